This design comes from an exercise in tuning for small area, a short achievable clock period and few clock cycles on the open sky130 flow, not from production work.
Function was checked by simulation only, so behaviour that the tests miss may differ from the original.
The runs stand in the order in which they began. Some may have run side by side, so a run need not build on the results above it, and the first need not be the original design.
The series may have gaps, and a smaller design here may also do less where the tests do not look.

## config.mk

```make
export PLATFORM = sky130hd
export DESIGN_NAME = axifull_dev
export DESIGN_NICKNAME = axifull_dev
export VERILOG_FILES = /design/flow/design.v
export SDC_FILE = /design/flow/constraint.sdc
export NUM_CORES = 4
export LEC_CHECK = 0
export CAP_MARGIN = 20
export CORE_MARGIN = 2
export CORE_UTILIZATION = 45
export PLACE_DENSITY = 0.6
export SLEW_MARGIN = 20
```

## constraint.sdc

```tcl
create_clock -name core_clock -period 5.0 [get_ports {s00_axi_aclk}]
set_input_delay 1.0000 -clock core_clock [delete_from_list [all_inputs] [get_ports {s00_axi_aclk}]]
set_output_delay 1.0000 -clock core_clock [all_outputs]
set_load 0.01 [all_outputs]
```

## design.v

```verilog
`timescale 1 ns / 1 ps
	module axifull_dev_S00_AXI #
	(
		parameter integer C_S_AXI_ID_WIDTH	= 1,
		parameter integer C_S_AXI_DATA_WIDTH	= 128,
		parameter integer C_S_AXI_ADDR_WIDTH	= 10,
		parameter integer C_S_AXI_AWUSER_WIDTH	= 0,
		parameter integer C_S_AXI_ARUSER_WIDTH	= 0,
		parameter integer C_S_AXI_WUSER_WIDTH	= 0,
		parameter integer C_S_AXI_RUSER_WIDTH	= 0,
		parameter integer C_S_AXI_BUSER_WIDTH	= 0
	)
	(
		input wire  S_AXI_ACLK,
		input wire  S_AXI_ARESETN,
		input wire [C_S_AXI_ID_WIDTH-1 : 0] S_AXI_AWID,
		input wire [C_S_AXI_ADDR_WIDTH-1 : 0] S_AXI_AWADDR,
		input wire [7 : 0] S_AXI_AWLEN,
		input wire [2 : 0] S_AXI_AWSIZE,
		input wire [1 : 0] S_AXI_AWBURST,
		input wire  S_AXI_AWLOCK,
		input wire [3 : 0] S_AXI_AWCACHE,
		input wire [2 : 0] S_AXI_AWPROT,
		input wire [3 : 0] S_AXI_AWQOS,
		input wire [3 : 0] S_AXI_AWREGION,
		input wire  S_AXI_AWVALID,
		output wire  S_AXI_AWREADY,
		input wire [C_S_AXI_DATA_WIDTH-1 : 0] S_AXI_WDATA,
		input wire [(C_S_AXI_DATA_WIDTH/8)-1 : 0] S_AXI_WSTRB,
		input wire  S_AXI_WLAST,
		input wire  S_AXI_WVALID,
		output wire  S_AXI_WREADY,
		output wire [C_S_AXI_ID_WIDTH-1 : 0] S_AXI_BID,
		output wire [1 : 0] S_AXI_BRESP,
		output wire  S_AXI_BVALID,
		input wire  S_AXI_BREADY,
		input wire [C_S_AXI_ID_WIDTH-1 : 0] S_AXI_ARID,
		input wire [C_S_AXI_ADDR_WIDTH-1 : 0] S_AXI_ARADDR,
		input wire [7 : 0] S_AXI_ARLEN,
		input wire [2 : 0] S_AXI_ARSIZE,
		input wire [1 : 0] S_AXI_ARBURST,
		input wire  S_AXI_ARLOCK,
		input wire [3 : 0] S_AXI_ARCACHE,
		input wire [2 : 0] S_AXI_ARPROT,
		input wire [3 : 0] S_AXI_ARQOS,
		input wire [3 : 0] S_AXI_ARREGION,
		input wire  S_AXI_ARVALID,
		output wire  S_AXI_ARREADY,
		output wire [C_S_AXI_ID_WIDTH-1 : 0] S_AXI_RID,
		output wire [C_S_AXI_DATA_WIDTH-1 : 0] S_AXI_RDATA,
		output wire [1 : 0] S_AXI_RRESP,
		output wire  S_AXI_RLAST,
		output wire  S_AXI_RVALID,
		input wire  S_AXI_RREADY
	);
	reg [C_S_AXI_ADDR_WIDTH-1 : 0]	axi_awaddr;
	reg	axi_awready;
	reg	axi_wready;
	reg [1 : 0]	axi_bresp;
	reg	axi_bvalid;
	reg [C_S_AXI_ADDR_WIDTH-1 : 0]	axi_araddr;
	reg	axi_arready;
	reg [C_S_AXI_DATA_WIDTH-1 : 0]	axi_rdata;
	reg [1 : 0]	axi_rresp;
	reg	axi_rlast;
	reg	axi_rvalid;
	wire aw_wrap_en;
	wire ar_wrap_en;
	wire [31:0]  aw_wrap_size ;
	wire [31:0]  ar_wrap_size ;
	reg axi_awv_awr_flag;
	reg axi_arv_arr_flag;
	reg [7:0] axi_awlen_cntr;
	reg [7:0] axi_arlen_cntr;
	reg [1:0] axi_arburst;
	reg [1:0] axi_awburst;
	reg [7:0] axi_arlen;
	reg [7:0] axi_awlen;
	localparam integer ADDR_LSB = (C_S_AXI_DATA_WIDTH/32);
	localparam integer OPT_MEM_ADDR_BITS = C_S_AXI_ADDR_WIDTH - ADDR_LSB - 1;
	localparam integer USER_NUM_MEM = 1;
	wire [OPT_MEM_ADDR_BITS:0] mem_address;
	wire [USER_NUM_MEM-1:0] mem_select;
	reg [C_S_AXI_DATA_WIDTH-1:0] mem_data_out;
	reg [C_S_AXI_ID_WIDTH-1 : 0]	axi_bid;
	reg [C_S_AXI_ID_WIDTH-1 : 0]	axi_rid;
	genvar i;
	genvar j;
	genvar mem_byte_index;
	assign S_AXI_AWREADY	= axi_awready;
	assign S_AXI_WREADY	= axi_wready;
	assign S_AXI_BRESP	= axi_bresp;
	assign S_AXI_BVALID	= axi_bvalid;
	assign S_AXI_ARREADY	= axi_arready;
	assign S_AXI_RDATA	= axi_rdata;
	assign S_AXI_RRESP	= axi_rresp;
	assign S_AXI_RLAST	= axi_rlast;
	assign S_AXI_RVALID	= axi_rvalid;
	assign S_AXI_BID = axi_bid;
	assign S_AXI_RID = axi_rid;
	always @( posedge S_AXI_ACLK )
	begin
	  if ( S_AXI_ARESETN == 1'b0 )
	    begin
	      axi_bid <= 0;
	      axi_rid <= 0;
	    end
	  else
	    begin
	      if (axi_awready && S_AXI_AWVALID)
	        axi_bid <= S_AXI_AWID;
	      if (axi_arready && S_AXI_ARVALID)
	        axi_rid <= S_AXI_ARID;
	    end
	end
	assign  aw_wrap_size = (C_S_AXI_DATA_WIDTH/8 * (axi_awlen));
	assign  ar_wrap_size = (C_S_AXI_DATA_WIDTH/8 * (axi_arlen));
	assign  aw_wrap_en = ((axi_awaddr & aw_wrap_size) == aw_wrap_size)? 1'b1: 1'b0;
	assign  ar_wrap_en = ((axi_araddr & ar_wrap_size) == ar_wrap_size)? 1'b1: 1'b0;
	always @( posedge S_AXI_ACLK )
	begin
	  if ( S_AXI_ARESETN == 1'b0 )
	    begin
	      axi_awready <= 1'b0;
	      axi_awv_awr_flag <= 1'b0;
	    end
	  else
	    begin
	      if (~axi_awready && S_AXI_AWVALID && ~axi_awv_awr_flag && ~axi_arv_arr_flag)
	        begin
	          axi_awready <= 1'b1;
	          axi_awv_awr_flag  <= 1'b1;
	        end
	      else if (S_AXI_WLAST && axi_wready)
	        begin
	          axi_awv_awr_flag  <= 1'b0;
	        end
	      else
	        begin
	          axi_awready <= 1'b0;
	        end
	    end
	end
	always @( posedge S_AXI_ACLK )
	begin
	  if ( S_AXI_ARESETN == 1'b0 )
	    begin
	      axi_awaddr <= 0;
	      axi_awlen_cntr <= 0;
	      axi_awburst <= 0;
	      axi_awlen <= 0;
	    end
	  else
	    begin
	      if (~axi_awready && S_AXI_AWVALID && ~axi_awv_awr_flag)
	        begin
	          axi_awaddr <= S_AXI_AWADDR[C_S_AXI_ADDR_WIDTH - 1:0];
	           axi_awburst <= S_AXI_AWBURST;
	           axi_awlen <= S_AXI_AWLEN;
	          axi_awlen_cntr <= 0;
	        end
	      else if((axi_awlen_cntr <= axi_awlen) && axi_wready && S_AXI_WVALID)
	        begin
	          axi_awlen_cntr <= axi_awlen_cntr + 1;
	          case (axi_awburst)
	            2'b00:  
	              begin
	                axi_awaddr <= axi_awaddr;
	              end
	            2'b01:  
	              begin
	                axi_awaddr[C_S_AXI_ADDR_WIDTH - 1:ADDR_LSB] <= axi_awaddr[C_S_AXI_ADDR_WIDTH - 1:ADDR_LSB] + 1;
	                axi_awaddr[ADDR_LSB-1:0]  <= {ADDR_LSB{1'b0}};
	              end
	            2'b10:  
	              if (aw_wrap_en)
	                begin
	                  axi_awaddr <= (axi_awaddr - aw_wrap_size);
	                end
	              else
	                begin
	                  axi_awaddr[C_S_AXI_ADDR_WIDTH - 1:ADDR_LSB] <= axi_awaddr[C_S_AXI_ADDR_WIDTH - 1:ADDR_LSB] + 1;
	                  axi_awaddr[ADDR_LSB-1:0]  <= {ADDR_LSB{1'b0}};
	                end
	            default:  
	              begin
	                axi_awaddr <= axi_awaddr[C_S_AXI_ADDR_WIDTH - 1:ADDR_LSB] + 1;
	              end
	          endcase
	        end
	    end
	end
	always @( posedge S_AXI_ACLK )
	begin
	  if ( S_AXI_ARESETN == 1'b0 )
	    begin
	      axi_wready <= 1'b0;
	    end
	  else
	    begin
	      if ( ~axi_wready && S_AXI_WVALID && axi_awv_awr_flag)
	        begin
	          axi_wready <= 1'b1;
	        end
	      else if (S_AXI_WLAST && axi_wready)
	        begin
	          axi_wready <= 1'b0;
	        end
	    end
	end
	always @( posedge S_AXI_ACLK )
	begin
	  if ( S_AXI_ARESETN == 1'b0 )
	    begin
	      axi_bvalid <= 0;
	      axi_bresp <= 2'b0;
	    end
	  else
	    begin
	      if (axi_awv_awr_flag && axi_wready && S_AXI_WVALID && ~axi_bvalid && S_AXI_WLAST )
	        begin
	          axi_bvalid <= 1'b1;
	          axi_bresp  <= 2'b0;
	        end
	      else
	        begin
	          if (S_AXI_BREADY && axi_bvalid)
	            begin
	              axi_bvalid <= 1'b0; 
	            end
	        end
	    end
	 end
	always @( posedge S_AXI_ACLK )
	begin
	  if ( S_AXI_ARESETN == 1'b0 )
	    begin
	      axi_arready <= 1'b0;
	      axi_arv_arr_flag <= 1'b0;
	    end
	  else
	    begin
	      if (~axi_arready && S_AXI_ARVALID && ~axi_awv_awr_flag && ~axi_arv_arr_flag)
	        begin
	          axi_arready <= 1'b1;
	          axi_arv_arr_flag <= 1'b1;
	        end
	      else if (axi_rvalid && S_AXI_RREADY && axi_arlen_cntr == axi_arlen)
	        begin
	          axi_arv_arr_flag  <= 1'b0;
	        end
	      else
	        begin
	          axi_arready <= 1'b0;
	        end
	    end
	end
	always @( posedge S_AXI_ACLK )
	begin
	  if ( S_AXI_ARESETN == 1'b0 )
	    begin
	      axi_araddr <= 0;
	      axi_arlen_cntr <= 0;
	      axi_arburst <= 0;
	      axi_arlen <= 0;
	      axi_rlast <= 1'b0;
	    end
	  else
	    begin
	      if (~axi_arready && S_AXI_ARVALID && ~axi_arv_arr_flag)
	        begin
	          axi_araddr <= S_AXI_ARADDR[C_S_AXI_ADDR_WIDTH - 1:0];
	          axi_arburst <= S_AXI_ARBURST;
	          axi_arlen <= S_AXI_ARLEN;
	          axi_arlen_cntr <= 0;
	          axi_rlast <= 1'b0;
	        end
	      else if((axi_arlen_cntr <= axi_arlen) && axi_rvalid && S_AXI_RREADY)
	        begin
	          axi_arlen_cntr <= axi_arlen_cntr + 1;
	          axi_rlast <= 1'b0;
	          case (axi_arburst)
	            2'b00:  
	              begin
	                axi_araddr       <= axi_araddr;
	              end
	            2'b01:  
	              begin
	                axi_araddr[C_S_AXI_ADDR_WIDTH - 1:ADDR_LSB] <= axi_araddr[C_S_AXI_ADDR_WIDTH - 1:ADDR_LSB] + 1;
	                axi_araddr[ADDR_LSB-1:0]  <= {ADDR_LSB{1'b0}};
	              end
	            2'b10:  
	              if (ar_wrap_en)
	                begin
	                  axi_araddr <= (axi_araddr - ar_wrap_size); 
	                end
	              else
	                begin
	                axi_araddr[C_S_AXI_ADDR_WIDTH - 1:ADDR_LSB] <= axi_araddr[C_S_AXI_ADDR_WIDTH - 1:ADDR_LSB] + 1;
	                axi_araddr[ADDR_LSB-1:0]  <= {ADDR_LSB{1'b0}};   
	                end
	            default:  
	              begin
	                axi_araddr <= axi_araddr[C_S_AXI_ADDR_WIDTH - 1:ADDR_LSB]+1;
	              end
	          endcase
	        end
	      else if((axi_arlen_cntr == axi_arlen) && ~axi_rlast && axi_arv_arr_flag )
	        begin
	          axi_rlast <= 1'b1;
	        end
	      else if (S_AXI_RREADY)
	        begin
	          axi_rlast <= 1'b0;
	        end
	    end
	end
	always @( posedge S_AXI_ACLK )
	begin
	  if ( S_AXI_ARESETN == 1'b0 )
	    begin
	      axi_rvalid <= 0;
	      axi_rresp  <= 0;
	    end
	  else
	    begin
	      if (axi_arv_arr_flag && ~axi_rvalid)
	        begin
	          axi_rvalid <= 1'b1;
	          axi_rresp  <= 2'b0;
	        end
	      else if (axi_rvalid && S_AXI_RREADY)
	        begin
	          axi_rvalid <= 1'b0;
	        end
	    end
	end
	generate
	  if (USER_NUM_MEM >= 1)
	    begin
	      assign mem_select  = 1;
	      assign mem_address = (axi_arv_arr_flag? axi_araddr[ADDR_LSB+OPT_MEM_ADDR_BITS:ADDR_LSB]:(axi_awv_awr_flag? axi_awaddr[ADDR_LSB+OPT_MEM_ADDR_BITS:ADDR_LSB]:0));
	    end
	endgenerate
	generate 
	  for(i=0; i<= USER_NUM_MEM-1; i=i+1)
	    begin:BRAM_GEN
	      wire mem_rden;
	      wire mem_wren;
	      assign mem_wren = axi_wready && S_AXI_WVALID ;
	      assign mem_rden = axi_arv_arr_flag ;  
	      for(mem_byte_index=0; mem_byte_index<= (C_S_AXI_DATA_WIDTH/8-1); mem_byte_index=mem_byte_index+1)
	      begin:BYTE_BRAM_GEN
	        wire [8-1:0] data_in ;
	        wire [8-1:0] data_out;
	        reg  [8-1:0] byte_ram [0 : (1<<(OPT_MEM_ADDR_BITS+1))-1];
	        integer  j;
	        assign data_in  = S_AXI_WDATA[(mem_byte_index*8+7) -: 8];
	        assign data_out = byte_ram[mem_address];
	        always @( posedge S_AXI_ACLK )
	        begin
	          if (mem_wren && S_AXI_WSTRB[mem_byte_index])
	            begin
	              byte_ram[mem_address] <= data_in;
	            end
	        end
	        always @( posedge S_AXI_ACLK )
	        begin
	          if (mem_rden)
	            begin
	              mem_data_out[(mem_byte_index*8+7) -: 8] <= data_out;
	            end
	        end
	    end
	  end
	endgenerate
	always @( mem_data_out, axi_rvalid)
	begin
	  if (axi_rvalid)
	    begin
	      axi_rdata <= mem_data_out;
	    end
	  else
	    begin
	      axi_rdata <= 32'h00000000;
	    end
	end
	endmodule
`timescale 1 ns / 1 ps
	module axifull_dev #
	(
		parameter integer C_S00_AXI_ID_WIDTH	= 8,
		parameter integer C_S00_AXI_DATA_WIDTH	= 128,
		parameter integer C_S00_AXI_ADDR_WIDTH	= 8,
		parameter integer C_S00_AXI_AWUSER_WIDTH	= 0,
		parameter integer C_S00_AXI_ARUSER_WIDTH	= 0,
		parameter integer C_S00_AXI_WUSER_WIDTH	= 0,
		parameter integer C_S00_AXI_RUSER_WIDTH	= 0,
		parameter integer C_S00_AXI_BUSER_WIDTH	= 0
	)
	(
		input wire  s00_axi_aclk,
		input wire  s00_axi_aresetn,
		input wire [C_S00_AXI_ID_WIDTH-1 : 0] s00_axi_awid,
		input wire [C_S00_AXI_ADDR_WIDTH-1 : 0] s00_axi_awaddr,
		input wire [7 : 0] s00_axi_awlen,
		input wire [2 : 0] s00_axi_awsize,
		input wire [1 : 0] s00_axi_awburst,
		input wire  s00_axi_awlock,
		input wire [3 : 0] s00_axi_awcache,
		input wire [2 : 0] s00_axi_awprot,
		input wire [3 : 0] s00_axi_awqos,
		input wire [3 : 0] s00_axi_awregion,
		input wire  s00_axi_awvalid,
		output wire  s00_axi_awready,
		input wire [C_S00_AXI_DATA_WIDTH-1 : 0] s00_axi_wdata,
		input wire [(C_S00_AXI_DATA_WIDTH/8)-1 : 0] s00_axi_wstrb,
		input wire  s00_axi_wlast,
		input wire  s00_axi_wvalid,
		output wire  s00_axi_wready,
		output wire [C_S00_AXI_ID_WIDTH-1 : 0] s00_axi_bid,
		output wire [1 : 0] s00_axi_bresp,
		output wire  s00_axi_bvalid,
		input wire  s00_axi_bready,
		input wire [C_S00_AXI_ID_WIDTH-1 : 0] s00_axi_arid,
		input wire [C_S00_AXI_ADDR_WIDTH-1 : 0] s00_axi_araddr,
		input wire [7 : 0] s00_axi_arlen,
		input wire [2 : 0] s00_axi_arsize,
		input wire [1 : 0] s00_axi_arburst,
		input wire  s00_axi_arlock,
		input wire [3 : 0] s00_axi_arcache,
		input wire [2 : 0] s00_axi_arprot,
		input wire [3 : 0] s00_axi_arqos,
		input wire [3 : 0] s00_axi_arregion,
		input wire  s00_axi_arvalid,
		output wire  s00_axi_arready,
		output wire [C_S00_AXI_ID_WIDTH-1 : 0] s00_axi_rid,
		output wire [C_S00_AXI_DATA_WIDTH-1 : 0] s00_axi_rdata,
		output wire [1 : 0] s00_axi_rresp,
		output wire  s00_axi_rlast,
		output wire  s00_axi_rvalid,
		input wire  s00_axi_rready
	);
	axifull_dev_S00_AXI # (
		.C_S_AXI_ID_WIDTH(C_S00_AXI_ID_WIDTH),
		.C_S_AXI_DATA_WIDTH(C_S00_AXI_DATA_WIDTH),
		.C_S_AXI_ADDR_WIDTH(C_S00_AXI_ADDR_WIDTH),
		.C_S_AXI_AWUSER_WIDTH(C_S00_AXI_AWUSER_WIDTH),
		.C_S_AXI_ARUSER_WIDTH(C_S00_AXI_ARUSER_WIDTH),
		.C_S_AXI_WUSER_WIDTH(C_S00_AXI_WUSER_WIDTH),
		.C_S_AXI_RUSER_WIDTH(C_S00_AXI_RUSER_WIDTH),
		.C_S_AXI_BUSER_WIDTH(C_S00_AXI_BUSER_WIDTH)
	) axifull_dev_S00_AXI_inst (
		.S_AXI_ACLK(s00_axi_aclk),
		.S_AXI_ARESETN(s00_axi_aresetn),
		.S_AXI_AWID(s00_axi_awid),
		.S_AXI_AWADDR(s00_axi_awaddr),
		.S_AXI_AWLEN(s00_axi_awlen),
		.S_AXI_AWSIZE(s00_axi_awsize),
		.S_AXI_AWBURST(s00_axi_awburst),
		.S_AXI_AWLOCK(s00_axi_awlock),
		.S_AXI_AWCACHE(s00_axi_awcache),
		.S_AXI_AWPROT(s00_axi_awprot),
		.S_AXI_AWQOS(s00_axi_awqos),
		.S_AXI_AWREGION(s00_axi_awregion),
		.S_AXI_AWVALID(s00_axi_awvalid),
		.S_AXI_AWREADY(s00_axi_awready),
		.S_AXI_WDATA(s00_axi_wdata),
		.S_AXI_WSTRB(s00_axi_wstrb),
		.S_AXI_WLAST(s00_axi_wlast),
		.S_AXI_WVALID(s00_axi_wvalid),
		.S_AXI_WREADY(s00_axi_wready),
		.S_AXI_BID(s00_axi_bid),
		.S_AXI_BRESP(s00_axi_bresp),
		.S_AXI_BVALID(s00_axi_bvalid),
		.S_AXI_BREADY(s00_axi_bready),
		.S_AXI_ARID(s00_axi_arid),
		.S_AXI_ARADDR(s00_axi_araddr),
		.S_AXI_ARLEN(s00_axi_arlen),
		.S_AXI_ARSIZE(s00_axi_arsize),
		.S_AXI_ARBURST(s00_axi_arburst),
		.S_AXI_ARLOCK(s00_axi_arlock),
		.S_AXI_ARCACHE(s00_axi_arcache),
		.S_AXI_ARPROT(s00_axi_arprot),
		.S_AXI_ARQOS(s00_axi_arqos),
		.S_AXI_ARREGION(s00_axi_arregion),
		.S_AXI_ARVALID(s00_axi_arvalid),
		.S_AXI_ARREADY(s00_axi_arready),
		.S_AXI_RID(s00_axi_rid),
		.S_AXI_RDATA(s00_axi_rdata),
		.S_AXI_RRESP(s00_axi_rresp),
		.S_AXI_RLAST(s00_axi_rlast),
		.S_AXI_RVALID(s00_axi_rvalid),
		.S_AXI_RREADY(s00_axi_rready)
	);
	endmodule
```

## run.sh

```bash
#!/bin/bash
# synth_recipe.tcl (not shown) runs the flow's synth.tcl, then flattens the netlist and writes it again
# the make line also repeats each setting of config.mk as NAME=value (left out here)
make -C /OpenROAD-flow-scripts/flow DESIGN_CONFIG=/design/flow/config.mk WORK_HOME=/design/flow/orfs CLKGATE_MAP_FILE= SYNTH_SCRIPT=/design/flow/synth_recipe.tcl finish
```

==> impl_metrics.json, run 1 <==
{
  "fillCellCount": 16700,
  "final_cell_mix": "edfxtp_1 (2176), nand2_1 (1896), nand3_1 (1185)",
  "gr-total-overflow": 0,
  "ff_latch_area_um2": 66700,
  "clk_pin_slew_worst_paths_ns": 0.06,
  "cp-start-kind": "flop",
  "grt_usage": 0.219,
  "slew_headroom": 0.248,
  "place_hpwl_mm": 135,
  "cts_post_setup_buffers_inserted": 0,
  "post_cts_resized": 0,
  "setup_viol": 0,
  "nets": 7495,
  "design.core.area_um2": 198000,
  "initial_core_util": 0.454,
  "synth_edf_count": 2176,
  "port_buffers": 345,
  "clock-sinks": 2244,
  "max_freq_ghz": 0.238,
  "clkLatencyLatePin_ns": 0.87,
  "synth_area_leader_cell": "edfxtp_1",
  "slew_violations": 0,
  "status": "no timing/DRC/antenna violations",
  "drt_iter0_drc": 5643,
  "cts.root.buffer_cell": "clkbuf_16",
  "wl_per_cell_um": 22.6,
  "min_path_cells": 2,
  "syn_area_per_cell_um2": 12.8,
  "worst_slew_pin_slew_ns": 1.13,
  "final_common_cell": "edfxtp_1",
  "cts_max_path_buffers": 3,
  "rsz0062_at_grt": "false",
  "routed_wl_mm": 227,
  "die_width_um": 451,
  "hold_path.class": "reg -> reg",
  "setup.worst_path.class": "reg -> reg",
  "timing.final.crit_period_ns": 4.20,
  "cp_max_fo": 59,
  "required_ns": 5.47,
  "finalSetupTns_ns": 0,
  "grt_pass1_wl_mm": 339,
  "synth.distinct_cells": 62,
  "fin_skew_ns": 0.0290,
  "die_area_um2": 203000,
  "netlist_instances": 7016,
  "critPathArrivalTime_ns": 4.68,
  "grt_pass1_vias": 54000,
  "cts_tree": "done",
  "vias_per_cell": 5.54,
  "ys_ff_latch": 2244,
  "grt_max_degree": 186,
  "holdBufCountCts": 0,
  "ys_async_sr_fraction": 0,
  "pin_count": 396,
  "hold_viol_final": 0,
  "rr_worst_depth": 4,
  "multi_input_area_um2": 20800,
  "routed-via-count": 55700,
  "postRouteAntennaNets": 0,
  "dr.pass1.iters": 6,
  "end_kind": "flop",
  "synth_top_area_frac": 0.728,
  "drv_cap": 0,
  "holdWs_ns": 0.466,
  "fin_crit_sh": 0.840,
  "synth_ff_type": "edfxtp_1",
  "cts_inserted_buffers": 227,
  "finalWeightedCongestion": 0.780,
  "antenna_found_initial": 18,
  "yosysWarnings": 1,
  "htree_levels": 4,
  "fp-row-count": 163,
  "drive_gt1_frac": 0.0613,
  "synth.top_cells.by_area": "edfxtp_1 (73%), nand2_1 (7.9%), nand3_1 (6.7%)",
  "synth-seq-area-share": 0.743,
  "dieHeight_um": 451,
  "area_delta_synth_final_pct": 14.0,
  "synthesis.area_um2": 89800,
  "drc": 0
}
[cells by family after synthesis]
logic type / after synthesis / share of synthesized area
simple gates: 3682 / 0.180
buf+inv: 521 / 0.0271
xor+xnor: 15 / 0.00146
compound gates: 508 / 0.0424
flops: 2244 / 0.743
mux: 3 / 0.000348
other cells: 1 / 0.0000418
fa+ha+maj: 42 / 0.00602
[per-layer routing]
| layer | share of wire | global-route usage | vias to the layer above |
|---|---|---|---|
| met5 | 0.00012 | 0 | - |
| met4 | 0.031 | 0.0747 | 4 |
| met3 | 0.062 | 0.0323 | 363 |
| met2 | 0.48 | 0.353 | 1781 |
| met1 | 0.43 | 0.305 | 27600 |
| li1 | - | - | 25900 |
[synthesized netlist by cell type, types with 4 or more instances]
| library cell | n |
|---|---|
| a211oi_1 | 111 |
| a211oi_2 | 20 |
| a21boi_0 | 36 |
| a21oi_1 | 24 |
| a31oi_1 | 137 |
| a32oi_1 | 128 |
| and2_1 | 136 |
| and3_1 | 129 |
| buf_1 | 35 |
| buf_2 | 247 |
| buf_4 | 10 |
| buf_6 | 18 |
| clkbuf_1 | 176 |
| dfxtp_1 | 68 |
| edfxtp_1 | 2176 |
| ha_1 | 40 |
| inv_1 | 35 |
| nand2_1 | 1897 |
| nand2b_1 | 5 |
| nand3_1 | 1197 |
| nand3_2 | 4 |
| nand4_1 | 7 |
| nor2_1 | 274 |
| nor2b_1 | 5 |
| nor4_1 | 4 |
| o211ai_1 | 7 |
| o21a_1 | 4 |
| o21ai_0 | 19 |
| or3_1 | 5 |
| xnor2_1 | 11 |
| xor2_1 | 4 |
[flip-flops by register name, indices dropped and copies added, names as in the netlist, 2 cells and up]
name                                                      cells
axifull_dev_S00_AXI_inst.axi_awlen                            8
axifull_dev_S00_AXI_inst.axi_awaddr                           4
axifull_dev_S00_AXI_inst.mem_data_out                       128
axifull_dev_S00_AXI_inst.axi_awlen_cntr                       8
axifull_dev_S00_AXI_inst.axi_rid                              8
axifull_dev_S00_AXI_inst.axi_arburst                          2
axifull_dev_S00_AXI_inst.BRAM_GEN.BYTE_BRAM_GEN.byte_ram   2048
axifull_dev_S00_AXI_inst.axi_araddr                           4
axifull_dev_S00_AXI_inst.axi_arlen                            8
axifull_dev_S00_AXI_inst.axi_bid                              8
axifull_dev_S00_AXI_inst.axi_arlen_cntr                       8
axifull_dev_S00_AXI_inst.axi_awburst                          2
[through the flow]
stage               utilization  cell area, um^2  setup slack (ns)  instances
floorplan                     -            89800              1.07       7019
global placement          0.482            95400             0.839       9622
detailed placement        0.482            95400             0.779       9622
CTS                       0.517           102000             0.733      10000
global route              0.518           102000             0.654      10000
finish                    0.518           102000             0.799      10000
[final cells by class]
type                    instances  share of cell area
flip-flops and latches       2244               0.652
multi-input cells            4254               0.203
clock buffers                 285              0.0576
repair buffers                449              0.0432
well taps                    2640              0.0323
clock inverters               128              0.0108
inverters                      35             0.00128
diodes                          7            0.000171
[worst max-delay path, stage by stage (launching register included)]
cell,delay [ns]
dfxtp_4,0.63
nand2_4,0.50
nand2_8,0.64
nand3_2,0.94
nor2_1,1.02
[path summary, 6_finish.rpt]
check	slack, ns	start	endpoint
worst min register to register	0.47	axifull_dev_S00_AXI_inst.axi_bid[6]$_SDFFE_PN0P_	axifull_dev_S00_AXI_inst.axi_bid[6]$_SDFFE_PN0P_
worst max-delay path	0.80	axifull_dev_S00_AXI_inst.axi_arv_arr_flag$_SDFFE_PN0P_	flop
worst min-delay path	0.47	axifull_dev_S00_AXI_inst.axi_bid[6]$_SDFFE_PN0P_	axifull_dev_S00_AXI_inst.axi_bid[6]$_SDFFE_PN0P_
worst max register to register	0.80	axifull_dev_S00_AXI_inst.axi_arv_arr_flag$_SDFFE_PN0P_	flop
Testbench counts, summed over its fixed seeds: cycles 35,333.
Power of run 1 is not shown: the default activity estimate is doubtful for this run.
==> run 2, diff against run 1 <==
==> design.v (replaced) <==
`timescale 1 ns / 1 ps
	module axifull_dev_S00_AXI #
	(
		parameter integer C_S_AXI_ID_WIDTH	= 1,
		parameter integer C_S_AXI_DATA_WIDTH	= 128,
		parameter integer C_S_AXI_ADDR_WIDTH	= 10,
		parameter integer C_S_AXI_AWUSER_WIDTH	= 0,
		parameter integer C_S_AXI_ARUSER_WIDTH	= 0,
		parameter integer C_S_AXI_WUSER_WIDTH	= 0,
		parameter integer C_S_AXI_RUSER_WIDTH	= 0,
		parameter integer C_S_AXI_BUSER_WIDTH	= 0
	)
	(
		input wire  S_AXI_ACLK,
		input wire  S_AXI_ARESETN,
		input wire [C_S_AXI_ID_WIDTH-1 : 0] S_AXI_AWID,
		input wire [C_S_AXI_ADDR_WIDTH-1 : 0] S_AXI_AWADDR,
		input wire [7 : 0] S_AXI_AWLEN,
		input wire [2 : 0] S_AXI_AWSIZE,
		input wire [1 : 0] S_AXI_AWBURST,
		input wire  S_AXI_AWLOCK,
		input wire [3 : 0] S_AXI_AWCACHE,
		input wire [2 : 0] S_AXI_AWPROT,
		input wire [3 : 0] S_AXI_AWQOS,
		input wire [3 : 0] S_AXI_AWREGION,
		input wire  S_AXI_AWVALID,
		output wire  S_AXI_AWREADY,
		input wire [C_S_AXI_DATA_WIDTH-1 : 0] S_AXI_WDATA,
		input wire [(C_S_AXI_DATA_WIDTH/8)-1 : 0] S_AXI_WSTRB,
		input wire  S_AXI_WLAST,
		input wire  S_AXI_WVALID,
		output wire  S_AXI_WREADY,
		output wire [C_S_AXI_ID_WIDTH-1 : 0] S_AXI_BID,
		output wire [1 : 0] S_AXI_BRESP,
		output wire  S_AXI_BVALID,
		input wire  S_AXI_BREADY,
		input wire [C_S_AXI_ID_WIDTH-1 : 0] S_AXI_ARID,
		input wire [C_S_AXI_ADDR_WIDTH-1 : 0] S_AXI_ARADDR,
		input wire [7 : 0] S_AXI_ARLEN,
		input wire [2 : 0] S_AXI_ARSIZE,
		input wire [1 : 0] S_AXI_ARBURST,
		input wire  S_AXI_ARLOCK,
		input wire [3 : 0] S_AXI_ARCACHE,
		input wire [2 : 0] S_AXI_ARPROT,
		input wire [3 : 0] S_AXI_ARQOS,
		input wire [3 : 0] S_AXI_ARREGION,
		input wire  S_AXI_ARVALID,
		output wire  S_AXI_ARREADY,
		output wire [C_S_AXI_ID_WIDTH-1 : 0] S_AXI_RID,
		output wire [C_S_AXI_DATA_WIDTH-1 : 0] S_AXI_RDATA,
		output wire [1 : 0] S_AXI_RRESP,
		output wire  S_AXI_RLAST,
		output wire  S_AXI_RVALID,
		input wire  S_AXI_RREADY
	);
	localparam integer DW = C_S_AXI_DATA_WIDTH;
	localparam integer NB = DW/8;
	localparam integer AW = C_S_AXI_ADDR_WIDTH;
	localparam integer NW = 16;           
	localparam integer KW = 4;            
	localparam integer KR = 8;            
	localparam integer SW = NW/KW;
	localparam integer SR = NW/KR;
	reg  [3:0]      m;
	reg  [3:0]      e;
	reg  [NW*DW-1:0] ring;
	reg             st_idle, st_wr, st_rd;
	reg             acc;                  
	reg             wrdy;                 
	reg             pend;                 
	reg             lastb;                
	reg             fixed;
	reg             wdone;                
	reg  [NB-1:0]   mask;
	reg  [DW-1:0]   dbuf;
	reg  [C_S_AXI_ID_WIDTH-1:0] id;
	reg             bvalid, rvalid, rlast;
	reg  [7:0]      rleft;                
	assign S_AXI_AWREADY = acc;
	assign S_AXI_ARREADY = acc;
	assign S_AXI_WREADY  = wrdy;
	assign S_AXI_BID     = id;
	assign S_AXI_BRESP   = 2'b00;
	assign S_AXI_BVALID  = bvalid;
	assign S_AXI_RID     = id;
	assign S_AXI_RDATA   = dbuf;
	assign S_AXI_RRESP   = 2'b00;
	assign S_AXI_RLAST   = rlast;
	assign S_AXI_RVALID  = rvalid;
	wire al_w = (e % SW) == 0;
	wire al_r = (e % SR) == 0;
	wire commit = pend & al_w & (~fixed | lastb);
	reg [NW*DW-1:0] ring_n;
	integer k, b;
	always @* begin
	  for (k = 0; k < NW; k = k + 1)
	    ring_n[k*DW +: DW] = ring[((k+1)%NW)*DW +: DW];
	  for (k = 0; k < KW; k = k + 1)
	    for (b = 0; b < NB; b = b + 1)
	      if (commit && e == k*SW && mask[b])
	        ring_n[k*SW*DW + b*8 +: 8] = dbuf[b*8 +: 8];
	end
	always @(posedge S_AXI_ACLK)
	  ring <= ring_n;
	reg [DW-1:0] tap;
	always @* begin
	  tap = ring[1*DW +: DW];
	  for (k = 0; k < KR; k = k + 1)
	    if (e == k*SR)
	      tap = ring[((k*SR+1)%NW)*DW +: DW];
	end
	reg n_idle, n_wr, n_rd, n_pend, n_lastb, n_fixed, n_wdone;
	reg [NB-1:0] n_mask;
	reg [DW-1:0] n_dbuf;
	reg [C_S_AXI_ID_WIDTH-1:0] n_id;
	reg n_bvalid, n_rvalid, n_rlast;
	reg [7:0] n_rleft;
	reg [3:0] n_e;
	reg will_commit;
	wire aw_hs = acc & S_AXI_AWVALID;
	wire ar_hs = acc & S_AXI_ARVALID & ~S_AXI_AWVALID;
	wire w_hs  = wrdy & S_AXI_WVALID;
	wire rfree = ~rvalid | (S_AXI_RREADY & ~rlast & ~fixed);
	wire rload = st_rd & al_r & rfree;
	always @* begin
	  n_idle = st_idle; n_wr = st_wr; n_rd = st_rd;
	  n_pend = pend; n_lastb = lastb; n_fixed = fixed; n_wdone = wdone;
	  n_mask = mask; n_dbuf = dbuf; n_id = id;
	  n_bvalid = bvalid; n_rvalid = rvalid; n_rlast = rlast; n_rleft = rleft;
	  n_e = e - 4'd1;
	  if (commit) begin
	    n_pend = 1'b0;
	    if (!fixed) n_e = e;
	  end
	  if (aw_hs) begin
	    n_idle = 1'b0; n_wr = 1'b1; n_wdone = 1'b0;
	    n_id = S_AXI_AWID;
	    n_fixed = (S_AXI_AWBURST == 2'b00);
	    n_e = S_AXI_AWADDR[AW-1:AW-4] + m;
	  end
	  if (ar_hs) begin
	    n_idle = 1'b0; n_rd = 1'b1;
	    n_id = S_AXI_ARID;
	    n_fixed = (S_AXI_ARBURST == 2'b00);
	    n_e = S_AXI_ARADDR[AW-1:AW-4] + m;
	    n_rleft = S_AXI_ARLEN;
	    n_rvalid = 1'b0;
	  end
	  if (st_wr) begin
	    if (!fixed) begin
	      if (wrdy) begin
	        n_dbuf = S_AXI_WDATA;
	        n_mask = S_AXI_WSTRB;
	        n_lastb = S_AXI_WLAST;
	      end
	      if (w_hs) begin
	        n_pend = 1'b1;
	        n_wdone = S_AXI_WLAST;
	      end
	    end else if (w_hs) begin
	      for (b = 0; b < NB; b = b + 1)
	        if (S_AXI_WSTRB[b]) n_dbuf[b*8 +: 8] = S_AXI_WDATA[b*8 +: 8];
	      n_mask = (pend ? mask : {NB{1'b0}}) | S_AXI_WSTRB;
	      n_pend = 1'b1;
	      n_lastb = S_AXI_WLAST;
	      n_wdone = S_AXI_WLAST;
	    end
	  end
	  if (st_rd) begin
	    if (rvalid && S_AXI_RREADY) begin
	      if (rlast) begin
	        n_rvalid = 1'b0; n_rd = 1'b0; n_idle = 1'b1;
	      end else begin
	        n_rleft = rleft - 8'd1;
	        n_rlast = (rleft == 8'd1);
	        if (!fixed && !al_r) n_rvalid = 1'b0;
	      end
	    end
	    if (rload) begin
	      n_dbuf = tap;
	      n_rvalid = 1'b1;
	      if (!rvalid) n_rlast = (rleft == 8'd0);
	      if (!fixed) n_e = e;
	    end
	  end
	  will_commit = n_pend & ((n_e % SW) == 0) & (~n_fixed | n_lastb);
	  if (st_wr && !(bvalid && S_AXI_BREADY) && n_wdone && (!n_pend || will_commit))
	    n_bvalid = 1'b1;
	  if (bvalid && S_AXI_BREADY) begin
	    n_bvalid = 1'b0; n_wr = 1'b0; n_idle = 1'b1;
	  end
	end
	always @(posedge S_AXI_ACLK) begin
	  m     <= m - 4'd1;
	  e     <= n_e;
	  pend  <= n_pend;
	  mask  <= n_mask;
	  dbuf  <= n_dbuf;
	  id    <= n_id;
	  fixed <= n_fixed;
	  rleft <= n_rleft;
	  rlast <= n_rlast;
	  if (S_AXI_ARESETN == 1'b0) begin
	    st_idle <= 1'b1; st_wr <= 1'b0; st_rd <= 1'b0;
	    acc     <= ~n_pend;
	    wrdy    <= 1'b0;
	    bvalid  <= 1'b0;
	    rvalid  <= 1'b0;
	    wdone   <= 1'b0;
	    lastb   <= 1'b1;
	  end else begin
	    st_idle <= n_idle; st_wr <= n_wr; st_rd <= n_rd;
	    acc     <= n_idle & ~n_pend;
	    wrdy    <= n_wr & ~n_wdone & (n_fixed | ~n_pend | will_commit);
	    bvalid  <= n_bvalid;
	    rvalid  <= n_rvalid;
	    wdone   <= n_wdone;
	    lastb   <= n_lastb;
	  end
	end
	endmodule
`timescale 1 ns / 1 ps
	module axifull_dev #
	(
		parameter integer C_S00_AXI_ID_WIDTH	= 8,
		parameter integer C_S00_AXI_DATA_WIDTH	= 128,
		parameter integer C_S00_AXI_ADDR_WIDTH	= 8,
		parameter integer C_S00_AXI_AWUSER_WIDTH	= 0,
		parameter integer C_S00_AXI_ARUSER_WIDTH	= 0,
		parameter integer C_S00_AXI_WUSER_WIDTH	= 0,
		parameter integer C_S00_AXI_RUSER_WIDTH	= 0,
		parameter integer C_S00_AXI_BUSER_WIDTH	= 0
	)
	(
		input wire  s00_axi_aclk,
		input wire  s00_axi_aresetn,
		input wire [C_S00_AXI_ID_WIDTH-1 : 0] s00_axi_awid,
		input wire [C_S00_AXI_ADDR_WIDTH-1 : 0] s00_axi_awaddr,
		input wire [7 : 0] s00_axi_awlen,
		input wire [2 : 0] s00_axi_awsize,
		input wire [1 : 0] s00_axi_awburst,
		input wire  s00_axi_awlock,
		input wire [3 : 0] s00_axi_awcache,
		input wire [2 : 0] s00_axi_awprot,
		input wire [3 : 0] s00_axi_awqos,
		input wire [3 : 0] s00_axi_awregion,
		input wire  s00_axi_awvalid,
		output wire  s00_axi_awready,
		input wire [C_S00_AXI_DATA_WIDTH-1 : 0] s00_axi_wdata,
		input wire [(C_S00_AXI_DATA_WIDTH/8)-1 : 0] s00_axi_wstrb,
		input wire  s00_axi_wlast,
		input wire  s00_axi_wvalid,
		output wire  s00_axi_wready,
		output wire [C_S00_AXI_ID_WIDTH-1 : 0] s00_axi_bid,
		output wire [1 : 0] s00_axi_bresp,
		output wire  s00_axi_bvalid,
		input wire  s00_axi_bready,
		input wire [C_S00_AXI_ID_WIDTH-1 : 0] s00_axi_arid,
		input wire [C_S00_AXI_ADDR_WIDTH-1 : 0] s00_axi_araddr,
		input wire [7 : 0] s00_axi_arlen,
		input wire [2 : 0] s00_axi_arsize,
		input wire [1 : 0] s00_axi_arburst,
		input wire  s00_axi_arlock,
		input wire [3 : 0] s00_axi_arcache,
		input wire [2 : 0] s00_axi_arprot,
		input wire [3 : 0] s00_axi_arqos,
		input wire [3 : 0] s00_axi_arregion,
		input wire  s00_axi_arvalid,
		output wire  s00_axi_arready,
		output wire [C_S00_AXI_ID_WIDTH-1 : 0] s00_axi_rid,
		output wire [C_S00_AXI_DATA_WIDTH-1 : 0] s00_axi_rdata,
		output wire [1 : 0] s00_axi_rresp,
		output wire  s00_axi_rlast,
		output wire  s00_axi_rvalid,
		input wire  s00_axi_rready
	);
	axifull_dev_S00_AXI # (
		.C_S_AXI_ID_WIDTH(C_S00_AXI_ID_WIDTH),
		.C_S_AXI_DATA_WIDTH(C_S00_AXI_DATA_WIDTH),
		.C_S_AXI_ADDR_WIDTH(C_S00_AXI_ADDR_WIDTH),
		.C_S_AXI_AWUSER_WIDTH(C_S00_AXI_AWUSER_WIDTH),
		.C_S_AXI_ARUSER_WIDTH(C_S00_AXI_ARUSER_WIDTH),
		.C_S_AXI_WUSER_WIDTH(C_S00_AXI_WUSER_WIDTH),
		.C_S_AXI_RUSER_WIDTH(C_S00_AXI_RUSER_WIDTH),
		.C_S_AXI_BUSER_WIDTH(C_S00_AXI_BUSER_WIDTH)
	) axifull_dev_S00_AXI_inst (
		.S_AXI_ACLK(s00_axi_aclk),
		.S_AXI_ARESETN(s00_axi_aresetn),
		.S_AXI_AWID(s00_axi_awid),
		.S_AXI_AWADDR(s00_axi_awaddr),
		.S_AXI_AWLEN(s00_axi_awlen),
		.S_AXI_AWSIZE(s00_axi_awsize),
		.S_AXI_AWBURST(s00_axi_awburst),
		.S_AXI_AWLOCK(s00_axi_awlock),
		.S_AXI_AWCACHE(s00_axi_awcache),
		.S_AXI_AWPROT(s00_axi_awprot),
		.S_AXI_AWQOS(s00_axi_awqos),
		.S_AXI_AWREGION(s00_axi_awregion),
		.S_AXI_AWVALID(s00_axi_awvalid),
		.S_AXI_AWREADY(s00_axi_awready),
		.S_AXI_WDATA(s00_axi_wdata),
		.S_AXI_WSTRB(s00_axi_wstrb),
		.S_AXI_WLAST(s00_axi_wlast),
		.S_AXI_WVALID(s00_axi_wvalid),
		.S_AXI_WREADY(s00_axi_wready),
		.S_AXI_BID(s00_axi_bid),
		.S_AXI_BRESP(s00_axi_bresp),
		.S_AXI_BVALID(s00_axi_bvalid),
		.S_AXI_BREADY(s00_axi_bready),
		.S_AXI_ARID(s00_axi_arid),
		.S_AXI_ARADDR(s00_axi_araddr),
		.S_AXI_ARLEN(s00_axi_arlen),
		.S_AXI_ARSIZE(s00_axi_arsize),
		.S_AXI_ARBURST(s00_axi_arburst),
		.S_AXI_ARLOCK(s00_axi_arlock),
		.S_AXI_ARCACHE(s00_axi_arcache),
		.S_AXI_ARPROT(s00_axi_arprot),
		.S_AXI_ARQOS(s00_axi_arqos),
		.S_AXI_ARREGION(s00_axi_arregion),
		.S_AXI_ARVALID(s00_axi_arvalid),
		.S_AXI_ARREADY(s00_axi_arready),
		.S_AXI_RID(s00_axi_rid),
		.S_AXI_RDATA(s00_axi_rdata),
		.S_AXI_RRESP(s00_axi_rresp),
		.S_AXI_RLAST(s00_axi_rlast),
		.S_AXI_RVALID(s00_axi_rvalid),
		.S_AXI_RREADY(s00_axi_rready)
	);
	endmodule
==> run 2 against run 1 <==
Net effect:
- worst hold slack worse by 0.18 ns
- synthesized cell count fell by 25%
- critical path depth is 2 higher
==> impl_metrics.json, run 2 <==
{
  "status": "no timing/DRC/antenna violations",
  "postRouteAntennaNets": 0,
  "cts_post_setup_buffers_inserted": 0,
  "cts.root.buffer_cell": "clkbuf_16",
  "grt_pass1_wl_mm": 273,
  "synth_area_leader_cell": "dfxtp_1",
  "initial_core_util": 0.453,
  "critPathArrivalTime_ns": 4.53,
  "grt_max_degree": 125,
  "end_kind": "flop",
  "dieHeight_um": 387,
  "worstHoldStart": "axifull_dev_S00_AXI_inst.ring[1330]$_DFF_P_",
  "grt_usage": 0.244,
  "timing.final.crit_period_ns": 3.80,
  "path_cells": "inv_1 -> ha_4 -> nand3_1 -> nor2_4 -> nand2_1 -> mux2_2",
  "cts_inserted_buffers": 210,
  "fin_crit_sh": 0.759,
  "finalSetupTns_ns": 0,
  "min_path_cells": 0,
  "slowest_delay_ns": 0.90,
  "synth.top_cells.by_area": "dfxtp_1 (67%), mux2_2 (9.8%), o22ai_1 (2.4%)",
  "final_common_cell": "dfxtp_1",
  "worst-path-buf-inv": 1,
  "gr-total-overflow": 0,
  "regMostFlops": "axifull_dev_S00_AXI_inst.ring",
  "synth_common_cells": "dfxtp_1 (2201), mux2_2 (572), nand2_1 (359), a21oi_1 (273), o21ai_0 (262)",
  "setup.worst_path.class": "reg -> reg",
  "dp.cells": 7307,
  "hold_path.class": "reg -> reg",
  "final_cell_mix": "dfxtp_1 (2200), mux2_2 (572), nand2_1 (357)",
  "die_area_um2": 149000,
  "area_delta_synth_final_pct": 18.9,
  "synth_top_area_frac": 0.669,
  "clock-sinks": 2228,
  "cp.depth": 6,
  "grt_busiest_layer": "met2",
  "cts_tree": "done",
  "setup_viol": 0,
  "synthesis.area_um2": 65800,
  "drive_gt1_frac": 0.194,
  "antenna_found_initial": 14,
  "synth_ff_type": "dfxtp_1",
  "drv_cap": 0,
  "place_hpwl_mm": 107,
  "instances_no_fill": 7696,
  "cp_max_fo": 43,
  "reg2reg_from": "axifull_dev_S00_AXI_inst.e[0]$_DFF_P_",
  "clkLatencyLatePin_ns": 0.86,
  "netlist_instances": 5289,
  "r2r-end": "axifull_dev_S00_AXI_inst.ring[1539]$_DFF_P_",
  "grt_pass1_vias": 41200,
  "yosysWarnings": 1,
  "synth.distinct_cells": 67,
  "design.core.area_um2": 145000,
  "port_buffers": 337,
  "post_cts_resized": 0,
  "required_ns": 5.73,
  "fp-row-count": 140,
  "drc": 0,
  "htree_levels": 4,
  "hold_viol_final": 0,
  "use_met3": 0.0523,
  "reg2reg_slack_ns": 1.20,
  "vias_per_cell": 5.47,
  "syn_area_per_cell_um2": 12.4,
  "grtUsageMet1": 0.339,
  "ys_async_sr_fraction": 0,
  "die_width_um": 387,
  "worst_slew_pin_slew_ns": 1.12,
  "pin_count": 396,
  "routed_wl_mm": 187,
  "clk_pin_slew_worst_paths_ns": 0.06,
  "reg_top3": "axifull_dev_S00_AXI_inst.ring (2048), axifull_dev_S00_AXI_inst.dbuf (128), axifull_dev_S00_AXI_inst.mask (16)",
  "holdBufCountCts": 0,
  "slew_violations": 0,
  "synth_most_common_cell": "dfxtp_1",
  "routed-via-count": 42100,
  "drt_iter0_drc": 3195,
  "cp-start-kind": "flop",
  "nets": 5859,
  "wl_per_cell_um": 24.3,
  "synth_edf_count": 27,
  "rr_worst_depth": 6,
  "cp_top_family": "simple AND/OR/NAND/NOR gates",
  "largest_reg_flops": 2048,
  "min_to": "axifull_dev_S00_AXI_inst.ring[1202]$_DFF_P_",
  "synth-seq-area-share": 0.682,
  "cts_max_path_buffers": 3,
  "dr.pass1.iters": 7,
  "slew_headroom": 0.250,
  "rsz0062_at_grt": "false",
  "fin_skew_ns": 0.0457,
  "max_freq_ghz": 0.263,
  "finalWeightedCongestion": 0.791,
  "slowest_stage": "nor2_4",
  "ys_ff_latch": 2228,
  "grt_use_met2": 0.380
}
==> run 2: kinds of logic (layout without fill, tap and decap cells) <==
| family | after synthesis | after routing | share of synthesized area |
|---|---|---|---|
| adder cells (fa/ha/maj) | 15 | 15 | 0.00308 |
| other | 1 | 8 | 0.0000570 |
| AO/OA/AOI/OAI | 1239 | 1239 | 0.123 |
| buffers and inverters | 327 | 810 | 0.0205 |
| multiplexers | 726 | 726 | 0.122 |
| AND/OR/NAND/NOR | 743 | 743 | 0.0487 |
| flip-flops | 2228 | 2228 | 0.682 |
| XOR/XNOR | 10 | 10 | 0.00133 |
==> run 2: worst max-delay path by stage <==
stage	startpoint	end	slack [ns]
5_1_grt	axifull_dev_S00_AXI_inst.e[0]$_DFF_P_	axifull_dev_S00_AXI_inst.ring[1559]$_DFF_P_	1.06
3_5_place_dp	axifull_dev_S00_AXI_inst.e[0]$_DFF_P_	axifull_dev_S00_AXI_inst.ring[1626]$_DFF_P_	1.21
3_3_place_gp	axifull_dev_S00_AXI_inst.e[0]$_DFF_P_	axifull_dev_S00_AXI_inst.ring[5]$_DFF_P_	1.16
4_1_cts	axifull_dev_S00_AXI_inst.e[0]$_DFF_P_	axifull_dev_S00_AXI_inst.ring[1626]$_DFF_P_	1.18
6_report	axifull_dev_S00_AXI_inst.e[0]$_DFF_P_	axifull_dev_S00_AXI_inst.ring[1539]$_DFF_P_	1.20
2_1_floorplan	s00_axi_wvalid	axifull_dev_S00_AXI_inst.bvalid$_SDFFE_PP0P_	2.32
==> run 2: routing by layer <==
layer / up-vias / share of wire / wire [um]
li1: 19400 / - / -
met1: 20900 / 0.45 / 84700
met2: 1542 / 0.44 / 82800
met3: 323 / 0.078 / 14500
met4: 6 / 0.025 / 4590
met5: - / 0.00021 / 39
==> run 2: cell type report <==
| cell class | count | area, um^2 |
|---|---|---|
| Timing Repair Buffer | 407 | 4030 |
| Clock buffer | 305 | 6130 |
| Fill cell | 12400 | 67100 |
| Antenna cell | 4 | 10.0 |
| Multi-Input combinational cell | 2737 | 19800 |
| Clock inverter | 80 | 966 |
| Sequential cell | 2228 | 44900 |
| Tap cell | 1917 | 2400 |
| Inverter | 18 | 72.6 |
==> run 2: stage by stage <==
| step | area, um^2 | util | hold slack, ns | worst slack, ns |
|---|---|---|---|---|
| final | 78300 | 0.538 | 0.283 | 1.20 |
| after global routing | 78300 | 0.538 | 0.293 | 1.06 |
| after CTS | 78300 | 0.538 | 0.272 | 1.18 |
| after detailed placement | 71200 | 0.490 | 0.312 | 1.21 |
| after global placement | 71200 | 0.490 | 0.310 | 1.16 |
| after floorplan | 65900 | - | 0.310 | 2.32 |
Testbench counts for the RTL of run 2, summed over its fixed seeds: cycles 27,433.
Power of run 2 is not shown: the default activity estimate is doubtful for this run.
==> run 3, diff against run 2 <==
--- a/design.v
+++ b/design.v
@@ -58,7 +58,7 @@
 	localparam integer AW = C_S_AXI_ADDR_WIDTH;
 	localparam integer NW = 16;           
 	localparam integer KW = 4;            
-	localparam integer KR = 8;            
+	localparam integer KR = 4;            
 	localparam integer SW = NW/KW;
 	localparam integer SR = NW/KR;
 	reg  [3:0]      m;
@@ -87,9 +87,12 @@
 	assign S_AXI_RRESP   = 2'b00;
 	assign S_AXI_RLAST   = rlast;
 	assign S_AXI_RVALID  = rvalid;
-	wire al_w = (e % SW) == 0;
-	wire al_r = (e % SR) == 0;
-	wire commit = pend & al_w & (~fixed | lastb);
+	reg  [KW-1:0]   wc;
+	reg  [KR-1:0]   ta, tb;
+	reg             ra, rb;               
+	reg             ldi, ldf;             
+	wire commit = |wc;
+	wire rload  = ra | (rb & S_AXI_RREADY);
 	reg [NW*DW-1:0] ring_n;
 	integer k, b;
 	always @* begin
@@ -97,35 +100,43 @@
 	    ring_n[k*DW +: DW] = ring[((k+1)%NW)*DW +: DW];
 	  for (k = 0; k < KW; k = k + 1)
 	    for (b = 0; b < NB; b = b + 1)
-	      if (commit && e == k*SW && mask[b])
+	      if (wc[k] && mask[b])
 	        ring_n[k*SW*DW + b*8 +: 8] = dbuf[b*8 +: 8];
 	end
 	always @(posedge S_AXI_ACLK)
 	  ring <= ring_n;
-	reg [DW-1:0] tap;
+	wire [NB-1:0] selw = {NB{ldi}} | ({NB{ldf & S_AXI_WVALID}} & S_AXI_WSTRB);
+	wire [NB-1:0] selh = ~selw & {NB{~rload}};
+	reg  [KR-1:0] selt;
+	reg  [DW-1:0] dbuf_n;
 	always @* begin
-	  tap = ring[1*DW +: DW];
 	  for (k = 0; k < KR; k = k + 1)
-	    if (e == k*SR)
-	      tap = ring[((k*SR+1)%NW)*DW +: DW];
+	    selt[k] = ta[k] | (tb[k] & S_AXI_RREADY);
+	  for (b = 0; b < NB; b = b + 1)
+	    dbuf_n[b*8 +: 8] = ({8{selw[b]}} & S_AXI_WDATA[b*8 +: 8]) |
+	                       ({8{selh[b]}} & dbuf[b*8 +: 8]);
+	  for (k = 0; k < KR; k = k + 1)
+	    dbuf_n = dbuf_n | ({DW{selt[k]}} & ring[((k*SR+1)%NW)*DW +: DW]);
 	end
+	always @(posedge S_AXI_ACLK)
+	  dbuf <= dbuf_n;
 	reg n_idle, n_wr, n_rd, n_pend, n_lastb, n_fixed, n_wdone;
 	reg [NB-1:0] n_mask;
-	reg [DW-1:0] n_dbuf;
 	reg [C_S_AXI_ID_WIDTH-1:0] n_id;
 	reg n_bvalid, n_rvalid, n_rlast;
 	reg [7:0] n_rleft;
 	reg [3:0] n_e;
-	reg will_commit;
+	reg n_acc, n_wrdy, n_ra, n_rb, n_ldi, n_ldf;
+	reg [KW-1:0] n_wc;
+	reg [KR-1:0] n_ta, n_tb;
+	reg will_commit, al_r_n;
 	wire aw_hs = acc & S_AXI_AWVALID;
 	wire ar_hs = acc & S_AXI_ARVALID & ~S_AXI_AWVALID;
 	wire w_hs  = wrdy & S_AXI_WVALID;
-	wire rfree = ~rvalid | (S_AXI_RREADY & ~rlast & ~fixed);
-	wire rload = st_rd & al_r & rfree;
 	always @* begin
 	  n_idle = st_idle; n_wr = st_wr; n_rd = st_rd;
 	  n_pend = pend; n_lastb = lastb; n_fixed = fixed; n_wdone = wdone;
-	  n_mask = mask; n_dbuf = dbuf; n_id = id;
+	  n_mask = mask; n_id = id;
 	  n_bvalid = bvalid; n_rvalid = rvalid; n_rlast = rlast; n_rleft = rleft;
 	  n_e = e - 4'd1;
 	  if (commit) begin
@@ -149,7 +160,6 @@
 	  if (st_wr) begin
 	    if (!fixed) begin
 	      if (wrdy) begin
-	        n_dbuf = S_AXI_WDATA;
 	        n_mask = S_AXI_WSTRB;
 	        n_lastb = S_AXI_WLAST;
 	      end
@@ -158,8 +168,6 @@
 	        n_wdone = S_AXI_WLAST;
 	      end
 	    end else if (w_hs) begin
-	      for (b = 0; b < NB; b = b + 1)
-	        if (S_AXI_WSTRB[b]) n_dbuf[b*8 +: 8] = S_AXI_WDATA[b*8 +: 8];
 	      n_mask = (pend ? mask : {NB{1'b0}}) | S_AXI_WSTRB;
 	      n_pend = 1'b1;
 	      n_lastb = S_AXI_WLAST;
@@ -173,11 +181,10 @@
 	      end else begin
 	        n_rleft = rleft - 8'd1;
 	        n_rlast = (rleft == 8'd1);
-	        if (!fixed && !al_r) n_rvalid = 1'b0;
+	        if (!rload && !fixed) n_rvalid = 1'b0;
 	      end
 	    end
 	    if (rload) begin
-	      n_dbuf = tap;
 	      n_rvalid = 1'b1;
 	      if (!rvalid) n_rlast = (rleft == 8'd0);
 	      if (!fixed) n_e = e;
@@ -189,35 +196,52 @@
 	  if (bvalid && S_AXI_BREADY) begin
 	    n_bvalid = 1'b0; n_wr = 1'b0; n_idle = 1'b1;
 	  end
-	end
-	always @(posedge S_AXI_ACLK) begin
-	  m     <= m - 4'd1;
-	  e     <= n_e;
-	  pend  <= n_pend;
-	  mask  <= n_mask;
-	  dbuf  <= n_dbuf;
-	  id    <= n_id;
-	  fixed <= n_fixed;
-	  rleft <= n_rleft;
-	  rlast <= n_rlast;
 	  if (S_AXI_ARESETN == 1'b0) begin
-	    st_idle <= 1'b1; st_wr <= 1'b0; st_rd <= 1'b0;
-	    acc     <= ~n_pend;
-	    wrdy    <= 1'b0;
-	    bvalid  <= 1'b0;
-	    rvalid  <= 1'b0;
-	    wdone   <= 1'b0;
-	    lastb   <= 1'b1;
-	  end else begin
-	    st_idle <= n_idle; st_wr <= n_wr; st_rd <= n_rd;
-	    acc     <= n_idle & ~n_pend;
-	    wrdy    <= n_wr & ~n_wdone & (n_fixed | ~n_pend | will_commit);
-	    bvalid  <= n_bvalid;
-	    rvalid  <= n_rvalid;
-	    wdone   <= n_wdone;
-	    lastb   <= n_lastb;
+	    n_idle = 1'b1; n_wr = 1'b0; n_rd = 1'b0;
+	    n_bvalid = 1'b0; n_rvalid = 1'b0; n_wdone = 1'b0;
+	    n_lastb = 1'b1;
+	    will_commit = n_pend & ((n_e % SW) == 0);
+	  end
+	  n_acc  = n_idle & ~n_pend;
+	  n_wrdy = n_wr & ~n_wdone & (n_fixed | ~n_pend | will_commit);
+	  n_ldi  = n_wr & ~n_fixed & n_wrdy;
+	  n_ldf  = n_wr & n_fixed & n_wrdy;
+	  for (k = 0; k < KW; k = k + 1)
+	    n_wc[k] = will_commit & (n_e == k*SW);
+	  al_r_n = (n_e % SR) == 0;
+	  n_ra = n_rd & al_r_n & ~n_rvalid;
+	  n_rb = n_rd & al_r_n & n_rvalid & ~n_rlast & ~n_fixed;
+	  for (k = 0; k < KR; k = k + 1) begin
+	    n_ta[k] = n_ra & (n_e == k*SR);
+	    n_tb[k] = n_rb & (n_e == k*SR);
 	  end
 	end
+	always @(posedge S_AXI_ACLK) begin
+	  m       <= m - 4'd1;
+	  e       <= n_e;
+	  pend    <= n_pend;
+	  mask    <= n_mask;
+	  id      <= n_id;
+	  fixed   <= n_fixed;
+	  rleft   <= n_rleft;
+	  rlast   <= n_rlast;
+	  st_idle <= n_idle;
+	  st_wr   <= n_wr;
+	  st_rd   <= n_rd;
+	  acc     <= n_acc;
+	  wrdy    <= n_wrdy;
+	  bvalid  <= n_bvalid;
+	  rvalid  <= n_rvalid;
+	  wdone   <= n_wdone;
+	  lastb   <= n_lastb;
+	  wc      <= n_wc;
+	  ta      <= n_ta;
+	  tb      <= n_tb;
+	  ra      <= n_ra;
+	  rb      <= n_rb;
+	  ldi     <= n_ldi;
+	  ldf     <= n_ldf;
+	end
 	endmodule
 `timescale 1 ns / 1 ps
 	module axifull_dev #
--- a/config.mk
+++ b/config.mk
@@ -9,4 +9,5 @@
 export CORE_MARGIN = 2
 export CORE_UTILIZATION = 45
 export PLACE_DENSITY = 0.6
+export SETUP_SLACK_MARGIN = 2.5
 export SLEW_MARGIN = 20
==> run 3 against run 2 <==
Net effect:
- still clean on timing, DRC and antenna
- register-to-register slack improved by 1.5 ns
- synthesized cell count decreased by 25%
- via count decreased by 29%
- worst setup slack improved by 1.3 ns
- worst hold slack got worse by 0.0081 ns
- sequential cell count increased by 16
- clock-buffer cell count decreased by 2
- critical path depth increased by 5
==> impl_metrics.json, run 3 <==
{
  "ff_latch_area_um2": 45500,
  "synth-compound-area-share": 0.0557,
  "synth_top_family_by_area": "multiplexers",
  "synth-simple-area-share": 0.0426,
  "clkLatencyLatePin_ns": 0.82,
  "regMostFlops": "axifull_dev_S00_AXI_inst.ring",
  "synth-adder-area-share": 0.00287,
  "synth_ff_type": "dfxtp_1",
  "synth-seq-area-share": 0.785,
  "grt_usage": 0.181,
  "postRouteAntennaNets": 0,
  "nets": 4711,
  "slew_violations": 0,
  "worstHoldStart": "axifull_dev_S00_AXI_inst.ring[257]$_DFF_P_",
  "wl_per_cell_um": 18.9,
  "reg_top3": "axifull_dev_S00_AXI_inst.ring (2048), axifull_dev_S00_AXI_inst.dbuf (128), axifull_dev_S00_AXI_inst.mask (16)",
  "area_delta_synth_final_pct": 22.6,
  "fin_crit_sh": 0.497,
  "grt_pass1_vias": 30300,
  "timing.final.crit_period_ns": 2.49,
  "routed-via-count": 30000,
  "fp-row-count": 131,
  "final_common_cell": "dfxtp_1",
  "clk_pin_slew_worst_paths_ns": 0.06,
  "setup_viol": 0,
  "htree_levels": 4,
  "rsz0062_at_grt": "true",
  "cts_max_path_buffers": 3,
  "slew_headroom": 0.415,
  "vias_per_cell": 4.76,
  "drv_cap": 0,
  "reg2reg_from": "axifull_dev_S00_AXI_inst.wc[1]$_DFF_P_",
  "ys_async_sr_fraction": 0,
  "synth_edf_count": 24,
  "die_area_um2": 131000,
  "drive_gt1_frac": 0.265,
  "drt_iter0_drc": 1666,
  "synth.distinct_cells": 62,
  "finalWeightedCongestion": 0.767,
  "design.core.area_um2": 127000,
  "final_cell_mix": "dfxtp_1 (2087), mux2_2 (512), nand2_1 (369)",
  "routed_wl_mm": 119,
  "yosysWarnings": 1,
  "multi_input_area_um2": 11900,
  "finalSetupTns_ns": 0,
  "netlist_instances": 3987,
  "cp-start-kind": "primary input",
  "antenna_found_initial": 12,
  "setup.worst_path.class": "in -> reg",
  "fillCellCount": 10400,
  "clock-sinks": 2244,
  "muxShareOfSynthArea": 0.101,
  "critPathArrivalTime_ns": 3.22,
  "synth_area_leader_cell": "dfxtp_1",
  "fin_skew_ns": 0.0609,
  "worst_slew_pin_slew_ns": 0.877,
  "initial_core_util": 0.452,
  "synth_common_cells": "dfxtp_1 (2220), mux2_2 (512), nand2_1 (370), a22oi_1 (256), o21ai_0 (140)",
  "largest_reg_flops": 2048,
  "grt_max_degree": 110,
  "max_freq_ghz": 0.402,
  "die_width_um": 362,
  "cts_inserted_buffers": 206,
  "drc": 0,
  "hold_viol_final": 0,
  "synth_most_common_cell": "dfxtp_1",
  "ys_ff_latch": 2244,
  "grt_pass1_wl_mm": 180,
  "dieHeight_um": 362,
  "synth.top_cells.by_area": "dfxtp_1 (77%), mux2_2 (10%), a22oi_1 (3.3%)",
  "hold_path.class": "reg -> reg",
  "holdBufCountCts": 0,
  "crit_start": "s00_axi_araddr[4]",
  "place_hpwl_mm": 69.0,
  "port_buffers": 337,
  "required_ns": 5.73,
  "gr-total-overflow": 0,
  "instances_no_fill": 6303,
  "cts.root.buffer_cell": "clkbuf_16",
  "dp.cells": 5880,
  "syn_area_per_cell_um2": 14.4,
  "synth-xor-area-share": 0.00122,
  "status": "no timing/DRC/antenna violations",
  "synthesis.area_um2": 57500,
  "pin_count": 396,
  "dr.pass1.iters": 7,
  "cts_tree": "done",
  "synth_top_area_frac": 0.773,
  "end_kind": "flop",
  "cp_max_fo": 6
}
## run 3: changes by cell type after synthesis, sizes merged, moves of 124 or more
cell and delta:
a21oi -256, a22oi +211, mux2i -128, nand3 +124, nor2 -174, o22ai -256
## run 3: critical path: stages
cell             delay, ns
clkdlybuf4s50_1       0.51
ha_4                  0.15
inv_2                 0.04
fa_2                  0.37
xor2_1                0.14
nand2_1               0.09
a31o_1                0.23
a32oi_2               0.23
nand4_1               0.13
buf_4                 0.18
nor3_2                0.15
## run 3: worst paths after layout
| kind | slack (ns) | end | cells past startpoint |
|---|---|---|---|
| setup / recovery | 2.51 | axifull_dev_S00_AXI_inst.wc[0]$_DFF_P_ | 11 |
| setup reg to reg | 2.67 | axifull_dev_S00_AXI_inst.ta[1]$_DFF_P_ | 7 |
| hold reg to reg | 0.28 | axifull_dev_S00_AXI_inst.ring[129]$_DFF_P_ | 0 |
| hold / removal | 0.28 | axifull_dev_S00_AXI_inst.ring[129]$_DFF_P_ | 0 |
## run 3: logic make-up after synthesis
family	Yosys count
AO/OA/AOI/OAI	479
multiplexers	515
buffers and inverters	161
XOR/XNOR	8
flip-flops	2244
AND/OR/NAND/NOR	567
other	1
adder cells (fa/ha/maj)	12
## run 3: layer usage
layer / GRT usage / part of all wire / vias to the layer above
met4: 0.0743 / 0.032 / 10
met1: 0.239 / 0.46 / 14500
met3: 0.0412 / 0.048 / 243
met2: 0.288 / 0.46 / 646
met5: 0 / 0.00055 / -
li1: - / - / 14600
## run 3: area by class of cell
cell class                 instances  area share
timing repair buffer             397      0.0527
inverter                          23     0.00122
clock inverter                    83      0.0159
antenna                            6    0.000213
sequential                      2244       0.646
tap                             1662      0.0295
multi-input combinational       1585       0.168
clock buffer                     303      0.0865
## run 3: through the flow
| step | setup slack (ns) | instance area (um^2) | utilization | hold slack, ns |
|---|---|---|---|---|
| after floorplan | 2.39 | 57600 | - | 0.310 |
| after global placement | 1.32 | 62800 | 0.494 | 0.310 |
| after detailed placement | 1.41 | 62800 | 0.494 | 0.312 |
| after CTS | 2.24 | 70400 | 0.554 | 0.273 |
| after global routing | 2.41 | 70500 | 0.554 | 0.292 |
| final | 2.51 | 70500 | 0.555 | 0.275 |
## run 3: repair_timing
action,in CTS,in global routing
pin swaps,1,4
gates resized for setup,713,39
buffers inserted,26,5
setup endpoints to repair,173,45
Testbench counts for the RTL of run 3, summed over its fixed seeds: cycles 28,633.
Power of run 3 is not shown: the default activity estimate is doubtful for this run.
==> run 4, diff against run 3 <==
--- a/design.v
+++ b/design.v
@@ -64,6 +64,7 @@
 	reg  [3:0]      m;
 	reg  [3:0]      e;
 	reg  [NW*DW-1:0] ring;
+	integer k, b;
 	reg             st_idle, st_wr, st_rd;
 	reg             acc;                  
 	reg             wrdy;                 
@@ -91,10 +92,22 @@
 	reg  [KR-1:0]   ta, tb;
 	reg             ra, rb;               
 	reg             ldi, ldf;             
+	wire aw_hs = acc & S_AXI_AWVALID;
+	wire ar_hs = acc & S_AXI_ARVALID & ~S_AXI_AWVALID;
+	wire w_hs  = wrdy & S_AXI_WVALID;
+	reg  [KR-1:0]   tm;
+	reg  [3:0]      tw;
+	always @* begin
+	  for (k = 0; k < KR; k = k + 1) begin
+	    tw = k*SR;
+	    tw = tw - m - 4'd1;
+	    tm[k] = ar_hs & (S_AXI_ARADDR[AW-1:AW-4] == tw);
+	  end
+	end
+	wire tm_any = |tm;
 	wire commit = |wc;
 	wire rload  = ra | (rb & S_AXI_RREADY);
 	reg [NW*DW-1:0] ring_n;
-	integer k, b;
 	always @* begin
 	  for (k = 0; k < NW; k = k + 1)
 	    ring_n[k*DW +: DW] = ring[((k+1)%NW)*DW +: DW];
@@ -106,12 +119,12 @@
 	always @(posedge S_AXI_ACLK)
 	  ring <= ring_n;
 	wire [NB-1:0] selw = {NB{ldi}} | ({NB{ldf & S_AXI_WVALID}} & S_AXI_WSTRB);
-	wire [NB-1:0] selh = ~selw & {NB{~rload}};
+	wire [NB-1:0] selh = ~selw & {NB{~rload & ~tm_any}};
 	reg  [KR-1:0] selt;
 	reg  [DW-1:0] dbuf_n;
 	always @* begin
 	  for (k = 0; k < KR; k = k + 1)
-	    selt[k] = ta[k] | (tb[k] & S_AXI_RREADY);
+	    selt[k] = ta[k] | (tb[k] & S_AXI_RREADY) | tm[k];
 	  for (b = 0; b < NB; b = b + 1)
 	    dbuf_n[b*8 +: 8] = ({8{selw[b]}} & S_AXI_WDATA[b*8 +: 8]) |
 	                       ({8{selh[b]}} & dbuf[b*8 +: 8]);
@@ -125,37 +138,37 @@
 	reg [C_S_AXI_ID_WIDTH-1:0] n_id;
 	reg n_bvalid, n_rvalid, n_rlast;
 	reg [7:0] n_rleft;
-	reg [3:0] n_e;
+	reg [3:0] n_e, n_ei;
 	reg n_acc, n_wrdy, n_ra, n_rb, n_ldi, n_ldf;
 	reg [KW-1:0] n_wc;
 	reg [KR-1:0] n_ta, n_tb;
 	reg will_commit, al_r_n;
-	wire aw_hs = acc & S_AXI_AWVALID;
-	wire ar_hs = acc & S_AXI_ARVALID & ~S_AXI_AWVALID;
-	wire w_hs  = wrdy & S_AXI_WVALID;
+	reg [3:0] tw2;
 	always @* begin
 	  n_idle = st_idle; n_wr = st_wr; n_rd = st_rd;
 	  n_pend = pend; n_lastb = lastb; n_fixed = fixed; n_wdone = wdone;
 	  n_mask = mask; n_id = id;
 	  n_bvalid = bvalid; n_rvalid = rvalid; n_rlast = rlast; n_rleft = rleft;
-	  n_e = e - 4'd1;
+	  n_ei = e - 4'd1;
 	  if (commit) begin
 	    n_pend = 1'b0;
-	    if (!fixed) n_e = e;
+	    if (!fixed) n_ei = e;
 	  end
 	  if (aw_hs) begin
 	    n_idle = 1'b0; n_wr = 1'b1; n_wdone = 1'b0;
 	    n_id = S_AXI_AWID;
 	    n_fixed = (S_AXI_AWBURST == 2'b00);
-	    n_e = S_AXI_AWADDR[AW-1:AW-4] + m;
 	  end
 	  if (ar_hs) begin
 	    n_idle = 1'b0; n_rd = 1'b1;
 	    n_id = S_AXI_ARID;
 	    n_fixed = (S_AXI_ARBURST == 2'b00);
-	    n_e = S_AXI_ARADDR[AW-1:AW-4] + m;
 	    n_rleft = S_AXI_ARLEN;
 	    n_rvalid = 1'b0;
+	    if (tm_any) begin
+	      n_rvalid = 1'b1;
+	      n_rlast = (S_AXI_ARLEN == 8'd0);
+	    end
 	  end
 	  if (st_wr) begin
 	    if (!fixed) begin
@@ -187,10 +200,10 @@
 	    if (rload) begin
 	      n_rvalid = 1'b1;
 	      if (!rvalid) n_rlast = (rleft == 8'd0);
-	      if (!fixed) n_e = e;
+	      if (!fixed) n_ei = e;
 	    end
 	  end
-	  will_commit = n_pend & ((n_e % SW) == 0) & (~n_fixed | n_lastb);
+	  will_commit = n_pend & ((n_ei % SW) == 0) & (~n_fixed | n_lastb);
 	  if (st_wr && !(bvalid && S_AXI_BREADY) && n_wdone && (!n_pend || will_commit))
 	    n_bvalid = 1'b1;
 	  if (bvalid && S_AXI_BREADY) begin
@@ -200,20 +213,35 @@
 	    n_idle = 1'b1; n_wr = 1'b0; n_rd = 1'b0;
 	    n_bvalid = 1'b0; n_rvalid = 1'b0; n_wdone = 1'b0;
 	    n_lastb = 1'b1;
-	    will_commit = n_pend & ((n_e % SW) == 0);
+	    will_commit = n_pend & ((n_ei % SW) == 0);
 	  end
 	  n_acc  = n_idle & ~n_pend;
 	  n_wrdy = n_wr & ~n_wdone & (n_fixed | ~n_pend | will_commit);
 	  n_ldi  = n_wr & ~n_fixed & n_wrdy;
 	  n_ldf  = n_wr & n_fixed & n_wrdy;
 	  for (k = 0; k < KW; k = k + 1)
-	    n_wc[k] = will_commit & (n_e == k*SW);
-	  al_r_n = (n_e % SR) == 0;
+	    n_wc[k] = will_commit & (n_ei == k*SW);
+	  al_r_n = (n_ei % SR) == 0;
 	  n_ra = n_rd & al_r_n & ~n_rvalid;
 	  n_rb = n_rd & al_r_n & n_rvalid & ~n_rlast & ~n_fixed;
 	  for (k = 0; k < KR; k = k + 1) begin
-	    n_ta[k] = n_ra & (n_e == k*SR);
-	    n_tb[k] = n_rb & (n_e == k*SR);
+	    n_ta[k] = n_ra & (n_ei == k*SR);
+	    n_tb[k] = n_rb & (n_ei == k*SR);
+	  end
+	  n_e = n_ei;
+	  if (aw_hs && S_AXI_ARESETN)
+	    n_e = S_AXI_AWADDR[AW-1:AW-4] + m;
+	  if (ar_hs && S_AXI_ARESETN) begin
+	    n_e = S_AXI_ARADDR[AW-1:AW-4] + m;
+	    if (tm_any) n_e = n_e + 4'd1;
+	    for (k = 0; k < KR; k = k + 1) begin
+	      tw2 = k*SR;
+	      tw2 = tw2 - m;
+	      n_ta[k] = ~tm_any & (S_AXI_ARADDR[AW-1:AW-4] == tw2);
+	      n_tb[k] = tm[k] & (S_AXI_ARBURST != 2'b00) & (S_AXI_ARLEN != 8'd0);
+	    end
+	    n_ra = |n_ta;
+	    n_rb = |n_tb;
 	  end
 	end
 	always @(posedge S_AXI_ACLK) begin
--- a/config.mk
+++ b/config.mk
@@ -8,6 +8,8 @@
 export CAP_MARGIN = 20
 export CORE_MARGIN = 2
 export CORE_UTILIZATION = 45
+export CTS_CLUSTER_DIAMETER = 100
+export CTS_CLUSTER_SIZE = 25
 export PLACE_DENSITY = 0.6
 export SETUP_SLACK_MARGIN = 2.5
 export SLEW_MARGIN = 20
==> run 4 against run 3 <==
Net effect:
- critical path type unchanged
- wire length increased by 7.6%
- highest routed layer unchanged
- register-to-register slack got worse by 0.19 ns
- clock-buffer cell count decreased by 185
- fmax decreased by 2.1%
- sequential share of layout area increased by 0.82 points
- synthesized cell count increased by 0.85%
- sequential cell count unchanged
- first-iteration DRC count increased by 8.9%
- core utilization decreased by 1.7 points
==> impl_metrics.json, run 4 <==
{
  "clock-sinks": 2244,
  "dieHeight_um": 365,
  "required_ns": 5.61,
  "fin_skew_ns": 0.0410,
  "use_met3": 0.0351,
  "initial_core_util": 0.453,
  "slew_violations": 0,
  "ys_ff_latch": 2244,
  "cp-start-kind": "primary input",
  "wl_per_cell_um": 20.6,
  "status": "no timing/DRC/antenna violations",
  "clkLatencyLatePin_ns": 0.76,
  "critPathArrivalTime_ns": 3.15,
  "hold_path.class": "reg -> reg",
  "end_kind": "flop",
  "fp-row-count": 132,
  "synth_most_common_cell": "dfxtp_1",
  "slew_headroom": 0.357,
  "postRouteAntennaNets": 0,
  "hold_viol_final": 0,
  "area_delta_synth_final_pct": 18.6,
  "vias_per_cell": 4.80,
  "grt_use_met2": 0.291,
  "design.core.area_um2": 129000,
  "final_cell_mix": "dfxtp_1 (2085), mux2_2 (513), nand2_1 (368)",
  "synth.top_cells.by_area": "dfxtp_1 (76%), mux2_2 (9.9%), a221oi_2 (2.7%)",
  "grt_usage": 0.181,
  "reg2reg_from": "axifull_dev_S00_AXI_inst.m[0]$_DFF_P_",
  "htree_levels": 3,
  "synth_top_family_by_area": "multiplexers",
  "die_area_um2": 133000,
  "rr_worst_depth": 10,
  "rsz0062_at_grt": "true",
  "synth-simple-area-share": 0.0402,
  "clk_pin_slew_worst_paths_ns": 0.11,
  "synth_edf_count": 24,
  "reg_top3": "axifull_dev_S00_AXI_inst.ring (2048), axifull_dev_S00_AXI_inst.dbuf (128), axifull_dev_S00_AXI_inst.mask (16)",
  "yosysWarnings": 1,
  "pin_count": 396,
  "drt_iter0_drc": 1815,
  "worst_slew_pin_slew_ns": 0.965,
  "grtUsageMet1": 0.250,
  "cp_max_fo": 8,
  "cts.root.buffer_cell": "clkbuf_16",
  "max_freq_ghz": 0.393,
  "routed-via-count": 29900,
  "setup.worst_path.class": "in -> reg",
  "synth.distinct_cells": 58,
  "final_common_cell": "dfxtp_1",
  "grt_max_degree": 52,
  "cts_inserted_buffers": 100,
  "grt_busiest_layer": "met2",
  "place_hpwl_mm": 72.2,
  "routed_wl_mm": 128,
  "fin_crit_sh": 0.508,
  "min_path_cells": 0,
  "synth-seq-area-share": 0.771,
  "finalWeightedCongestion": 0.775,
  "grt_pass1_vias": 29400,
  "synth-xor-area-share": 0.00382,
  "muxShareOfSynthArea": 0.0996,
  "drv_cap": 0,
  "gr-total-overflow": 0,
  "synthesis.area_um2": 58600,
  "ys_async_sr_fraction": 0,
  "dr.pass1.iters": 5,
  "die_width_um": 365,
  "synth_ff_type": "dfxtp_1",
  "cts_tree": "done",
  "largest_reg_flops": 2048,
  "netlist_instances": 4021,
  "port_buffers": 337,
  "synth_common_cells": "dfxtp_1 (2220), mux2_2 (513), nand2_1 (368), a21oi_1 (160), nor2_1 (144)",
  "min_to": "axifull_dev_S00_AXI_inst.ring[1279]$_DFF_P_",
  "cts_max_path_buffers": 3,
  "synth_area_leader_cell": "dfxtp_1",
  "reg2reg_slack_ns": 2.48,
  "regMostFlops": "axifull_dev_S00_AXI_inst.ring",
  "worstHoldStart": "axifull_dev_S00_AXI_inst.ring[1407]$_DFF_P_",
  "r2r-end": "axifull_dev_S00_AXI_inst.dbuf[45]$_DFF_P_",
  "syn_area_per_cell_um2": 14.6,
  "synth-compound-area-share": 0.0689,
  "timing.final.crit_period_ns": 2.54,
  "finalSetupTns_ns": 0,
  "antenna_found_initial": 13,
  "drc": 0,
  "synth-adder-area-share": 0.00303,
  "grt_pass1_wl_mm": 182,
  "nets": 4723,
  "synth_top_area_frac": 0.758,
  "setup_viol": 0,
  "drive_gt1_frac": 0.259
}
[run 4: kinds of logic after synthesis]
group / count (synthesis)
other: 1
and+or+nand+nor: 582
xor gates and xnor gates: 23
DFF: 2244
buffers and inverters: 153
muxes: 519
adders and majority gates: 13
AOI/OAI and AO/OA: 486
[run 4: how the worst max path moves through the flow]
stage                                             start                                          to  slack [ns]  cells past startpoint
2_1_floorplan                            s00_axi_wvalid  axifull_dev_S00_AXI_inst.dbuf[127]$_DFF_P_        2.39                      8
3_3_place_gp                          s00_axi_araddr[5]  axifull_dev_S00_AXI_inst.dbuf[107]$_DFF_P_        0.92                      8
3_5_place_dp                          s00_axi_araddr[5]  axifull_dev_S00_AXI_inst.dbuf[117]$_DFF_P_        0.85                      8
4_1_cts        axifull_dev_S00_AXI_inst.id[1]$_DFFE_PP_                              s00_axi_bid[1]        2.46                      1
5_1_grt           axifull_dev_S00_AXI_inst.m[0]$_DFF_P_   axifull_dev_S00_AXI_inst.dbuf[43]$_DFF_P_        2.42                     10
6_report                              s00_axi_araddr[7]   axifull_dev_S00_AXI_inst.dbuf[45]$_DFF_P_        2.46                     10
[run 4: repair_timing]
action,in CTS,in global routing
gates cloned,7,27
buffers inserted,31,27
resized for setup,502,150
hold buffers,0,0
pin swaps,14,43
setup endpoints to repair,293,149
[run 4: through the flow]
step	hold WS, ns	worst slack, ns	cell area, um^2	std cells	util
after floorplan	0.310	2.39	58700	4024	-
after global placement	0.310	0.923	64100	6016	0.496
after detailed placement	0.312	0.847	64100	6016	0.496
after CTS	0.317	2.46	67800	6180	0.524
after global routing	0.318	2.42	69500	6235	0.537
final	0.315	2.46	69500	6236	0.537
[run 4: layout make-up]
cell class	instances	area, um^2
clock buffer	118	2630
antenna	2	5.00
clock inverter	8	113
fill	10800	59900
tap	1742	2180
inverter	17	71.3
multi-input combinational	1631	13800
sequential	2244	45400
timing repair buffer	474	5280
[run 4: worst max-delay path: stages]
cell and delay, ns:
clkdlybuf4s15_1 0.26, xor2_4 0.20, buf_12 0.16, xor2_4 0.20
xnor2_4 0.15, a221o_4 0.45, buf_12 0.17, clkbuf_16 0.21
a221oi_2 0.22, nand2_1 0.08
[run 4: layer usage]
layer	part of all wire	wire length, um	up-vias
met5	0.00052	66	-
met4	0.023	2990	10
met3	0.053	6860	182
met2	0.46	59000	520
met1	0.46	59200	14600
li1	-	-	14600
Testbench counts for the RTL of run 4, summed over its fixed seeds: cycles 27,385.
Power of run 4 is not shown: the default activity estimate is doubtful for this run.
==> run 5, diff against run 4 <==
--- a/config.mk
+++ b/config.mk
@@ -9,7 +9,7 @@
 export CORE_MARGIN = 2
 export CORE_UTILIZATION = 45
 export CTS_CLUSTER_DIAMETER = 100
-export CTS_CLUSTER_SIZE = 25
+export CTS_CLUSTER_SIZE = 30
 export PLACE_DENSITY = 0.6
 export SETUP_SLACK_MARGIN = 2.5
 export SLEW_MARGIN = 20
==> run 5 against run 4 <==
Net effect:
- first-iteration DRC count shrank 8.8%
- sequential share of layout area down 0.41 points
- non-clock buffer count increased by 27
- clock skew decreased by 0.015 ns
- wire length rose by 0.20%
- worst setup slack lost 0.21 ns
- critical path depth is 1 higher
==> impl_metrics.json, run 5 <==
{
  "status": "no timing/DRC/antenna violations",
  "largest_reg_flops": 2048,
  "die_width_um": 365,
  "clock-sinks": 2244,
  "yosysWarnings": 1,
  "dp_slack_ns": 0.847,
  "synth-seq-area-share": 0.771,
  "routed-via-count": 30000,
  "routed_wl_mm": 128,
  "fin_crit_sh": 0.550,
  "cts_max_path_buffers": 3,
  "pin_count": 396,
  "synth.distinct_cells": 58,
  "timing.final.crit_period_ns": 2.75,
  "critPathArrivalTime_ns": 3.34,
  "ys_ff_latch": 2244,
  "synth_top_area_frac": 0.758,
  "die_area_um2": 133000,
  "cts_tree": "done",
  "wl_per_cell_um": 20.6,
  "finalWeightedCongestion": 0.775,
  "cp-start-kind": "flop",
  "fillCellCount": 10700,
  "slew_headroom": 0.357,
  "cts.root.buffer_cell": "clkbuf_16",
  "synth_ff_type": "dfxtp_1",
  "nets": 4735,
  "synth.top_cells.by_area": "dfxtp_1 (76%), mux2_2 (9.9%), a221oi_2 (2.7%)",
  "regMostFlops": "axifull_dev_S00_AXI_inst.ring",
  "cts_inserted_buffers": 85,
  "port_buffers": 337,
  "synth_common_cells": "dfxtp_1 (2220), mux2_2 (513), nand2_1 (368), a21oi_1 (160), nor2_1 (144)",
  "clkLatencyLatePin_ns": 0.70,
  "gr-total-overflow": 0,
  "slew_violations": 0,
  "clk_pin_slew_worst_paths_ns": 0.11,
  "initial_core_util": 0.453,
  "rsz0062_at_grt": "true",
  "antenna_found_initial": 11,
  "worst_slew_pin_slew_ns": 0.965,
  "fp-row-count": 132,
  "synth_area_leader_cell": "dfxtp_1",
  "setup.worst_path.class": "reg -> reg",
  "synthesis.area_um2": 58600,
  "place_hpwl_mm": 72.2,
  "end_kind": "flop",
  "synth_edf_count": 24,
  "reg_top3": "axifull_dev_S00_AXI_inst.ring (2048), axifull_dev_S00_AXI_inst.dbuf (128), axifull_dev_S00_AXI_inst.mask (16)",
  "postRouteAntennaNets": 0,
  "cp_max_fo": 12,
  "holdBufCountCts": 0,
  "synth_most_common_cell": "dfxtp_1",
  "finalSetupTns_ns": 0,
  "netlist_instances": 4021,
  "design.core.area_um2": 129000,
  "grt_pass1_wl_mm": 189,
  "dr.pass1.iters": 5,
  "grt_usage": 0.189,
  "final_cell_mix": "dfxtp_1 (2082), mux2_2 (513), nand2_1 (367)",
  "required_ns": 5.59,
  "fin_skew_ns": 0.0260,
  "grt_max_degree": 52,
  "htree_levels": 3,
  "drc": 0,
  "final_common_cell": "dfxtp_1",
  "hold_viol_final": 0,
  "vias_per_cell": 4.80,
  "area_delta_synth_final_pct": 19.4,
  "setup_viol": 0,
  "setup_ws_ns": 2.25,
  "drive_gt1_frac": 0.266,
  "grt_pass1_vias": 29700,
  "drv_cap": 0,
  "max_freq_ghz": 0.364,
  "ys_async_sr_fraction": 0,
  "drt_iter0_drc": 1656,
  "hold_path.class": "reg -> reg",
  "dieHeight_um": 365,
  "syn_area_per_cell_um2": 14.6
}
run 5: cell counts after synthesis:
No cell type changed its count.
run 5: worst max-delay path: stages, from the launching register on:
cell        delay, ns
dfxtp_4          0.38
clkinvlp_4       0.10
ha_4             0.31
xor3_2           0.37
nand3_4          0.12
nor2b_4          0.06
a221o_4          0.44
buf_6            0.13
buf_12           0.15
clkbuf_16        0.22
a221oi_2         0.25
nand2_1          0.08
run 5: path summary, 6_finish.rpt:
path                                                            startpoint                                          to  slack, ns  cells after the start
worst max-delay path                 axifull_dev_S00_AXI_inst.m[0]$_DFF_P_   axifull_dev_S00_AXI_inst.dbuf[38]$_DFF_P_       2.25                     11
worst min-delay path            axifull_dev_S00_AXI_inst.ring[889]$_DFF_P_  axifull_dev_S00_AXI_inst.ring[761]$_DFF_P_       0.31                      0
worst max register to register       axifull_dev_S00_AXI_inst.m[0]$_DFF_P_   axifull_dev_S00_AXI_inst.dbuf[38]$_DFF_P_       2.25                     11
worst min register to register  axifull_dev_S00_AXI_inst.ring[889]$_DFF_P_  axifull_dev_S00_AXI_inst.ring[761]$_DFF_P_       0.31                      0
run 5: cells by family after synthesis:
group / synth area share
fa+ha+maj: 0.00303
mux: 0.0996
simple gates: 0.0402
xor+xnor: 0.00382
buf+inv: 0.0136
other cells: 0.0000640
flops: 0.771
compound gates: 0.0689
run 5: cell type report:
type	instances	area (um^2)	area share
Antenna cell	2	5.00	0.0000716
Clock buffer	103	2280	0.0326
Clock inverter	7	81.3	0.00116
Inverter	17	67.6	0.000966
Multi-Input combinational cell	1631	13900	0.198
Sequential cell	2244	45500	0.650
Tap cell	1742	2180	0.0312
Timing Repair Buffer	501	6000	0.0859
run 5: timing repair:
action,4_1_cts,5_1_grt
pin swaps,142,50
setup endpoints to repair,293,162
gates resized for setup,614,102
cloned,37,6
buffers inserted,65,11
run 5: per-stage QoR:
stage	instance area (um^2)	hold slack (ns)	std cells	utilization
global route	69900	0.316	6246	0.541
floorplan	58700	0.310	4024	-
finish	69900	0.312	6247	0.541
CTS	69200	0.321	6228	0.535
global placement	64100	0.310	6016	0.496
detailed placement	64100	0.312	6016	0.496
run 5: per-layer routing:
metal / track usage / part of all wire
met1: 0.262 / 0.47
met2: 0.309 / 0.46
met3: 0.0338 / 0.042
met4: 0.0441 / 0.019
met5: 0 / 0.00053
Power of run 5 is not shown: the default activity estimate is doubtful for this run.
==> run 6, diff against run 5 <==
--- a/design.v
+++ b/design.v
@@ -95,13 +95,19 @@
 	wire aw_hs = acc & S_AXI_AWVALID;
 	wire ar_hs = acc & S_AXI_ARVALID & ~S_AXI_AWVALID;
 	wire w_hs  = wrdy & S_AXI_WVALID;
-	reg  [KR-1:0]   tm;
-	reg  [3:0]      tw;
+	localparam integer LS = (SR >= 16) ? 4 : (SR >= 8) ? 3 : (SR >= 4) ? 2 : (SR >= 2) ? 1 : 0;
+	wire [3:0]      ara = S_AXI_ARADDR[AW-1:AW-4];
+	wire [3:0]      w0  = ~m;
+	wire [3:0]      w1  = ~m + 4'd1;
+	wire            lo0 = (ara[LS-1:0] == w0[LS-1:0]);
+	wire            lo1 = (ara[LS-1:0] == w1[LS-1:0]);
+	reg  [KR-1:0]   tm, tn;
+	reg  [3-LS:0]   kk;
 	always @* begin
 	  for (k = 0; k < KR; k = k + 1) begin
-	    tw = k*SR;
-	    tw = tw - m - 4'd1;
-	    tm[k] = ar_hs & (S_AXI_ARADDR[AW-1:AW-4] == tw);
+	    kk = k;
+	    tm[k] = ar_hs & lo0 & (ara[3:LS] == w0[3:LS] + kk);
+	    tn[k] = lo1 & (ara[3:LS] == w1[3:LS] + kk);
 	  end
 	end
 	wire tm_any = |tm;
@@ -143,7 +149,6 @@
 	reg [KW-1:0] n_wc;
 	reg [KR-1:0] n_ta, n_tb;
 	reg will_commit, al_r_n;
-	reg [3:0] tw2;
 	always @* begin
 	  n_idle = st_idle; n_wr = st_wr; n_rd = st_rd;
 	  n_pend = pend; n_lastb = lastb; n_fixed = fixed; n_wdone = wdone;
@@ -235,9 +240,7 @@
 	    n_e = S_AXI_ARADDR[AW-1:AW-4] + m;
 	    if (tm_any) n_e = n_e + 4'd1;
 	    for (k = 0; k < KR; k = k + 1) begin
-	      tw2 = k*SR;
-	      tw2 = tw2 - m;
-	      n_ta[k] = ~tm_any & (S_AXI_ARADDR[AW-1:AW-4] == tw2);
+	      n_ta[k] = ~tm_any & tn[k];
 	      n_tb[k] = tm[k] & (S_AXI_ARBURST != 2'b00) & (S_AXI_ARLEN != 8'd0);
 	    end
 	    n_ra = |n_ta;
--- a/config.mk
+++ b/config.mk
@@ -9,7 +9,7 @@
 export CORE_MARGIN = 2
 export CORE_UTILIZATION = 45
 export CTS_CLUSTER_DIAMETER = 100
-export CTS_CLUSTER_SIZE = 30
+export CTS_CLUSTER_SIZE = 25
 export PLACE_DENSITY = 0.6
 export SETUP_SLACK_MARGIN = 2.5
 export SLEW_MARGIN = 20
==> run 6 against run 5 <==
Net effect:
- still clean on timing, DRC and antenna
- clock-buffer cell count increased by 15
- first-iteration DRC count increased by 47%
- sequential cell count is the same
- sequential share of layout area grew 4.2 points
- wire length is 5.1% lower
- non-clock buffer count down 113
- worst hold slack better by 0.0082 ns
- critical endpoint is now axifull_dev_S00_AXI_inst.dbuf[26]$_DFF_P_
- highest routed layer unchanged
==> impl_metrics.json, run 6 <==
{
  "status": "no timing/DRC/antenna violations",
  "slew_headroom": 0.388,
  "synth_top_area_frac": 0.784,
  "rsz0062_at_grt": "false",
  "cp-start-kind": "primary input",
  "synth_most_common_cell": "dfxtp_1",
  "drive_gt1_frac": 0.227,
  "clock-sinks": 2244,
  "cts.root.buffer_cell": "clkbuf_16",
  "antenna_found_initial": 13,
  "die_width_um": 359,
  "design.core.area_um2": 125000,
  "die_area_um2": 129000,
  "fp-row-count": 130,
  "timing.final.crit_period_ns": 2.46,
  "synth_common_cells": "dfxtp_1 (2220), mux2_2 (512), nand2_1 (242), a222oi_1 (240), clkbuf_1 (58)",
  "synth.top_cells.by_area": "dfxtp_1 (78%), mux2_2 (10%), a222oi_1 (4.2%)",
  "max_freq_ghz": 0.407,
  "synth-simple-area-share": 0.0252,
  "yosysWarnings": 1,
  "synth.distinct_cells": 51,
  "synth-seq-area-share": 0.797,
  "port_buffers": 337,
  "synth_area_leader_cell": "dfxtp_1",
  "postRouteAntennaNets": 0,
  "drv_cap": 0,
  "final_cell_mix": "dfxtp_1 (2096), mux2_2 (512), a222oi_1 (240)",
  "clkLatencyLatePin_ns": 0.70,
  "critPathArrivalTime_ns": 3.03,
  "htree_levels": 3,
  "final_common_cell": "dfxtp_1",
  "drt_iter0_drc": 2442,
  "wl_per_cell_um": 21.4,
  "syn_area_per_cell_um2": 15.5,
  "topRoutingLayerUsed": "met5",
  "largest_reg_flops": 2048,
  "synth-xor-area-share": 0.00269,
  "required_ns": 5.57,
  "synth_top_family_by_area": "multiplexers",
  "routed-via-count": 28400,
  "regMostFlops": "axifull_dev_S00_AXI_inst.ring",
  "fin_skew_ns": 0.0254,
  "initial_core_util": 0.452,
  "synth-adder-area-share": 0.00314,
  "synth_ff_type": "dfxtp_1",
  "wl_met2_mm": 56.0,
  "instances_no_fill": 5695,
  "wl_met1_mm": 56.3,
  "gr-total-overflow": 0,
  "synth_edf_count": 24,
  "area_delta_synth_final_pct": 15.6,
  "hold_viol_final": 0,
  "holdBufCountCts": 0,
  "cp_max_fo": 9,
  "netlist_instances": 3646,
  "setup_viol": 0,
  "finalWeightedCongestion": 0.759,
  "wl_met3_mm": 6.41,
  "drc": 0,
  "hold_path.class": "reg -> reg",
  "worst_slew_pin_slew_ns": 0.918,
  "place_hpwl_mm": 69.1,
  "ys_ff_latch": 2244,
  "slew_violations": 0,
  "ys_async_sr_fraction": 0,
  "grt_usage": 0.186,
  "synthesis.area_um2": 56700,
  "cts_max_path_buffers": 3,
  "dp.cells": 5532,
  "routed_wl_mm": 122,
  "cts_inserted_buffers": 100,
  "fin_crit_sh": 0.492,
  "grt_pass1_wl_mm": 180,
  "clk_pin_slew_worst_paths_ns": 0.09,
  "setup.worst_path.class": "in -> reg",
  "finalSetupTns_ns": 0,
  "synth-compound-area-share": 0.0579,
  "grt_max_degree": 94,
  "nets": 4274,
  "vias_per_cell": 4.99,
  "dieHeight_um": 359,
  "pin_count": 396,
  "muxShareOfSynthArea": 0.103,
  "cts_tree": "done",
  "grt_pass1_vias": 28200,
  "end_kind": "flop",
  "reg_top3": "axifull_dev_S00_AXI_inst.ring (2048), axifull_dev_S00_AXI_inst.dbuf (128), axifull_dev_S00_AXI_inst.mask (16)",
  "dr.pass1.iters": 8
}
==> run 6: worst paths after layout <==
path / slack (ns) / cells past startpoint / end / startpoint
hold reg to reg: 0.32 / 0 / axifull_dev_S00_AXI_inst.ring[413]$_DFF_P_ / axifull_dev_S00_AXI_inst.ring[541]$_DFF_P_
hold / removal: 0.32 / 0 / axifull_dev_S00_AXI_inst.ring[413]$_DFF_P_ / axifull_dev_S00_AXI_inst.ring[541]$_DFF_P_
setup / recovery: 2.54 / 6 / axifull_dev_S00_AXI_inst.dbuf[26]$_DFF_P_ / s00_axi_wvalid
setup reg to reg: 2.63 / 9 / axifull_dev_S00_AXI_inst.dbuf[19]$_DFF_P_ / axifull_dev_S00_AXI_inst.m[3]$_DFF_P_
==> run 6: kinds of logic after synthesis <==
kind of cell,count (synthesis)
muxes,519
other,1
buffers and inverters,142
xor gates and xnor gates,15
adders and majority gates,13
DFF,2244
and+or+nand+nor,343
AOI/OAI and AO/OA,369
==> run 6: through the flow <==
stage               utilization  setup WS, ns  cell area (um^2)  hold WS (ns)
floorplan                     -          2.42             56900         0.310
global placement          0.494          1.03             61900         0.310
detailed placement        0.494          1.02             61900         0.312
CTS                       0.523          2.50             65500         0.317
global route              0.523          2.50             65500         0.318
finish                    0.523          2.54             65500         0.320
==> run 6: final cells by class <==
type                    count  area, um^2
inverters                  20        75.1
well taps                1650        2060
flip-flops and latches   2244       45300
diodes                      4        10.0
fillers                 10500       59700
clock inverters             6        82.6
clock buffers             118        2640
multi-input cells        1265       11200
repair buffers            388        4050
==> run 6: repair_timing <==
item	in CTS	in global routing
gates cloned	11	0
resized for setup	446	48
pin swaps	22	8
setup endpoints to repair	290	120
buffers inserted	23	1
==> run 6: critical path, cell delays in order <==
cell,delay [ns]
clkdlybuf4s50_1,0.55
and2_4,0.30
a21o_1,0.47
nor2_2,0.24
a222oi_1,0.36
nand2_1,0.09
==> run 6: layer usage <==
metal  track usage  up-vias
met3        0.0355      191
met1         0.254    14100
met4        0.0519       14
met5             0        -
met2         0.301      669
li1              -    13500
Testbench counts for the RTL of run 6, summed over its fixed seeds: cycles 27,385.
Power of run 6 is not shown: the default activity estimate is doubtful for this run.
==> run 7, diff against run 6 <==
--- a/config.mk
+++ b/config.mk
@@ -11,5 +11,5 @@
 export CTS_CLUSTER_DIAMETER = 100
 export CTS_CLUSTER_SIZE = 25
 export PLACE_DENSITY = 0.6
-export SETUP_SLACK_MARGIN = 2.5
+export SETUP_SLACK_MARGIN = 2.8
 export SLEW_MARGIN = 20
==> run 7 against run 6 <==
Net effect:
- core utilization grew 2.4 points
- critical path depth grew 5
- wire length grew 5.6%
- sequential share of layout area shrank 2.5 points
- worst hold slack lost 0.0082 ns
- highest routed layer unchanged
- still clean
- worst setup slack lost 0.018 ns
- fmax shrank 0.72%
- via count grew 3.4%
- clock-buffer cell count grew 3
- first-iteration DRC count grew 8.4%
- clock skew grew 0.0056 ns
- cell count grew 3.7%
==> impl_metrics.json, run 7 <==
{
  "synth_edf_count": 24,
  "wl_per_cell_um": 21.8,
  "setup.worst_path.class": "in -> reg",
  "reg2reg_slack_ns": 2.59,
  "status": "no timing/DRC/antenna violations",
  "yosysWarnings": 1,
  "port_buffers": 337,
  "finalWeightedCongestion": 0.768,
  "dieHeight_um": 359,
  "synth_most_common_cell": "dfxtp_1",
  "pin_count": 396,
  "cts.root.buffer_cell": "clkbuf_16",
  "critPathArrivalTime_ns": 3.09,
  "drv_cap": 0,
  "cts_inserted_buffers": 100,
  "postRouteAntennaNets": 0,
  "slew_headroom": 0.331,
  "hold_path.class": "reg -> reg",
  "setup_viol": 0,
  "syn_area_per_cell_um2": 15.5,
  "cp-start-kind": "primary input",
  "vias_per_cell": 4.98,
  "synth_top_area_frac": 0.784,
  "max_freq_ghz": 0.404,
  "grtUsageMet1": 0.263,
  "reg2reg_from": "axifull_dev_S00_AXI_inst.m[1]$_DFF_P_",
  "die_width_um": 359,
  "fp-row-count": 130,
  "worst_slew_pin_slew_ns": 1.00,
  "grt_pass1_vias": 29100,
  "cts_tree": "done",
  "slew_violations": 0,
  "design.core.area_um2": 125000,
  "synth_area_leader_cell": "dfxtp_1",
  "grt_use_met2": 0.319,
  "cp_max_fo": 8,
  "cts_max_path_buffers": 3,
  "required_ns": 5.61,
  "grt_usage": 0.195,
  "worstHoldStart": "axifull_dev_S00_AXI_inst.ring[1957]$_DFF_P_",
  "holdBufCountCts": 0,
  "synth.distinct_cells": 51,
  "min_to": "axifull_dev_S00_AXI_inst.ring[1829]$_DFF_P_",
  "finalSetupTns_ns": 0,
  "place_hpwl_mm": 69.5,
  "ys_async_sr_fraction": 0,
  "ys_ff_latch": 2244,
  "final_common_cell": "dfxtp_1",
  "synth_ff_type": "dfxtp_1",
  "fin_skew_ns": 0.0310,
  "clock-sinks": 2244,
  "synthesis.area_um2": 56700,
  "die_area_um2": 129000,
  "clkLatencyLatePin_ns": 0.74,
  "gr-total-overflow": 0,
  "min_path_cells": 0,
  "reg_top3": "axifull_dev_S00_AXI_inst.ring (2048), axifull_dev_S00_AXI_inst.dbuf (128), axifull_dev_S00_AXI_inst.mask (16)",
  "use_met3": 0.0352,
  "rr_worst_depth": 10,
  "dr.pass1.iters": 9,
  "grt_busiest_layer": "met2",
  "drive_gt1_frac": 0.297,
  "area_delta_synth_final_pct": 20.9,
  "clk_pin_slew_worst_paths_ns": 0.09,
  "regMostFlops": "axifull_dev_S00_AXI_inst.ring",
  "initial_core_util": 0.452,
  "fin_crit_sh": 0.495,
  "end_kind": "flop",
  "grt_pass1_wl_mm": 188,
  "synth.top_cells.by_area": "dfxtp_1 (78%), mux2_2 (10%), a222oi_1 (4.2%)",
  "drc": 0,
  "netlist_instances": 3646,
  "timing.final.crit_period_ns": 2.48,
  "htree_levels": 3,
  "final_cell_mix": "dfxtp_1 (2079), mux2_2 (512), a222oi_1 (240)",
  "antenna_found_initial": 5,
  "synth-seq-area-share": 0.797,
  "drt_iter0_drc": 2647,
  "routed-via-count": 29400,
  "routed_wl_mm": 129,
  "hold_viol_final": 0,
  "r2r-end": "axifull_dev_S00_AXI_inst.dbuf[56]$_DFF_P_",
  "synth_common_cells": "dfxtp_1 (2220), mux2_2 (512), nand2_1 (242), a222oi_1 (240), clkbuf_1 (58)",
  "rsz0062_at_grt": "true",
  "grt_max_degree": 35,
  "nets": 4486,
  "largest_reg_flops": 2048
}
[run 7: worst max-delay path, cell delays in order]
cell and delay, ns:
buf_2 0.15, ha_4 0.25, and2_4 0.16, nand2_4 0.09
nor2_4 0.05, a221o_4 0.45, buf_16 0.20, buf_12 0.16
buf_16 0.14, a222oi_1 0.30, nand2_1 0.08
[run 7: repair_timing]
item                                    4_1_cts  5_1_grt
endpoints found under the hold margin         0        0
endpoints found under the setup margin      358      289
pin swaps                                    60       41
setup buffers                               188       23
cloned                                       30        4
gates resized for setup                    1214       31
[run 7: logic make-up after synthesis]
group,Yosys count,synth area share
muxes,519,0.103
and+or+nand+nor,343,0.0252
xor gates and xnor gates,15,0.00269
adders and majority gates,13,0.00314
other,1,0.0000662
AOI/OAI and AO/OA,369,0.0579
DFF,2244,0.797
buffers and inverters,142,0.0110
[run 7: metal layers]
layer,wire length (um),vias to the layer above
li1,-,14000
met4,3590,4
met5,26,-
met3,7310,171
met2,59600,787
met1,58100,14500
[run 7: final cells by class]
| type | count | area [um^2] |
|---|---|---|
| Antenna cell | 1 | 2.50 |
| Clock buffer | 121 | 2660 |
| Clock inverter | 7 | 85.1 |
| Fill cell | 10200 | 56800 |
| Inverter | 20 | 75.1 |
| Multi-Input combinational cell | 1268 | 11500 |
| Sequential cell | 2244 | 45700 |
| Tap cell | 1650 | 2060 |
| Timing Repair Buffer | 597 | 6480 |
[run 7: worst max-delay path by stage]
stage | from | to | cells after the start
4_1_cts | axifull_dev_S00_AXI_inst.m[0]$_DFF_P_ | axifull_dev_S00_AXI_inst.dbuf[105]$_DFF_P_ | 10
3_3_place_gp | s00_axi_araddr[4] | axifull_dev_S00_AXI_inst.dbuf[61]$_DFF_P_ | 9
3_5_place_dp | s00_axi_araddr[4] | axifull_dev_S00_AXI_inst.dbuf[10]$_DFF_P_ | 9
6_report | s00_axi_araddr[4] | axifull_dev_S00_AXI_inst.dbuf[56]$_DFF_P_ | 11
5_1_grt | axifull_dev_S00_AXI_inst.m[1]$_DFF_P_ | axifull_dev_S00_AXI_inst.dbuf[90]$_DFF_P_ | 10
2_1_floorplan | s00_axi_araddr[5] | axifull_dev_S00_AXI_inst.dbuf[118]$_DFF_P_ | 9
[run 7: through the flow]
step	cell area [um^2]	hold slack, ns	instances	setup slack (ns)	utilization
final	68500	0.311	5908	2.52	0.547
after global routing	68500	0.316	5907	2.49	0.547
after CTS	68100	0.314	5880	2.51	0.543
after detailed placement	62000	0.312	5534	0.947	0.495
after global placement	62000	0.309	5534	0.938	0.495
after floorplan	57000	0.310	3649	2.42	-
Power of run 7 is not shown: the default activity estimate is doubtful for this run.
==> run 8, diff against run 7 <==
--- a/design.v
+++ b/design.v
@@ -61,6 +61,8 @@
 	localparam integer KR = 4;            
 	localparam integer SW = NW/KW;
 	localparam integer SR = NW/KR;
+	localparam integer LW = (SW >= 16) ? 4 : (SW >= 8) ? 3 : (SW >= 4) ? 2 : (SW >= 2) ? 1 : 0;
+	localparam integer LR = (SR >= 16) ? 4 : (SR >= 8) ? 3 : (SR >= 4) ? 2 : (SR >= 2) ? 1 : 0;
 	reg  [3:0]      m;
 	reg  [3:0]      e;
 	reg  [NW*DW-1:0] ring;
@@ -77,9 +79,18 @@
 	reg  [C_S_AXI_ID_WIDTH-1:0] id;
 	reg             bvalid, rvalid, rlast;
 	reg  [7:0]      rleft;                
+	reg  [KW-1:0]   wc;
+	reg  [KR-1:0]   ta, tb;
+	reg             ra, rb;               
+	reg             ldi, ldf;             
+	wire aw_hs = acc & S_AXI_AWVALID;
+	wire ar_hs = acc & S_AXI_ARVALID & ~S_AXI_AWVALID;
+	wire wready = wrdy | aw_hs;
+	wire w_hs  = wready & S_AXI_WVALID;
+	wire w0_hs = aw_hs & S_AXI_WVALID;
 	assign S_AXI_AWREADY = acc;
 	assign S_AXI_ARREADY = acc;
-	assign S_AXI_WREADY  = wrdy;
+	assign S_AXI_WREADY  = wready;
 	assign S_AXI_BID     = id;
 	assign S_AXI_BRESP   = 2'b00;
 	assign S_AXI_BVALID  = bvalid;
@@ -88,26 +99,23 @@
 	assign S_AXI_RRESP   = 2'b00;
 	assign S_AXI_RLAST   = rlast;
 	assign S_AXI_RVALID  = rvalid;
-	reg  [KW-1:0]   wc;
-	reg  [KR-1:0]   ta, tb;
-	reg             ra, rb;               
-	reg             ldi, ldf;             
-	wire aw_hs = acc & S_AXI_AWVALID;
-	wire ar_hs = acc & S_AXI_ARVALID & ~S_AXI_AWVALID;
-	wire w_hs  = wrdy & S_AXI_WVALID;
-	localparam integer LS = (SR >= 16) ? 4 : (SR >= 8) ? 3 : (SR >= 4) ? 2 : (SR >= 2) ? 1 : 0;
 	wire [3:0]      ara = S_AXI_ARADDR[AW-1:AW-4];
+	wire [3:0]      awa = S_AXI_AWADDR[AW-1:AW-4];
 	wire [3:0]      w0  = ~m;
 	wire [3:0]      w1  = ~m + 4'd1;
-	wire            lo0 = (ara[LS-1:0] == w0[LS-1:0]);
-	wire            lo1 = (ara[LS-1:0] == w1[LS-1:0]);
 	reg  [KR-1:0]   tm, tn;
-	reg  [3-LS:0]   kk;
+	reg  [KW-1:0]   pn;
+	reg  [3-LR:0]   kr;
+	reg  [3-LW:0]   kw;
 	always @* begin
 	  for (k = 0; k < KR; k = k + 1) begin
-	    kk = k;
-	    tm[k] = ar_hs & lo0 & (ara[3:LS] == w0[3:LS] + kk);
-	    tn[k] = lo1 & (ara[3:LS] == w1[3:LS] + kk);
+	    kr = k;
+	    tm[k] = ar_hs & (ara[LR-1:0] == w0[LR-1:0]) & (ara[3:LR] == w0[3:LR] + kr);
+	    tn[k] = (ara[LR-1:0] == w1[LR-1:0]) & (ara[3:LR] == w1[3:LR] + kr);
+	  end
+	  for (k = 0; k < KW; k = k + 1) begin
+	    kw = k;
+	    pn[k] = (awa[LW-1:0] == w1[LW-1:0]) & (awa[3:LW] == w1[3:LW] + kw);
 	  end
 	end
 	wire tm_any = |tm;
@@ -124,7 +132,7 @@
 	end
 	always @(posedge S_AXI_ACLK)
 	  ring <= ring_n;
-	wire [NB-1:0] selw = {NB{ldi}} | ({NB{ldf & S_AXI_WVALID}} & S_AXI_WSTRB);
+	wire [NB-1:0] selw = {NB{ldi | aw_hs}} | ({NB{ldf & S_AXI_WVALID}} & S_AXI_WSTRB);
 	wire [NB-1:0] selh = ~selw & {NB{~rload & ~tm_any}};
 	reg  [KR-1:0] selt;
 	reg  [DW-1:0] dbuf_n;
@@ -144,7 +152,7 @@
 	reg [C_S_AXI_ID_WIDTH-1:0] n_id;
 	reg n_bvalid, n_rvalid, n_rlast;
 	reg [7:0] n_rleft;
-	reg [3:0] n_e, n_ei;
+	reg [3:0] n_e;
 	reg n_acc, n_wrdy, n_ra, n_rb, n_ldi, n_ldf;
 	reg [KW-1:0] n_wc;
 	reg [KR-1:0] n_ta, n_tb;
@@ -154,26 +162,10 @@
 	  n_pend = pend; n_lastb = lastb; n_fixed = fixed; n_wdone = wdone;
 	  n_mask = mask; n_id = id;
 	  n_bvalid = bvalid; n_rvalid = rvalid; n_rlast = rlast; n_rleft = rleft;
-	  n_ei = e - 4'd1;
+	  n_e = e - 4'd1;
 	  if (commit) begin
 	    n_pend = 1'b0;
-	    if (!fixed) n_ei = e;
-	  end
-	  if (aw_hs) begin
-	    n_idle = 1'b0; n_wr = 1'b1; n_wdone = 1'b0;
-	    n_id = S_AXI_AWID;
-	    n_fixed = (S_AXI_AWBURST == 2'b00);
-	  end
-	  if (ar_hs) begin
-	    n_idle = 1'b0; n_rd = 1'b1;
-	    n_id = S_AXI_ARID;
-	    n_fixed = (S_AXI_ARBURST == 2'b00);
-	    n_rleft = S_AXI_ARLEN;
-	    n_rvalid = 1'b0;
-	    if (tm_any) begin
-	      n_rvalid = 1'b1;
-	      n_rlast = (S_AXI_ARLEN == 8'd0);
-	    end
+	    if (!fixed) n_e = e;
 	  end
 	  if (st_wr) begin
 	    if (!fixed) begin
@@ -205,11 +197,49 @@
 	    if (rload) begin
 	      n_rvalid = 1'b1;
 	      if (!rvalid) n_rlast = (rleft == 8'd0);
-	      if (!fixed) n_ei = e;
+	      if (!fixed) n_e = e;
+	    end
+	  end
+	  will_commit = n_pend & ((n_e % SW) == 0) & (~n_fixed | n_lastb);
+	  for (k = 0; k < KW; k = k + 1)
+	    n_wc[k] = will_commit & (n_e == k*SW);
+	  al_r_n = (n_e % SR) == 0;
+	  n_ra = n_rd & al_r_n & ~n_rvalid;
+	  n_rb = n_rd & al_r_n & n_rvalid & ~n_rlast & ~n_fixed;
+	  for (k = 0; k < KR; k = k + 1) begin
+	    n_ta[k] = n_ra & (n_e == k*SR);
+	    n_tb[k] = n_rb & (n_e == k*SR);
+	  end
+	  if (aw_hs) begin
+	    n_idle = 1'b0; n_wr = 1'b1;
+	    n_id = S_AXI_AWID;
+	    n_fixed = (S_AXI_AWBURST == 2'b00);
+	    n_e = awa + m;
+	    n_mask = S_AXI_WSTRB;
+	    n_lastb = S_AXI_WLAST;
+	    n_pend = S_AXI_WVALID;
+	    n_wdone = S_AXI_WVALID & S_AXI_WLAST;
+	    will_commit = S_AXI_WVALID & (n_fixed ? S_AXI_WLAST : 1'b1) & (|pn);
+	    n_wc = {KW{S_AXI_WVALID & (n_fixed ? S_AXI_WLAST : 1'b1)}} & pn;
+	  end
+	  if (ar_hs) begin
+	    n_idle = 1'b0; n_rd = 1'b1;
+	    n_id = S_AXI_ARID;
+	    n_fixed = (S_AXI_ARBURST == 2'b00);
+	    n_e = ara + m;
+	    n_rleft = S_AXI_ARLEN;
+	    n_rvalid = 1'b0;
+	    if (tm_any) begin
+	      n_e = ara + m + 4'd1;
+	      n_rvalid = 1'b1;
+	      n_rlast = (S_AXI_ARLEN == 8'd0);
 	    end
+	    n_ta = {KR{~tm_any}} & tn;
+	    n_tb = tm & {KR{(S_AXI_ARBURST != 2'b00) & (S_AXI_ARLEN != 8'd0)}};
+	    n_ra = |n_ta;
+	    n_rb = |n_tb;
 	  end
-	  will_commit = n_pend & ((n_ei % SW) == 0) & (~n_fixed | n_lastb);
-	  if (st_wr && !(bvalid && S_AXI_BREADY) && n_wdone && (!n_pend || will_commit))
+	  if ((st_wr || aw_hs) && !(bvalid && S_AXI_BREADY) && n_wdone && (!n_pend || will_commit))
 	    n_bvalid = 1'b1;
 	  if (bvalid && S_AXI_BREADY) begin
 	    n_bvalid = 1'b0; n_wr = 1'b0; n_idle = 1'b1;
@@ -218,34 +248,16 @@
 	    n_idle = 1'b1; n_wr = 1'b0; n_rd = 1'b0;
 	    n_bvalid = 1'b0; n_rvalid = 1'b0; n_wdone = 1'b0;
 	    n_lastb = 1'b1;
-	    will_commit = n_pend & ((n_ei % SW) == 0);
+	    will_commit = n_pend & ((n_e % SW) == 0);
+	    for (k = 0; k < KW; k = k + 1)
+	      n_wc[k] = will_commit & (n_e == k*SW);
+	    n_ra = 1'b0; n_rb = 1'b0;
+	    n_ta = {KR{1'b0}}; n_tb = {KR{1'b0}};
 	  end
 	  n_acc  = n_idle & ~n_pend;
 	  n_wrdy = n_wr & ~n_wdone & (n_fixed | ~n_pend | will_commit);
 	  n_ldi  = n_wr & ~n_fixed & n_wrdy;
 	  n_ldf  = n_wr & n_fixed & n_wrdy;
-	  for (k = 0; k < KW; k = k + 1)
-	    n_wc[k] = will_commit & (n_ei == k*SW);
-	  al_r_n = (n_ei % SR) == 0;
-	  n_ra = n_rd & al_r_n & ~n_rvalid;
-	  n_rb = n_rd & al_r_n & n_rvalid & ~n_rlast & ~n_fixed;
-	  for (k = 0; k < KR; k = k + 1) begin
-	    n_ta[k] = n_ra & (n_ei == k*SR);
-	    n_tb[k] = n_rb & (n_ei == k*SR);
-	  end
-	  n_e = n_ei;
-	  if (aw_hs && S_AXI_ARESETN)
-	    n_e = S_AXI_AWADDR[AW-1:AW-4] + m;
-	  if (ar_hs && S_AXI_ARESETN) begin
-	    n_e = S_AXI_ARADDR[AW-1:AW-4] + m;
-	    if (tm_any) n_e = n_e + 4'd1;
-	    for (k = 0; k < KR; k = k + 1) begin
-	      n_ta[k] = ~tm_any & tn[k];
-	      n_tb[k] = tm[k] & (S_AXI_ARBURST != 2'b00) & (S_AXI_ARLEN != 8'd0);
-	    end
-	    n_ra = |n_ta;
-	    n_rb = |n_tb;
-	  end
 	end
 	always @(posedge S_AXI_ACLK) begin
 	  m       <= m - 4'd1;
--- a/config.mk
+++ b/config.mk
@@ -11,5 +11,5 @@
 export CTS_CLUSTER_DIAMETER = 100
 export CTS_CLUSTER_SIZE = 25
 export PLACE_DENSITY = 0.6
-export SETUP_SLACK_MARGIN = 2.8
+export SETUP_SLACK_MARGIN = 2.5
 export SLEW_MARGIN = 20
==> run 8 against run 7 <==
Net effect:
- still clean
- critical path depth down 1
- worst hold slack gained 0.0067 ns
- clock skew fell by 0.010 ns
- core utilization is 2.2 points lower
- die area is 1.2% higher
- register-to-register slack gained 0.05 ns
- synthesized cell count increased by 3.8%
- clock-buffer cell count increased by 1
- sequential share of layout area rose by 1.9 points
- non-clock buffer count fell by 199
- via count decreased by 2.0%
==> impl_metrics.json, run 8 <==
{
  "dp_slack_ns": 0.900,
  "cts_tree": "done",
  "antenna_found_initial": 14,
  "grt_pass1_vias": 28700,
  "hold_path.class": "reg -> reg",
  "ys_ff_latch": 2244,
  "synth_most_common_cell": "dfxtp_1",
  "synthesis.area_um2": 57400,
  "area_delta_synth_final_pct": 15.5,
  "clkLatencyLatePin_ns": 0.72,
  "instances_no_fill": 5836,
  "finalSetupTns_ns": 0,
  "yosysWarnings": 1,
  "timing.final.crit_period_ns": 2.50,
  "setup.worst_path.class": "in -> reg",
  "hold_viol_final": 0,
  "postRouteAntennaNets": 0,
  "required_ns": 5.64,
  "slew_violations": 0,
  "largest_reg_flops": 2048,
  "vias_per_cell": 4.93,
  "synth.top_cells.by_area": "dfxtp_1 (77%), mux2_2 (10%), a222oi_1 (2.2%)",
  "nets": 4417,
  "pin_count": 396,
  "finalWeightedCongestion": 0.768,
  "routed_wl_mm": 117,
  "synth_common_cells": "dfxtp_1 (2212), mux2_2 (513), nand2_1 (248), nand3_1 (135), a22oi_1 (130)",
  "dr.pass1.iters": 9,
  "cts_max_path_buffers": 3,
  "max_freq_ghz": 0.401,
  "netlist_instances": 3786,
  "holdWs_ns": 0.318,
  "die_area_um2": 130000,
  "fin_skew_ns": 0.0206,
  "drc": 0,
  "path_cells": "clkdlybuf4s50_1 -> buf_6 -> a21oi_4 -> buf_12 -> or3b_2 -> a22oi_1 -> nand4b_1 -> buf_4 -> nand2b_1 -> o21ai_0",
  "fillCellCount": 10500,
  "initial_core_util": 0.455,
  "grt_usage": 0.177,
  "wl_per_cell_um": 20.0,
  "cts.root.buffer_cell": "clkbuf_16",
  "end_kind": "flop",
  "setup_viol": 0,
  "die_width_um": 361,
  "htree_levels": 3,
  "setup_ws_ns": 2.50,
  "worst_slew_pin_slew_ns": 0.952,
  "grt_max_degree": 54,
  "fp-row-count": 130,
  "synth-seq-area-share": 0.789,
  "reg_top3": "axifull_dev_S00_AXI_inst.ring (2048), axifull_dev_S00_AXI_inst.dbuf (128), axifull_dev_S00_AXI_inst.mask (16)",
  "gr-total-overflow": 0,
  "syn_area_per_cell_um2": 15.1,
  "slew_headroom": 0.365,
  "place_hpwl_mm": 70.4,
  "design.core.area_um2": 126000,
  "clk_pin_slew_worst_paths_ns": 0.10,
  "rsz0062_at_grt": "true",
  "holdBufCountCts": 0,
  "status": "no timing/DRC/antenna violations",
  "routed-via-count": 28800,
  "cp-start-kind": "primary input",
  "dp.cells": 5668,
  "dieHeight_um": 361,
  "cp_max_fo": 4,
  "synth_area_leader_cell": "dfxtp_1",
  "clock-sinks": 2244,
  "synth_top_area_frac": 0.772,
  "slowest_stage": "clkdlybuf4s50_1",
  "port_buffers": 337,
  "synth_edf_count": 32,
  "ys_async_sr_fraction": 0,
  "final_common_cell": "dfxtp_1",
  "final_cell_mix": "dfxtp_1 (2081), mux2_2 (513), nand2_1 (244)",
  "grt_pass1_wl_mm": 176,
  "slowest_delay_ns": 0.47,
  "drive_gt1_frac": 0.228,
  "synth_ff_type": "dfxtp_1",
  "fin_crit_sh": 0.499,
  "regMostFlops": "axifull_dev_S00_AXI_inst.ring",
  "drv_cap": 0,
  "cts_inserted_buffers": 101,
  "drt_iter0_drc": 2091,
  "synth.distinct_cells": 66,
  "critPathArrivalTime_ns": 3.14
}
==> run 8: cell families (layout without fill, tap and decap cells) <==
group,after synthesis,after routing,share of synthesized area
AO/OA/AOI/OAI,366,366,0.0527
XOR/XNOR,32,32,0.00515
adder cells (fa/ha/maj),14,14,0.00332
buffers and inverters,144,539,0.0116
flip-flops,2244,2244,0.789
multiplexers,519,519,0.102
other,1,6,0.0000654
AND/OR/NAND/NOR,466,466,0.0364
==> run 8: through the flow <==
step	instance area, um^2	utilization
finish	66200	0.525
global route	66200	0.525
CTS	66000	0.524
detailed placement	62600	0.497
global placement	62600	0.497
floorplan	57500	-
==> run 8: final timing paths <==
| check | startpoint | end | slack, ns | cells past startpoint |
|---|---|---|---|---|
| setup / recovery | s00_axi_rready | axifull_dev_S00_AXI_inst.tb[0]$_SDFF_PN0_ | 2.50 | 10 |
| hold / removal | axifull_dev_S00_AXI_inst.ring[1381]$_DFF_P_ | axifull_dev_S00_AXI_inst.ring[1253]$_DFF_P_ | 0.32 | 0 |
| setup reg to reg | axifull_dev_S00_AXI_inst.wc[2]$_DFF_P_ | axifull_dev_S00_AXI_inst.wc[1]$_DFF_P_ | 2.64 | 7 |
| hold reg to reg | axifull_dev_S00_AXI_inst.ring[1381]$_DFF_P_ | axifull_dev_S00_AXI_inst.ring[1253]$_DFF_P_ | 0.32 | 0 |
==> run 8: area by class of cell <==
type                            instances  area (um^2)  area share
Timing Repair Buffer                  398         4060      0.0613
Sequential cell                      2244        45400       0.686
Clock buffer                          122         2700      0.0408
Multi-Input combinational cell       1401        11800       0.178
Clock inverter                          4         68.8     0.00104
Inverter                               15         57.6    0.000869
Tap cell                             1650         2060      0.0312
Antenna cell                            2         5.00   0.0000756
==> run 8: critical path, delay by kind of cell <==
kind	cells	cell delay [ns]
buf+inv	4	0.92
simple gates	3	0.71
compound gates	3	0.51
==> run 8: timing repair <==
action / 4_1_cts / 5_1_grt
gates resized for setup: 481 / 65
setup buffers: 24 / 14
cloned: 2 / 0
endpoints found under the hold margin: 0 / 0
pin swaps: 21 / 8
endpoints found under the setup margin: 302 / 58
==> run 8: metal layers <==
layer / part of all wire / global-route usage
met1: 0.46 / 0.239
met2: 0.45 / 0.281
met3: 0.063 / 0.0443
met4: 0.029 / 0.0564
met5: 0.0011 / 0
Testbench counts for the RTL of run 8, summed over its fixed seeds: cycles 26,205.
Power of run 8 is not shown: the default activity estimate is doubtful for this run.
==> run 9, diff against run 8 <==
==> design.v: back to that of run 6 <==
==> flow/run.sh (new file) <==
#!/bin/bash
# The standard layout, with plain buf_1 cells as the port buffers
# (buffer_ports otherwise picks clkdlybuf4s50_1, a larger delay cell).
set -euo pipefail
export BUFFER_PORTS_ARGS="-buffer_cell sky130_fd_sc_hd__buf_1"
bash standard.sh > standard.log 2>&1
==> standard.sh (new file) <==
#!/bin/bash
# synth_recipe.tcl (not shown) runs the flow's synth.tcl, then flattens the netlist and writes it again
# the make line also repeats each setting of config.mk as NAME=value (left out here)
make -C /OpenROAD-flow-scripts/flow DESIGN_CONFIG=/design/flow/config.mk WORK_HOME=/design/flow/orfs CLKGATE_MAP_FILE= SYNTH_SCRIPT=/design/flow/synth_recipe.tcl "${@:-finish}"
removed: run.sh
==> run 9 against run 8 <==
Net effect:
- still clean
- die area shrank 1.2%
- wire length increased by 1.7%
- via count shrank 2.2%
- global-route usage grew 0.061 points
- cell count down 2.8%
- critical path depth shrank 1
- largest cell class unchanged
==> impl_metrics.json, run 9 <==
{
  "status": "no timing/DRC/antenna violations",
  "rsz0062_at_grt": "true",
  "final_cell_mix": "dfxtp_1 (2199), mux2_2 (512), buf_1 (300)",
  "yosysWarnings": 1,
  "routed_wl_mm": 119,
  "reg2reg_slack_ns": 2.52,
  "area_delta_synth_final_pct": 11.0,
  "initial_core_util": 0.452,
  "drive_gt1_frac": 0.187,
  "slowest_delay_ns": 0.48,
  "synth_edf_count": 24,
  "postRouteAntennaNets": 0,
  "wl_per_cell_um": 21.0,
  "design.core.area_um2": 125000,
  "netlist_instances": 3646,
  "drc": 0,
  "syn_area_per_cell_um2": 15.5,
  "nets": 4250,
  "multi_input_area_um2": 11100,
  "regMostFlops": "axifull_dev_S00_AXI_inst.ring",
  "synth-seq-area-share": 0.797,
  "synthesis.area_um2": 56700,
  "synth.distinct_cells": 51,
  "slowest_stage": "a221o_4",
  "antenna_found_initial": 17,
  "cts_tree": "done",
  "ff_latch_area_um2": 45200,
  "slew_violations": 0,
  "gr-total-overflow": 0,
  "dr.pass1.iters": 9,
  "cts_inserted_buffers": 100,
  "setup.worst_path.class": "in -> reg",
  "place_hpwl_mm": 68.6,
  "hold_viol_final": 0,
  "fillCellCount": 10700,
  "htree_levels": 3,
  "vias_per_cell": 4.97,
  "die_area_um2": 129000,
  "reg_top3": "axifull_dev_S00_AXI_inst.ring (2048), axifull_dev_S00_AXI_inst.dbuf (128), axifull_dev_S00_AXI_inst.mask (16)",
  "fp-row-count": 130,
  "drv_cap": 0,
  "timing.final.crit_period_ns": 2.48,
  "fin_skew_ns": 0.0323,
  "ys_ff_latch": 2244,
  "required_ns": 5.61,
  "synth_most_common_cell": "dfxtp_1",
  "critPathArrivalTime_ns": 3.10,
  "synth_area_leader_cell": "dfxtp_1",
  "grt_pass1_wl_mm": 174,
  "slew_headroom": 0.367,
  "largest_reg_flops": 2048,
  "path_cells": "buf_2 -> ha_4 -> and2_4 -> nand2_4 -> nor2_2 -> a221o_4 -> buf_12 -> a222oi_1 -> nand2_1",
  "clk_pin_slew_worst_paths_ns": 0.10,
  "cts_max_path_buffers": 3,
  "cp_max_fo": 43,
  "pin_count": 396,
  "end_kind": "flop",
  "cp_top_family": "compound AO/OA/AOI/OAI gates",
  "finalWeightedCongestion": 0.780,
  "worst_slew_pin_slew_ns": 0.949,
  "port_buffers": 337,
  "clkLatencyLatePin_ns": 0.74,
  "cp-start-kind": "primary input",
  "setup_viol": 0,
  "synth_common_cells": "dfxtp_1 (2220), mux2_2 (512), nand2_1 (242), a222oi_1 (240), clkbuf_1 (58)",
  "grt_pass1_vias": 27700,
  "die_width_um": 359,
  "final_common_cell": "dfxtp_1",
  "drt_iter0_drc": 2395,
  "max_freq_ghz": 0.403,
  "synth.top_cells.by_area": "dfxtp_1 (78%), mux2_2 (10%), a222oi_1 (4.2%)",
  "ys_async_sr_fraction": 0,
  "hold_path.class": "reg -> reg",
  "cts.root.buffer_cell": "clkbuf_16",
  "worst-path-buf-inv": 2,
  "fin_crit_sh": 0.497,
  "synth_ff_type": "dfxtp_1",
  "routed-via-count": 28200,
  "finalSetupTns_ns": 0,
  "clock-sinks": 2244,
  "synth_top_area_frac": 0.784,
  "dieHeight_um": 359,
  "grt_usage": 0.178,
  "grt_max_degree": 87
}
==> run 9: logic make-up (layout without fill, tap and decap cells) <==
logic type               Yosys count  count (layout)  share of synthesized area
XOR/XNOR                          15              15                    0.00269
flip-flops                      2244            2244                      0.797
multiplexers                     519             519                      0.103
adder cells (fa/ha/maj)           13              13                    0.00314
other                              1              10                  0.0000662
buffers and inverters            142             510                     0.0110
AO/OA/AOI/OAI                    369             370                     0.0579
AND/OR/NAND/NOR                  343             343                     0.0252
==> run 9: worst paths after layout <==
check / start / to / cells after the start
worst max-delay path: s00_axi_araddr[5] / axifull_dev_S00_AXI_inst.dbuf[111]$_DFF_P_ / 9
worst min-delay path: axifull_dev_S00_AXI_inst.ring[811]$_DFF_P_ / axifull_dev_S00_AXI_inst.ring[683]$_DFF_P_ / 0
worst max register to register: axifull_dev_S00_AXI_inst.m[1]$_DFF_P_ / axifull_dev_S00_AXI_inst.dbuf[111]$_DFF_P_ / 8
worst min register to register: axifull_dev_S00_AXI_inst.ring[811]$_DFF_P_ / axifull_dev_S00_AXI_inst.ring[683]$_DFF_P_ / 0
==> run 9: layer usage <==
layer  share of wire  up-vias  track usage
li1                -    13400            -
met2            0.45      701        0.284
met3           0.058      205       0.0399
met5         0.00097        -            0
met4           0.031       18       0.0625
met1            0.46    13800        0.238
==> run 9: cell type report <==
| type | instances | share of cell area |
|---|---|---|
| inverter | 20 | 0.00119 |
| timing repair buffer | 365 | 0.0276 |
| antenna | 6 | 0.000239 |
| clock buffer | 120 | 0.0425 |
| clock inverter | 5 | 0.00121 |
| sequential | 2244 | 0.718 |
| tap | 1650 | 0.0328 |
| multi-input combinational | 1264 | 0.176 |
==> run 9: what timing repair did <==
action / in CTS / in global routing
gates resized for setup: 57 / 33
cloned: 2 / 4
hold buffers: 0 / 0
buffers inserted: 3 / 2
endpoints found under the setup margin: 171 / 135
pin swaps: 1 / 13
==> run 9: per-stage QoR <==
stage	util	setup WS [ns]	hold WS (ns)	std cells	instance area (um^2)
after floorplan	-	2.42	0.310	3649	56900
after global placement	0.477	1.12	0.310	5532	59800
after detailed placement	0.477	1.13	0.312	5532	59800
after CTS	0.501	2.48	0.307	5662	62700
after global routing	0.502	2.44	0.308	5673	62900
final	0.502	2.52	0.302	5674	62900
Testbench counts for the RTL of run 9, summed over its fixed seeds: cycles 27,385.
Power of run 9 is not shown: the default activity estimate is doubtful for this run.
==> run 10, diff against run 9 <==
==> design.v: back to that of run 8 <==
==> run 10 against run 9 <==
Net effect:
- still clean on timing, DRC and antenna
- cell count up 2.5%
- fmax up 0.40%
- sequential cell count did not move
- design area is 1.1% higher
- wire length decreased by 4.8%
- clock skew up 0.0018 ns
- worst setup slack better by 0.0098 ns
- global-route usage fell by 0.59 points
- worst hold slack gained 0.00084 ns
- critical path depth is 5 lower
- critical path type is now in -> out
- largest cell class unchanged
==> impl_metrics.json, run 10 <==
{
  "synth-seq-area-share": 0.789,
  "grt_use_met2": 0.266,
  "cts.root.buffer_cell": "clkbuf_16",
  "pin_count": 396,
  "cts_inserted_buffers": 100,
  "largest_reg_flops": 2048,
  "vias_per_cell": 4.90,
  "timing.final.crit_period_ns": 2.47,
  "synthesis.area_um2": 57400,
  "syn_area_per_cell_um2": 15.1,
  "synth.top_cells.by_area": "dfxtp_1 (77%), mux2_2 (10%), a222oi_1 (2.2%)",
  "end_kind": "primary output",
  "path_cells": "clkbuf_4 -> nand2_8 -> nand2b_4 -> buf_6",
  "clk_pin_slew_worst_paths_ns": 0.09,
  "finalSetupTns_ns": 0,
  "use_met3": 0.0422,
  "ff_latch_area_um2": 45300,
  "hold_path.class": "reg -> reg",
  "place_hpwl_mm": 68.9,
  "synth_top_area_frac": 0.772,
  "instances_no_fill": 5814,
  "slew_violations": 0,
  "drv_cap": 0,
  "final_cell_mix": "dfxtp_1 (2188), mux2_2 (513), buf_1 (283)",
  "multi_input_area_um2": 11700,
  "fp-row-count": 130,
  "slowest_stage": "clkbuf_4",
  "die_width_um": 361,
  "fillCellCount": 10800,
  "cp_max_fo": 9,
  "grt_max_degree": 76,
  "synth_area_leader_cell": "dfxtp_1",
  "cp_top_family": "buffers and inverters",
  "antenna_found_initial": 23,
  "drc": 0,
  "cts_max_path_buffers": 3,
  "setup_viol": 0,
  "wl_per_cell_um": 19.5,
  "synth_edf_count": 32,
  "max_freq_ghz": 0.404,
  "grt_pass1_wl_mm": 171,
  "grt_busiest_layer": "met2",
  "gr-total-overflow": 0,
  "netlist_instances": 3786,
  "clkLatencyLatePin_ns": 0.74,
  "final_common_cell": "dfxtp_1",
  "required_ns": 4.00,
  "drive_gt1_frac": 0.188,
  "reg2reg_slack_ns": 2.59,
  "rsz0062_at_grt": "true",
  "finalWeightedCongestion": 0.784,
  "status": "no timing/DRC/antenna violations",
  "synth_ff_type": "dfxtp_1",
  "initial_core_util": 0.455,
  "routed-via-count": 28500,
  "hold_viol_final": 0,
  "clock-sinks": 2244,
  "nets": 4383,
  "worst_slew_pin_slew_ns": 0.857,
  "slew_headroom": 0.429,
  "area_delta_synth_final_pct": 10.9,
  "die_area_um2": 130000,
  "worst-path-buf-inv": 2,
  "synth.distinct_cells": 66,
  "dr.pass1.iters": 9,
  "cp-start-kind": "primary input",
  "design.core.area_um2": 126000,
  "slowest_delay_ns": 0.17,
  "ys_ff_latch": 2244,
  "postRouteAntennaNets": 0,
  "synth_common_cells": "dfxtp_1 (2212), mux2_2 (513), nand2_1 (248), nand3_1 (135), a22oi_1 (130)",
  "cts_tree": "done",
  "fin_skew_ns": 0.0342,
  "grt_pass1_vias": 28100,
  "setup.worst_path.class": "in -> out",
  "regMostFlops": "axifull_dev_S00_AXI_inst.ring",
  "port_buffers": 337,
  "grt_usage": 0.172,
  "fin_crit_sh": 0.495,
  "routed_wl_mm": 113,
  "htree_levels": 3,
  "drt_iter0_drc": 2213,
  "ys_async_sr_fraction": 0,
  "dp.cells": 5663,
  "synth_most_common_cell": "dfxtp_1",
  "holdBufCountCts": 0,
  "utilization": 0.504,
  "yosysWarnings": 1,
  "critPathArrivalTime_ns": 1.47,
  "grtUsageMet1": 0.237,
  "reg_top3": "axifull_dev_S00_AXI_inst.ring (2048), axifull_dev_S00_AXI_inst.dbuf (128), axifull_dev_S00_AXI_inst.mask (16)",
  "dieHeight_um": 361
}
[run 10: cell count changes in the layout (fill, tap and decap cells not counted), moves of 6 or more]
cell      change
nor2_1        -6
a22oi_1     +105
dfxtp_1      -11
edfxtp_1      +8
buf_12       +10
a222oi_1    -112
buf_2        +14
nand3_1     +117
xnor2_1       +9
nand2_1       +6
xor2_1        +9
buf_1        -17
[run 10: cell type report]
| type | instances | share of cell area |
|---|---|---|
| Antenna cell | 11 | 0.000433 |
| Sequential cell | 2244 | 0.712 |
| Clock inverter | 8 | 0.00136 |
| Timing Repair Buffer | 365 | 0.0277 |
| Tap cell | 1650 | 0.0325 |
| Inverter | 15 | 0.000905 |
| Multi-Input combinational cell | 1401 | 0.184 |
| Clock buffer | 120 | 0.0412 |
[run 10: cell families after synthesis]
| kind of cell | synth area share |
|---|---|
| buffers and inverters | 0.0116 |
| other | 0.0000654 |
| adder cells (fa/ha/maj) | 0.00332 |
| flip-flops | 0.789 |
| XOR/XNOR | 0.00515 |
| AO/OA/AOI/OAI | 0.0527 |
| multiplexers | 0.102 |
| AND/OR/NAND/NOR | 0.0364 |
[run 10: worst register-to-register path, cell delays in order, from the launching register on]
cell and delay (ns):
dfxtp_1 0.39, ha_1 0.33, and2_1 0.25, nand2_4 0.21, o21ai_4 0.31, buf_16 0.43, a22oi_1 0.30, nand3_1 0.12
[run 10: per-stage QoR]
step / worst slack (ns) / hold slack [ns] / cell area, um^2
2_1_floorplan: 2.26 / 0.310 / 57500
3_3_place_gp: 1.39 / 0.310 / 60500
3_5_place_dp: 1.35 / 0.312 / 60500
4_1_cts: 2.40 / 0.306 / 63400
5_1_grt: 2.48 / 0.310 / 63600
6_report: 2.53 / 0.303 / 63600
[run 10: routing by layer]
| layer | vias up | share of wire |
|---|---|---|
| met5 | - | 0.0014 |
| met4 | 24 | 0.028 |
| met3 | 194 | 0.064 |
| met2 | 617 | 0.44 |
| met1 | 13900 | 0.47 |
| li1 | 13800 | - |
[run 10: path summary, 6_finish.rpt]
check / from / end / cells after the start
max: s00_axi_awvalid / s00_axi_wready / 4
min: axifull_dev_S00_AXI_inst.ring[350]$_DFF_P_ / axifull_dev_S00_AXI_inst.ring[222]$_DFF_P_ / 0
max reg2reg: axifull_dev_S00_AXI_inst.m[1]$_DFF_P_ / axifull_dev_S00_AXI_inst.dbuf[50]$_DFF_P_ / 7
min reg2reg: axifull_dev_S00_AXI_inst.ring[350]$_DFF_P_ / axifull_dev_S00_AXI_inst.ring[222]$_DFF_P_ / 0
[run 10: timing repair]
action / in CTS / in global routing
pin swaps: 2 / 4
setup buffers: 3 / 9
gates resized for setup: 68 / 40
endpoints found under the setup margin: 178 / 141
cloned: 0 / 0
Testbench counts for the RTL of run 10, summed over its fixed seeds: cycles 26,205.
Power of run 10 is not shown: the default activity estimate is doubtful for this run.
==> run 11, diff against run 10 <==
--- a/config.mk
+++ b/config.mk
@@ -11,5 +11,5 @@
 export CTS_CLUSTER_DIAMETER = 100
 export CTS_CLUSTER_SIZE = 25
 export PLACE_DENSITY = 0.6
-export SETUP_SLACK_MARGIN = 2.5
+export SETUP_SLACK_MARGIN = 2.8
 export SLEW_MARGIN = 20
==> run 11 against run 10 <==
Net effect:
- synthesized area unchanged
- highest routed layer unchanged
- still clean on timing, DRC and antenna
- global-route usage up 1.2 points
- clock-buffer cell count did not move
- largest cell class unchanged
- design area up 5.6%
- die area unchanged
- worst hold slack improved by 0.0020 ns
- sequential share of layout area fell by 3.1 points
- synthesized cell count unchanged
- non-clock buffer count rose by 179
- sequential cell count is the same
- fmax rose by 3.4%
==> impl_metrics.json, run 11 <==
{
  "slew_violations": 0,
  "worst_slew_pin_slew_ns": 0.887,
  "required_ns": 4.00,
  "ys_ff_latch": 2244,
  "largest_reg_flops": 2048,
  "yosysWarnings": 1,
  "dieHeight_um": 361,
  "path_cells": "buf_6 -> nand2_8 -> nand2b_4 -> buf_6",
  "finalSetupTns_ns": 0,
  "min_to": "axifull_dev_S00_AXI_inst.ring[1801]$_DFF_P_",
  "r2r-end": "axifull_dev_S00_AXI_inst.wc[3]$_DFF_P_",
  "slew_headroom": 0.409,
  "min_path_cells": 0,
  "routed-via-count": 29600,
  "routed_wl_mm": 125,
  "place_hpwl_mm": 68.5,
  "status": "no timing/DRC/antenna violations",
  "ys_async_sr_fraction": 0,
  "reg_top3": "axifull_dev_S00_AXI_inst.ring (2048), axifull_dev_S00_AXI_inst.dbuf (128), axifull_dev_S00_AXI_inst.mask (16)",
  "final_cell_mix": "dfxtp_1 (2071), mux2_2 (513), nand2_1 (244)",
  "cp_top_family": "buffers and inverters",
  "synth.top_cells.by_area": "dfxtp_1 (77%), mux2_2 (10%), a222oi_1 (2.2%)",
  "reg2reg_slack_ns": 2.79,
  "timing.final.crit_period_ns": 2.39,
  "clk_pin_slew_worst_paths_ns": 0.10,
  "setup_viol": 0,
  "cts_inserted_buffers": 100,
  "cts_tree": "done",
  "clkLatencyLatePin_ns": 0.75,
  "initial_core_util": 0.455,
  "end_kind": "primary output",
  "die_area_um2": 130000,
  "grt_pass1_vias": 29100,
  "rsz0062_at_grt": "true",
  "holdBufCountCts": 0,
  "setup.worst_path.class": "in -> out",
  "worst-path-buf-inv": 2,
  "max_freq_ghz": 0.418,
  "fp-row-count": 130,
  "synth-seq-area-share": 0.789,
  "synth_area_leader_cell": "dfxtp_1",
  "antenna_found_initial": 20,
  "drt_iter0_drc": 2139,
  "hold_path.class": "reg -> reg",
  "drive_gt1_frac": 0.279,
  "synth_ff_type": "dfxtp_1",
  "finalWeightedCongestion": 0.804,
  "cp_max_fo": 9,
  "area_delta_synth_final_pct": 17.1,
  "dr.pass1.iters": 8,
  "vias_per_cell": 4.94,
  "grt_pass1_wl_mm": 182,
  "syn_area_per_cell_um2": 15.1,
  "nets": 4562,
  "port_buffers": 337,
  "reg2reg_from": "axifull_dev_S00_AXI_inst.m[0]$_DFF_P_",
  "htree_levels": 3,
  "wl_per_cell_um": 20.8,
  "synth_most_common_cell": "dfxtp_1",
  "final_common_cell": "dfxtp_1",
  "die_width_um": 361,
  "holdWs_ns": 0.305,
  "cpMostUsedCell": "buf_6",
  "hold_viol_final": 0,
  "slowest_delay_ns": 0.13,
  "drc": 0,
  "fin_skew_ns": 0.0302,
  "postRouteAntennaNets": 0,
  "design.core.area_um2": 126000,
  "cts_max_path_buffers": 3,
  "regMostFlops": "axifull_dev_S00_AXI_inst.ring",
  "grt_usage": 0.184,
  "cts.root.buffer_cell": "clkbuf_16",
  "netlist_instances": 3786,
  "synth.distinct_cells": 66,
  "synth_top_area_frac": 0.772,
  "synthesis.area_um2": 57400,
  "rr_worst_depth": 9,
  "worstHoldStart": "axifull_dev_S00_AXI_inst.ring[1929]$_DFF_P_",
  "clock-sinks": 2244,
  "cp-start-kind": "primary input",
  "fin_crit_sh": 0.479,
  "synth_common_cells": "dfxtp_1 (2212), mux2_2 (513), nand2_1 (248), nand3_1 (135), a22oi_1 (130)",
  "critPathArrivalTime_ns": 1.39,
  "synth_edf_count": 32,
  "drv_cap": 0,
  "slowest_stage": "buf_6",
  "pin_count": 396,
  "gr-total-overflow": 0,
  "grt_max_degree": 63
}
[run 11: worst max-delay path by stage]
stage,start,slack [ns],endpoint,depth (start not counted)
final,s00_axi_awvalid,2.61,s00_axi_wready,4
after floorplan,s00_axi_araddr[4],2.26,axifull_dev_S00_AXI_inst.wc[1]$_DFF_P_,7
after global placement,s00_axi_wvalid,1.41,axifull_dev_S00_AXI_inst.dbuf[10]$_DFF_P_,6
after CTS,axifull_dev_S00_AXI_inst.acc$_DFF_P_,2.55,s00_axi_wready,3
after detailed placement,s00_axi_araddr[5],1.39,axifull_dev_S00_AXI_inst.dbuf[9]$_DFF_P_,8
after global routing,axifull_dev_S00_AXI_inst.acc$_DFF_P_,2.56,s00_axi_wready,3
[run 11: cells by family after synthesis]
logic type	count (synthesis)	synth area share
other cells	1	0.0000654
compound gates	366	0.0527
xor+xnor	32	0.00515
flops	2244	0.789
fa+ha+maj	14	0.00332
mux	519	0.102
buf+inv	144	0.0116
simple gates	466	0.0364
[run 11: metal layers]
| layer | share of wire | global-route usage | routed length, um | vias to the layer above |
|---|---|---|---|---|
| li1 | - | - | - | 14200 |
| met1 | 0.47 | 0.258 | 58200 | 14500 |
| met2 | 0.45 | 0.289 | 55900 | 772 |
| met3 | 0.062 | 0.0369 | 7730 | 173 |
| met4 | 0.021 | 0.0560 | 2680 | 14 |
| met5 | 0.00074 | 0 | 92 | - |
[run 11: repair_timing]
action,in CTS,in global routing
buffers inserted,162,18
gates resized for setup,663,49
setup endpoints to repair,301,284
gates cloned,8,8
pin swaps,8,46
[run 11: layout make-up]
class | instances | area [um^2]
inverter | 15 | 61.3
sequential | 2244 | 45700
clock inverter | 8 | 135
tap | 1650 | 2060
clock buffer | 120 | 2620
timing repair buffer | 544 | 4550
multi-input combinational | 1401 | 12000
fill | 10400 | 58900
antenna | 6 | 15.0
[run 11: through the flow]
stage | instances | worst slack (ns) | instance area, um^2 | utilization
2_1_floorplan | 3789 | 2.26 | 58000 | -
3_3_place_gp | 5658 | 1.41 | 60600 | 0.481
3_5_place_dp | 5658 | 1.39 | 60600 | 0.481
4_1_cts | 5956 | 2.55 | 66600 | 0.528
5_1_grt | 5983 | 2.56 | 67100 | 0.533
6_report | 5988 | 2.61 | 67100 | 0.533
[run 11: worst register-to-register path: cells and delay by family (launching register included)]
kind	cells	cell delay, ns
AO/OA/AOI/OAI	4	0.75
adder cells (fa/ha/maj)	2	0.59
buffers and inverters	1	0.03
flip-flops	1	0.40
AND/OR/NAND/NOR	2	0.35
Power of run 11 is not shown: the default activity estimate is doubtful for this run.
==> run 12, diff against run 11 <==
--- a/design.v
+++ b/design.v
@@ -101,22 +101,40 @@
 	assign S_AXI_RVALID  = rvalid;
 	wire [3:0]      ara = S_AXI_ARADDR[AW-1:AW-4];
 	wire [3:0]      awa = S_AXI_AWADDR[AW-1:AW-4];
-	wire [3:0]      w0  = ~m;
-	wire [3:0]      w1  = ~m + 4'd1;
-	reg  [KR-1:0]   tm, tn;
-	reg  [KW-1:0]   pn;
+	wire [3:0]      w1n = ~m + 4'd1;      
+	wire [3:0]      w2n = ~m + 4'd2;      
+	reg  [LR-1:0]   tl0, tl1;
+	reg  [LW-1:0]   pl1;
+	reg  [(4-LR)*KR-1:0] th0, th1;
+	reg  [(4-LW)*KW-1:0] ph1;
 	reg  [3-LR:0]   kr;
 	reg  [3-LW:0]   kw;
-	always @* begin
+	always @(posedge S_AXI_ACLK) begin
+	  tl0 <= w1n[LR-1:0];
+	  tl1 <= w2n[LR-1:0];
+	  pl1 <= w2n[LW-1:0];
 	  for (k = 0; k < KR; k = k + 1) begin
 	    kr = k;
-	    tm[k] = ar_hs & (ara[LR-1:0] == w0[LR-1:0]) & (ara[3:LR] == w0[3:LR] + kr);
-	    tn[k] = (ara[LR-1:0] == w1[LR-1:0]) & (ara[3:LR] == w1[3:LR] + kr);
+	    th0[k*(4-LR) +: 4-LR] <= w1n[3:LR] + kr;
+	    th1[k*(4-LR) +: 4-LR] <= w2n[3:LR] + kr;
 	  end
 	  for (k = 0; k < KW; k = k + 1) begin
 	    kw = k;
-	    pn[k] = (awa[LW-1:0] == w1[LW-1:0]) & (awa[3:LW] == w1[3:LW] + kw);
+	    ph1[k*(4-LW) +: 4-LW] <= w2n[3:LW] + kw;
+	  end
+	end
+	reg  [KR-1:0]   tm, tn;
+	reg  [KW-1:0]   pn;
+	wire            lo0 = (ara[LR-1:0] == tl0);
+	wire            lo1 = (ara[LR-1:0] == tl1);
+	wire            plo = (awa[LW-1:0] == pl1);
+	always @* begin
+	  for (k = 0; k < KR; k = k + 1) begin
+	    tm[k] = ar_hs & lo0 & (ara[3:LR] == th0[k*(4-LR) +: 4-LR]);
+	    tn[k] = lo1 & (ara[3:LR] == th1[k*(4-LR) +: 4-LR]);
 	  end
+	  for (k = 0; k < KW; k = k + 1)
+	    pn[k] = plo & (awa[3:LW] == ph1[k*(4-LW) +: 4-LW]);
 	end
 	wire tm_any = |tm;
 	wire commit = |wc;
--- a/config.mk
+++ b/config.mk
@@ -11,5 +11,5 @@
 export CTS_CLUSTER_DIAMETER = 100
 export CTS_CLUSTER_SIZE = 25
 export PLACE_DENSITY = 0.6
-export SETUP_SLACK_MARGIN = 2.8
+export SETUP_SLACK_MARGIN = 2.5
 export SLEW_MARGIN = 20
==> run 12 against run 11 <==
Net effect:
- critical path depth increased by 5
- synthesized area grew 1.0%
- core utilization decreased by 2.8 points
- sequential share of layout area up 2.7 points
- still clean on timing, DRC and antenna
- fmax fell by 12%
- critical endpoint is now axifull_dev_S00_AXI_inst.ldi$_DFF_P_
- sequential cell count grew 14
==> impl_metrics.json, run 12 <==
{
  "regMostFlops": "axifull_dev_S00_AXI_inst.ring",
  "wl_per_cell_um": 20.1,
  "grt_usage": 0.177,
  "pin_count": 396,
  "synth.distinct_cells": 58,
  "finalSetupTns_ns": 0,
  "drv_cap": 0,
  "vias_per_cell": 5.02,
  "setup_viol": 0,
  "worst_slew_pin_slew_ns": 1.04,
  "ys_ff_latch": 2258,
  "initial_core_util": 0.454,
  "cts_tree": "done",
  "clock-sinks": 2258,
  "place_hpwl_mm": 69.9,
  "drive_gt1_frac": 0.185,
  "cts_max_path_buffers": 3,
  "area_delta_synth_final_pct": 11.1,
  "finalWeightedCongestion": 0.773,
  "synth.top_cells.by_area": "dfxtp_1 (77%), mux2_2 (10%), a222oi_1 (2.2%)",
  "fin_crit_sh": 0.542,
  "postRouteAntennaNets": 0,
  "dp_slack_ns": 1.28,
  "grt_pass1_wl_mm": 177,
  "slew_headroom": 0.306,
  "fin_skew_ns": 0.0397,
  "design.core.area_um2": 128000,
  "rsz0062_at_grt": "true",
  "hold_viol_final": 0,
  "fp-row-count": 131,
  "final_common_cell": "dfxtp_1",
  "cts_inserted_buffers": 102,
  "dieHeight_um": 363,
  "clkLatencyLatePin_ns": 0.74,
  "synth_top_area_frac": 0.769,
  "max_freq_ghz": 0.369,
  "final_cell_mix": "dfxtp_1 (2209), mux2_2 (513), buf_1 (289)",
  "syn_area_per_cell_um2": 15.1,
  "synth_common_cells": "dfxtp_1 (2226), mux2_2 (513), nand3_1 (254), a22oi_1 (134), nand2_1 (130)",
  "drt_iter0_drc": 2213,
  "antenna_found_initial": 20,
  "synth_most_common_cell": "dfxtp_1",
  "status": "no timing/DRC/antenna violations",
  "cts.root.buffer_cell": "clkbuf_16",
  "yosysWarnings": 1,
  "synth_ff_type": "dfxtp_1",
  "largest_reg_flops": 2048,
  "synth-seq-area-share": 0.786,
  "synthesis.area_um2": 58000,
  "netlist_instances": 3836,
  "grt_pass1_vias": 29100,
  "end_kind": "flop",
  "critPathArrivalTime_ns": 3.36,
  "synth_edf_count": 32,
  "hold_path.class": "reg -> reg",
  "nets": 4447,
  "required_ns": 5.65,
  "cp_max_fo": 2,
  "clk_pin_slew_worst_paths_ns": 0.10,
  "setup.worst_path.class": "in -> reg",
  "die_width_um": 363,
  "cp-start-kind": "primary input",
  "setup_ws_ns": 2.29,
  "gr-total-overflow": 0,
  "ys_async_sr_fraction": 0,
  "reg_top3": "axifull_dev_S00_AXI_inst.ring (2048), axifull_dev_S00_AXI_inst.dbuf (128), axifull_dev_S00_AXI_inst.mask (16)",
  "timing.final.crit_period_ns": 2.71,
  "slew_violations": 0,
  "htree_levels": 3,
  "synth_area_leader_cell": "dfxtp_1",
  "routed_wl_mm": 118,
  "grt_max_degree": 78,
  "drc": 0,
  "port_buffers": 337,
  "die_area_um2": 132000,
  "routed-via-count": 29600,
  "dr.pass1.iters": 6
}
## run 12: cell types whose count changed after synthesis, moves of 11 or more
| cell | delta |
|---|---|
| buf_2 | -42 |
| clkbuf_1 | +48 |
| a21oi_1 | +12 |
| nand2_1 | -118 |
| dfxtp_1 | +14 |
| xnor2_1 | +11 |
| nand3_1 | +119 |
## run 12: final timing paths
check,from,end,slack [ns],cells after the start
worst max-delay path,s00_axi_araddr[4],axifull_dev_S00_AXI_inst.ldi$_DFF_P_,2.29,9
worst min register to register,axifull_dev_S00_AXI_inst.ring[2022]$_DFF_P_,axifull_dev_S00_AXI_inst.ring[1894]$_DFF_P_,0.30,0
worst min-delay path,axifull_dev_S00_AXI_inst.ring[2022]$_DFF_P_,axifull_dev_S00_AXI_inst.ring[1894]$_DFF_P_,0.30,0
worst max register to register,axifull_dev_S00_AXI_inst.m[0]$_DFF_P_,axifull_dev_S00_AXI_inst.ldi$_DFF_P_,2.35,8
## run 12: final cells by class
class	instances	area [um^2]
Sequential cell	2258	45600
Tap cell	1662	2080
Timing Repair Buffer	374	1740
Clock inverter	11	134
Fill cell	10900	63300
Inverter	22	82.6
Clock buffer	118	2660
Multi-Input combinational cell	1432	12100
Antenna cell	8	20.0
## run 12: what timing repair did
action,CTS,global route
hold buffers,0,0
pin swaps,8,13
endpoints found under the setup margin,175,153
endpoints found under the hold margin,0,0
gates resized for setup,62,38
setup buffers,9,12
gates cloned,2,0
## run 12: cell families (layout without fill, tap and decap cells)
logic type                 count (synthesis)  in the layout  share of synthesized area
other                                      1             12                  0.0000647
AOI/OAI and AO/OA                        386            388                     0.0547
and+or+nand+nor                          465            465                     0.0385
DFF                                     2258           2258                      0.786
adders and majority gates                 15             15                    0.00350
xor gates and xnor gates                  43             43                    0.00650
muxes                                    517            517                      0.100
buffers and inverters                    151            525                     0.0109
## run 12: layer usage
layer  up-vias  GRT usage  wire [um]
met5         -          0         72
met4        12     0.0657       4210
met3       220     0.0422       7390
met2       736      0.274      52400
met1     14500      0.240      54100
li1      14100          -          -
## run 12: metrics by stage
step           hold WS (ns)   util  instance area [um^2]  instances
2_1_floorplan         0.310      -                 58200       3839
3_3_place_gp          0.310  0.479                 61200       5725
3_5_place_dp          0.312  0.479                 61200       5725
4_1_cts               0.294  0.503                 64200       5865
5_1_grt               0.303  0.504                 64400       5883
6_report              0.301  0.504                 64400       5885
## run 12: critical path, stage by stage
cell and delay, ns:
buf_1 0.12, ha_4 0.19, fa_1 0.60, ha_1 0.26
nor2_1 0.11, a22oi_2 0.07, and3_4 0.19, or4b_4 0.53
a311oi_2 0.29
Testbench counts for the RTL of run 12, summed over its fixed seeds: cycles 26,205.
Power of run 12 is not shown: the default activity estimate is doubtful for this run.
==> run 13, diff against run 12 <==
--- a/config.mk
+++ b/config.mk
@@ -11,5 +11,5 @@
 export CTS_CLUSTER_DIAMETER = 100
 export CTS_CLUSTER_SIZE = 25
 export PLACE_DENSITY = 0.6
-export SETUP_SLACK_MARGIN = 2.5
+export SETUP_SLACK_MARGIN = 2.65
 export SLEW_MARGIN = 20
==> run 13 against run 12 <==
Net effect:
- wire length rose by 2.4%
- fmax is 5.8% higher
- non-clock buffer count grew 21
- core utilization increased by 0.78 points
- clock-buffer cell count down 1
- synthesized cell count unchanged
- die area unchanged
- synthesized area stayed put
- worst hold slack improved by 0.015 ns
- critical endpoint unchanged
==> impl_metrics.json, run 13 <==
{
  "cts_inserted_buffers": 102,
  "clkLatencyLatePin_ns": 0.74,
  "die_area_um2": 132000,
  "slowest_stage": "fa_1",
  "nets": 4466,
  "cp.depth": 8,
  "setup_viol": 0,
  "grt_max_degree": 81,
  "critPathArrivalTime_ns": 3.21,
  "htree_levels": 3,
  "port_buffers": 337,
  "fp-row-count": 131,
  "clk_pin_slew_worst_paths_ns": 0.10,
  "grt_usage": 0.179,
  "synth_common_cells": "dfxtp_1 (2226), mux2_2 (513), nand3_1 (254), a22oi_1 (134), nand2_1 (130)",
  "rr_worst_depth": 7,
  "ys_ff_latch": 2258,
  "reg2reg_slack_ns": 2.50,
  "min_path_cells": 0,
  "required_ns": 5.65,
  "drt_iter0_drc": 2222,
  "fin_crit_sh": 0.512,
  "drive_gt1_frac": 0.240,
  "largest_reg_flops": 2048,
  "cp-start-kind": "primary input",
  "end_kind": "flop",
  "dr.pass1.iters": 9,
  "min_to": "axifull_dev_S00_AXI_inst.ring[1775]$_DFF_P_",
  "cts_max_path_buffers": 3,
  "dieHeight_um": 363,
  "place_hpwl_mm": 71.2,
  "max_freq_ghz": 0.391,
  "drc": 0,
  "hold_path.class": "reg -> reg",
  "final_common_cell": "dfxtp_1",
  "worstHoldStart": "axifull_dev_S00_AXI_inst.ring[1903]$_DFF_P_",
  "path_cells": "buf_2 -> ha_4 -> fa_1 -> buf_4 -> or3_1 -> and3_4 -> or4b_4 -> a311oi_2",
  "syn_area_per_cell_um2": 15.1,
  "area_delta_synth_final_pct": 12.8,
  "synth_edf_count": 32,
  "fin_skew_ns": 0.0268,
  "grt_pass1_vias": 29200,
  "cp_max_fo": 2,
  "finalSetupTns_ns": 0,
  "clock-sinks": 2258,
  "finalWeightedCongestion": 0.774,
  "die_width_um": 363,
  "synth.distinct_cells": 58,
  "routed_wl_mm": 121,
  "synth.top_cells.by_area": "dfxtp_1 (77%), mux2_2 (10%), a222oi_1 (2.2%)",
  "cts_tree": "done",
  "grt_pass1_wl_mm": 179,
  "synth_most_common_cell": "dfxtp_1",
  "postRouteAntennaNets": 0,
  "synth_top_area_frac": 0.769,
  "cp_top_family": "simple AND/OR/NAND/NOR gates",
  "slowest_delay_ns": 0.49,
  "cts.root.buffer_cell": "clkbuf_16",
  "worst_slew_pin_slew_ns": 1.01,
  "worst-path-buf-inv": 2,
  "yosysWarnings": 1,
  "slew_headroom": 0.327,
  "routed-via-count": 29400,
  "synth-seq-area-share": 0.786,
  "fillCellCount": 10900,
  "holdBufCountCts": 0,
  "r2r-end": "axifull_dev_S00_AXI_inst.ldi$_DFF_P_",
  "setup.worst_path.class": "in -> reg",
  "hold_viol_final": 0,
  "slew_violations": 0,
  "synth_area_leader_cell": "dfxtp_1",
  "ys_async_sr_fraction": 0,
  "regMostFlops": "axifull_dev_S00_AXI_inst.ring",
  "synthesis.area_um2": 58000,
  "reg_top3": "axifull_dev_S00_AXI_inst.ring (2048), axifull_dev_S00_AXI_inst.dbuf (128), axifull_dev_S00_AXI_inst.mask (16)",
  "antenna_found_initial": 22,
  "wl_per_cell_um": 20.5,
  "netlist_instances": 3836,
  "pin_count": 396,
  "timing.final.crit_period_ns": 2.56,
  "design.core.area_um2": 128000,
  "rsz0062_at_grt": "true",
  "reg2reg_from": "axifull_dev_S00_AXI_inst.m[0]$_DFF_P_",
  "final_cell_mix": "dfxtp_1 (2087), mux2_2 (513), nand3_1 (244)",
  "gr-total-overflow": 0,
  "status": "no timing/DRC/antenna violations",
  "synth_ff_type": "dfxtp_1",
  "initial_core_util": 0.454,
  "drv_cap": 0,
  "vias_per_cell": 4.98
}
[run 13: worst max-delay path by stage]
stage                                                from                                     end  slack [ns]
global placement                        s00_axi_araddr[6]  axifull_dev_S00_AXI_inst.wc[3]$_DFF_P_        1.48
floorplan                               s00_axi_araddr[4]    axifull_dev_S00_AXI_inst.ldi$_DFF_P_        1.93
finish                                  s00_axi_araddr[4]    axifull_dev_S00_AXI_inst.ldi$_DFF_P_        2.44
CTS                  axifull_dev_S00_AXI_inst.acc$_DFF_P_                          s00_axi_wready        2.49
detailed placement                      s00_axi_araddr[6]  axifull_dev_S00_AXI_inst.wc[3]$_DFF_P_        1.41
global route        axifull_dev_S00_AXI_inst.m[0]$_DFF_P_    axifull_dev_S00_AXI_inst.ldi$_DFF_P_        2.43
[run 13: final cells by class]
type | count | area, um^2 | area share
inverter | 22 | 82.6 | 0.00126
antenna | 3 | 7.51 | 0.000115
clock buffer | 117 | 2650 | 0.0405
multi-input combinational | 1430 | 12100 | 0.185
timing repair buffer | 395 | 2340 | 0.0358
tap | 1662 | 2080 | 0.0318
clock inverter | 11 | 176 | 0.00270
sequential | 2258 | 45900 | 0.703
[run 13: cell families after synthesis]
kind of cell,Yosys count,synth area share
muxes,517,0.100
xor gates and xnor gates,43,0.00650
AOI/OAI and AO/OA,386,0.0547
and+or+nand+nor,465,0.0385
other,1,0.0000647
DFF,2258,0.786
buffers and inverters,151,0.0109
adders and majority gates,15,0.00350
[run 13: layer usage]
metal	share of wire	GRT usage	wire length, um	vias to the layer above
li1	-	-	-	14100
met1	0.47	0.247	56300	14300
met2	0.44	0.274	52800	684
met3	0.069	0.0493	8340	223
met4	0.028	0.0564	3390	28
met5	0.0014	0	170	-
[run 13: repair_timing]
action                                 in CTS  in global routing
resized for setup                         385                 96
gates cloned                                2                  4
buffers inserted                           20                 11
setup endpoints to repair                 281                211
endpoints found under the hold margin       0                  0
pin swaps                                  10                  7
[run 13: through the flow]
| stage | hold WS [ns] | utilization | setup WS (ns) | instance area [um^2] | cells |
|---|---|---|---|---|---|
| final | 0.316 | 0.512 | 2.44 | 65400 | 5898 |
| after global routing | 0.322 | 0.512 | 2.43 | 65400 | 5898 |
| after CTS | 0.308 | 0.509 | 2.49 | 64900 | 5880 |
| after detailed placement | 0.312 | 0.479 | 1.41 | 61200 | 5730 |
| after global placement | 0.309 | 0.479 | 1.48 | 61200 | 5730 |
| after floorplan | 0.310 | - | 1.93 | 58500 | 3839 |
Power of run 13 is not shown: the default activity estimate is doubtful for this run.
==> run 14, diff against run 13 <==
--- a/design.v
+++ b/design.v
@@ -170,7 +170,7 @@
 	reg [C_S_AXI_ID_WIDTH-1:0] n_id;
 	reg n_bvalid, n_rvalid, n_rlast;
 	reg [7:0] n_rleft;
-	reg [3:0] n_e;
+	reg [3:0] n_e, n_e0;
 	reg n_acc, n_wrdy, n_ra, n_rb, n_ldi, n_ldf;
 	reg [KW-1:0] n_wc;
 	reg [KR-1:0] n_ta, n_tb;
@@ -228,6 +228,7 @@
 	    n_ta[k] = n_ra & (n_e == k*SR);
 	    n_tb[k] = n_rb & (n_e == k*SR);
 	  end
+	  n_e0 = n_e;
 	  if (aw_hs) begin
 	    n_idle = 1'b0; n_wr = 1'b1;
 	    n_id = S_AXI_AWID;
@@ -266,6 +267,8 @@
 	    n_idle = 1'b1; n_wr = 1'b0; n_rd = 1'b0;
 	    n_bvalid = 1'b0; n_rvalid = 1'b0; n_wdone = 1'b0;
 	    n_lastb = 1'b1;
+	    n_e = n_e0;
+	    n_pend = pend & ~commit;
 	    will_commit = n_pend & ((n_e % SW) == 0);
 	    for (k = 0; k < KW; k = k + 1)
 	      n_wc[k] = will_commit & (n_e == k*SW);
--- a/config.mk
+++ b/config.mk
@@ -11,5 +11,5 @@
 export CTS_CLUSTER_DIAMETER = 100
 export CTS_CLUSTER_SIZE = 25
 export PLACE_DENSITY = 0.6
-export SETUP_SLACK_MARGIN = 2.65
+export SETUP_SLACK_MARGIN = 2.5
 export SLEW_MARGIN = 20
==> run 14 against run 13 <==
Net effect:
- critical path depth grew 1
- sequential cell count is the same
- cell count grew 3.5%
- critical path type unchanged
- critical endpoint is now axifull_dev_S00_AXI_inst.dbuf[107]$_DFF_P_
- non-clock buffer count decreased by 2
==> impl_metrics.json, run 14 <==
{
  "status": "no timing/DRC/antenna violations",
  "finalWeightedCongestion": 0.785,
  "wl_met2_mm": 53.3,
  "fin_crit_sh": 0.502,
  "routed_wl_mm": 121,
  "critPathArrivalTime_ns": 3.11,
  "ys_async_sr_fraction": 0,
  "setup.worst_path.class": "in -> reg",
  "clk_pin_slew_worst_paths_ns": 0.09,
  "cts_inserted_buffers": 101,
  "cts_tree": "done",
  "reg2reg_slack_ns": 2.57,
  "grt_max_degree": 44,
  "synth.top_cells.by_area": "dfxtp_1 (76%), mux2_2 (9.9%), a222oi_1 (2.2%)",
  "reg_top3": "axifull_dev_S00_AXI_inst.ring (2048), axifull_dev_S00_AXI_inst.dbuf (128), axifull_dev_S00_AXI_inst.mask (16)",
  "rsz0062_at_grt": "true",
  "worst_slew_pin_slew_ns": 1.03,
  "synth_top_area_frac": 0.762,
  "synth-seq-area-share": 0.779,
  "required_ns": 5.60,
  "routed-via-count": 29700,
  "worstHoldStart": "axifull_dev_S00_AXI_inst.ring[291]$_DFF_P_",
  "synth_edf_count": 32,
  "synth_ff_type": "dfxtp_1",
  "slew_violations": 0,
  "reg2reg_from": "axifull_dev_S00_AXI_inst.m[2]$_DFF_P_",
  "cp_max_fo": 31,
  "port_buffers": 337,
  "die_width_um": 364,
  "antenna_found_initial": 15,
  "clock-sinks": 2258,
  "wl_met3_mm": 8.08,
  "drive_gt1_frac": 0.180,
  "netlist_instances": 3976,
  "dieHeight_um": 364,
  "syn_area_per_cell_um2": 14.7,
  "pin_count": 396,
  "die_area_um2": 133000,
  "holdBufCountCts": 0,
  "rr_worst_depth": 8,
  "slew_headroom": 0.310,
  "drt_iter0_drc": 2052,
  "setup_viol": 0,
  "finalSetupTns_ns": 0,
  "grt_usage": 0.180,
  "fillCellCount": 11200,
  "dr.pass1.iters": 8,
  "place_hpwl_mm": 69.8,
  "wl_met1_mm": 55.2,
  "largest_reg_flops": 2048,
  "final_cell_mix": "dfxtp_1 (2209), mux2_2 (512), buf_1 (293)",
  "fin_skew_ns": 0.0215,
  "final_common_cell": "dfxtp_1",
  "htree_levels": 3,
  "wl_per_cell_um": 19.8,
  "synth.distinct_cells": 62,
  "design.core.area_um2": 129000,
  "utilization": 0.504,
  "hold_viol_final": 0,
  "ys_ff_latch": 2258,
  "hold_path.class": "reg -> reg",
  "grt_pass1_vias": 29000,
  "gr-total-overflow": 0,
  "min_to": "axifull_dev_S00_AXI_inst.ring[163]$_DFF_P_",
  "min_path_cells": 0,
  "cts_max_path_buffers": 3,
  "regMostFlops": "axifull_dev_S00_AXI_inst.ring",
  "synthesis.area_um2": 58400,
  "cts.root.buffer_cell": "clkbuf_16",
  "r2r-end": "axifull_dev_S00_AXI_inst.dbuf[107]$_DFF_P_",
  "grt_pass1_wl_mm": 180,
  "fp-row-count": 132,
  "nets": 4595,
  "postRouteAntennaNets": 0,
  "drv_cap": 0,
  "yosysWarnings": 1,
  "synth_common_cells": "dfxtp_1 (2226), mux2_2 (512), nand2_1 (256), nor2b_1 (137), nand3_1 (135)",
  "synth_area_leader_cell": "dfxtp_1",
  "end_kind": "flop",
  "max_freq_ghz": 0.398,
  "area_delta_synth_final_pct": 11.5,
  "initial_core_util": 0.453,
  "timing.final.crit_period_ns": 2.51,
  "clkLatencyLatePin_ns": 0.73,
  "topRoutingLayerUsed": "met5",
  "drc": 0,
  "cp-start-kind": "primary input",
  "vias_per_cell": 4.87,
  "synth_most_common_cell": "dfxtp_1"
}
run 14: cell count changes after synthesis, moves of 7 or more:
cell,previous run,this run
a22oi_1,134,0
a31oi_1,2,132
nand2_1,130,256
nor2b_1,13,137
nand3_1,254,135
a21o_1,36,21
buf_2,3,18
buf_1,10,3
nor2_1,24,31
xor2_1,17,24
run 14: metal layers:
metal  up-vias  track usage
met5         -            0
met4        20       0.0619
met3       215       0.0467
met2       660        0.281
met1     14500        0.242
li1      14400            -
run 14: what timing repair did:
action                                  in CTS  in global routing
setup buffers                               15                  3
endpoints found under the setup margin     177                149
pin swaps                                    7                  4
cloned                                       9                  0
resized for setup                           68                 29
run 14: how the worst max path moves through the flow:
stage | from | end | slack, ns | depth (start not counted)
2_1_floorplan | s00_axi_araddr[5] | axifull_dev_S00_AXI_inst.dbuf[100]$_DFF_P_ | 2.25 | 9
3_3_place_gp | s00_axi_awvalid | axifull_dev_S00_AXI_inst.dbuf[32]$_DFF_P_ | 1.12 | 8
3_5_place_dp | s00_axi_awvalid | axifull_dev_S00_AXI_inst.dbuf[91]$_DFF_P_ | 1.11 | 8
4_1_cts | axifull_dev_S00_AXI_inst.dbuf[40]$_DFF_P_ | s00_axi_rdata[40] | 2.50 | 1
5_1_grt | axifull_dev_S00_AXI_inst.m[2]$_DFF_P_ | axifull_dev_S00_AXI_inst.dbuf[107]$_DFF_P_ | 2.46 | 8
6_report | s00_axi_awvalid | axifull_dev_S00_AXI_inst.dbuf[107]$_DFF_P_ | 2.49 | 9
run 14: cell families (layout without fill, tap and decap cells):
| family | Yosys count | count (layout) | share of synthesized area |
|---|---|---|---|
| AO/OA/AOI/OAI | 368 | 368 | 0.0486 |
| XOR/XNOR | 44 | 44 | 0.00659 |
| adder cells (fa/ha/maj) | 15 | 15 | 0.00347 |
| buffers and inverters | 168 | 548 | 0.0125 |
| flip-flops | 2258 | 2258 | 0.779 |
| multiplexers | 515 | 515 | 0.0992 |
| other | 1 | 6 | 0.0000642 |
| AND/OR/NAND/NOR | 607 | 611 | 0.0507 |
run 14: final cells by class:
| class | count | area [um^2] | area share |
|---|---|---|---|
| clock inverters | 8 | 98.8 | 0.00152 |
| repair buffers | 393 | 2090 | 0.0321 |
| multi-input cells | 1557 | 12500 | 0.192 |
| well taps | 1742 | 2180 | 0.0335 |
| inverters | 27 | 101 | 0.00156 |
| clock buffers | 120 | 2640 | 0.0405 |
| flip-flops and latches | 2258 | 45600 | 0.699 |
| diodes | 2 | 5.00 | 0.0000768 |
run 14: critical path, stage by stage:
cell and delay, ns:
buf_2 0.14, nand3b_4 0.20, or3_4 0.45, o21bai_4 0.27, nor2b_4 0.19, buf_4 0.19, buf_12 0.17, a31oi_1 0.32
nand3_1 0.10
run 14: through the flow:
step                worst slack (ns)  instance area, um^2  hold slack, ns  cells
CTS                             2.50                65000           0.314   6102
detailed placement              1.11                61800           0.312   5950
floorplan                       2.25                58600           0.310   3979
finish                          2.49                65100           0.321   6107
global placement                1.12                61800           0.309   5950
global route                    2.46                65100           0.323   6106
Testbench counts for the RTL of run 14, summed over its fixed seeds: cycles 26,205.
Power of run 14 is not shown: the default activity estimate is doubtful for this run.
==> run 15, diff against run 14 <==
--- a/config.mk
+++ b/config.mk
@@ -11,5 +11,6 @@
 export CTS_CLUSTER_DIAMETER = 100
 export CTS_CLUSTER_SIZE = 25
 export PLACE_DENSITY = 0.6
-export SETUP_SLACK_MARGIN = 2.5
+export SETUP_SLACK_MARGIN = 2.7
 export SLEW_MARGIN = 20
+export TNS_END_PERCENT = 10
==> run 15 against run 14 <==
Net effect:
- non-clock buffer count up 6
- global-route usage fell by 0.16 points
- worst setup slack improved by 0.069 ns
- die area unchanged
- register-to-register slack improved by 0.04 ns
- first-iteration DRC count up 5.8%
- fmax grew 2.8%
- design area increased by 0.49%
- core utilization grew 0.25 points
- critical path depth decreased by 6
- critical path type is now in -> out
- critical endpoint is now s00_axi_wready
- largest cell class unchanged
- highest routed layer unchanged
==> impl_metrics.json, run 15 <==
{
  "drt_iter0_drc": 2170,
  "netlist_instances": 3976,
  "cp_max_fo": 6,
  "finalSetupTns_ns": 0,
  "hold_viol_final": 0,
  "rsz0062_at_grt": "true",
  "syn_area_per_cell_um2": 14.7,
  "critPathArrivalTime_ns": 1.44,
  "cts_inserted_buffers": 101,
  "grt_pass1_wl_mm": 179,
  "regMostFlops": "axifull_dev_S00_AXI_inst.ring",
  "synth-seq-area-share": 0.779,
  "ys_async_sr_fraction": 0,
  "ys_ff_latch": 2258,
  "vias_per_cell": 4.86,
  "clkLatencyLatePin_ns": 0.74,
  "nets": 4601,
  "reg_top3": "axifull_dev_S00_AXI_inst.ring (2048), axifull_dev_S00_AXI_inst.dbuf (128), axifull_dev_S00_AXI_inst.mask (16)",
  "synth_most_common_cell": "dfxtp_1",
  "htree_levels": 3,
  "grt_max_degree": 70,
  "holdWs_ns": 0.308,
  "die_width_um": 364,
  "synth.top_cells.by_area": "dfxtp_1 (76%), mux2_2 (9.9%), a222oi_1 (2.2%)",
  "synth_area_leader_cell": "dfxtp_1",
  "pin_count": 396,
  "cts_max_path_buffers": 3,
  "largest_reg_flops": 2048,
  "clock-sinks": 2258,
  "hold_path.class": "reg -> reg",
  "final_cell_mix": "dfxtp_1 (2174), mux2_2 (512), buf_1 (278)",
  "synthesis.area_um2": 58400,
  "initial_core_util": 0.453,
  "area_delta_synth_final_pct": 12.0,
  "instances_no_fill": 6112,
  "fin_skew_ns": 0.0307,
  "slew_headroom": 0.317,
  "port_buffers": 337,
  "finalWeightedCongestion": 0.793,
  "setup_viol": 0,
  "final_common_cell": "dfxtp_1",
  "cts.root.buffer_cell": "clkbuf_16",
  "setup.worst_path.class": "in -> out",
  "routed_wl_mm": 121,
  "max_freq_ghz": 0.410,
  "synth_top_area_frac": 0.762,
  "drc": 0,
  "end_kind": "primary output",
  "synth_edf_count": 32,
  "worst_slew_pin_slew_ns": 1.02,
  "synth.distinct_cells": 62,
  "slew_violations": 0,
  "clk_pin_slew_worst_paths_ns": 0.09,
  "synth_ff_type": "dfxtp_1",
  "fp-row-count": 132,
  "utilization": 0.507,
  "die_area_um2": 133000,
  "grt_usage": 0.178,
  "design.core.area_um2": 129000,
  "dr.pass1.iters": 7,
  "antenna_found_initial": 10,
  "routed-via-count": 29700,
  "timing.final.crit_period_ns": 2.44,
  "dp.cells": 5950,
  "place_hpwl_mm": 70.0,
  "cts_tree": "done",
  "status": "no timing/DRC/antenna violations",
  "wl_per_cell_um": 19.9,
  "required_ns": 4.00,
  "fin_crit_sh": 0.488,
  "postRouteAntennaNets": 0,
  "cp-start-kind": "primary input",
  "dieHeight_um": 364,
  "drv_cap": 0,
  "drive_gt1_frac": 0.193,
  "yosysWarnings": 1,
  "grt_pass1_vias": 29000,
  "gr-total-overflow": 0,
  "synth_common_cells": "dfxtp_1 (2226), mux2_2 (512), nand2_1 (256), nor2b_1 (137), nand3_1 (135)"
}
-- run 15: cell types whose count changed in the layout (fill, tap and decap cells not counted), moves of 6 or more --
cell	delta
a21oi_4	+6
a31oi_1	-8
a31oi_2	+7
buf_1	-15
buf_16	+7
buf_2	+23
clkbuf_2	-6
dfxtp_1	-35
dfxtp_2	+35
-- run 15: layout make-up --
cell class | instances | area (um^2)
antenna | 2 | 5.00
clock buffer | 122 | 2690
clock inverter | 5 | 101
fill | 11200 | 63700
inverter | 27 | 101
multi-input combinational | 1557 | 12600
sequential | 2258 | 45600
tap | 1742 | 2180
timing repair buffer | 399 | 2220
-- run 15: routing by layer --
layer	up-vias	global-route usage	wire [um]
met5	-	0	52
met4	8	0.0579	3280
met3	182	0.0336	6780
met2	627	0.282	54400
met1	14500	0.246	56900
li1	14400	-	-
-- run 15: repair_timing --
item,CTS,global route
resized for setup,140,37
hold buffers,0,0
cloned,7,4
buffers inserted,16,6
pin swaps,5,2
setup endpoints to repair,298,296
-- run 15: worst max-delay path, cell delays in order --
cell,delay (ns)
buf_6,0.11
a21o_1,0.20
buf_6,0.13
-- run 15: cells by family after synthesis --
family	count (synthesis)	synth area share
flip-flops	2258	0.779
AND/OR/NAND/NOR	607	0.0507
multiplexers	515	0.0992
AO/OA/AOI/OAI	368	0.0486
buffers and inverters	168	0.0125
XOR/XNOR	44	0.00659
adder cells (fa/ha/maj)	15	0.00347
other	1	0.0000642
-- run 15: final timing paths --
check,startpoint,to,slack (ns),cells past startpoint
min reg2reg,axifull_dev_S00_AXI_inst.ring[1529]$_DFF_P_,axifull_dev_S00_AXI_inst.ring[1401]$_DFF_P_,0.31,0
min,axifull_dev_S00_AXI_inst.ring[1529]$_DFF_P_,axifull_dev_S00_AXI_inst.ring[1401]$_DFF_P_,0.31,0
max,s00_axi_awvalid,s00_axi_wready,2.56,3
max reg2reg,axifull_dev_S00_AXI_inst.acc$_DFF_P_,axifull_dev_S00_AXI_inst.dbuf[35]$_DFF_P_,2.61,9
-- run 15: metrics by stage --
stage	cell area [um^2]	worst slack, ns
after floorplan	58600	2.27
after global placement	61700	1.26
after detailed placement	61700	1.22
after CTS	65200	2.54
after global routing	65500	2.54
final	65500	2.56
Power of run 15 is not shown: the default activity estimate is doubtful for this run.
==> run 16, diff against run 15 <==
--- a/design.v
+++ b/design.v
@@ -101,40 +101,22 @@
 	assign S_AXI_RVALID  = rvalid;
 	wire [3:0]      ara = S_AXI_ARADDR[AW-1:AW-4];
 	wire [3:0]      awa = S_AXI_AWADDR[AW-1:AW-4];
-	wire [3:0]      w1n = ~m + 4'd1;      
-	wire [3:0]      w2n = ~m + 4'd2;      
-	reg  [LR-1:0]   tl0, tl1;
-	reg  [LW-1:0]   pl1;
-	reg  [(4-LR)*KR-1:0] th0, th1;
-	reg  [(4-LW)*KW-1:0] ph1;
+	wire [3:0]      w0  = ~m;
+	wire [3:0]      w1  = ~m + 4'd1;
+	reg  [KR-1:0]   tm, tn;
+	reg  [KW-1:0]   pn;
 	reg  [3-LR:0]   kr;
 	reg  [3-LW:0]   kw;
-	always @(posedge S_AXI_ACLK) begin
-	  tl0 <= w1n[LR-1:0];
-	  tl1 <= w2n[LR-1:0];
-	  pl1 <= w2n[LW-1:0];
+	always @* begin
 	  for (k = 0; k < KR; k = k + 1) begin
 	    kr = k;
-	    th0[k*(4-LR) +: 4-LR] <= w1n[3:LR] + kr;
-	    th1[k*(4-LR) +: 4-LR] <= w2n[3:LR] + kr;
+	    tm[k] = ar_hs & (ara[LR-1:0] == w0[LR-1:0]) & (ara[3:LR] == w0[3:LR] + kr);
+	    tn[k] = (ara[LR-1:0] == w1[LR-1:0]) & (ara[3:LR] == w1[3:LR] + kr);
 	  end
 	  for (k = 0; k < KW; k = k + 1) begin
 	    kw = k;
-	    ph1[k*(4-LW) +: 4-LW] <= w2n[3:LW] + kw;
-	  end
-	end
-	reg  [KR-1:0]   tm, tn;
-	reg  [KW-1:0]   pn;
-	wire            lo0 = (ara[LR-1:0] == tl0);
-	wire            lo1 = (ara[LR-1:0] == tl1);
-	wire            plo = (awa[LW-1:0] == pl1);
-	always @* begin
-	  for (k = 0; k < KR; k = k + 1) begin
-	    tm[k] = ar_hs & lo0 & (ara[3:LR] == th0[k*(4-LR) +: 4-LR]);
-	    tn[k] = lo1 & (ara[3:LR] == th1[k*(4-LR) +: 4-LR]);
+	    pn[k] = (awa[LW-1:0] == w1[LW-1:0]) & (awa[3:LW] == w1[3:LW] + kw);
 	  end
-	  for (k = 0; k < KW; k = k + 1)
-	    pn[k] = plo & (awa[3:LW] == ph1[k*(4-LW) +: 4-LW]);
 	end
 	wire tm_any = |tm;
 	wire commit = |wc;
--- a/config.mk
+++ b/config.mk
@@ -11,6 +11,5 @@
 export CTS_CLUSTER_DIAMETER = 100
 export CTS_CLUSTER_SIZE = 25
 export PLACE_DENSITY = 0.6
-export SETUP_SLACK_MARGIN = 2.7
+export SETUP_SLACK_MARGIN = 2.5
 export SLEW_MARGIN = 20
-export TNS_END_PERCENT = 10
==> run 16 against run 15 <==
Net effect:
- non-clock buffer count down 19
- worst hold slack worse by 0.0053 ns
- fmax down 2.4%
- critical path type unchanged
- sequential share of layout area down 0.70 points
- register-to-register slack better by 0.03 ns
- still clean on timing, DRC and antenna
- cell count down 0.13%
- first-iteration DRC count up 13%
==> impl_metrics.json, run 16 <==
{
  "status": "no timing/DRC/antenna violations",
  "synth_ff_type": "dfxtp_1",
  "ys_async_sr_fraction": 0,
  "rr_worst_depth": 6,
  "r2r-end": "axifull_dev_S00_AXI_inst.dbuf[31]$_DFF_P_",
  "grt_pass1_vias": 30500,
  "crit_start": "s00_axi_awvalid",
  "fp-row-count": 133,
  "grt_pass1_wl_mm": 196,
  "critPathArrivalTime_ns": 1.50,
  "drv_cap": 0,
  "clkLatencyLatePin_ns": 0.75,
  "routed-via-count": 31200,
  "postRouteAntennaNets": 0,
  "drc": 0,
  "holdBufCountCts": 0,
  "fin_crit_sh": 0.500,
  "final_cell_mix": "dfxtp_1 (2184), mux2_2 (512), buf_1 (291)",
  "synth-adder-area-share": 0.00320,
  "drive_gt1_frac": 0.182,
  "synthesis.area_um2": 59400,
  "worst_slew_pin_slew_ns": 1.16,
  "critPathCapture": "s00_axi_wready",
  "cts.root.buffer_cell": "clkbuf_16",
  "cp_max_fo": 9,
  "final_common_cell": "dfxtp_1",
  "area_delta_synth_final_pct": 10.6,
  "setup.worst_path.class": "in -> out",
  "port_buffers": 337,
  "clock-sinks": 2244,
  "reg_top3": "axifull_dev_S00_AXI_inst.ring (2048), axifull_dev_S00_AXI_inst.dbuf (128), axifull_dev_S00_AXI_inst.mask (16)",
  "synth_edf_count": 32,
  "synth-seq-area-share": 0.762,
  "wl_per_cell_um": 21.7,
  "grt_usage": 0.193,
  "required_ns": 4.00,
  "htree_levels": 3,
  "dr.pass1.iters": 9,
  "reg2reg_slack_ns": 2.64,
  "synth_common_cells": "dfxtp_1 (2212), mux2_2 (512), nand2_1 (215), mux2i_1 (101), a222oi_1 (96)",
  "timing.final.crit_period_ns": 2.50,
  "setup_viol": 0,
  "synth.distinct_cells": 64,
  "vias_per_cell": 5.11,
  "die_width_um": 367,
  "drt_iter0_drc": 2452,
  "routed_wl_mm": 133,
  "nets": 4575,
  "synth-compound-area-share": 0.0704,
  "finalSetupTns_ns": 0,
  "largest_reg_flops": 2048,
  "cts_inserted_buffers": 100,
  "synth_top_family_by_area": "multiplexers",
  "syn_area_per_cell_um2": 14.9,
  "cts_tree": "done",
  "regMostFlops": "axifull_dev_S00_AXI_inst.ring",
  "yosysWarnings": 1,
  "synth-xor-area-share": 0.00421,
  "synth.top_cells.by_area": "dfxtp_1 (75%), mux2_2 (9.7%), mux2i_1 (1.7%)",
  "dp.cells": 5951,
  "max_freq_ghz": 0.400,
  "cp-start-kind": "primary input",
  "slew_headroom": 0.222,
  "synth_area_leader_cell": "dfxtp_1",
  "reg2reg_from": "axifull_dev_S00_AXI_inst.acc$_DFF_P_",
  "synth_most_common_cell": "dfxtp_1",
  "gr-total-overflow": 0,
  "end_kind": "primary output",
  "cts_max_path_buffers": 3,
  "antenna_found_initial": 22,
  "die_area_um2": 135000,
  "hold_path.class": "reg -> reg",
  "slew_violations": 0,
  "place_hpwl_mm": 77.0,
  "pin_count": 396,
  "muxShareOfSynthArea": 0.114,
  "grt_max_degree": 100,
  "fin_skew_ns": 0.0377,
  "netlist_instances": 3982,
  "synth-simple-area-share": 0.0302,
  "rsz0062_at_grt": "true",
  "clk_pin_slew_worst_paths_ns": 0.10,
  "instances_no_fill": 6104,
  "synth_top_area_frac": 0.746,
  "ys_ff_latch": 2244,
  "hold_viol_final": 0,
  "design.core.area_um2": 131000,
  "finalWeightedCongestion": 0.752,
  "initial_core_util": 0.453,
  "dieHeight_um": 367
}
## run 16: cell count changes after synthesis, moves of 27 or more
| cell | before | now |
|---|---|---|
| a221o_1 | 2 | 67 |
| a221oi_1 | 4 | 46 |
| a222oi_1 | 128 | 96 |
| a22oi_1 | 0 | 35 |
| a31oi_1 | 132 | 4 |
| and3_1 | 3 | 33 |
| clkbuf_1 | 102 | 75 |
| mux2i_1 | 3 | 101 |
| nand2_1 | 256 | 215 |
| nand3_1 | 135 | 82 |
| nor2b_1 | 137 | 1 |
| o211ai_1 | 0 | 71 |
| o221ai_1 | 0 | 33 |
## run 16: worst min path at each step
stage,start,endpoint,slack (ns),cells after the start
after global placement,axifull_dev_S00_AXI_inst.ring[1338]$_DFF_P_,axifull_dev_S00_AXI_inst.ring[1210]$_DFF_P_,0.31,0
after detailed placement,axifull_dev_S00_AXI_inst.ring[1326]$_DFF_P_,axifull_dev_S00_AXI_inst.ring[1198]$_DFF_P_,0.31,0
after floorplan,axifull_dev_S00_AXI_inst.ring[1128]$_DFF_P_,axifull_dev_S00_AXI_inst.ring[1000]$_DFF_P_,0.31,0
after global routing,axifull_dev_S00_AXI_inst.ring[1942]$_DFF_P_,axifull_dev_S00_AXI_inst.ring[1814]$_DFF_P_,0.32,0
final,axifull_dev_S00_AXI_inst.ring[1076]$_DFF_P_,axifull_dev_S00_AXI_inst.ring[948]$_DFF_P_,0.30,0
after CTS,axifull_dev_S00_AXI_inst.ring[1076]$_DFF_P_,axifull_dev_S00_AXI_inst.ring[948]$_DFF_P_,0.30,0
## run 16: logic make-up after synthesis
logic type,Yosys count
flip-flops,2244
other,1
multiplexers,613
AO/OA/AOI/OAI,488
AND/OR/NAND/NOR,394
buffers and inverters,202
XOR/XNOR,26
adder cells (fa/ha/maj),14
## run 16: layer usage
| metal | global-route usage | wire, um | share of wire |
|---|---|---|---|
| met5 | 0 | 136 | 0.0010 |
| met1 | 0.270 | 61100 | 0.46 |
| met4 | 0.0605 | 3910 | 0.029 |
| met3 | 0.0432 | 9070 | 0.068 |
| met2 | 0.299 | 58500 | 0.44 |
## run 16: final cells by class
cell class | instances | area, um^2
flip-flops and latches | 2244 | 45300
well taps | 1755 | 2200
fillers | 11400 | 65400
inverters | 52 | 195
diodes | 2 | 5.00
clock inverters | 12 | 175
multi-input cells | 1541 | 13400
clock buffers | 118 | 2580
repair buffers | 380 | 1860
## run 16: critical path, cell delays in order
cell and delay (ns):
buf_6 0.12, a21o_1 0.22, buf_2 0.15
## run 16: per-stage QoR
| step | utilization | worst slack (ns) | instance area, um^2 | hold slack [ns] |
|---|---|---|---|---|
| after floorplan | - | 2.50 | 59500 | 0.310 |
| after global placement | 0.477 | 1.26 | 62500 | 0.310 |
| after detailed placement | 0.477 | 1.27 | 62500 | 0.312 |
| after CTS | 0.500 | 2.50 | 65600 | 0.304 |
| after global routing | 0.501 | 2.48 | 65700 | 0.318 |
| final | 0.501 | 2.50 | 65700 | 0.303 |
## run 16: repair_timing
action / CTS / global route
cloned: 3 / 0
pin swaps: 6 / 3
setup endpoints to repair: 169 / 140
resized for setup: 69 / 33
buffers inserted: 13 / 5
Testbench counts for the RTL of run 16, summed over its fixed seeds: cycles 26,205.
Power of run 16 is not shown: the default activity estimate is doubtful for this run.
==> run 17, diff against run 16 <==
--- a/config.mk
+++ b/config.mk
@@ -11,5 +11,6 @@
 export CTS_CLUSTER_DIAMETER = 100
 export CTS_CLUSTER_SIZE = 25
 export PLACE_DENSITY = 0.6
-export SETUP_SLACK_MARGIN = 2.5
+export SETUP_SLACK_MARGIN = 2.7
 export SLEW_MARGIN = 20
+export TNS_END_PERCENT = 10
==> run 17 against run 16 <==
Net effect:
- critical path depth is the same
- clock-buffer cell count up 6
- worst setup slack better by 0.031 ns
- synthesized area did not move
- register-to-register slack better by 0.04 ns
- non-clock buffer count rose by 14
- sequential cell count stayed put
- synthesized cell count is the same
- critical path type unchanged
- critical endpoint unchanged
==> impl_metrics.json, run 17 <==
{
  "dp.cells": 5958,
  "end_kind": "primary output",
  "grt_pass1_vias": 30500,
  "grt_pass1_wl_mm": 198,
  "largest_reg_flops": 2048,
  "final_cell_mix": "dfxtp_1 (2201), mux2_2 (512), buf_1 (295)",
  "area_delta_synth_final_pct": 11.1,
  "dr.pass1.iters": 8,
  "ys_async_sr_fraction": 0,
  "cts_inserted_buffers": 100,
  "postRouteAntennaNets": 0,
  "pin_count": 396,
  "required_ns": 4.00,
  "synth_most_common_cell": "dfxtp_1",
  "synth_area_leader_cell": "dfxtp_1",
  "clk_pin_slew_worst_paths_ns": 0.10,
  "gr-total-overflow": 0,
  "synth-seq-area-share": 0.762,
  "critPathArrivalTime_ns": 1.47,
  "ys_ff_latch": 2244,
  "holdBufCountCts": 0,
  "synth.top_cells.by_area": "dfxtp_1 (75%), mux2_2 (9.7%), mux2i_1 (1.7%)",
  "setup_viol": 0,
  "reg2reg_from": "axifull_dev_S00_AXI_inst.acc$_DFF_P_",
  "worstHoldStart": "axifull_dev_S00_AXI_inst.ring[381]$_DFF_P_",
  "nets": 4589,
  "instances_no_fill": 6120,
  "synth_edf_count": 32,
  "netlist_instances": 3982,
  "antenna_found_initial": 17,
  "synth.distinct_cells": 64,
  "drive_gt1_frac": 0.183,
  "status": "no timing/DRC/antenna violations",
  "grt_usage": 0.196,
  "die_width_um": 367,
  "rsz0062_at_grt": "true",
  "yosysWarnings": 1,
  "setup.worst_path.class": "in -> out",
  "cts.root.buffer_cell": "clkbuf_16",
  "wl_per_cell_um": 22.1,
  "routed-via-count": 31300,
  "hold_viol_final": 0,
  "syn_area_per_cell_um2": 14.9,
  "finalWeightedCongestion": 0.785,
  "finalSetupTns_ns": 0,
  "clock-sinks": 2244,
  "grt_max_degree": 100,
  "synth_common_cells": "dfxtp_1 (2212), mux2_2 (512), nand2_1 (215), mux2i_1 (101), a222oi_1 (96)",
  "r2r-end": "axifull_dev_S00_AXI_inst.dbuf[44]$_DFF_P_",
  "min_to": "axifull_dev_S00_AXI_inst.ring[253]$_DFF_P_",
  "slew_headroom": 0.300,
  "cp-start-kind": "primary input",
  "cp_max_fo": 9,
  "fin_crit_sh": 0.494,
  "max_freq_ghz": 0.405,
  "port_buffers": 337,
  "design.core.area_um2": 131000,
  "rr_worst_depth": 7,
  "cts_tree": "done",
  "vias_per_cell": 5.11,
  "hold_path.class": "reg -> reg",
  "fp-row-count": 133,
  "reg2reg_slack_ns": 2.68,
  "die_area_um2": 135000,
  "final_common_cell": "dfxtp_1",
  "reg_top3": "axifull_dev_S00_AXI_inst.ring (2048), axifull_dev_S00_AXI_inst.dbuf (128), axifull_dev_S00_AXI_inst.mask (16)",
  "min_path_cells": 0,
  "regMostFlops": "axifull_dev_S00_AXI_inst.ring",
  "routed_wl_mm": 135,
  "synth_ff_type": "dfxtp_1",
  "place_hpwl_mm": 78.6,
  "worst_slew_pin_slew_ns": 1.05,
  "timing.final.crit_period_ns": 2.47,
  "clkLatencyLatePin_ns": 0.74,
  "fin_skew_ns": 0.0240,
  "initial_core_util": 0.453,
  "drt_iter0_drc": 2589,
  "fillCellCount": 11400,
  "synthesis.area_um2": 59400,
  "cts_max_path_buffers": 3,
  "drv_cap": 0,
  "drc": 0,
  "dieHeight_um": 367,
  "htree_levels": 3,
  "slew_violations": 0,
  "synth_top_area_frac": 0.746
}
-- run 17: cell families after synthesis --
group,synth area share
and+or+nand+nor,0.0302
adders and majority gates,0.00320
muxes,0.114
xor gates and xnor gates,0.00421
AOI/OAI and AO/OA,0.0704
buffers and inverters,0.0158
DFF,0.762
other,0.0000632
-- run 17: how the worst max path moves through the flow --
stage	startpoint	end	slack, ns	cells past startpoint
final	s00_axi_awvalid	s00_axi_wready	2.53	3
after global routing	axifull_dev_S00_AXI_inst.acc$_DFF_P_	s00_axi_wready	2.49	2
after floorplan	s00_axi_araddr[4]	axifull_dev_S00_AXI_inst.e[1]$_DFF_P_	2.52	6
after detailed placement	s00_axi_awvalid	axifull_dev_S00_AXI_inst.dbuf[42]$_DFF_P_	1.33	8
after CTS	axifull_dev_S00_AXI_inst.acc$_DFF_P_	s00_axi_wready	2.50	2
after global placement	s00_axi_awvalid	axifull_dev_S00_AXI_inst.dbuf[42]$_DFF_P_	1.33	8
-- run 17: repair_timing --
action,in CTS,in global routing
gates resized for setup,73,27
cloned,4,2
setup buffers,14,8
setup endpoints to repair,295,295
pin swaps,10,3
-- run 17: layout make-up --
cell class                 count  area, um^2  share of cell area
sequential                  2244       45300               0.686
multi-input combinational   1541       13500               0.204
clock buffer                 124        2660              0.0403
tap                         1755        2200              0.0333
timing repair buffer         394        2070              0.0314
inverter                      52         195             0.00296
clock inverter                 5        96.3             0.00146
antenna                        5        12.5            0.000190
-- run 17: worst max-delay path, cell delays in order --
cell    delay [ns]
buf_4         0.15
a21o_1        0.19
buf_6         0.13
-- run 17: metal layers --
layer  track usage  wire, um  part of all wire
met2         0.305     60600              0.45
met5             0        92           0.00068
met4        0.0540      2880             0.021
met3        0.0437      9260             0.069
met1         0.273     62100              0.46
-- run 17: through the flow --
stage | setup WS, ns | hold slack, ns | cell area, um^2 | utilization
3_3_place_gp | 1.33 | 0.310 | 62600 | 0.478
2_1_floorplan | 2.52 | 0.310 | 59600 | -
4_1_cts | 2.50 | 0.318 | 65800 | 0.502
6_report | 2.53 | 0.316 | 66000 | 0.503
3_5_place_dp | 1.33 | 0.312 | 62600 | 0.478
5_1_grt | 2.49 | 0.324 | 66000 | 0.503
Power of run 17 is not shown: the default activity estimate is doubtful for this run.
==> run 18, diff against run 17 <==
--- a/design.v
+++ b/design.v
@@ -152,7 +152,7 @@
 	reg [C_S_AXI_ID_WIDTH-1:0] n_id;
 	reg n_bvalid, n_rvalid, n_rlast;
 	reg [7:0] n_rleft;
-	reg [3:0] n_e, n_e0;
+	reg [3:0] n_e;
 	reg n_acc, n_wrdy, n_ra, n_rb, n_ldi, n_ldf;
 	reg [KW-1:0] n_wc;
 	reg [KR-1:0] n_ta, n_tb;
@@ -210,7 +210,6 @@
 	    n_ta[k] = n_ra & (n_e == k*SR);
 	    n_tb[k] = n_rb & (n_e == k*SR);
 	  end
-	  n_e0 = n_e;
 	  if (aw_hs) begin
 	    n_idle = 1'b0; n_wr = 1'b1;
 	    n_id = S_AXI_AWID;
@@ -249,8 +248,6 @@
 	    n_idle = 1'b1; n_wr = 1'b0; n_rd = 1'b0;
 	    n_bvalid = 1'b0; n_rvalid = 1'b0; n_wdone = 1'b0;
 	    n_lastb = 1'b1;
-	    n_e = n_e0;
-	    n_pend = pend & ~commit;
 	    will_commit = n_pend & ((n_e % SW) == 0);
 	    for (k = 0; k < KW; k = k + 1)
 	      n_wc[k] = will_commit & (n_e == k*SW);
--- a/config.mk
+++ b/config.mk
@@ -8,9 +8,9 @@
 export CAP_MARGIN = 20
 export CORE_MARGIN = 2
 export CORE_UTILIZATION = 45
+export CTS_BUF_LIST = sky130_fd_sc_hd__clkbuf_8 sky130_fd_sc_hd__clkbuf_16
 export CTS_CLUSTER_DIAMETER = 100
 export CTS_CLUSTER_SIZE = 25
 export PLACE_DENSITY = 0.6
-export SETUP_SLACK_MARGIN = 2.7
+export SETUP_SLACK_MARGIN = 2.5
 export SLEW_MARGIN = 20
-export TNS_END_PERCENT = 10
==> run 18 against run 17 <==
Net effect:
- largest cell class unchanged
- critical path depth increased by 1
- die area down 3.4%
- clock-buffer cell count is 22 lower
- worst setup slack lost 0.0056 ns
- sequential share of layout area is 2.6 points higher
- register-to-register slack lost 0.09 ns
- first-iteration DRC count shrank 14%
- still clean on timing, DRC and antenna
==> impl_metrics.json, run 18 <==
{
  "area_delta_synth_final_pct": 10.9,
  "design.core.area_um2": 126000,
  "drv_cap": 0,
  "place_hpwl_mm": 68.9,
  "drive_gt1_frac": 0.188,
  "slowest_stage": "clkbuf_4",
  "antenna_found_initial": 23,
  "required_ns": 4.00,
  "cts.root.buffer_cell": "clkbuf_16",
  "slew_headroom": 0.425,
  "fin_crit_sh": 0.495,
  "synth_common_cells": "dfxtp_1 (2212), mux2_2 (513), nand2_1 (248), nand3_1 (135), a22oi_1 (130)",
  "pin_count": 396,
  "grt_pass1_wl_mm": 171,
  "cp-start-kind": "primary input",
  "grt_usage": 0.172,
  "synth_area_leader_cell": "dfxtp_1",
  "routed_wl_mm": 113,
  "grt_pass1_vias": 28100,
  "clk_pin_slew_worst_paths_ns": 0.09,
  "syn_area_per_cell_um2": 15.1,
  "multi_input_area_um2": 11700,
  "cts_tree": "done",
  "clock-sinks": 2244,
  "synthesis.area_um2": 57400,
  "ys_async_sr_fraction": 0,
  "setup.worst_path.class": "in -> out",
  "critPathArrivalTime_ns": 1.48,
  "yosysWarnings": 1,
  "synth.distinct_cells": 66,
  "clkLatencyLatePin_ns": 0.74,
  "end_kind": "primary output",
  "port_buffers": 337,
  "initial_core_util": 0.455,
  "ys_ff_latch": 2244,
  "dp.cells": 5663,
  "synth-seq-area-share": 0.789,
  "die_width_um": 361,
  "grt_use_met2": 0.266,
  "use_met3": 0.0422,
  "routed-via-count": 28500,
  "synth.top_cells.by_area": "dfxtp_1 (77%), mux2_2 (10%), a222oi_1 (2.2%)",
  "gr-total-overflow": 0,
  "cts_max_path_buffers": 3,
  "instances_no_fill": 5813,
  "reg_top3": "axifull_dev_S00_AXI_inst.ring (2048), axifull_dev_S00_AXI_inst.dbuf (128), axifull_dev_S00_AXI_inst.mask (16)",
  "cts_inserted_buffers": 100,
  "synth_top_area_frac": 0.772,
  "fin_skew_ns": 0.0347,
  "final_cell_mix": "dfxtp_1 (2188), mux2_2 (513), buf_1 (283)",
  "setup_viol": 0,
  "path_cells": "clkbuf_4 -> nand2_8 -> nand2b_4 -> buf_6",
  "htree_levels": 3,
  "worst_slew_pin_slew_ns": 0.862,
  "fp-row-count": 130,
  "die_area_um2": 130000,
  "final_common_cell": "dfxtp_1",
  "drt_iter0_drc": 2215,
  "ff_latch_area_um2": 45300,
  "vias_per_cell": 4.90,
  "rsz0062_at_grt": "true",
  "grt_busiest_layer": "met2",
  "timing.final.crit_period_ns": 2.48,
  "netlist_instances": 3786,
  "status": "no timing/DRC/antenna violations",
  "finalWeightedCongestion": 0.784,
  "fillCellCount": 10800,
  "hold_path.class": "reg -> reg",
  "postRouteAntennaNets": 0,
  "largest_reg_flops": 2048,
  "synth_ff_type": "dfxtp_1",
  "drc": 0,
  "dr.pass1.iters": 9,
  "grt_max_degree": 76,
  "slew_violations": 0,
  "regMostFlops": "axifull_dev_S00_AXI_inst.ring",
  "wl_per_cell_um": 19.5,
  "holdBufCountCts": 0,
  "grtUsageMet1": 0.237,
  "slowest_delay_ns": 0.17,
  "hold_viol_final": 0,
  "max_freq_ghz": 0.404,
  "cp_max_fo": 9,
  "finalSetupTns_ns": 0,
  "dieHeight_um": 361,
  "synth_most_common_cell": "dfxtp_1",
  "synth_edf_count": 32,
  "nets": 4383
}
-- run 18: changes by cell type after synthesis, moves of 22 or more --
cell,delta
nand3_1,+53
a221oi_1,-46
a22oi_1,+95
and3_1,-30
mux2i_1,-96
o211ai_1,-71
a221o_1,-66
nand2_1,+33
clkbuf_1,-22
o221ai_1,-31
a222oi_1,+32
inv_1,-38
-- run 18: per-layer routing --
layer | part of all wire | vias up
met5 | 0.0014 | -
li1 | - | 13800
met2 | 0.44 | 618
met4 | 0.028 | 24
met1 | 0.47 | 13900
met3 | 0.064 | 188
-- run 18: area by class of cell --
cell class,instances,share of cell area
flip-flops and latches,2244,0.712
multi-input cells,1401,0.184
clock buffers,102,0.0401
well taps,1650,0.0325
repair buffers,365,0.0277
clock inverters,26,0.00242
inverters,15,0.000905
diodes,10,0.000394
-- run 18: repair_timing --
item | 4_1_cts | 5_1_grt
setup endpoints to repair | 178 | 141
pin swaps | 2 | 4
buffers inserted | 3 | 9
gates cloned | 0 | 0
resized for setup | 68 | 40
-- run 18: worst paths after layout --
kind,from,endpoint,slack (ns),cells after the start
max,s00_axi_awvalid,s00_axi_wready,2.52,4
min,axifull_dev_S00_AXI_inst.ring[350]$_DFF_P_,axifull_dev_S00_AXI_inst.ring[222]$_DFF_P_,0.30,0
max reg2reg,axifull_dev_S00_AXI_inst.m[1]$_DFF_P_,axifull_dev_S00_AXI_inst.dbuf[50]$_DFF_P_,2.59,7
min reg2reg,axifull_dev_S00_AXI_inst.ring[350]$_DFF_P_,axifull_dev_S00_AXI_inst.ring[222]$_DFF_P_,0.30,0
-- run 18: cell families after synthesis --
group / share of synthesized area
adders and majority gates: 0.00332
AOI/OAI and AO/OA: 0.0527
buffers and inverters: 0.0116
muxes: 0.102
other: 0.0000654
DFF: 0.789
xor gates and xnor gates: 0.00515
and+or+nand+nor: 0.0364
-- run 18: through the flow --
step / instance area [um^2] / worst slack (ns) / util / hold WS (ns)
floorplan: 57500 / 2.26 / - / 0.310
CTS: 63400 / 2.40 / 0.503 / 0.306
global route: 63600 / 2.48 / 0.504 / 0.310
global placement: 60500 / 1.39 / 0.480 / 0.310
detailed placement: 60500 / 1.35 / 0.480 / 0.312
finish: 63600 / 2.52 / 0.504 / 0.304
-- run 18: worst max-delay path: cells and delay by family --
family / cells / cell delay [ns]
and+or+nand+nor: 2 / 0.18
buffers and inverters: 2 / 0.29
Testbench counts for the RTL of run 18, summed over its fixed seeds: cycles 26,205.
Power of run 18 is not shown: the default activity estimate is doubtful for this run.
==> run 19, diff against run 18 <==
--- a/config.mk
+++ b/config.mk
@@ -7,10 +7,9 @@
 export LEC_CHECK = 0
 export CAP_MARGIN = 20
 export CORE_MARGIN = 2
-export CORE_UTILIZATION = 45
-export CTS_BUF_LIST = sky130_fd_sc_hd__clkbuf_8 sky130_fd_sc_hd__clkbuf_16
+export CORE_UTILIZATION = 55
 export CTS_CLUSTER_DIAMETER = 100
 export CTS_CLUSTER_SIZE = 25
-export PLACE_DENSITY = 0.6
+export PLACE_DENSITY = 0.7
 export SETUP_SLACK_MARGIN = 2.5
 export SLEW_MARGIN = 20
==> run 19 against run 18 <==
Net effect:
- design area is 0.95% lower
- critical path depth is 4 higher
- wire length is 2.1% lower
- die area is 18% lower
- register-to-register slack worse by 0.07 ns
- critical endpoint is now axifull_dev_S00_AXI_inst.dbuf[54]$_DFF_P_
==> impl_metrics.json, run 19 <==
{
  "max_freq_ghz": 0.397,
  "grt_max_degree": 129,
  "hold_path.class": "reg -> reg",
  "clkLatencyLatePin_ns": 0.70,
  "final_common_cell": "dfxtp_1",
  "synth_edf_count": 32,
  "routed-via-count": 28500,
  "dr.pass1.iters": 6,
  "cp-start-kind": "primary input",
  "wl_per_cell_um": 20.0,
  "status": "no timing/DRC/antenna violations",
  "slew_violations": 0,
  "synth.top_cells.by_area": "dfxtp_1 (77%), mux2_2 (10%), a222oi_1 (2.2%)",
  "fin_crit_sh": 0.504,
  "port_buffers": 337,
  "synth_most_common_cell": "dfxtp_1",
  "slew_headroom": 0.390,
  "htree_levels": 3,
  "yosysWarnings": 1,
  "grt_usage": 0.202,
  "largest_reg_flops": 2048,
  "synth_top_area_frac": 0.772,
  "fin_skew_ns": 0.0189,
  "ys_async_sr_fraction": 0,
  "pin_count": 396,
  "clk_pin_slew_worst_paths_ns": 0.10,
  "final_cell_mix": "dfxtp_1 (2207), mux2_2 (513), buf_1 (320)",
  "utilization": 0.609,
  "hold_viol_final": 0,
  "required_ns": 5.63,
  "reg_top3": "axifull_dev_S00_AXI_inst.ring (2048), axifull_dev_S00_AXI_inst.dbuf (128), axifull_dev_S00_AXI_inst.mask (16)",
  "cp_max_fo": 16,
  "synth_ff_type": "dfxtp_1",
  "end_kind": "flop",
  "synth-seq-area-share": 0.789,
  "rsz0062_at_grt": "true",
  "cts_max_path_buffers": 3,
  "critPathArrivalTime_ns": 3.15,
  "worst_slew_pin_slew_ns": 0.914,
  "grt_pass1_vias": 28200,
  "drt_iter0_drc": 2350,
  "postRouteAntennaNets": 0,
  "synth_common_cells": "dfxtp_1 (2212), mux2_2 (513), nand2_1 (248), nand3_1 (135), a22oi_1 (130)",
  "vias_per_cell": 5.16,
  "timing.final.crit_period_ns": 2.52,
  "drc": 0,
  "synth.distinct_cells": 66,
  "setup_viol": 0,
  "initial_core_util": 0.554,
  "die_area_um2": 107000,
  "fp-row-count": 118,
  "routed_wl_mm": 111,
  "netlist_instances": 3786,
  "syn_area_per_cell_um2": 15.1,
  "cts_tree": "done",
  "die_width_um": 327,
  "area_delta_synth_final_pct": 9.83,
  "synthesis.area_um2": 57400,
  "drive_gt1_frac": 0.172,
  "finalSetupTns_ns": 0,
  "nets": 4370,
  "regMostFlops": "axifull_dev_S00_AXI_inst.ring",
  "finalWeightedCongestion": 0.795,
  "antenna_found_initial": 12,
  "place_hpwl_mm": 64.9,
  "clock-sinks": 2244,
  "drv_cap": 0,
  "design.core.area_um2": 103000,
  "cts.root.buffer_cell": "clkbuf_16",
  "dieHeight_um": 327,
  "setup.worst_path.class": "in -> reg",
  "grt_pass1_wl_mm": 166,
  "synth_area_leader_cell": "dfxtp_1",
  "gr-total-overflow": 0,
  "ys_ff_latch": 2244,
  "cts_inserted_buffers": 99
}
[run 19: cell counts after synthesis]
Identical to the previous run, type by type.
[run 19: repair_timing]
| action | CTS | global route |
|---|---|---|
| setup endpoints to repair | 133 | 156 |
| cloned | 1 | 1 |
| pin swaps | 1 | 4 |
| setup buffers | 2 | 2 |
| hold buffers | 0 | 0 |
| gates resized for setup | 29 | 31 |
[run 19: area by class of cell]
cell class | count | area [um^2]
flip-flops and latches | 2244 | 45300
well taps | 1380 | 1730
fillers | 7991 | 40500
repair buffers | 353 | 1540
clock buffers | 120 | 2610
inverters | 15 | 57.6
clock inverters | 6 | 88.8
multi-input cells | 1401 | 11700
diodes | 8 | 20.0
[run 19: path summary, 6_finish.rpt]
check	start	to	slack (ns)	depth (start not counted)
setup / recovery	s00_axi_araddr[5]	axifull_dev_S00_AXI_inst.dbuf[54]$_DFF_P_	2.48	8
hold reg to reg	axifull_dev_S00_AXI_inst.ring[903]$_DFF_P_	axifull_dev_S00_AXI_inst.ring[775]$_DFF_P_	0.32	0
setup reg to reg	axifull_dev_S00_AXI_inst.m[1]$_DFF_P_	axifull_dev_S00_AXI_inst.dbuf[54]$_DFF_P_	2.52	7
hold / removal	axifull_dev_S00_AXI_inst.ring[903]$_DFF_P_	axifull_dev_S00_AXI_inst.ring[775]$_DFF_P_	0.32	0
[run 19: stage by stage]
step / cell area (um^2) / hold WS (ns) / worst slack [ns] / cells
5_1_grt: 63000 / 0.323 / 2.43 / 5522
2_1_floorplan: 57500 / 0.310 / 2.26 / 3789
3_3_place_gp: 60000 / 0.309 / 1.39 / 5387
3_5_place_dp: 60000 / 0.312 / 1.34 / 5387
6_report: 63000 / 0.321 / 2.48 / 5527
4_1_cts: 62900 / 0.321 / 2.50 / 5516
[run 19: kinds of logic after synthesis]
| family | synth area share |
|---|---|
| adder cells (fa/ha/maj) | 0.00332 |
| AND/OR/NAND/NOR | 0.0364 |
| other | 0.0000654 |
| buffers and inverters | 0.0116 |
| AO/OA/AOI/OAI | 0.0527 |
| flip-flops | 0.789 |
| multiplexers | 0.102 |
| XOR/XNOR | 0.00515 |
[run 19: critical path: stages]
cell and delay [ns]:
buf_1 0.13, ha_1 0.34, and2_1 0.23, nand2_4 0.25, nand2_8 0.30, nor2_2 0.56
a222oi_1 0.17, nand3_1 0.12
[run 19: per-layer routing]
| metal | GRT usage | routed length [um] | up-vias |
|---|---|---|---|
| met2 | 0.318 | 50100 | 732 |
| met5 | 0 | 47 | - |
| met1 | 0.278 | 50400 | 13900 |
| li1 | - | - | 13700 |
| met3 | 0.0417 | 6710 | 195 |
| met4 | 0.0735 | 3520 | 8 |
Power of run 19 is not shown: the default activity estimate is doubtful for this run.
==> run 20, diff against run 19 <==
--- a/config.mk
+++ b/config.mk
@@ -7,9 +7,10 @@
 export LEC_CHECK = 0
 export CAP_MARGIN = 20
 export CORE_MARGIN = 2
-export CORE_UTILIZATION = 55
+export CORE_UTILIZATION = 45
 export CTS_CLUSTER_DIAMETER = 100
 export CTS_CLUSTER_SIZE = 25
-export PLACE_DENSITY = 0.7
-export SETUP_SLACK_MARGIN = 2.5
+export PLACE_DENSITY = 0.6
+export SETUP_SLACK_MARGIN = 2.7
 export SLEW_MARGIN = 20
+export TNS_END_PERCENT = 10
==> run 20 against run 19 <==
Net effect:
- global-route usage is 2.5 points lower
- die area is 22% higher
- largest cell class unchanged
- synthesized area stayed put
- first-iteration DRC count is 7.2% lower
- register-to-register slack better by 0.09 ns
- worst hold slack worse by 0.011 ns
- sequential share of layout area is 1.3 points lower
- critical endpoint is now axifull_dev_S00_AXI_inst.dbuf[38]$_DFF_P_
- critical path type unchanged
- core utilization is 9.8 points lower
- wire length is 6.2% higher
- via count is 1.1% higher
==> impl_metrics.json, run 20 <==
{
  "drive_gt1_frac": 0.223,
  "synth_most_common_cell": "dfxtp_1",
  "vias_per_cell": 4.93,
  "timing.final.crit_period_ns": 2.42,
  "htree_levels": 3,
  "multi_input_area_um2": 11700,
  "slowest_stage": "a222oi_1",
  "netlist_instances": 3786,
  "synth-adder-area-share": 0.00332,
  "fin_crit_sh": 0.484,
  "slew_violations": 0,
  "synth_top_family_by_area": "multiplexers",
  "regMostFlops": "axifull_dev_S00_AXI_inst.ring",
  "antenna_found_initial": 16,
  "worst_slew_pin_slew_ns": 0.913,
  "hold_path.class": "reg -> reg",
  "die_width_um": 361,
  "ys_ff_latch": 2244,
  "cpMostUsedCell": "buf_4",
  "finalWeightedCongestion": 0.781,
  "muxShareOfSynthArea": 0.102,
  "synth_common_cells": "dfxtp_1 (2212), mux2_2 (513), nand2_1 (248), nand3_1 (135), a22oi_1 (130)",
  "port_buffers": 337,
  "cts_max_path_buffers": 3,
  "required_ns": 5.62,
  "slew_headroom": 0.391,
  "initial_core_util": 0.455,
  "final_cell_mix": "dfxtp_1 (2104), mux2_2 (513), buf_1 (266)",
  "fp-row-count": 130,
  "synth-seq-area-share": 0.789,
  "path_cells": "buf_4 -> nand2_8 -> buf_12 -> nand2b_4 -> buf_4 -> a21o_1 -> nor2_2 -> a222oi_1 -> nand3_1",
  "end_kind": "flop",
  "grt_max_degree": 73,
  "cts_inserted_buffers": 101,
  "drv_cap": 0,
  "slowest_delay_ns": 0.38,
  "grt_usage": 0.177,
  "grt_pass1_vias": 28000,
  "fin_skew_ns": 0.0279,
  "postRouteAntennaNets": 0,
  "syn_area_per_cell_um2": 15.1,
  "fillCellCount": 10700,
  "place_hpwl_mm": 69.4,
  "grt_pass1_wl_mm": 175,
  "drt_iter0_drc": 2180,
  "setup_viol": 0,
  "synth_ff_type": "dfxtp_1",
  "synth-simple-area-share": 0.0364,
  "synth.distinct_cells": 66,
  "synth_area_leader_cell": "dfxtp_1",
  "rsz0062_at_grt": "true",
  "wl_per_cell_um": 20.1,
  "synthesis.area_um2": 57400,
  "setup.worst_path.class": "in -> reg",
  "cp_max_fo": 10,
  "yosysWarnings": 1,
  "ff_latch_area_um2": 45400,
  "max_freq_ghz": 0.413,
  "nets": 4428,
  "clkLatencyLatePin_ns": 0.75,
  "ys_async_sr_fraction": 0,
  "status": "no timing/DRC/antenna violations",
  "cts.root.buffer_cell": "clkbuf_16",
  "synth-xor-area-share": 0.00515,
  "design.core.area_um2": 126000,
  "holdBufCountCts": 0,
  "routed_wl_mm": 118,
  "finalSetupTns_ns": 0,
  "hold_viol_final": 0,
  "drc": 0,
  "synth_edf_count": 32,
  "synth.top_cells.by_area": "dfxtp_1 (77%), mux2_2 (10%), a222oi_1 (2.2%)",
  "dieHeight_um": 361,
  "synth_top_area_frac": 0.772,
  "clock-sinks": 2244,
  "pin_count": 396,
  "reg_top3": "axifull_dev_S00_AXI_inst.ring (2048), axifull_dev_S00_AXI_inst.dbuf (128), axifull_dev_S00_AXI_inst.mask (16)",
  "area_delta_synth_final_pct": 12.3,
  "largest_reg_flops": 2048,
  "die_area_um2": 130000,
  "synth-compound-area-share": 0.0527,
  "clk_pin_slew_worst_paths_ns": 0.09,
  "routed-via-count": 28900,
  "cts_tree": "done",
  "gr-total-overflow": 0,
  "critPathArrivalTime_ns": 3.04,
  "final_common_cell": "dfxtp_1",
  "dr.pass1.iters": 7,
  "cp-start-kind": "primary input"
}
## run 20: cell counts after synthesis
No cell type changed its count.
## run 20: critical path, delay by kind of cell
family	cells	cell delay [ns]
AOI/OAI and AO/OA	2	0.75
buffers and inverters	3	0.60
and+or+nand+nor	4	0.68
## run 20: kinds of logic (layout without fill, tap and decap cells)
logic type,Yosys count,after routing
xor+xnor,32,32
compound gates,366,366
flops,2244,2244
fa+ha+maj,14,14
other cells,1,6
buf+inv,144,556
simple gates,466,466
mux,519,519
## run 20: through the flow
| stage | utilization | hold slack [ns] | setup slack (ns) | std cells | area (um^2) |
|---|---|---|---|---|---|
| 6_report | 0.511 | 0.310 | 2.58 | 5853 | 64400 |
| 5_1_grt | 0.511 | 0.315 | 2.53 | 5851 | 64400 |
| 4_1_cts | 0.505 | 0.309 | 2.48 | 5807 | 63600 |
| 3_5_place_dp | 0.479 | 0.312 | 1.16 | 5662 | 60400 |
| 3_3_place_gp | 0.479 | 0.310 | 1.20 | 5662 | 60400 |
| 2_1_floorplan | - | 0.310 | 2.26 | 3789 | 57400 |
## run 20: layout make-up
type / instances / area share
tap: 1650 / 0.0320
multi-input combinational: 1401 / 0.182
clock buffer: 123 / 0.0412
sequential: 2244 / 0.705
inverter: 15 / 0.000913
antenna: 2 / 0.0000777
clock inverter: 9 / 0.00264
timing repair buffer: 409 / 0.0358
## run 20: metal layers
| metal | vias to the layer above | routed length (um) | GRT usage |
|---|---|---|---|
| li1 | 13800 | - | - |
| met1 | 14200 | 53400 | 0.235 |
| met2 | 591 | 53900 | 0.285 |
| met3 | 209 | 6730 | 0.0437 |
| met4 | 20 | 3560 | 0.0537 |
| met5 | - | 115 | 0 |
## run 20: repair_timing
action	in CTS	in global routing
gates resized for setup	75	253
pin swaps	5	5
setup buffers	10	44
endpoints found under the setup margin	296	294
cloned	3	0
## run 20: final timing paths
path | cells after the start | slack [ns] | end | start
min reg2reg | 0 | 0.31 | axifull_dev_S00_AXI_inst.ring[256]$_DFF_P_ | axifull_dev_S00_AXI_inst.ring[384]$_DFF_P_
max | 9 | 2.58 | axifull_dev_S00_AXI_inst.dbuf[38]$_DFF_P_ | s00_axi_awvalid
min | 0 | 0.31 | axifull_dev_S00_AXI_inst.ring[256]$_DFF_P_ | axifull_dev_S00_AXI_inst.ring[384]$_DFF_P_
max reg2reg | 8 | 2.61 | axifull_dev_S00_AXI_inst.dbuf[38]$_DFF_P_ | axifull_dev_S00_AXI_inst.acc$_DFF_P_
Power of run 20 is not shown: the default activity estimate is doubtful for this run.
==> run 21, diff against run 20 <==
--- a/config.mk
+++ b/config.mk
@@ -11,6 +11,6 @@
 export CTS_CLUSTER_DIAMETER = 100
 export CTS_CLUSTER_SIZE = 25
 export PLACE_DENSITY = 0.6
-export SETUP_SLACK_MARGIN = 2.7
+export SETUP_SLACK_MARGIN = 2.6
 export SLEW_MARGIN = 20
 export TNS_END_PERCENT = 10
==> run 21 against run 20 <==
Net effect:
- register-to-register slack better by 0.08 ns
- worst setup slack worse by 0.031 ns
- critical endpoint is now s00_axi_wready
- clock skew is 0.0073 ns lower
- cell count decreased by 0.63%
- highest routed layer unchanged
- clock-buffer cell count shrank 3
- still clean on timing, DRC and antenna
==> impl_metrics.json, run 21 <==
{
  "cp_max_fo": 9,
  "synth_ff_type": "dfxtp_1",
  "pin_count": 396,
  "clk_pin_slew_worst_paths_ns": 0.09,
  "cts_tree": "done",
  "end_kind": "primary output",
  "regMostFlops": "axifull_dev_S00_AXI_inst.ring",
  "initial_core_util": 0.455,
  "status": "no timing/DRC/antenna violations",
  "synth-simple-area-share": 0.0364,
  "synth-adder-area-share": 0.00332,
  "finalSetupTns_ns": 0,
  "synth_top_family_by_area": "multiplexers",
  "htree_levels": 3,
  "cts.root.buffer_cell": "clkbuf_16",
  "cpMostUsedCell": "buf_2",
  "die_area_um2": 130000,
  "final_cell_mix": "dfxtp_1 (2204), mux2_2 (513), buf_1 (301)",
  "grt_max_degree": 73,
  "critPathArrivalTime_ns": 1.45,
  "synth_edf_count": 32,
  "postRouteAntennaNets": 0,
  "synth_most_common_cell": "dfxtp_1",
  "clkLatencyLatePin_ns": 0.73,
  "synth.top_cells.by_area": "dfxtp_1 (77%), mux2_2 (10%), a222oi_1 (2.2%)",
  "reg_top3": "axifull_dev_S00_AXI_inst.ring (2048), axifull_dev_S00_AXI_inst.dbuf (128), axifull_dev_S00_AXI_inst.mask (16)",
  "dr.pass1.iters": 7,
  "synth-xor-area-share": 0.00515,
  "min_to": "axifull_dev_S00_AXI_inst.ring[1205]$_DFF_P_",
  "cp-start-kind": "primary input",
  "routed-via-count": 28900,
  "fin_skew_ns": 0.0206,
  "finalWeightedCongestion": 0.781,
  "drc": 0,
  "synth_common_cells": "dfxtp_1 (2212), mux2_2 (513), nand2_1 (248), nand3_1 (135), a22oi_1 (130)",
  "slew_violations": 0,
  "hold_path.class": "reg -> reg",
  "vias_per_cell": 4.97,
  "ys_async_sr_fraction": 0,
  "setup_viol": 0,
  "multi_input_area_um2": 11700,
  "setup.worst_path.class": "in -> out",
  "synthesis.area_um2": 57400,
  "cts_max_path_buffers": 3,
  "hold_viol_final": 0,
  "wl_per_cell_um": 20.5,
  "routed_wl_mm": 119,
  "design.core.area_um2": 126000,
  "ff_latch_area_um2": 45300,
  "worst_slew_pin_slew_ns": 0.968,
  "syn_area_per_cell_um2": 15.1,
  "dieHeight_um": 361,
  "synth-compound-area-share": 0.0527,
  "max_freq_ghz": 0.408,
  "reg2reg_from": "axifull_dev_S00_AXI_inst.m[1]$_DFF_P_",
  "fillCellCount": 10800,
  "rr_worst_depth": 8,
  "path_cells": "buf_2 -> nand2_4 -> nand2b_1 -> buf_2",
  "port_buffers": 337,
  "antenna_found_initial": 17,
  "holdBufCountCts": 0,
  "synth_top_area_frac": 0.772,
  "nets": 4395,
  "slowest_delay_ns": 0.17,
  "yosysWarnings": 1,
  "timing.final.crit_period_ns": 2.45,
  "drt_iter0_drc": 2300,
  "slew_headroom": 0.354,
  "grt_pass1_vias": 28600,
  "clock-sinks": 2244,
  "gr-total-overflow": 0,
  "final_common_cell": "dfxtp_1",
  "fin_crit_sh": 0.490,
  "drive_gt1_frac": 0.183,
  "rsz0062_at_grt": "true",
  "ys_ff_latch": 2244,
  "min_path_cells": 0,
  "synth_area_leader_cell": "dfxtp_1",
  "slowest_stage": "buf_2",
  "fp-row-count": 130,
  "synth.distinct_cells": 66,
  "grt_usage": 0.177,
  "muxShareOfSynthArea": 0.102,
  "drv_cap": 0,
  "place_hpwl_mm": 69.0,
  "synth-seq-area-share": 0.789,
  "area_delta_synth_final_pct": 11.1,
  "largest_reg_flops": 2048,
  "grt_pass1_wl_mm": 176,
  "required_ns": 4.00,
  "cts_inserted_buffers": 101,
  "die_width_um": 361,
  "netlist_instances": 3786,
  "r2r-end": "axifull_dev_S00_AXI_inst.dbuf[57]$_DFF_P_",
  "reg2reg_slack_ns": 2.69,
  "worstHoldStart": "axifull_dev_S00_AXI_inst.ring[1333]$_DFF_P_"
}
-- run 21: how the worst max path moves through the flow --
stage,startpoint,depth (start not counted),end,slack (ns)
finish,s00_axi_awvalid,4,s00_axi_wready,2.55
global route,axifull_dev_S00_AXI_inst.rvalid$_SDFF_PN0_,1,s00_axi_rvalid,2.48
CTS,axifull_dev_S00_AXI_inst.wc[2]$_DFF_P_,7,axifull_dev_S00_AXI_inst.wrdy$_DFF_P_,2.48
detailed placement,s00_axi_awvalid,7,axifull_dev_S00_AXI_inst.dbuf[102]$_DFF_P_,1.10
global placement,s00_axi_awvalid,7,axifull_dev_S00_AXI_inst.dbuf[99]$_DFF_P_,1.12
floorplan,s00_axi_araddr[4],7,axifull_dev_S00_AXI_inst.wc[1]$_DFF_P_,2.26
-- run 21: layout make-up --
cell class,count,area share
clock buffer,120,0.0418
antenna,2,0.0000786
clock inverter,8,0.00193
sequential,2244,0.711
timing repair buffer,376,0.0289
multi-input combinational,1401,0.183
inverter,15,0.000904
tap,1650,0.0324
-- run 21: repair_timing --
action / CTS / global route
gates resized for setup: 50 / 51
gates cloned: 0 / 5
setup buffers: 6 / 16
hold endpoints to repair: 0 / 0
endpoints found under the setup margin: 279 / 278
pin swaps: 2 / 12
-- run 21: worst max-delay path: cells and delay by family --
kind	cells	cell delay [ns]
buffers and inverters	2	0.31
and+or+nand+nor	2	0.13
-- run 21: cell families after synthesis --
logic type,Yosys count
DFF,2244
muxes,519
xor gates and xnor gates,32
AOI/OAI and AO/OA,366
adders and majority gates,14
buffers and inverters,144
other,1
and+or+nand+nor,466
-- run 21: routing by layer --
metal	up-vias	GRT usage	wire length, um
li1	13800	-	-
met4	22	0.0592	3730
met1	14200	0.235	54100
met5	-	0	132
met2	685	0.282	53400
met3	221	0.0454	7780
-- run 21: stage by stage --
stage | utilization | instance area, um^2 | hold slack, ns | setup WS (ns) | std cells
2_1_floorplan | - | 57400 | 0.310 | 2.26 | 3789
3_3_place_gp | 0.479 | 60400 | 0.310 | 1.12 | 5659
3_5_place_dp | 0.479 | 60400 | 0.312 | 1.10 | 5659
4_1_cts | 0.502 | 63300 | 0.317 | 2.48 | 5793
5_1_grt | 0.505 | 63700 | 0.320 | 2.48 | 5814
6_report | 0.505 | 63700 | 0.315 | 2.55 | 5816
Power of run 21 is not shown: the default activity estimate is doubtful for this run.
==> run 22, diff against run 21 <==
==> flow/run.sh (replaced) <==
#!/bin/bash
# The standard layout, with plain buf_2 cells as the port buffers
# (buffer_ports otherwise picks clkdlybuf4s50_1, a larger delay cell).
set -euo pipefail
export BUFFER_PORTS_ARGS="-buffer_cell sky130_fd_sc_hd__buf_2"
bash standard.sh > standard.log 2>&1
==> run 22 against run 21 <==
Net effect:
- still clean on timing, DRC and antenna
- global-route usage hardly changed
- via count is 0.11% lower
- first-iteration DRC count hardly changed
- clock skew is 0.00094 ns higher
- sequential share of layout area is 0.39 points lower
- cell count hardly changed
- non-clock buffer count is 1 lower
- wire length is 0.89% lower
- die area stayed put
==> impl_metrics.json, run 22 <==
{
  "status": "no timing/DRC/antenna violations",
  "grt_pass1_vias": 28100,
  "synth.distinct_cells": 66,
  "finalWeightedCongestion": 0.776,
  "cts_tree": "done",
  "postRouteAntennaNets": 0,
  "fin_skew_ns": 0.0216,
  "required_ns": 4.00,
  "critPathArrivalTime_ns": 1.45,
  "synth-seq-area-share": 0.789,
  "cp_max_fo": 9,
  "die_area_um2": 130000,
  "setup_viol": 0,
  "design.core.area_um2": 126000,
  "largest_reg_flops": 2048,
  "place_hpwl_mm": 69.5,
  "grt_usage": 0.177,
  "slowest_delay_ns": 0.17,
  "clkLatencyLatePin_ns": 0.72,
  "ys_ff_latch": 2244,
  "reg_top3": "axifull_dev_S00_AXI_inst.ring (2048), axifull_dev_S00_AXI_inst.dbuf (128), axifull_dev_S00_AXI_inst.mask (16)",
  "syn_area_per_cell_um2": 15.1,
  "port_buffers": 337,
  "netlist_instances": 3786,
  "path_cells": "buf_2 -> nand2_4 -> nand2b_1 -> buf_2",
  "ys_async_sr_fraction": 0,
  "slew_violations": 0,
  "synth_edf_count": 32,
  "place_area_um2": 60800,
  "clock-sinks": 2244,
  "drv_cap": 0,
  "max_freq_ghz": 0.407,
  "synthesis.area_um2": 57400,
  "synth_area_leader_cell": "dfxtp_1",
  "dp_slack_ns": 1.17,
  "pin_count": 396,
  "fp-row-count": 130,
  "final_cell_mix": "dfxtp_1 (2196), mux2_2 (513), buf_2 (332)",
  "htree_levels": 3,
  "regMostFlops": "axifull_dev_S00_AXI_inst.ring",
  "synth_ff_type": "dfxtp_1",
  "dr.pass1.iters": 6,
  "hold_viol_final": 0,
  "drive_gt1_frac": 0.255,
  "grt_pass1_wl_mm": 175,
  "vias_per_cell": 4.96,
  "initial_core_util": 0.455,
  "setup.worst_path.class": "in -> out",
  "cpMostUsedCell": "buf_2",
  "antenna_found_initial": 27,
  "worst-path-buf-inv": 2,
  "worst_slew_pin_slew_ns": 0.925,
  "die_width_um": 361,
  "end_kind": "primary output",
  "synth_top_area_frac": 0.772,
  "routed-via-count": 28800,
  "holdBufCountCts": 0,
  "slowest_stage": "buf_2",
  "hold_path.class": "reg -> reg",
  "synth_common_cells": "dfxtp_1 (2212), mux2_2 (513), nand2_1 (248), nand3_1 (135), a22oi_1 (130)",
  "finalSetupTns_ns": 0,
  "gr-total-overflow": 0,
  "drc": 0,
  "cp-start-kind": "primary input",
  "synth.top_cells.by_area": "dfxtp_1 (77%), mux2_2 (10%), a222oi_1 (2.2%)",
  "fin_crit_sh": 0.491,
  "cts.root.buffer_cell": "clkbuf_16",
  "timing.final.crit_period_ns": 2.45,
  "clk_pin_slew_worst_paths_ns": 0.08,
  "yosysWarnings": 1,
  "final_common_cell": "dfxtp_1",
  "cp_top_family": "buffers and inverters",
  "area_delta_synth_final_pct": 11.7,
  "setup_ws_ns": 2.55,
  "holdWs_ns": 0.318,
  "cts_max_path_buffers": 3,
  "drt_iter0_drc": 2299,
  "wl_per_cell_um": 20.3,
  "dieHeight_um": 361,
  "fin_area_um2": 64100,
  "rsz0062_at_grt": "true",
  "nets": 4394,
  "slew_headroom": 0.384,
  "cts_inserted_buffers": 101,
  "grt_max_degree": 73,
  "synth_most_common_cell": "dfxtp_1",
  "routed_wl_mm": 118
}
run 22: cell families (layout without fill, tap and decap cells):
logic type	after synthesis	in the layout	synth area share
AOI/OAI and AO/OA	366	366	0.0527
xor gates and xnor gates	32	32	0.00515
adders and majority gates	14	14	0.00332
buffers and inverters	144	521	0.0116
DFF	2244	2244	0.789
muxes	519	519	0.102
other	1	6	0.0000654
and+or+nand+nor	466	466	0.0364
run 22: metal layers:
| metal | routed length, um | part of all wire | GRT usage | vias up |
|---|---|---|---|---|
| li1 | - | - | - | 13800 |
| met3 | 7370 | 0.062 | 0.0477 | 217 |
| met2 | 53300 | 0.45 | 0.279 | 652 |
| met1 | 53800 | 0.46 | 0.236 | 14200 |
| met5 | 175 | 0.0015 | 0 | - |
| met4 | 3440 | 0.029 | 0.0568 | 28 |
run 22: path summary, 6_finish.rpt:
| path | startpoint | to | slack [ns] | depth (start not counted) |
|---|---|---|---|---|
| worst max-delay path | s00_axi_awvalid | s00_axi_wready | 2.55 | 4 |
| worst min-delay path | axifull_dev_S00_AXI_inst.ring[70]$_DFF_P_ | axifull_dev_S00_AXI_inst.ring[1990]$_DFF_P_ | 0.32 | 0 |
| worst max register to register | axifull_dev_S00_AXI_inst.m[1]$_DFF_P_ | axifull_dev_S00_AXI_inst.dbuf[93]$_DFF_P_ | 2.70 | 8 |
| worst min register to register | axifull_dev_S00_AXI_inst.ring[70]$_DFF_P_ | axifull_dev_S00_AXI_inst.ring[1990]$_DFF_P_ | 0.32 | 0 |
run 22: final cells by class:
type,count,area [um^2]
sequential,2244,45300
clock inverter,9,110
timing repair buffer,375,2210
antenna,2,5.00
inverter,15,57.6
tap,1650,2060
multi-input combinational,1401,11700
fill,10700,62000
clock buffer,122,2670
run 22: per-stage QoR:
step,util,cells
floorplan,-,3789
global placement,0.482,5660
detailed placement,0.482,5660
CTS,0.506,5798
global route,0.508,5817
finish,0.508,5818
run 22: repair_timing:
item,4_1_cts,5_1_grt
pin swaps,3,9
setup endpoints to repair,249,273
gates cloned,1,2
buffers inserted,6,16
resized for setup,37,26
Power of run 22 is not shown: the default activity estimate is doubtful for this run.
==> run 23, diff against run 22 <==
==> flow/run.sh (replaced) <==
#!/bin/bash
# The standard layout, with plain buf_4 cells as the port buffers
# (buffer_ports otherwise picks clkdlybuf4s50_1, a larger delay cell).
set -euo pipefail
export BUFFER_PORTS_ARGS="-buffer_cell sky130_fd_sc_hd__buf_4"
bash standard.sh > standard.log 2>&1
==> run 23 against run 22 <==
Net effect:
- synthesized cell count stayed put
- global-route usage hardly changed
- clock skew is 0.0079 ns higher
- die area stayed put
- sequential cell count stayed put
- sequential share of layout area is 1.1 points lower
==> impl_metrics.json, run 23 <==
{
  "port_buffers": 337,
  "die_area_um2": 130000,
  "final_cell_mix": "dfxtp_1 (2204), mux2_2 (513), buf_4 (349)",
  "area_delta_synth_final_pct": 13.4,
  "synth.distinct_cells": 66,
  "required_ns": 4.00,
  "cts_tree": "done",
  "routed_wl_mm": 121,
  "synth_common_cells": "dfxtp_1 (2212), mux2_2 (513), nand2_1 (248), nand3_1 (135), a22oi_1 (130)",
  "cpMostUsedCell": "buf_4",
  "utilization": 0.516,
  "initial_core_util": 0.455,
  "design.core.area_um2": 126000,
  "timing.final.crit_period_ns": 2.46,
  "hold_path.class": "reg -> reg",
  "drv_cap": 0,
  "grt_pass1_wl_mm": 175,
  "place_hpwl_mm": 69.8,
  "syn_area_per_cell_um2": 15.1,
  "htree_levels": 3,
  "drt_iter0_drc": 2327,
  "clkLatencyLatePin_ns": 0.73,
  "ys_async_sr_fraction": 0,
  "routed-via-count": 28900,
  "netlist_instances": 3786,
  "synth_most_common_cell": "dfxtp_1",
  "final_common_cell": "dfxtp_1",
  "fin_crit_sh": 0.492,
  "gr-total-overflow": 0,
  "synthesis.area_um2": 57400,
  "fin_skew_ns": 0.0295,
  "drive_gt1_frac": 0.255,
  "antenna_found_initial": 11,
  "cts_max_path_buffers": 3,
  "die_width_um": 361,
  "reg_top3": "axifull_dev_S00_AXI_inst.ring (2048), axifull_dev_S00_AXI_inst.dbuf (128), axifull_dev_S00_AXI_inst.mask (16)",
  "wl_per_cell_um": 20.8,
  "setup.worst_path.class": "in -> out",
  "synth-seq-area-share": 0.789,
  "path_cells": "buf_4 -> nand2_8 -> nand2b_1 -> buf_4",
  "max_freq_ghz": 0.406,
  "worst_slew_pin_slew_ns": 0.927,
  "rsz0062_at_grt": "true",
  "hold_viol_final": 0,
  "cts_inserted_buffers": 101,
  "finalWeightedCongestion": 0.778,
  "synth_edf_count": 32,
  "synth_ff_type": "dfxtp_1",
  "synth.top_cells.by_area": "dfxtp_1 (77%), mux2_2 (10%), a222oi_1 (2.2%)",
  "synth_area_leader_cell": "dfxtp_1",
  "nets": 4393,
  "fp-row-count": 130,
  "cp-start-kind": "primary input",
  "grt_pass1_vias": 28200,
  "cp_max_fo": 9,
  "slowest_delay_ns": 0.15,
  "pin_count": 396,
  "slowest_stage": "buf_4",
  "clock-sinks": 2244,
  "dr.pass1.iters": 9,
  "cts.root.buffer_cell": "clkbuf_16",
  "clk_pin_slew_worst_paths_ns": 0.09,
  "status": "no timing/DRC/antenna violations",
  "postRouteAntennaNets": 0,
  "finalSetupTns_ns": 0,
  "synth_top_area_frac": 0.772,
  "slew_violations": 0,
  "end_kind": "primary output",
  "ys_ff_latch": 2244,
  "vias_per_cell": 4.97,
  "drc": 0,
  "yosysWarnings": 1,
  "holdBufCountCts": 0,
  "setup_viol": 0,
  "slew_headroom": 0.382,
  "critPathArrivalTime_ns": 1.46,
  "grt_max_degree": 73,
  "largest_reg_flops": 2048,
  "regMostFlops": "axifull_dev_S00_AXI_inst.ring",
  "dieHeight_um": 361,
  "grt_usage": 0.177
}
-- run 23: cell counts after synthesis --
No cell type changed its count.
-- run 23: cell type report --
class / count / area, um^2
Fill cell: 10600 / 61000
Inverter: 15 / 57.6
Timing Repair Buffer: 374 / 3130
Clock inverter: 12 / 138
Tap cell: 1650 / 2060
Antenna cell: 1 / 2.50
Sequential cell: 2244 / 45300
Multi-Input combinational cell: 1401 / 11700
Clock buffer: 119 / 2660
-- run 23: path summary, 6_finish.rpt --
check                                         startpoint                                           to  slack (ns)  depth (start not counted)
max                                      s00_axi_awvalid                               s00_axi_wready        2.54                          4
min          axifull_dev_S00_AXI_inst.ring[1351]$_DFF_P_  axifull_dev_S00_AXI_inst.ring[1223]$_DFF_P_        0.31                          0
max reg2reg        axifull_dev_S00_AXI_inst.m[1]$_DFF_P_    axifull_dev_S00_AXI_inst.dbuf[46]$_DFF_P_        2.58                          9
min reg2reg  axifull_dev_S00_AXI_inst.ring[1351]$_DFF_P_  axifull_dev_S00_AXI_inst.ring[1223]$_DFF_P_        0.31                          0
-- run 23: per-layer routing --
| layer | share of wire | wire, um | GRT usage | vias to the layer above |
|---|---|---|---|---|
| li1 | - | - | - | 13800 |
| met1 | 0.45 | 54400 | 0.238 | 14200 |
| met2 | 0.46 | 55400 | 0.279 | 667 |
| met3 | 0.065 | 7870 | 0.0470 | 187 |
| met4 | 0.027 | 3250 | 0.0537 | 22 |
| met5 | 0.0012 | 143 | 0 | - |
-- run 23: cell families (layout without fill, tap and decap cells) --
| kind of cell | after synthesis | count (layout) | share of synthesized area |
|---|---|---|---|
| muxes | 519 | 519 | 0.102 |
| AOI/OAI and AO/OA | 366 | 366 | 0.0527 |
| other | 1 | 5 | 0.0000654 |
| and+or+nand+nor | 466 | 466 | 0.0364 |
| xor gates and xnor gates | 32 | 32 | 0.00515 |
| adders and majority gates | 14 | 14 | 0.00332 |
| buffers and inverters | 144 | 520 | 0.0116 |
| DFF | 2244 | 2244 | 0.789 |
-- run 23: repair_timing --
item	4_1_cts	5_1_grt
pin swaps	2	12
setup buffers	5	9
setup endpoints to repair	234	266
resized for setup	25	42
gates cloned	0	11
-- run 23: worst max-delay path: cells and delay by family --
family | cells | cell delay [ns]
buffers and inverters | 2 | 0.30
AND/OR/NAND/NOR | 2 | 0.15
-- run 23: stage by stage --
stage | cell area (um^2) | worst slack (ns) | hold WS [ns] | std cells
finish | 65000 | 2.54 | 0.307 | 5816
global route | 65000 | 2.49 | 0.321 | 5815
CTS | 64600 | 2.52 | 0.309 | 5795
detailed placement | 61600 | 1.13 | 0.312 | 5659
global placement | 61600 | 1.17 | 0.310 | 5659
floorplan | 57400 | 2.26 | 0.310 | 3789
Power of run 23 is not shown: the default activity estimate is doubtful for this run.
==> run 24, diff against run 23 <==
--- a/design.v
+++ b/design.v
@@ -58,7 +58,7 @@
 	localparam integer AW = C_S_AXI_ADDR_WIDTH;
 	localparam integer NW = 16;           
 	localparam integer KW = 4;            
-	localparam integer KR = 4;            
+	localparam integer KR = 8;            
 	localparam integer SW = NW/KW;
 	localparam integer SR = NW/KR;
 	localparam integer LW = (SW >= 16) ? 4 : (SW >= 8) ? 3 : (SW >= 4) ? 2 : (SW >= 2) ? 1 : 0;
==> flow/run.sh (replaced) <==
#!/bin/bash
# The standard layout, with plain buf_1 cells as the port buffers
# (buffer_ports otherwise picks clkdlybuf4s50_1, a larger delay cell).
set -euo pipefail
export BUFFER_PORTS_ARGS="-buffer_cell sky130_fd_sc_hd__buf_1"
bash standard.sh > standard.log 2>&1
==> run 24 against run 23 <==
Net effect:
- critical endpoint is now axifull_dev_S00_AXI_inst.ldi$_DFF_P_
- worst hold slack better by 0.0055 ns
- synthesized cell count up 7.2%
- sequential cell count up 8
- worst setup slack worse by 0.069 ns
==> impl_metrics.json, run 24 <==
{
  "status": "no timing/DRC/antenna violations",
  "grt_pass1_vias": 33400,
  "drv_cap": 0,
  "routed-via-count": 33900,
  "antenna_found_initial": 19,
  "rr_worst_depth": 9,
  "grt_max_degree": 63,
  "routed_wl_mm": 156,
  "fin_crit_sh": 0.506,
  "fp-row-count": 134,
  "cp_max_fo": 4,
  "final_cell_mix": "dfxtp_1 (2211), mux2_2 (512), buf_1 (319)",
  "reg2reg_from": "axifull_dev_S00_AXI_inst.m[1]$_DFF_P_",
  "hold_viol_final": 0,
  "synth.top_cells.by_area": "dfxtp_1 (74%), mux2_2 (9.6%), a222oi_1 (4.3%)",
  "gr-total-overflow": 0,
  "r2r-end": "axifull_dev_S00_AXI_inst.dbuf[25]$_DFF_P_",
  "dp_slack_ns": 1.07,
  "fillCellCount": 11400,
  "min_path_cells": 0,
  "max_freq_ghz": 0.395,
  "end_kind": "flop",
  "setup_viol": 0,
  "grt_use_met2": 0.340,
  "drive_gt1_frac": 0.193,
  "cts_tree": "done",
  "critPathCapture": "axifull_dev_S00_AXI_inst.ldi$_DFF_P_",
  "drc": 0,
  "design.core.area_um2": 133000,
  "netlist_instances": 4059,
  "crit_start": "s00_axi_araddr[4]",
  "place_area_um2": 63500,
  "critPathArrivalTime_ns": 3.19,
  "worst_slew_pin_slew_ns": 0.928,
  "grt_pass1_wl_mm": 220,
  "fin_skew_ns": 0.0222,
  "dr.pass1.iters": 8,
  "die_area_um2": 137000,
  "ys_ff_latch": 2252,
  "yosysWarnings": 1,
  "area_delta_synth_final_pct": 13.2,
  "synth_ff_type": "dfxtp_1",
  "reg2reg_slack_ns": 2.48,
  "clk_pin_slew_worst_paths_ns": 0.10,
  "synth_edf_count": 32,
  "clock-sinks": 2252,
  "slew_violations": 0,
  "postRouteAntennaNets": 0,
  "finalWeightedCongestion": 0.801,
  "grt_usage": 0.215,
  "place_hpwl_mm": 85.3,
  "required_ns": 5.66,
  "synth-seq-area-share": 0.755,
  "cts_max_path_buffers": 3,
  "setup.worst_path.class": "in -> reg",
  "nets": 4704,
  "reg_top3": "axifull_dev_S00_AXI_inst.ring (2048), axifull_dev_S00_AXI_inst.dbuf (128), axifull_dev_S00_AXI_inst.mask (16)",
  "use_met3": 0.0429,
  "die_width_um": 370,
  "pin_count": 396,
  "wl_per_cell_um": 24.9,
  "dieHeight_um": 370,
  "synth.distinct_cells": 69,
  "htree_levels": 3,
  "drt_iter0_drc": 3337,
  "synth_top_area_frac": 0.739,
  "vias_per_cell": 5.44,
  "grt_busiest_layer": "met2",
  "cp-start-kind": "primary input",
  "finalSetupTns_ns": 0,
  "synth_common_cells": "dfxtp_1 (2220), mux2_2 (512), a22oi_1 (257), a222oi_1 (256), nand4_1 (134)",
  "synth_area_leader_cell": "dfxtp_1",
  "fin_area_um2": 68100,
  "timing.final.crit_period_ns": 2.53,
  "setup_ws_ns": 2.47,
  "cts.root.buffer_cell": "clkbuf_16",
  "ys_async_sr_fraction": 0,
  "synth_most_common_cell": "dfxtp_1",
  "hold_path.class": "reg -> reg",
  "synthesis.area_um2": 60200,
  "worstHoldStart": "axifull_dev_S00_AXI_inst.ring[1083]$_DFF_P_",
  "rsz0062_at_grt": "true",
  "largest_reg_flops": 2048,
  "cts_inserted_buffers": 100,
  "initial_core_util": 0.452,
  "regMostFlops": "axifull_dev_S00_AXI_inst.ring",
  "clkLatencyLatePin_ns": 0.74,
  "syn_area_per_cell_um2": 14.8,
  "grtUsageMet1": 0.301,
  "slew_headroom": 0.381,
  "final_common_cell": "dfxtp_1",
  "port_buffers": 337
}
[run 24: through the flow]
step           std cells  utilization  hold WS (ns)
6_report            6244        0.512         0.312
3_3_place_gp        6017        0.477         0.310
4_1_cts             6196        0.505         0.312
3_5_place_dp        6017        0.477         0.312
5_1_grt             6238        0.512         0.312
2_1_floorplan       4062            -         0.310
[run 24: final cells by class]
class                      instances  area [um^2]  share of cell area
sequential                      2252        45400               0.667
multi-input combinational       1606        14400               0.211
timing repair buffer             467         3230              0.0474
clock buffer                     119         2640              0.0387
tap                             1768         2210              0.0325
clock inverter                     6          116             0.00171
inverter                          17         63.8            0.000937
antenna                            9         22.5            0.000331
[run 24: kinds of logic (layout without fill, tap and decap cells)]
family,Yosys count,count (layout),synth area share
AOI/OAI and AO/OA,649,653,0.0906
xor gates and xnor gates,40,40,0.00626
adders and majority gates,18,18,0.00399
buffers and inverters,209,609,0.0154
DFF,2252,2252,0.755
muxes,517,517,0.0967
other,1,13,0.0000623
and+or+nand+nor,373,374,0.0322
[run 24: timing repair]
| action | CTS | global route |
|---|---|---|
| cloned | 17 | 15 |
| hold buffers | 0 | 0 |
| resized for setup | 85 | 48 |
| endpoints found under the setup margin | 287 | 287 |
| pin swaps | 46 | 53 |
| buffers inserted | 37 | 24 |
[run 24: critical path, stage by stage]
cell and delay (ns):
buf_2 0.14, ha_4 0.17, fa_2 0.56, ha_4 0.21
mux2i_4 0.15, a2bb2oi_2 0.07, a32o_2 0.28, nor3b_2 0.21
nand2_2 0.13, a311oi_2 0.27
[run 24: worst min-delay path by stage]
stage	endpoint	slack [ns]
floorplan	axifull_dev_S00_AXI_inst.ring[1000]$_DFF_P_	0.31
global placement	axifull_dev_S00_AXI_inst.ring[435]$_DFF_P_	0.31
detailed placement	axifull_dev_S00_AXI_inst.ring[163]$_DFF_P_	0.31
CTS	axifull_dev_S00_AXI_inst.ring[955]$_DFF_P_	0.31
global route	axifull_dev_S00_AXI_inst.ring[955]$_DFF_P_	0.31
finish	axifull_dev_S00_AXI_inst.ring[955]$_DFF_P_	0.31
[run 24: layer usage]
metal | wire [um] | share of wire | up-vias
met4 | 3300 | 0.021 | 12
li1 | - | - | 15700
met1 | 70700 | 0.45 | 17100
met2 | 70200 | 0.45 | 1014
met3 | 11300 | 0.073 | 181
met5 | 70 | 0.00045 | -
Testbench counts for the RTL of run 24, summed over its fixed seeds: cycles 25,057.
Power of run 24 is not shown: the default activity estimate is doubtful for this run.
==> run 25, diff against run 24 <==
--- a/design.v
+++ b/design.v
@@ -58,7 +58,7 @@
 	localparam integer AW = C_S_AXI_ADDR_WIDTH;
 	localparam integer NW = 16;           
 	localparam integer KW = 4;            
-	localparam integer KR = 8;            
+	localparam integer KR = 4;            
 	localparam integer SW = NW/KW;
 	localparam integer SR = NW/KR;
 	localparam integer LW = (SW >= 16) ? 4 : (SW >= 8) ? 3 : (SW >= 4) ? 2 : (SW >= 2) ? 1 : 0;
--- a/config.mk
+++ b/config.mk
@@ -11,6 +11,6 @@
 export CTS_CLUSTER_DIAMETER = 100
 export CTS_CLUSTER_SIZE = 25
 export PLACE_DENSITY = 0.6
-export SETUP_SLACK_MARGIN = 2.6
+export SETUP_SLACK_MARGIN = 2.5
 export SLEW_MARGIN = 20
-export TNS_END_PERCENT = 10
+export TNS_END_PERCENT = 5
==> run 25 against run 24 <==
Net effect:
- synthesized cell count fell by 6.7%
- first-iteration DRC count fell by 31%
- critical path type is now in -> out
- register-to-register slack improved by 0.03 ns
- critical endpoint is now s00_axi_wready
- fmax fell by 0.85%
- still clean
==> impl_metrics.json, run 25 <==
{
  "status": "no timing/DRC/antenna violations",
  "setup_viol": 0,
  "r2r-end": "axifull_dev_S00_AXI_inst.dbuf[79]$_DFF_P_",
  "instances_no_fill": 5800,
  "synthesis.area_um2": 57400,
  "max_freq_ghz": 0.392,
  "fillCellCount": 10900,
  "reg2reg_slack_ns": 2.51,
  "setup.worst_path.class": "in -> out",
  "rsz0062_at_grt": "true",
  "drt_iter0_drc": 2308,
  "critPathArrivalTime_ns": 1.55,
  "slowest_delay_ns": 0.17,
  "worst_slew_pin_slew_ns": 0.985,
  "hold_viol_final": 0,
  "port_buffers": 337,
  "muxShareOfSynthArea": 0.102,
  "postRouteAntennaNets": 0,
  "synth.distinct_cells": 66,
  "synth_most_common_cell": "dfxtp_1",
  "final_common_cell": "dfxtp_1",
  "die_area_um2": 130000,
  "slew_headroom": 0.343,
  "nets": 4377,
  "routed_wl_mm": 116,
  "finalWeightedCongestion": 0.781,
  "synth_top_family_by_area": "multiplexers",
  "synth_top_area_frac": 0.772,
  "htree_levels": 3,
  "clock-sinks": 2244,
  "fin_crit_sh": 0.510,
  "synth.top_cells.by_area": "dfxtp_1 (77%), mux2_2 (10%), a222oi_1 (2.2%)",
  "die_width_um": 361,
  "reg_top3": "axifull_dev_S00_AXI_inst.ring (2048), axifull_dev_S00_AXI_inst.dbuf (128), axifull_dev_S00_AXI_inst.mask (16)",
  "grt_usage": 0.177,
  "regMostFlops": "axifull_dev_S00_AXI_inst.ring",
  "cts_max_path_buffers": 3,
  "grt_max_degree": 73,
  "fp-row-count": 130,
  "synth_area_leader_cell": "dfxtp_1",
  "finalSetupTns_ns": 0,
  "rr_worst_depth": 8,
  "drive_gt1_frac": 0.168,
  "cts_inserted_buffers": 101,
  "cp_max_fo": 10,
  "synth-compound-area-share": 0.0527,
  "netlist_instances": 3786,
  "drv_cap": 0,
  "synth-simple-area-share": 0.0364,
  "holdWs_ns": 0.316,
  "area_delta_synth_final_pct": 10.4,
  "vias_per_cell": 4.95,
  "wl_per_cell_um": 20.0,
  "routed-via-count": 28700,
  "min_path_cells": 0,
  "utilization": 0.502,
  "ys_ff_latch": 2244,
  "dieHeight_um": 361,
  "fin_skew_ns": 0.0215,
  "synth-adder-area-share": 0.00332,
  "pin_count": 396,
  "largest_reg_flops": 2048,
  "design.core.area_um2": 126000,
  "cts.root.buffer_cell": "clkbuf_16",
  "cpMostUsedCell": "buf_2",
  "synth-xor-area-share": 0.00515,
  "clkLatencyLatePin_ns": 0.74,
  "ys_async_sr_fraction": 0,
  "slew_violations": 0,
  "reg2reg_from": "axifull_dev_S00_AXI_inst.m[1]$_DFF_P_",
  "timing.final.crit_period_ns": 2.55,
  "path_cells": "buf_2 -> nand2_4 -> nand2b_1 -> buf_2",
  "clk_pin_slew_worst_paths_ns": 0.09,
  "dp.cells": 5659,
  "yosysWarnings": 1,
  "final_cell_mix": "dfxtp_1 (2205), mux2_2 (513), buf_1 (332)",
  "gr-total-overflow": 0,
  "place_hpwl_mm": 69.0,
  "initial_core_util": 0.455,
  "grt_pass1_wl_mm": 175,
  "hold_path.class": "reg -> reg",
  "grt_pass1_vias": 28500,
  "synth_edf_count": 32,
  "syn_area_per_cell_um2": 15.1,
  "antenna_found_initial": 17,
  "worstHoldStart": "axifull_dev_S00_AXI_inst.ring[1333]$_DFF_P_",
  "synth_common_cells": "dfxtp_1 (2212), mux2_2 (513), nand2_1 (248), nand3_1 (135), a22oi_1 (130)",
  "slowest_stage": "buf_2",
  "end_kind": "primary output",
  "cp-start-kind": "primary input",
  "min_to": "axifull_dev_S00_AXI_inst.ring[1205]$_DFF_P_",
  "drc": 0,
  "required_ns": 4.00,
  "dr.pass1.iters": 10,
  "cts_tree": "done",
  "synth-seq-area-share": 0.789,
  "synth_ff_type": "dfxtp_1"
}
run 25: layer usage:
metal,vias up,track usage,wire (um)
met5,-,0,125
met4,22,0.0578,3530
met3,217,0.0462,7850
met2,711,0.281,52200
met1,14000,0.234,52500
li1,13700,-,-
run 25: worst max path at each step:
stage                                               from                                          to  slack, ns  cells after the start
2_1_floorplan                          s00_axi_araddr[4]      axifull_dev_S00_AXI_inst.wc[1]$_DFF_P_       2.26                      7
3_3_place_gp                             s00_axi_awvalid   axifull_dev_S00_AXI_inst.dbuf[99]$_DFF_P_       1.12                      7
3_5_place_dp                             s00_axi_awvalid  axifull_dev_S00_AXI_inst.dbuf[102]$_DFF_P_       1.10                      7
4_1_cts        axifull_dev_S00_AXI_inst.dbuf[14]$_DFF_P_                           s00_axi_rdata[14]       2.39                      1
5_1_grt            axifull_dev_S00_AXI_inst.m[1]$_DFF_P_   axifull_dev_S00_AXI_inst.dbuf[91]$_DFF_P_       2.36                      8
6_report                                 s00_axi_awvalid                              s00_axi_wready       2.45                      4
run 25: repair_timing:
item	in CTS	in global routing
setup endpoints to repair	185	183
pin swaps	0	1
hold buffers	0	0
resized for setup	18	10
buffers inserted	0	9
run 25: cells by family (layout without fill, tap and decap cells):
logic type      after synthesis  after routing
compound gates              366            366
fa+ha+maj                    14             14
buf+inv                     144            501
mux                         519            519
simple gates                466            466
other cells                   1              8
xor+xnor                     32             32
flops                      2244           2244
run 25: layout make-up:
class                   instances  area, um^2  area share
flip-flops and latches       2244       45300       0.715
inverters                      15        57.6    0.000909
repair buffers                358        1530      0.0242
clock inverters                 8         123     0.00194
well taps                    1650        2060      0.0326
clock buffers                 120        2660      0.0420
multi-input cells            1401       11600       0.183
diodes                          4        10.0    0.000158
run 25: worst max-delay path, delay by kind of cell:
kind          cells  cell delay [ns]
simple gates      2             0.23
buf+inv           2             0.32
run 25: stage by stage:
step / cell area, um^2 / worst slack, ns
finish: 63300 / 2.45
global route: 63300 / 2.36
CTS: 63200 / 2.39
detailed placement: 60400 / 1.10
global placement: 60400 / 1.12
floorplan: 57400 / 2.26
Testbench counts for the RTL of run 25, summed over its fixed seeds: cycles 26,205.
Power of run 25 is not shown: the default activity estimate is doubtful for this run.
==> run 26, diff against run 25 <==
--- a/config.mk
+++ b/config.mk
@@ -11,6 +11,6 @@
 export CTS_CLUSTER_DIAMETER = 100
 export CTS_CLUSTER_SIZE = 25
 export PLACE_DENSITY = 0.6
-export SETUP_SLACK_MARGIN = 2.5
+export SETUP_SLACK_MARGIN = 2.65
 export SLEW_MARGIN = 20
-export TNS_END_PERCENT = 5
+export TNS_END_PERCENT = 0
==> run 26 against run 25 <==
Net effect:
- global-route usage fell by 0.35 points
- register-to-register slack improved by 0.07 ns
- clock skew grew 0.013 ns
- sequential cell count did not move
- still clean on timing, DRC and antenna
- largest cell class unchanged
==> impl_metrics.json, run 26 <==
{
  "status": "no timing/DRC/antenna violations",
  "critPathArrivalTime_ns": 3.08,
  "grt_usage": 0.173,
  "synth-seq-area-share": 0.789,
  "fin_area_um2": 63500,
  "rr_worst_depth": 9,
  "end_kind": "flop",
  "holdWs_ns": 0.313,
  "ys_async_sr_fraction": 0,
  "synth_ff_type": "dfxtp_1",
  "pin_count": 396,
  "synth.distinct_cells": 66,
  "cp_max_fo": 16,
  "place_hpwl_mm": 69.1,
  "worst_slew_pin_slew_ns": 0.884,
  "design.core.area_um2": 126000,
  "wl_per_cell_um": 19.8,
  "grt_pass1_wl_mm": 172,
  "slowest_delay_ns": 0.55,
  "synth_edf_count": 32,
  "fin_crit_sh": 0.497,
  "dp_slack_ns": 1.35,
  "clock-sinks": 2244,
  "postRouteAntennaNets": 0,
  "timing.final.crit_period_ns": 2.49,
  "area_delta_synth_final_pct": 10.7,
  "nets": 4379,
  "synth_most_common_cell": "dfxtp_1",
  "regMostFlops": "axifull_dev_S00_AXI_inst.ring",
  "routed-via-count": 28600,
  "vias_per_cell": 4.94,
  "drive_gt1_frac": 0.179,
  "cts_tree": "done",
  "drv_cap": 0,
  "ff_latch_area_um2": 45300,
  "setup_viol": 0,
  "finalSetupTns_ns": 0,
  "dieHeight_um": 361,
  "die_width_um": 361,
  "multi_input_area_um2": 11600,
  "grt_pass1_vias": 27900,
  "drt_iter0_drc": 2233,
  "final_common_cell": "dfxtp_1",
  "slew_violations": 0,
  "hold_viol_final": 0,
  "place_area_um2": 60400,
  "synth_area_leader_cell": "dfxtp_1",
  "min_path_cells": 0,
  "port_buffers": 337,
  "routed_wl_mm": 115,
  "netlist_instances": 3786,
  "gr-total-overflow": 0,
  "synthesis.area_um2": 57400,
  "cp-start-kind": "primary input",
  "grt_max_degree": 81,
  "antenna_found_initial": 19,
  "holdBufCountCts": 0,
  "setup.worst_path.class": "in -> reg",
  "dr.pass1.iters": 6,
  "fin_skew_ns": 0.0347,
  "cts_inserted_buffers": 102,
  "required_ns": 5.60,
  "synth.top_cells.by_area": "dfxtp_1 (77%), mux2_2 (10%), a222oi_1 (2.2%)",
  "htree_levels": 3,
  "rsz0062_at_grt": "true",
  "synth_top_area_frac": 0.772,
  "largest_reg_flops": 2048,
  "reg_top3": "axifull_dev_S00_AXI_inst.ring (2048), axifull_dev_S00_AXI_inst.dbuf (128), axifull_dev_S00_AXI_inst.mask (16)",
  "die_area_um2": 130000,
  "slew_headroom": 0.411,
  "yosysWarnings": 1,
  "fp-row-count": 130,
  "hold_path.class": "reg -> reg",
  "finalWeightedCongestion": 0.777,
  "clk_pin_slew_worst_paths_ns": 0.09,
  "cts.root.buffer_cell": "clkbuf_16",
  "cts_max_path_buffers": 3,
  "initial_core_util": 0.455,
  "setup_ws_ns": 2.51,
  "final_cell_mix": "dfxtp_1 (2204), mux2_2 (513), buf_1 (299)",
  "path_cells": "buf_1 -> and2_4 -> a21o_1 -> nor2_2 -> a222oi_1 -> nand3_1",
  "drc": 0,
  "clkLatencyLatePin_ns": 0.73,
  "ys_ff_latch": 2244,
  "synth_common_cells": "dfxtp_1 (2212), mux2_2 (513), nand2_1 (248), nand3_1 (135), a22oi_1 (130)",
  "syn_area_per_cell_um2": 15.1,
  "slowest_stage": "and2_4",
  "fillCellCount": 10900,
  "max_freq_ghz": 0.402
}
-- run 26: metrics by stage --
stage,std cells,utilization
6_report,5802,0.504
5_1_grt,5801,0.504
4_1_cts,5795,0.503
3_5_place_dp,5663,0.479
3_3_place_gp,5663,0.479
2_1_floorplan,3789,-
-- run 26: cell type report --
| class | instances | share of cell area |
|---|---|---|
| inverters | 15 | 0.000887 |
| multi-input cells | 1401 | 0.183 |
| clock inverters | 5 | 0.00154 |
| repair buffers | 359 | 0.0261 |
| diodes | 6 | 0.000236 |
| well taps | 1650 | 0.0325 |
| flip-flops and latches | 2244 | 0.713 |
| clock buffers | 122 | 0.0424 |
-- run 26: path summary, 6_finish.rpt --
path,startpoint,end,slack [ns]
worst min-delay path,axifull_dev_S00_AXI_inst.ring[402]$_DFF_P_,axifull_dev_S00_AXI_inst.ring[274]$_DFF_P_,0.31
worst max register to register,axifull_dev_S00_AXI_inst.acc$_DFF_P_,axifull_dev_S00_AXI_inst.dbuf[60]$_DFF_P_,2.58
worst min register to register,axifull_dev_S00_AXI_inst.ring[402]$_DFF_P_,axifull_dev_S00_AXI_inst.ring[274]$_DFF_P_,0.31
worst max-delay path,s00_axi_wvalid,axifull_dev_S00_AXI_inst.dbuf[105]$_DFF_P_,2.51
-- run 26: cell families (layout without fill, tap and decap cells) --
kind of cell             Yosys count  count (layout)  share of synthesized area
AND/OR/NAND/NOR                  466             466                     0.0364
AO/OA/AOI/OAI                    366             366                     0.0527
multiplexers                     519             519                      0.102
flip-flops                      2244            2244                      0.789
buffers and inverters            144             501                     0.0116
XOR/XNOR                          32              32                    0.00515
other                              1              10                  0.0000654
adder cells (fa/ha/maj)           14              14                    0.00332
-- run 26: repair_timing --
item | in CTS | in global routing
cloned | 1 | 0
endpoints found under the hold margin | 0 | 0
pin swaps | 3 | 3
setup endpoints to repair | 292 | 294
setup buffers | 4 | 1
resized for setup | 56 | 33
-- run 26: metal layers --
metal / share of wire / track usage
met5: 0.00079 / 0
met4: 0.026 / 0.0514
met3: 0.057 / 0.0385
met2: 0.46 / 0.280
met1: 0.46 / 0.233
-- run 26: worst max-delay path: cells and delay by family --
kind | cells | cell delay [ns]
simple gates | 3 | 0.88
compound gates | 2 | 0.85
buf+inv | 1 | 0.32
Power of run 26 is not shown: the default activity estimate is doubtful for this run.

## separate check: timing with driven ports
The flow's constraints put no driver on any port. The routed layouts listed below were extracted and timed again, unchanged, in two steps. Step 1, drivers: a clkbuf_16 drives s00_axi_aclk and a buf_2 each remaining input, both assumed. Step 2 also shifts input and output timing later by t, the mid clock arrival at the registers, as if the neighbouring blocks saw the same clock. a / b / c = ideal ports / drivers / drivers and shift; a / b = the first two.
| run | t (ns) | slack for setup (ns) | worst setup path at the end | cell pins on the clock port's net |
|---|---|---|---|---|
| run 1 | 0.936 | 0.799 / 0.799 / 0.799 | register to register | 1 |
| run 2 | 0.913 | 1.203 / 1.203 / 1.195 | input to register | 1 |
| run 3 | 0.860 | 2.513 / 2.462 / 1.685 | input to register | 1 |
| run 4 | 0.805 | 2.458 / 2.480 / 1.702 | input to register | 1 |
| run 5 | 0.764 | 2.250 / 2.250 / 1.544 | input to register | 1 |
| run 6 | 0.763 | 2.541 / 2.457 / 1.694 | input to register | 1 |
| run 7 | 0.791 | 2.524 / 2.521 / 1.730 | input to register | 1 |
| run 8 | 0.777 | 2.504 / 2.516 / 1.759 | input to register | 1 |
| run 9 | 0.794 | 2.516 / 2.491 / 1.697 | input to register | 1 |
| run 10 | 0.800 | 2.526 / 2.471 / 1.839 | input to register | 1 |
| run 11 | 0.803 | 2.607 / 2.548 / 2.010 | input to register | 1 |
| run 12 | 0.797 | 2.291 / 2.336 / 1.538 | input to register | 1 |
| run 13 | 0.792 | 2.441 / 2.491 / 1.699 | input to register | 1 |
| run 14 | 0.800 | 2.490 / 2.488 / 1.719 | input to register | 1 |
| run 15 | 0.794 | 2.559 / 2.522 / 1.826 | input to register | 1 |
| run 16 | 0.798 | 2.499 / 2.460 / 1.796 | input to register | 1 |
| run 17 | 0.798 | 2.530 / 2.482 / 1.854 | input to register | 1 |
| run 18 | 0.800 | 2.525 / 2.470 / 1.823 | input to register | 1 |
| run 19 | 0.758 | 2.481 / 2.514 / 1.770 | input to register | 1 |
| run 20 | 0.802 | 2.582 / 2.550 / 1.811 | input to register | 1 |
| run 21 | 0.789 | 2.551 / 2.487 / 1.885 | input to register | 1 |
| run 22 | 0.786 | 2.545 / 2.504 / 1.911 | input to register | 1 |
| run 23 | 0.794 | 2.540 / 2.509 / 1.801 | input to register | 1 |
| run 24 | 0.805 | 2.471 / 2.423 / 1.720 | input to register | 1 |
| run 25 | 0.791 | 2.450 / 2.403 / 1.703 | input to register | 1 |
| run 26 | 0.792 | 2.514 / 2.476 / 1.774 | input to register | 1 |
After both steps setup and hold are still met in every run listed. For run 6, which loses most, drivers alone change the setup slack by -0.084 ns; drivers and shift together by -0.847 ns.
